What follows belongs to an exercise in optimizing a design on an open flow for small area; a production flow would make more cautious choices. At most, simulation tests tie the RTL to the original design; equivalence was not proved. The runs stand in the order in which they began. Some may have run side by side, so a run need not build on the results above it, and the first need not be the original design. Some runs may be left out. An edit can pass the tests and still lose a function that they never use. The RTL of runs 4 to 8 was laid out without a check of its function. Power and IR drop assume default switching activity.

==> flow/design.v <==
`timescale 1ns / 10ps
module flex_counter
#(
	parameter NUM_CNT_BITS = 4
)
(
	input wire clk,
	input wire n_rst,
	input wire clear,
	input wire count_enable,
	input wire colsFlag,
	input wire [NUM_CNT_BITS-1:0] rollover_val,
	output reg [NUM_CNT_BITS-1:0] count_out,
	output reg rollover_flag
);
reg [NUM_CNT_BITS-1:0] count_out_storage;
reg rollover_flag_storage;
always_comb
begin
	count_out_storage = count_out;
	rollover_flag_storage = rollover_flag;
	if(clear == 1)
	begin
		count_out_storage = 0;
		rollover_flag_storage = 0;
	end
	else
	begin	
		if(count_enable == 1)
		begin
			count_out_storage = count_out + 1;
			rollover_flag_storage = 0;
			if((rollover_val < count_out_storage)) 
			begin
				count_out_storage = 1;
			end
			if(rollover_val == count_out_storage)
			begin
				rollover_flag_storage = 1;
			end
		end
	end
end
always_ff@(posedge clk, negedge n_rst)
begin
	if(n_rst == 0)
	begin
		count_out <= '0;  
		rollover_flag <= 1'b0;
	end
	else
	begin
		count_out <= count_out_storage;
		rollover_flag <= rollover_flag_storage;
	end
end
endmodule
`timescale 1ns / 10ps
module flex_counter2
#(
	parameter NUM_CNT_BITS = 4
)
(
	input wire clk,
	input wire n_rst,
	input wire clear,
	input wire count_enable,
	input wire [NUM_CNT_BITS-1:0] rollover_val,
	output reg [NUM_CNT_BITS-1:0] count_out,
	output reg rollover_flag
);
reg [NUM_CNT_BITS-1:0] count_out_storage;
reg rollover_flag_storage;
always_comb
begin
	count_out_storage = count_out;
	rollover_flag_storage = rollover_flag;
	if(clear == 1)
	begin
		count_out_storage = 0;
		rollover_flag_storage = 0;
	end
	else
	begin	
		if(count_enable == 1)
		begin
			count_out_storage = count_out + 1;
			rollover_flag_storage = 0;
			if(rollover_val < count_out_storage)
			begin
				count_out_storage = 0;
			end
			if(rollover_val == count_out_storage)
			begin
				rollover_flag_storage = 1;
			end
		end
	end
end
always_ff@(posedge clk, negedge n_rst)
begin
	if(n_rst == 0)
	begin
		count_out <= '0;  
		rollover_flag <= 1'b0;
	end
	else
	begin
		count_out <= count_out_storage;
		rollover_flag <= rollover_flag_storage;
	end
end
endmodule
module controller2
(
	input wire clk,
	input wire n_rst,
	input wire [31:0] startSignal,
	input wire [31:0] readDone,
	input wire [31:0] rwError,
	input wire [3:0] countVal,
	input wire [3:0] countOut,
 	input wire [31:0] signalToAssertWriteEnable,
	input wire [31:0] writeDone,
	output wire executeRead,
	output wire [31:0] readEnable,
	output wire [31:0] outputError,
	output wire grayReady,
	output wire grayReady2,
	output wire writeEnable,
	output wire [31:0] realOutputEnable
);
parameter [2:0] idle=3'b000, generateAddress=3'b001, waitForData=3'b010, storeGray=3'b011, error=3'b100, writing=3'b101;
reg [2:0] state, nxtState;
reg start,assertWrite,assertWriteTemp;
always_comb
begin
    nxtState=state;
	assertWrite=0;
	start=0;
    case(state)
	idle: begin
		if(startSignal[0]==1)
		begin
			nxtState=generateAddress;
		end
		else
		begin
			nxtState=idle;
		end
	end 
	generateAddress: begin
		nxtState=waitForData;
	end
	waitForData: begin
		if(readDone[0]==1 && rwError[0]==0)
		begin
			start=1;
			nxtState=storeGray;
		end
		else if (rwError[0]==1)
		begin
			nxtState=error;
		end
		else
		begin
			nxtState=waitForData;
		end
	end
	storeGray: begin
		if(countVal==9 && countOut==9)
		begin
			assertWrite=1'b1;
			nxtState=writing;
		end
		else if (countVal==3 && countOut==3)
		begin
			assertWrite=1'b1;
			nxtState=writing;
		end
 else
		begin
			nxtState=generateAddress;  
		end
	end
	writing: begin
		if(writeDone[0]==1)
		begin
			nxtState=generateAddress;
		end
		else
		begin
			nxtState=writing;
		end
	end
	error: begin
		nxtState=error;
	end
    endcase   
end
always @(posedge clk, negedge n_rst)
begin
    if(n_rst == 0)
    begin
        state<=idle;
	assertWriteTemp=0;
    end
    else
    begin
        state<=nxtState;
	assertWriteTemp=assertWrite;
    end
end
assign executeRead=(state==generateAddress);
assign readEnable=(state==waitForData);
assign outputError=(state==error);
assign grayReady= start ? 1 : 0;
assign grayReady2=(state==storeGray);
assign writeEnable= assertWriteTemp ? 1 : 0;
assign realOutputEnable= (state==writing);
endmodule 
module readController
(	
 	input logic clk,	
	input logic n_rst, 
	input logic [1:0] rowCount,
	input logic [9:0] colCount,
	input logic [8:0] offsetCount,
	input logic startSobel,
	input logic executeRead,  
	output logic [31:0] readAddress,	 
	output logic [3:0] numPixToLoad	 
);
logic [3:0] temp_numPixToLoad,temp2_numPixToLoad;
logic [31:0] temp_readAddress;
logic [3:0] set_numPixToLoad;
logic [31:0] set_readAddress;
always_comb
begin
	temp_readAddress = set_readAddress;
	temp_numPixToLoad = 4'b1001;
	if(colCount > 2'd2) 
	begin 
	  temp_numPixToLoad = 4'b0011; 
	end
	if(executeRead == 1'b1)
	begin
		temp_readAddress = ((rowCount + offsetCount)*640 + colCount) * 32;
	end 
end
always_ff@(posedge clk, negedge n_rst)
begin
	if(n_rst == 0)
	begin
		set_readAddress <= 32'b0;
		temp2_numPixToLoad <= 4'b1001;  	
	end
	else
	begin
		set_readAddress <= temp_readAddress;
		temp2_numPixToLoad <= temp_numPixToLoad;
	end
end
always_ff@(posedge clk, negedge n_rst)
begin
	if(n_rst == 0)
	begin
		set_numPixToLoad <= 4'b1001;  	
	end
	else
	begin
		set_numPixToLoad <= temp2_numPixToLoad;
	end
end
assign readAddress = set_readAddress;
assign numPixToLoad = set_numPixToLoad;
endmodule
module readCounters
(
	input logic clk,
	input logic n_rst,
	input logic executeRead, 
	output logic [1:0] rowCount,
	output logic [9:0] colCount,
	output logic [8:0] offsetCount,
	output logic cols_rollover_flag
);
logic rows_rollover_flag;
logic cols_rollover_flag_Temp,cols_rollover_flag_Temp2,cols_rollover_flag_Temp3;
logic offset_rollover_flag;
flex_counter2 #(2) ROWS(.clk(clk), .n_rst(n_rst), .count_enable(executeRead), .clear(rows_rollover_flag), .rollover_val(2'd3), .count_out(rowCount), .rollover_flag(rows_rollover_flag));  
flex_counter2 #(10) COLS(.clk(clk), .n_rst(n_rst), .count_enable(rows_rollover_flag), .clear(cols_rollover_flag_Temp), .rollover_val(10'd640), .count_out(colCount), .rollover_flag(cols_rollover_flag_Temp));  
flex_counter2 #(9) OFFSET(.clk(clk), .n_rst(n_rst), .count_enable(cols_rollover_flag_Temp), .clear(offset_rollover_flag), .rollover_val(9'd478), .count_out(offsetCount), .rollover_flag(offset_rollover_flag));  
always_ff@(posedge clk, negedge n_rst)
begin
	if(n_rst == 0)
	begin
		cols_rollover_flag_Temp2<=0;
	end
	else
	begin
		cols_rollover_flag_Temp2<=cols_rollover_flag_Temp;		
	end
end
always_ff@(posedge clk, negedge n_rst)
begin
	if(n_rst == 0)
	begin
		cols_rollover_flag_Temp3<=0;
	end
	else
	begin
		cols_rollover_flag_Temp3<=cols_rollover_flag_Temp2;		
	end
end
assign cols_rollover_flag=cols_rollover_flag_Temp3;
endmodule
module rgbToGray2
(
	input clk,
	input n_rst,
	input logic [31:0] inputData,
	output logic [7:0] grayPixel
);
logic [15:0] r;
logic [15:0] g;
logic [15:0] b;
logic [15:0] total;
reg [7:0] grayTemp;
always_comb
begin
	r = 54*inputData[23:16];
	g = 184*inputData[15:8];
	b = 18*inputData[7:0];
end
assign total = r + g + b;
always_ff@(posedge clk, negedge n_rst)
begin
	if(n_rst == 0)
	begin
		grayTemp<='0;
	end
	else
	begin
		grayTemp <= total[15:8]; 
	end
end
assign grayPixel=grayTemp;
endmodule 
module concat2(
input logic clk,
input logic n_rst,
input logic [7:0] pixel,
input logic [3:0] numPixToLoad,
input logic [3:0] count,
input logic grayReady,
input logic grayReady2,
output logic [71:0] matrix,
output logic [7:0] s1,s2,s3,s4,s5,s6,s7,s8,s9
);
reg [7:0] t1,t2,t3,t4,t5,t6,t7,t8,t9,m1,m2,m3,m4,m5,m6,m7,m8,m9;
always_comb
begin
	t1=m1;
	t2=m2;
	t3=m3;
	t4=m4;
	t5=m5;
	t6=m6;
	t7=m7;
	t8=m8;
	t9=m9;
	if(numPixToLoad==4'd9)
	begin
		t1=m1;
		t2=m2;
		t3=m3;
		t4=m4;
		t5=m5;
		t6=m6;
		t7=m7;
		t8=m8;
		t9=m9;
		if(count==4'd1) 
		begin
			t1=pixel;
		end
		else if(count==4'd2) 
		begin
			t4=pixel;		
		end
		else if(count==4'd3) 
		begin
			t7=pixel;
		end
		else if(count==4'd4) 
		begin
			t2=pixel;
		end
		else if(count==4'd5) 
		begin
			t5=pixel;
		end
		else if(count==4'd6) 
		begin
			t8=pixel;
		end
		else if(count==4'd7) 
		begin
			t3=pixel;
		end
		else if(count==4'd8) 
		begin
			t6=pixel;
		end
		else  
		begin
				t9=pixel;
		end
	end
	if(numPixToLoad==4'd3)
	begin
		t1=m1;
		t2=m2;
		t3=m3;
		t4=m4;
		t5=m5;
		t6=m6;
		t7=m7;
		t8=m8;
		t9=m9;
		if(count==4'd1 && grayReady2==1)
		begin
			t1=m2;
			t2=m3;
			t4=m5;
			t5=m6;
			t7=m8;
			t8=m9;
			t3=pixel;
		end
		if(count==4'd2 && grayReady2==1)
		begin
			t6=pixel;
		end
		if(count==4'd3 && grayReady2==1)
		begin
			t9=pixel;
		end
	end
end
always_ff@(posedge clk, negedge n_rst)
begin
	if(n_rst == 0)
	begin
		m1<='0;
		m2<='0;
		m3<='0;
		m4<='0;
		m5<='0;
		m6<='0;
		m7<='0;
		m8<='0;
		m9<='0;    
	end
	else
	begin
		m1<=t1;
		m2<=t2;
		m3<=t3;
		m4<=t4;
		m5<=t5;
		m6<=t6;
		m7<=t7;
		m8<=t8;
		m9<=t9;
	end
end
assign s1=m1;
assign s2=m2;
assign s3=m3;
assign s4=m4;
assign s5=m5;
assign s6=m6;
assign s7=m7;
assign s8=m8;
assign s9=m9;
assign matrix={m1,m2,m3,m4,m5,m6,m7,m8,m9};
endmodule 
module sobel( 
input wire clk,
input wire n_rst,
input wire [71:0] data,
output wire [7:0] out
);
reg [7:0] p1,p2,p3,p4,p5,p6,p7,p8,p9,outTemp;
assign p1=data[71:64];
assign p2=data[63:56];
assign p3=data[55:48];
assign p4=data[47:40];
assign p5=data[39:32];  
assign p6=data[31:24];
assign p7=data[23:16];
assign p8=data[15:8];
assign p9=data[7:0];
wire signed [10:0] gX,gY;   
wire signed [10:0] absGX,absGY;	
wire [10:0] sum;			
assign gX=((p3-p1)+((p6-p4)*2)+(p9-p7));   
assign gY=((p1-p7)+((p2-p8)*2)+(p3-p9));
assign absGX = (gX[10]? ~gX+1 : gX);	  
assign absGY = (gY[10]? ~gY+1 : gY);	
assign sum = (absGX+absGY);		 
assign outTemp = (sum[10]|sum[9]|sum[8])?8'd255 : sum[7:0];   
assign out=outTemp; 
endmodule
module captureOutput2(
	input wire clk,
	input wire n_rst,
	input wire holdIt,
	input wire [7:0] sobelValue,
	output wire [31:0] out,
	output wire useIt,
	output wire [31:0] read,
	output wire [31:0] write
);
reg [7:0] temp,temp2,temp3;
reg useItTemp,useItTemp2;
reg [31:0] readTemp,writeTemp;
reg rstTemp;
always_comb
begin
	if (holdIt==1)
	begin
		temp=sobelValue;
		useItTemp=1;
	end
	else
	begin
		temp='0;
		useItTemp=0;
	end
end
always_ff@(posedge clk, negedge n_rst)
begin
	if(n_rst == 0)
	begin
		temp2 <= '0;
		useItTemp2<=0;
	end
	else
	begin
		temp2 <= temp;
		useItTemp2<=useItTemp;
	end
end
always_ff@(posedge clk)
begin
	temp3<=out;
end
assign out= {24'd0, holdIt ? temp : temp3};
assign useIt=holdIt;
assign read=!useIt;
assign write=useIt;
endmodule 
module edgeDetection2(
	input logic clk,
    	input logic n_rst,
    	input logic startSignal,   
    	input logic [23:0] inputData,      
    	input logic rwError,        
    	input logic readDone,      
    	input logic writeDone,      
    	output logic [31:0] readAddress,      
    	output logic [7:0] outputData,      
    	output logic readEnable,   
    	output logic writeEnable,  
    	output logic outputError   
);
reg [1:0] rowCount;
reg [9:0] colCount;
reg [8:0] offsetCount;
reg [3:0] numPixToLoad;
reg executeRead;
reg grayReady,grayReady2;
reg [3:0] countOut;
reg startSobel;
reg [71:0] matrix;
reg [7:0] s1,s2,s3,s4,s5,s6,s7,s8,s9;
reg [7:0] grayPixel;
reg cols_rollover_flag;
reg assertWrite;
reg [7:0] sobelData;
reg [31:0] readTempSignal;
reg [31:0] writeEnableTempSignal;
logic [31:0] startSignal32, inputData32, rwError32, readDone32, writeDone32;
logic [31:0] outputData32, readEnable32, writeEnable32, outputError32;
assign startSignal32 = {31'd0, startSignal};
assign inputData32 = {8'd0, inputData};
assign rwError32 = {31'd0, rwError};
assign readDone32 = {31'd0, readDone};
assign writeDone32 = {31'd0, writeDone};
assign outputData = outputData32[7:0];
assign readEnable = readEnable32[0];
assign writeEnable = writeEnable32[0];
assign outputError = outputError32[0];
controller2 controller(
.clk(clk),
.n_rst(n_rst),
.startSignal(startSignal32),
.readDone(readDone32),
.rwError(rwError32),
.countVal(numPixToLoad),
.countOut(countOut),
.executeRead(executeRead),
.readEnable(readEnable32),
.outputError(outputError32),
.grayReady(grayReady),
.grayReady2(grayReady2),
.writeEnable(assertWrite),
.signalToAssertWriteEnable(writeEnableTempSignal),
.writeDone(writeDone32),
.realOutputEnable(writeEnable32)
);
readController readController(
.clk(clk),	
.n_rst(n_rst), 
.rowCount(rowCount),
.colCount(colCount),
.offsetCount(offsetCount),
.executeRead(executeRead),
.startSobel(startSobel),
.readAddress(readAddress),	
.numPixToLoad(numPixToLoad)	
);
readCounters readCounter(
.clk(clk),
.n_rst(n_rst),
.executeRead(executeRead), 
.rowCount(rowCount),
.colCount(colCount),
.offsetCount(offsetCount),
.cols_rollover_flag(cols_rollover_flag)
);
rgbToGray2 rgbToGray(
.clk(clk),
.n_rst(n_rst),
.inputData(inputData32),
.grayPixel(grayPixel)
);
flex_counter flexCounterStore(
.clk(clk),
.n_rst(n_rst),
.clear(cols_rollover_flag | rwError), 
.count_enable(grayReady),
.rollover_val(numPixToLoad),
.colsFlag(cols_rollover_flag),
.count_out(countOut),
.rollover_flag(startSobel)
);
concat2 concat(
.clk(clk),
.n_rst(n_rst),
.pixel(grayPixel),
.grayReady(grayReady),
.grayReady2(grayReady2),
.numPixToLoad(numPixToLoad),
.count(countOut),
.matrix(matrix),
.s1(s1),
.s2(s2),
.s3(s3),
.s4(s4),
.s5(s5),
.s6(s6),
.s7(s7),
.s8(s8),
.s9(s9)
);
sobel sobel(
.clk(clk),
.n_rst(n_rst),
.data(matrix),
.out(sobelData)
);
captureOutput2 captureOutput(
.clk(clk),
.n_rst(n_rst),
.holdIt(assertWrite),
.sobelValue(sobelData),
.out(outputData32),
.write(writeEnableTempSignal),
.read(readTempSignal)
);
endmodule 
==> flow/run.sh <==
#!/bin/bash
# synth_recipe.tcl (not shown) runs the flow's synth.tcl, then flattens the netlist and writes it again
# the make line also repeats each setting of config.mk as NAME=value (left out here)
make -C /OpenROAD-flow-scripts/flow DESIGN_CONFIG=/design/flow/config.mk WORK_HOME=/design/flow/orfs CLKGATE_MAP_FILE= SYNTH_SCRIPT=/design/flow/synth_recipe.tcl finish
==> flow/config.mk <==
export PLATFORM = sky130hd
export DESIGN_NAME = edgeDetection2
export DESIGN_NICKNAME = edgeDetection2
export VERILOG_FILES = /design/flow/design.v
export SDC_FILE = /design/flow/constraint.sdc
export NUM_CORES = 4
export LEC_CHECK = 0
export CAP_MARGIN = 20
export CORE_MARGIN = 2
export CORE_UTILIZATION = 40
export SLEW_MARGIN = 20
==> flow/constraint.sdc <==
create_clock -name core_clock -period 12.0 [get_ports {clk}]
set_input_delay 2.4000 -clock core_clock [delete_from_list [all_inputs] [get_ports {clk}]]
set_output_delay 2.4000 -clock core_clock [all_outputs]
set_load 0.01 [all_outputs]
==> run summary, run 1 <==
DIE HEIGHT=193 µm; post-synthesis cell area=0.0142 mm²; Antenna Nets Post-Route=0; Worst Setup Path Type=reg2out; core area=0.0353 mm²; GR Util All Layers=between 15 and 20%; post-cts sizing count=0; largest net degree at the start of global routing=86; async set-reset flop share out of synthesis=a little over nine tenths; Critical Path AT=7.71 ns; clock latency on the worst-skew pair=0.44 ns; die area=between 0.03 and 0.04 mm²; ys flop type=dfrtp_1; pins over their slew limit=0; Req. time, crit path=9.60 ns; initial antenna violation count=0; CTS Buffer Depth=2; number of global-route vias before repair=11000; Top cell by count, worst path=a21oi_1; DR vias/cell=5.11; cell count of the worst reg-to-reg path=29; TritonCTS buffer count=17; CP Capture Point=outputData[0]; Critical Path Start=concat.m7[1]; clock root buffer=clkbuf_16; reg-to-reg slack, setup=5.19 ns; Hold Slack=0.354 ns; Synth warnings=20; wire per inst=14.5 µm; HP Class=reg2reg; actual transition at the worst max-transition pin=1.00 ns; worst reg2reg startpoint=concat.m7[1]; Worst R2R End=captureOutput.temp3[0]; total gr overflow=0; RSZ-0062 raised after global routing=no; Layout area overhead=12.1%; synth unique cells=84; Clock transition at path regs=0.07 ns; layout cells sized above 1=4.76%; syn avg cell area=8.46 µm²; area of the multi-input gates=between 0.009 and 0.01 mm²; Largest stage delay, worst path=0.63 ns; Port Buffer Count=61; crit start category=flop; Worst path slowest cell=o311ai_2; Yosys top cell by area=dfrtp_1; Yosys top cell area share=24.1%; initial DRC count=about 530; Post-CTS Setup Inserts=0; nets=between 2000 and 2500; Clock Skews=0.0181 ns; Std-Cell Rows=69; CTS tree=built; fmax=98.9 MHz; Post-Syn Instances=1682; synthesis-stage register bit count=147; Finished Layout Cells=2206; Max-Cap Viols=0; worst-path fanout max=10; Hold Vio Cnt, Final=0; detailed-route via count=11300; initial core utilization=between 40% and 50%; # DRC=0; first-pass GRT wire length=54000 µm; Synth area leaders=dfrtp_1 (24%), ha_1 (17%), fa_1 (8.4%); Max-slew headroom=around a third; setup tns final=0 ns; CP Capture Type=output port; Post-synth EDFFs=0; Filler cells=3483; Die Wd=193 µm; DPL Wire Length=roughly 25000 µm; Final Critical Period=10.11 ns; CTS sink cnt=147; wirelength, routed=32000 µm; Final GP Congestion=0.841; Final period util=between 80% and 90%; placed cell count=2173; status=complete, no violations; Final setup viols=0; commonest non-fill, non-tap cell in the layout=inv_1; Reg area=between 0.003 and 0.004 mm²; H-tree depth=4; hold_buf cts=0; I/O pins=73; First-pass DRT Iterations=5; commonest cells after routing, fill and taps aside=inv_1 (249), ha_1 (190), a21oi_1 (182), dfrtp_1 (137), nor2_1 (132); sequential fraction of the synthesis area=between 20% and 30%; diode count=0
## cells in the mapped netlist, types with 3 or more instances
master and instances:
and3_1 14, a21oi_1 183, dfxtp_1 8, o21a_1 17, buf_1 3, inv_1 249
a211oi_1 10, xnor2_1 63, mux2_2 14, buf_4 11, fa_1 60, o21ai_0 95
a31oi_1 7, xor2_1 48, nand3b_1 4, nor3_1 27, dfrtp_1 137, o22ai_1 3
a22oi_1 4, nor4_1 5, nor2_1 133, o211ai_1 5, clkbuf_1 33, or2_2 9
o41ai_1 3, nand2b_1 34, and2_1 7, o21bai_1 10, nand4_1 9, a21o_1 27
nand2_1 95, or3_1 12, ha_1 191, nor2b_1 37, or2b_1 3, o31ai_1 8
nand3_1 41
## cells by family (layout without fill, tap and decap cells)
kind of cell             after synthesis  count (layout)  share of synthesized area [%]
AO/OA/AOI/OAI                        409             409                           17.1
XOR/XNOR                             113             113                           7.11
adder cells (fa/ha/maj)              251             251                           25.2
buffers and inverters                298             351                           8.17
flip-flops                           147             147                           25.6
multiplexers                          16              16                           1.25
other                                  1              11                         0.0264
AND/OR/NAND/NOR                      447             447                           15.5
## area by class of cell
class                      instances  area share, %
clock inverter                    15           1.32
tap                              461           3.62
clock buffer                      17           2.67
timing repair buffer              70           4.26
multi-input combinational       1247           59.4
sequential                       147           22.8
inverter                         249           5.86
## metrics by stage
stage	utilization, %	area (µm²)	setup WS, ns
floorplan	-	14300	3.46
detailed placement	43.3	15300	2.39
global placement	43.3	15300	2.53
CTS	45.1	15900	1.90
finish	45.2	15900	1.89
global route	45.2	15900	1.21
## critical path: cells and delay by family, from the launching register on
kind / cells / cell delay, ns
buf+inv: 4 / 0.82
fa+ha+maj: 4 / 1.25
xor+xnor: 2 / 0.56
mux: 1 / 0.43
flops: 1 / 0.42
compound gates: 15 / 3.11
simple gates: 4 / 0.69
## worst min path at each step
stage | end | cells after the start | from
4_1_cts | readController.set_numPixToLoad[1] | 0 | readController.temp2_numPixToLoad[1]
5_1_grt | readController.set_numPixToLoad[3] | 0 | readController.temp2_numPixToLoad[3]
6_report | readController.set_numPixToLoad[1] | 0 | readController.temp2_numPixToLoad[1]
2_1_floorplan | readController.set_numPixToLoad[1] | 0 | readController.temp2_numPixToLoad[1]
3_5_place_dp | readController.set_numPixToLoad[1] | 0 | readController.temp2_numPixToLoad[1]
3_3_place_gp | readController.set_numPixToLoad[1] | 0 | readController.temp2_numPixToLoad[1]
## registers in the layout (all words and copies together) (netlist names), 8 cells and up
signal                          cells
rgbToGray.grayTemp                  8
concat.m3                           8
concat.m1                           8
readCounter.COLS.count_out         10
readCounter.OFFSET.count_out        9
captureOutput.temp3                 8
concat.m9                           8
concat.m7                           8
concat.m6                           8
concat.m2                           8
readController.set_readAddress     21
concat.m4                           8
concat.m8                           8
concat.m5                           8
## layer usage
layer  up-vias  global-route usage (%)  part of all wire, %
met5         -                       0                    0
met2       161                    30.2                   46
met1      5321                    24.6                   50
li1       5765                       -                    -
met4         0                    3.88                  1.1
met3        32                    2.31                  2.8
Power of run 1 is not shown: the default activity estimate is doubtful for this run.
==> inputs of run 2 (changes only) <==
==> flow/design.v (replaced) <==
module fa_u(input a, input b, input c, output s, output co);
assign {co, s} = a + b + c;
endmodule
module ha_u(input a, input b, output s, output co);
assign {co, s} = a + b;
endmodule
module maj_u(input a, input b, input c, output co);
assign co = (a & b) | (a & c) | (b & c);
endmodule
module addr_calc(input [1:0] row, input [8:0] off, input [9:7] col, output [11:0] hi);
wire ad1, ad2; fa_u uad1 (.a(off[0]), .b(row[0]), .c(col[7]), .s(ad1), .co(ad2));
wire ad3, ad4; fa_u uad3 (.a(off[1]), .b(row[1]), .c(col[8]), .s(ad3), .co(ad4));
wire ad5, ad6; ha_u uad5 (.a(ad2), .b(ad3), .s(ad5), .co(ad6));
wire ad7, ad8; fa_u uad7 (.a(off[2]), .b(off[0]), .c(row[0]), .s(ad7), .co(ad8));
wire ad9, ad10; fa_u uad9 (.a(col[9]), .b(ad4), .c(ad7), .s(ad9), .co(ad10));
wire ad11, ad12; ha_u uad11 (.a(ad6), .b(ad9), .s(ad11), .co(ad12));
wire ad13, ad14; fa_u uad13 (.a(off[3]), .b(off[1]), .c(row[1]), .s(ad13), .co(ad14));
wire ad15, ad16; fa_u uad15 (.a(ad8), .b(ad13), .c(ad10), .s(ad15), .co(ad16));
wire ad17, ad18; ha_u uad17 (.a(ad12), .b(ad15), .s(ad17), .co(ad18));
wire ad19, ad20; fa_u uad19 (.a(off[4]), .b(off[2]), .c(ad14), .s(ad19), .co(ad20));
wire ad21, ad22; fa_u uad21 (.a(ad19), .b(ad16), .c(ad18), .s(ad21), .co(ad22));
wire ad23, ad24; fa_u uad23 (.a(off[5]), .b(off[3]), .c(ad20), .s(ad23), .co(ad24));
wire ad25, ad26; ha_u uad25 (.a(ad23), .b(ad22), .s(ad25), .co(ad26));
wire ad27, ad28; fa_u uad27 (.a(off[6]), .b(off[4]), .c(ad24), .s(ad27), .co(ad28));
wire ad29, ad30; ha_u uad29 (.a(ad27), .b(ad26), .s(ad29), .co(ad30));
wire ad31, ad32; fa_u uad31 (.a(off[7]), .b(off[5]), .c(ad28), .s(ad31), .co(ad32));
wire ad33, ad34; ha_u uad33 (.a(ad31), .b(ad30), .s(ad33), .co(ad34));
wire ad35, ad36; fa_u uad35 (.a(off[8]), .b(off[6]), .c(ad32), .s(ad35), .co(ad36));
wire ad37, ad38; ha_u uad37 (.a(ad35), .b(ad34), .s(ad37), .co(ad38));
wire ad39, ad40; fa_u uad39 (.a(off[7]), .b(ad36), .c(ad38), .s(ad39), .co(ad40));
wire ad41, ad42; ha_u uad41 (.a(off[8]), .b(ad40), .s(ad41), .co(ad42));
assign hi = {ad42, ad41, ad39, ad37, ad33, ad29, ad25, ad21, ad17, ad11, ad5, ad1};
endmodule
module grey_conv(input [23:0] inputData, output [7:0] g);
wire [7:0] R = inputData[23:16], G = inputData[15:8], B = inputData[7:0];
wire gc1, gc2; ha_u ugc1 (.a(R[0]), .b(B[0]), .s(gc1), .co(gc2));
wire gc3, gc4; fa_u ugc3 (.a(R[1]), .b(R[0]), .c(B[1]), .s(gc3), .co(gc4));
wire gc5, gc6; fa_u ugc5 (.a(G[0]), .b(gc2), .c(gc3), .s(gc5), .co(gc6));
wire gc7, gc8; fa_u ugc7 (.a(R[2]), .b(R[1]), .c(B[2]), .s(gc7), .co(gc8));
wire gc9, gc10; fa_u ugc9 (.a(G[1]), .b(gc4), .c(gc7), .s(gc9), .co(gc10));
wire gc11, gc12; ha_u ugc11 (.a(gc6), .b(gc9), .s(gc11), .co(gc12));
wire gc13, gc14; fa_u ugc13 (.a(R[3]), .b(R[2]), .c(B[3]), .s(gc13), .co(gc14));
wire gc15, gc16; fa_u ugc15 (.a(G[2]), .b(G[0]), .c(gc8), .s(gc15), .co(gc16));
wire gc17, gc18; fa_u ugc17 (.a(gc13), .b(gc10), .c(gc15), .s(gc17), .co(gc18));
wire gc19, gc20; ha_u ugc19 (.a(gc12), .b(gc17), .s(gc19), .co(gc20));
wire gc21, gc22; fa_u ugc21 (.a(R[4]), .b(R[3]), .c(B[4]), .s(gc21), .co(gc22));
wire gc23, gc24; fa_u ugc23 (.a(G[3]), .b(G[1]), .c(gc14), .s(gc23), .co(gc24));
wire gc25, gc26; fa_u ugc25 (.a(gc21), .b(gc16), .c(gc23), .s(gc25), .co(gc26));
wire gc27, gc28; fa_u ugc27 (.a(gc18), .b(gc25), .c(gc20), .s(gc27), .co(gc28));
wire gc29, gc30; fa_u ugc29 (.a(R[5]), .b(R[4]), .c(B[5]), .s(gc29), .co(gc30));
wire gc31, gc32; fa_u ugc31 (.a(G[4]), .b(G[2]), .c(gc22), .s(gc31), .co(gc32));
wire gc33, gc34; fa_u ugc33 (.a(gc29), .b(gc24), .c(gc31), .s(gc33), .co(gc34));
wire gc35, gc36; fa_u ugc35 (.a(gc26), .b(gc33), .c(gc28), .s(gc35), .co(gc36));
wire gc37, gc38; fa_u ugc37 (.a(R[6]), .b(R[5]), .c(B[6]), .s(gc37), .co(gc38));
wire gc39, gc40; fa_u ugc39 (.a(G[5]), .b(G[3]), .c(gc30), .s(gc39), .co(gc40));
wire gc41, gc42; fa_u ugc41 (.a(gc37), .b(gc32), .c(gc39), .s(gc41), .co(gc42));
wire gc43, gc44; fa_u ugc43 (.a(gc34), .b(gc41), .c(gc36), .s(gc43), .co(gc44));
wire gc45, gc46; fa_u ugc45 (.a(R[7]), .b(R[6]), .c(B[7]), .s(gc45), .co(gc46));
wire gc47, gc48; fa_u ugc47 (.a(G[6]), .b(G[4]), .c(gc38), .s(gc47), .co(gc48));
wire gc49, gc50; fa_u ugc49 (.a(gc45), .b(gc40), .c(gc47), .s(gc49), .co(gc50));
wire gc51, gc52; fa_u ugc51 (.a(gc42), .b(gc49), .c(gc44), .s(gc51), .co(gc52));
wire gc53, gc54; fa_u ugc53 (.a(R[7]), .b(G[7]), .c(G[5]), .s(gc53), .co(gc54));
wire gc55, gc56; fa_u ugc55 (.a(gc46), .b(gc53), .c(gc48), .s(gc55), .co(gc56));
wire gc57, gc58; fa_u ugc57 (.a(gc50), .b(gc55), .c(gc52), .s(gc57), .co(gc58));
wire gc59, gc60; fa_u ugc59 (.a(G[6]), .b(gc54), .c(gc56), .s(gc59), .co(gc60));
wire gc61, gc62; ha_u ugc61 (.a(gc59), .b(gc58), .s(gc61), .co(gc62));
wire gc63, gc64; fa_u ugc63 (.a(G[7]), .b(gc60), .c(gc62), .s(gc63), .co(gc64));
wire gc66 = G[0] & gc5;
wire gc68; maj_u ugc68 (.a(G[1]), .b(gc66), .c(gc11), .co(gc68));
wire gc69, gc70; fa_u ugc69 (.a(G[2]), .b(gc1), .c(gc19), .s(gc69), .co(gc70));
wire gc72 = gc68 & gc69;
wire gc73, gc74; fa_u ugc73 (.a(G[3]), .b(gc5), .c(gc70), .s(gc73), .co(gc74));
wire gc76; maj_u ugc76 (.a(gc27), .b(gc72), .c(gc73), .co(gc76));
wire gc77, gc78; fa_u ugc77 (.a(G[4]), .b(gc11), .c(gc74), .s(gc77), .co(gc78));
wire gc80; maj_u ugc80 (.a(gc35), .b(gc76), .c(gc77), .co(gc80));
wire gc81, gc82; fa_u ugc81 (.a(G[5]), .b(gc19), .c(gc78), .s(gc81), .co(gc82));
wire gc84; maj_u ugc84 (.a(gc43), .b(gc80), .c(gc81), .co(gc84));
wire gc85, gc86; fa_u ugc85 (.a(G[6]), .b(gc27), .c(gc82), .s(gc85), .co(gc86));
wire gc87, gc88; fa_u ugc87 (.a(gc51), .b(gc84), .c(gc85), .s(gc87), .co(gc88));
wire gc89, gc90; fa_u ugc89 (.a(G[7]), .b(gc35), .c(gc86), .s(gc89), .co(gc90));
wire gc91, gc92; fa_u ugc91 (.a(gc57), .b(gc88), .c(gc89), .s(gc91), .co(gc92));
wire gc93, gc94; fa_u ugc93 (.a(gc43), .b(gc61), .c(gc90), .s(gc93), .co(gc94));
wire gc95, gc96; ha_u ugc95 (.a(gc92), .b(gc93), .s(gc95), .co(gc96));
wire gc97, gc98; fa_u ugc97 (.a(gc51), .b(gc63), .c(gc94), .s(gc97), .co(gc98));
wire gc99, gc100; ha_u ugc99 (.a(gc96), .b(gc97), .s(gc99), .co(gc100));
wire gc101, gc102; fa_u ugc101 (.a(gc57), .b(gc64), .c(gc98), .s(gc101), .co(gc102));
wire gc103, gc104; ha_u ugc103 (.a(gc100), .b(gc101), .s(gc103), .co(gc104));
wire gc105, gc106; fa_u ugc105 (.a(gc61), .b(gc102), .c(gc104), .s(gc105), .co(gc106));
wire gc107, gc108; ha_u ugc107 (.a(gc63), .b(gc106), .s(gc107), .co(gc108));
wire gc109 = gc64 ^ gc108;
assign g = {gc109, gc107, gc105, gc103, gc99, gc95, gc91, gc87};
endmodule
module sobel_mag(input [7:0] m1,m2,m3,m4,m6,m7,m8,m9, output [7:0] outputData);
wire sa1 = ~(m3[0] ^ ~m7[0]);
wire sa2 = m3[0] | ~m7[0];
wire sa3, sa4; fa_u usa3 (.a(m3[1]), .b(~m7[1]), .c(sa2), .s(sa3), .co(sa4));
wire sa5, sa6; fa_u usa5 (.a(m3[2]), .b(~m7[2]), .c(sa4), .s(sa5), .co(sa6));
wire sa7, sa8; fa_u usa7 (.a(m3[3]), .b(~m7[3]), .c(sa6), .s(sa7), .co(sa8));
wire sa9, sa10; fa_u usa9 (.a(m3[4]), .b(~m7[4]), .c(sa8), .s(sa9), .co(sa10));
wire sa11, sa12; fa_u usa11 (.a(m3[5]), .b(~m7[5]), .c(sa10), .s(sa11), .co(sa12));
wire sa13, sa14; fa_u usa13 (.a(m3[6]), .b(~m7[6]), .c(sa12), .s(sa13), .co(sa14));
wire sa15, sa16; fa_u usa15 (.a(m3[7]), .b(~m7[7]), .c(sa14), .s(sa15), .co(sa16));
wire sa17 = ~sa16;
wire sa19 = ~(m9[0] ^ ~m1[0]);
wire sa20 = m9[0] | ~m1[0];
wire sa21, sa22; fa_u usa21 (.a(m9[1]), .b(~m1[1]), .c(sa20), .s(sa21), .co(sa22));
wire sa23, sa24; fa_u usa23 (.a(m9[2]), .b(~m1[2]), .c(sa22), .s(sa23), .co(sa24));
wire sa25, sa26; fa_u usa25 (.a(m9[3]), .b(~m1[3]), .c(sa24), .s(sa25), .co(sa26));
wire sa27, sa28; fa_u usa27 (.a(m9[4]), .b(~m1[4]), .c(sa26), .s(sa27), .co(sa28));
wire sa29, sa30; fa_u usa29 (.a(m9[5]), .b(~m1[5]), .c(sa28), .s(sa29), .co(sa30));
wire sa31, sa32; fa_u usa31 (.a(m9[6]), .b(~m1[6]), .c(sa30), .s(sa31), .co(sa32));
wire sa33, sa34; fa_u usa33 (.a(m9[7]), .b(~m1[7]), .c(sa32), .s(sa33), .co(sa34));
wire sa35 = ~sa34;
wire sa37 = ~(m6[0] ^ ~m4[0]);
wire sa38 = m6[0] | ~m4[0];
wire sa39, sa40; fa_u usa39 (.a(m6[1]), .b(~m4[1]), .c(sa38), .s(sa39), .co(sa40));
wire sa41, sa42; fa_u usa41 (.a(m6[2]), .b(~m4[2]), .c(sa40), .s(sa41), .co(sa42));
wire sa43, sa44; fa_u usa43 (.a(m6[3]), .b(~m4[3]), .c(sa42), .s(sa43), .co(sa44));
wire sa45, sa46; fa_u usa45 (.a(m6[4]), .b(~m4[4]), .c(sa44), .s(sa45), .co(sa46));
wire sa47, sa48; fa_u usa47 (.a(m6[5]), .b(~m4[5]), .c(sa46), .s(sa47), .co(sa48));
wire sa49, sa50; fa_u usa49 (.a(m6[6]), .b(~m4[6]), .c(sa48), .s(sa49), .co(sa50));
wire sa51, sa52; fa_u usa51 (.a(m6[7]), .b(~m4[7]), .c(sa50), .s(sa51), .co(sa52));
wire sa53 = ~sa52;
wire sa55 = ~(m2[0] ^ ~m8[0]);
wire sa56 = m2[0] | ~m8[0];
wire sa57, sa58; fa_u usa57 (.a(m2[1]), .b(~m8[1]), .c(sa56), .s(sa57), .co(sa58));
wire sa59, sa60; fa_u usa59 (.a(m2[2]), .b(~m8[2]), .c(sa58), .s(sa59), .co(sa60));
wire sa61, sa62; fa_u usa61 (.a(m2[3]), .b(~m8[3]), .c(sa60), .s(sa61), .co(sa62));
wire sa63, sa64; fa_u usa63 (.a(m2[4]), .b(~m8[4]), .c(sa62), .s(sa63), .co(sa64));
wire sa65, sa66; fa_u usa65 (.a(m2[5]), .b(~m8[5]), .c(sa64), .s(sa65), .co(sa66));
wire sa67, sa68; fa_u usa67 (.a(m2[6]), .b(~m8[6]), .c(sa66), .s(sa67), .co(sa68));
wire sa69, sa70; fa_u usa69 (.a(m2[7]), .b(~m8[7]), .c(sa68), .s(sa69), .co(sa70));
wire sa71 = ~sa70;
wire sa73, sa74; ha_u usa73 (.a(sa1), .b(sa19), .s(sa73), .co(sa74));
wire sa75, sa76; fa_u usa75 (.a(sa37), .b(sa74), .c(sa3), .s(sa75), .co(sa76));
wire sa77, sa78; ha_u usa77 (.a(sa21), .b(sa75), .s(sa77), .co(sa78));
wire sa79, sa80; fa_u usa79 (.a(sa39), .b(sa5), .c(sa23), .s(sa79), .co(sa80));
wire sa81, sa82; fa_u usa81 (.a(sa76), .b(sa78), .c(sa79), .s(sa81), .co(sa82));
wire sa83, sa84; fa_u usa83 (.a(sa41), .b(sa7), .c(sa25), .s(sa83), .co(sa84));
wire sa85, sa86; fa_u usa85 (.a(sa80), .b(sa82), .c(sa83), .s(sa85), .co(sa86));
wire sa87, sa88; fa_u usa87 (.a(sa43), .b(sa9), .c(sa27), .s(sa87), .co(sa88));
wire sa89, sa90; fa_u usa89 (.a(sa84), .b(sa86), .c(sa87), .s(sa89), .co(sa90));
wire sa91, sa92; fa_u usa91 (.a(sa45), .b(sa11), .c(sa29), .s(sa91), .co(sa92));
wire sa93, sa94; fa_u usa93 (.a(sa88), .b(sa90), .c(sa91), .s(sa93), .co(sa94));
wire sa95, sa96; fa_u usa95 (.a(sa47), .b(sa13), .c(sa31), .s(sa95), .co(sa96));
wire sa97, sa98; fa_u usa97 (.a(sa92), .b(sa94), .c(sa95), .s(sa97), .co(sa98));
wire sa99, sa100; fa_u usa99 (.a(sa49), .b(sa15), .c(sa33), .s(sa99), .co(sa100));
wire sa101, sa102; fa_u usa101 (.a(sa96), .b(sa98), .c(sa99), .s(sa101), .co(sa102));
wire sa103, sa104; fa_u usa103 (.a(sa51), .b(~sa17), .c(~sa35), .s(sa103), .co(sa104));
wire sa105, sa106; fa_u usa105 (.a(sa100), .b(sa103), .c(sa102), .s(sa105), .co(sa106));
wire sa107, sa108; fa_u usa107 (.a(~sa53), .b(sa104), .c(sa106), .s(sa107), .co(sa108));
wire sa109 = ~sa108;
wire sa111 = ~(sa1 ^ ~sa19);
wire sa112 = sa1 | ~sa19;
wire sa113, sa114; fa_u usa113 (.a(sa55), .b(sa3), .c(~sa21), .s(sa113), .co(sa114));
wire sa115, sa116; ha_u usa115 (.a(sa112), .b(sa113), .s(sa115), .co(sa116));
wire sa117, sa118; fa_u usa117 (.a(sa57), .b(sa5), .c(~sa23), .s(sa117), .co(sa118));
wire sa119, sa120; fa_u usa119 (.a(sa114), .b(sa116), .c(sa117), .s(sa119), .co(sa120));
wire sa121, sa122; fa_u usa121 (.a(sa59), .b(sa7), .c(~sa25), .s(sa121), .co(sa122));
wire sa123, sa124; fa_u usa123 (.a(sa118), .b(sa120), .c(sa121), .s(sa123), .co(sa124));
wire sa125, sa126; fa_u usa125 (.a(sa61), .b(sa9), .c(~sa27), .s(sa125), .co(sa126));
wire sa127, sa128; fa_u usa127 (.a(sa122), .b(sa124), .c(sa125), .s(sa127), .co(sa128));
wire sa129, sa130; fa_u usa129 (.a(sa63), .b(sa11), .c(~sa29), .s(sa129), .co(sa130));
wire sa131, sa132; fa_u usa131 (.a(sa126), .b(sa128), .c(sa129), .s(sa131), .co(sa132));
wire sa133, sa134; fa_u usa133 (.a(sa65), .b(sa13), .c(~sa31), .s(sa133), .co(sa134));
wire sa135, sa136; fa_u usa135 (.a(sa130), .b(sa132), .c(sa133), .s(sa135), .co(sa136));
wire sa137, sa138; fa_u usa137 (.a(sa67), .b(sa15), .c(~sa33), .s(sa137), .co(sa138));
wire sa139, sa140; fa_u usa139 (.a(sa134), .b(sa136), .c(sa137), .s(sa139), .co(sa140));
wire sa141, sa142; fa_u usa141 (.a(sa69), .b(~sa17), .c(sa35), .s(sa141), .co(sa142));
wire sa143, sa144; fa_u usa143 (.a(sa138), .b(sa141), .c(sa140), .s(sa143), .co(sa144));
wire sa145, sa146; fa_u usa145 (.a(~sa71), .b(sa142), .c(sa144), .s(sa145), .co(sa146));
wire sa147 = ~sa146;
wire sa149, sa150; fa_u usa149 (.a(ax0), .b(ay0), .c(sa109), .s(sa149), .co(sa150));
wire sa151, sa152; ha_u usa151 (.a(sa147), .b(sa149), .s(sa151), .co(sa152));
wire sa153, sa154; fa_u usa153 (.a(ax1), .b(ay1), .c(sa150), .s(sa153), .co(sa154));
wire sa155, sa156; ha_u usa155 (.a(sa152), .b(sa153), .s(sa155), .co(sa156));
wire sa157, sa158; fa_u usa157 (.a(ax2), .b(ay2), .c(sa154), .s(sa157), .co(sa158));
wire sa159, sa160; ha_u usa159 (.a(sa156), .b(sa157), .s(sa159), .co(sa160));
wire sa161, sa162; fa_u usa161 (.a(ax3), .b(ay3), .c(sa158), .s(sa161), .co(sa162));
wire sa163, sa164; ha_u usa163 (.a(sa160), .b(sa161), .s(sa163), .co(sa164));
wire sa165, sa166; fa_u usa165 (.a(ax4), .b(ay4), .c(sa162), .s(sa165), .co(sa166));
wire sa167, sa168; ha_u usa167 (.a(sa164), .b(sa165), .s(sa167), .co(sa168));
wire sa169, sa170; fa_u usa169 (.a(ax5), .b(ay5), .c(sa166), .s(sa169), .co(sa170));
wire sa171, sa172; ha_u usa171 (.a(sa168), .b(sa169), .s(sa171), .co(sa172));
wire sa173, sa174; fa_u usa173 (.a(ax6), .b(ay6), .c(sa170), .s(sa173), .co(sa174));
wire sa175, sa176; ha_u usa175 (.a(sa172), .b(sa173), .s(sa175), .co(sa176));
wire sa177, sa178; fa_u usa177 (.a(ax7), .b(ay7), .c(sa174), .s(sa177), .co(sa178));
wire sa179, sa180; ha_u usa179 (.a(sa176), .b(sa177), .s(sa179), .co(sa180));
wire sa181, sa182; fa_u usa181 (.a(ax8), .b(ay8), .c(sa178), .s(sa181), .co(sa182));
wire sa183, sa184; ha_u usa183 (.a(sa180), .b(sa181), .s(sa183), .co(sa184));
wire sa185, sa186; fa_u usa185 (.a(ax9), .b(ay9), .c(sa182), .s(sa185), .co(sa186));
wire sa187, sa188; ha_u usa187 (.a(sa184), .b(sa185), .s(sa187), .co(sa188));
wire sa189 = sa186 ^ sa188;
wire ax0 = sa73 ^ sa109;
wire ay0 = sa111 ^ sa147;
wire ax1 = sa77 ^ sa109;
wire ay1 = sa115 ^ sa147;
wire ax2 = sa81 ^ sa109;
wire ay2 = sa119 ^ sa147;
wire ax3 = sa85 ^ sa109;
wire ay3 = sa123 ^ sa147;
wire ax4 = sa89 ^ sa109;
wire ay4 = sa127 ^ sa147;
wire ax5 = sa93 ^ sa109;
wire ay5 = sa131 ^ sa147;
wire ax6 = sa97 ^ sa109;
wire ay6 = sa135 ^ sa147;
wire ax7 = sa101 ^ sa109;
wire ay7 = sa139 ^ sa147;
wire ax8 = sa105 ^ sa109;
wire ay8 = sa143 ^ sa147;
wire ax9 = sa107 ^ sa109;
wire ay9 = sa145 ^ sa147;
wire sat = sa189 | sa187 | sa183;
assign outputData = {sa179, sa175, sa171, sa167, sa163, sa159, sa155, sa151} | {8{sat}};
endmodule
module edgeDetection2(
    input  logic        clk,
    input  logic        n_rst,
    input  logic        startSignal,
    input  logic [23:0] inputData,
    input  logic        rwError,
    input  logic        readDone,
    input  logic        writeDone,
    output logic [31:0] readAddress,
    output logic [7:0]  outputData,
    output logic        readEnable,
    output logic        writeEnable,
    output logic        outputError
);
localparam [2:0] IDLE = 3'd0, GEN = 3'd1, WAITD = 3'd2, STORE = 3'd3,
                 ERR = 3'd4, WRITE = 3'd5;
reg [2:0] state;
wire exec  = (state == GEN);
wire store = (state == STORE);
wire grab  = (state == WAITD) & readDone & ~rwError;
reg  [3:0] cnt;      
reg        np3;      
wire       cntTop = np3 ? (cnt == 4'd3) : (cnt == 4'd9);
always_ff @(posedge clk, negedge n_rst)
    if (!n_rst) state <= IDLE;
    else case (state)
        IDLE:    if (startSignal) state <= GEN;
        GEN:     state <= WAITD;
        WAITD:   if (rwError) state <= ERR; else if (readDone) state <= STORE;
        STORE:   state <= cntTop ? WRITE : GEN;
        WRITE:   if (writeDone) state <= GEN;
        default: state <= state;
    endcase
assign readEnable  = (state == WAITD);
assign writeEnable = (state == WRITE);
assign outputError = (state == ERR);
reg [1:0] row;       
reg [9:0] col;       
reg [8:0] off;       
wire rowWrap = row[1] & row[0];
wire colWrap = col[9] & col[7];
wire offWrap = &{off[8:6], off[4:1]};
reg  colWrapD1, colWrapD2;
reg  np3Pre;
wire [9:0] colInc; wire [10:0] colC;
wire [8:0] offInc; wire [9:0] offC;
assign colC[0] = 1'b1;
assign offC[0] = 1'b1;
genvar gi;
generate
    for (gi = 0; gi < 10; gi = gi + 1) begin : colIncBit
        ha_u u (.a(col[gi]), .b(colC[gi]), .s(colInc[gi]), .co(colC[gi+1]));
    end
    for (gi = 0; gi < 9; gi = gi + 1) begin : offIncBit
        ha_u u (.a(off[gi]), .b(offC[gi]), .s(offInc[gi]), .co(offC[gi+1]));
    end
endgenerate
always_ff @(posedge clk, negedge n_rst)
    if (!n_rst) begin
        row <= '0; col <= '0; off <= '0;
        colWrapD1 <= 1'b0; colWrapD2 <= 1'b0;
        np3Pre <= 1'b0; np3 <= 1'b0;
    end else begin
        if (rowWrap) row <= '0; else if (exec) row <= {row[1] ^ row[0], ~row[0]};
        if (colWrap) col <= '0; else if (rowWrap) col <= colInc;
        if (offWrap) off <= '0; else if (colWrap) off <= offInc;
        colWrapD1 <= colWrap;
        colWrapD2 <= colWrapD1;
        np3Pre <= (|col[9:2]) | (col[1] & col[0]);
        np3 <= np3Pre;
    end
wire [11:0] addrHi;
addr_calc addrCalc (.row(row), .off(off), .col(col[9:7]), .hi(addrHi));
reg [18:0] addr;
always_ff @(posedge clk)
    if (exec) addr <= {addrHi, col[6:0]};
assign readAddress = {8'd0, addr, 5'd0};
always_ff @(posedge clk, negedge n_rst)
    if (!n_rst) cnt <= '0;
    else if (colWrapD2) cnt <= '0;
    else if (grab) begin
        if (np3 ? (cnt >= 4'd3) : (cnt >= 4'd9)) cnt <= 4'd1;
        else cnt <= cnt + 4'd1;
    end
wire [7:0] grey;
grey_conv greyConv (.inputData(inputData), .g(grey));
reg [7:0] pixel;
always_ff @(posedge clk) pixel <= grey;
reg [7:0] m1, m2, m3, m4, m5, m6, m7, m8, m9;
always_ff @(posedge clk) begin
    if (!np3) begin
        case (cnt)
            4'd1: m1 <= pixel;
            4'd2: m4 <= pixel;
            4'd3: m7 <= pixel;
            4'd4: m2 <= pixel;
            4'd5: m5 <= pixel;
            4'd6: m8 <= pixel;
            4'd7: m3 <= pixel;
            4'd8: m6 <= pixel;
            default: m9 <= pixel;
        endcase
    end else if (store) begin
        if (cnt == 4'd1) begin
            m1 <= m2; m2 <= m3; m3 <= pixel;
            m4 <= m5; m5 <= m6;
            m7 <= m8; m8 <= m9;
        end
        if (cnt == 4'd2) m6 <= pixel;
        if (cnt == 4'd3) m9 <= pixel;
    end
end
sobel_mag sobelMag (.m1(m1), .m2(m2), .m3(m3), .m4(m4), .m6(m6), .m7(m7),
                    .m8(m8), .m9(m9), .outputData(outputData));
endmodule
--- a/flow/config.mk
+++ b/flow/config.mk
@@ -11 +11,2 @@
 export SLEW_MARGIN = 20
+export SYNTH_HIERARCHICAL = 1
==> run 2 against run 1 <==
The layout now fails its checks (setup timing). Synthesized cell count down 59%. Routed wire length down 51%. Register-to-register slack better by 2.7 ns. Area after synthesis down 37%. Critical endpoint is now outputData[1]. Non-clock buffer count up 7.
==> run summary, run 2 <==
die area=approximately 0.023 mm²; nets=959; Largest stage delay, worst path=0.55 ns; diode count=0; Worst R2R End=addr[17]; DR vias/cell=about 4.8; Final period util=105%; Layout area overhead=17.8%; Post-Syn Instances=approximately 690; GR Util All Layers=between 10% and 20%; pins over their slew limit=0; # DRC=0; DIE HEIGHT=153 µm; number of global-route vias before repair=5488; Port Buffer Count=59; Synth area leaders=edfxtp_1 (31%), fa_1 (28%), dfrtp_1 (9.0%); ys flop type=edfxtp_1; DPL Wire Length=12700 µm; initial DRC count=roughly 230; syn avg cell area=12.9 µm²; Max-Cap Viols=0; synthesis-stage register bit count=roughly 130; Final GP Congestion=between 0.7 and 0.8; initial antenna violation count=0; hold path endpoint=np3; RSZ-0062 raised after global routing=yes; Std-Cell Rows=54; commonest cells after routing, fill and taps aside=nand2_1 (125), edfxtp_1 (91), fa_1 (85), ha_1 (58), inv_1 (55); hold_buf cts=0; Worst path slowest cell=fa_2; first-pass GRT wire length=27100 µm; post-synthesis cell area=0.00889 mm²; biggest regs=addr x19, col x10, off x9; CP Capture Type=output port; Synth warnings=7; Die Wd=153 µm; CTS Buffer Depth=2; total gr overflow=0; First-pass DRT Iterations=4; most frequent cells after synthesis=nand2_1 (125), fa_1 (123), edfxtp_1 (91); Antenna Nets Post-Route=0; CTS sink cnt=between 100 and 150; Worst Setup Path Type=reg2out; Top cell by count, worst path=fa_2; I/O pins=73; max FFs per register=19; Reg with most FFs=addr; Yosys top cell by area=edfxtp_1; Critical Path AT=10.15 ns; commonest non-fill, non-tap cell in the layout=nand2_1; layout cells sized above 1=16.1%; core area=0.0218 mm²; Req. time, crit path=around 9.6 ns; reg-to-reg slack, setup=7.89 ns; most frequent cell after synthesis=nand2_1; largest net degree at the start of global routing=68; CTS tree=built; placed cell count=1007; crit start category=flop; Finished Layout Cells=1040; cell count of the worst reg-to-reg path=9; clock root buffer=clkbuf_16; Final setup viols=8; H-tree depth=4; initial core utilization=about 41%; detailed-route via count=4948; violated checks=setup timing; Hold Vio Cnt, Final=0; Post-synth EDFFs=between 90 and 100; actual transition at the worst max-transition pin=roughly 1.0 ns; synth unique cells=46; async set-reset flop share out of synthesis=around 24%; Final Worst Setup Slack=-0.546 ns; HP Start=np3Pre; Clock transition at path regs=0.06 ns; wirelength, routed=15800 µm; HP Class=reg2reg; status=failed layout checks; Yosys top cell area share=30.7%; Critical Path Start=m9[0]; worst reg2reg startpoint=off[3]; Clock Skews=0.0125 ns; Max-slew headroom=30.2%; sequential fraction of the synthesis area=41.5%; hold depth=0; clock latency on the worst-skew pair=~0.42 ns; fmax=79.7 MHz; wire per inst=15.2 µm; worst-path fanout max=8; Final Critical Period=between 10 and 15 ns; TritonCTS buffer count=17
run 2: cell count changes after synthesis, moves of 35 or more:
| cell | before | now |
|---|---|---|
| a21oi_1 | 183 | 19 |
| dfrtp_1 | 137 | 32 |
| edfxtp_1 | 0 | 91 |
| fa_1 | 60 | 123 |
| ha_1 | 191 | 59 |
| inv_1 | 249 | 56 |
| nand3_1 | 41 | 6 |
| nor2_1 | 133 | 17 |
| o21ai_0 | 95 | 3 |
| xnor2_1 | 63 | 20 |
| xor2_1 | 48 | 3 |
run 2: how the worst max path moves through the flow:
stage | endpoint | cells after the start | slack (ns)
after CTS | outputData[1] | 30 | -0.60
after global routing | outputData[2] | 29 | -0.87
after floorplan | outputData[0] | 29 | 0.03
final | outputData[1] | 30 | -0.55
after global placement | outputData[7] | 30 | -0.63
after detailed placement | outputData[5] | 29 | -0.75
run 2: worst max-delay path, delay by kind of cell (launching register included):
family                   cells  cell delay, ns
AND/OR/NAND/NOR              1            0.43
XOR/XNOR                     2            0.36
buffers and inverters        4            0.35
flip-flops                   1            0.38
adder cells (fa/ha/maj)     23            8.21
run 2: cell families after synthesis:
group | count (synthesis) | share of synthesized area, %
other cells | 2 | 0.0844
mux | 11 | 1.25
flops | 131 | 41.5
fa+ha+maj | 186 | 36.5
compound gates | 32 | 2.07
xor+xnor | 23 | 2.27
buf+inv | 106 | 5.99
simple gates | 197 | 10.3
run 2: Yosys stat by module, one instance, submodules excluded:
module | cells inside | times used
ha_u | 1 | 48
maj_u | 1 | 4
sobel_mag | 87 | 1
edgeDetection2 | 403 | 1
grey_conv | 11 | 1
addr_calc | 12 | 1
fa_u | 1 | 123
run 2: layout make-up:
cell class / count / area (µm²)
clock buffer: 19 / 464
clock inverter: 13 / 121
fill: 1891 / 11300
inverter: 56 / 210
multi-input combinational: 464 / 4900
sequential: 131 / 3690
tap: 280 / 350
timing repair buffer: 77 / 736
run 2: timing repair:
item,in CTS,in global routing
pin swaps,33,0
setup endpoints to repair,8,8
buffers inserted,0,1
gates resized for setup,47,0
run 2: per-layer routing:
metal  share of wire (%)  GRT usage (%)  wire [µm]
met5                   0              0          0
met3                 3.3           2.55        523
met2                  50           23.9       7830
met1                  46           19.6       7290
met4                0.95           3.92        150
run 2: per-stage QoR:
stage	setup slack (ns)	TNS (ns)	util, %	hold WS (ns)	instance area (µm²)
2_1_floorplan	0.0287	0	-	0.331	9080
3_3_place_gp	-0.634	-5.05	45.1	0.336	9840
3_5_place_dp	-0.753	-5.98	45.1	0.344	9840
4_1_cts	-0.597	-4.77	47.9	0.358	10500
5_1_grt	-0.872	-6.93	48.0	0.370	10500
6_report	-0.546	-4.35	48.0	0.356	10500
Power of run 2 is left out: the tool's default activity adds up to more than one toggle a clock period on the data nets, which glitch-free logic cannot reach.
==> inputs of run 3 (changes only) <==
--- a/flow/design.v
+++ b/flow/design.v
@@ -328,4 +328,8 @@
 end
+wire [7:0] mag;
 sobel_mag sobelMag (.m1(m1), .m2(m2), .m3(m3), .m4(m4), .m6(m6), .m7(m7),
-                    .m8(m8), .m9(m9), .outputData(outputData));
+                    .m8(m8), .m9(pixel), .outputData(mag));
+reg [7:0] outR;
+always_ff @(posedge clk) outR <= mag;
+assign outputData = outR;
 endmodule
==> run 3 against run 2 <==
The run now finishes clean. Final cell count did not move. Via count rose by 0.61%. Non-clock buffer count fell by 13. First-iteration DRC count rose by 2.1%. Register-to-register slack got worse by 6.9 ns. Clock skew fell by 0.0031 ns. Global-route usage rose by 0.59 points. Sequential cell count rose by 8. Critical path depth fell by 3. Routed wire length rose by 5.1%.
==> run summary, run 3 <==
placed cell count=1008; Reg with most FFs=addr; die area=between 0.02 and 0.025 mm²; RSZ-0062 raised after global routing=no; crit start category=flop; core area=about 0.022 mm²; cell count of the worst reg-to-reg path=27; post-cts sizing count=0; clock latency on the worst-skew pair=0.43 ns; Final Critical Period=10.97 ns; detailed-route via count=4978; total gr overflow=0; Finished Layout Cells=1040; wirelength, routed=16600 µm; actual transition at the worst max-transition pin=a little under 1 ns; setup tns final=0 ns; ys flop type=edfxtp_1; Post-Syn Instances=around 700; commonest cells after routing, fill and taps aside=nand2_1 (125), fa_1 (123), edfxtp_1 (91), ha_1 (59), clkdlybuf4s50_1 (59); Clock transition at path regs=approximately 0.070 ns; initial core utilization=40.3%; number of global-route vias before repair=5525; layout cells sized above 1=6.23%; initial DRC count=238; Req. time, crit path=12.30 ns; CP Capture Type=flop; Final setup viols=0; reg-to-reg slack, setup=1.03 ns; post-synthesis cell area=0.00905 mm²; Post-CTS Setup Inserts=0; worst-path fanout max=11; wire per inst=16.0 µm; DPL Wire Length=12900 µm; Yosys top cell by area=edfxtp_1; HP Start=np3Pre; Antenna Nets Post-Route=0; Yosys top cell area share=a little under a third; Worst Setup Path Type=reg2reg; Final period util=91.4%; CTS Buffer Depth=2; Hold Slack=approximately 0.36 ns; Clock Skews=around 0.0094 ns; Critical Path AT=11.26 ns; H-tree depth=4; initial antenna violation count=0; nets=954; worst reg2reg startpoint=m3[0]; Synth area leaders=edfxtp_1 (30%), fa_1 (27%), dfrtp_1 (8.8%); synthesis-stage register bit count=139; TritonCTS buffer count=17; diode count=0; Std-Cell Rows=55; First-pass DRT Iterations=4; CTS tree=built; largest net degree at the start of global routing=68; hold_buf cts=0; Final GP Congestion=0.873; most frequent cells after synthesis=nand2_1 (125), fa_1 (123), edfxtp_1 (91); clock root buffer=clkbuf_16; CTS sink cnt=139; max FFs per register=19; Placement Setup Slack=0.992 ns; async set-reset flop share out of synthesis=23.0%; sequential fraction of the synthesis area=42.6%; pins over their slew limit=0; Post-synth EDFFs=91; Max-Cap Viols=0; Layout area overhead=15.1%; biggest regs=addr x19, col x10, off x9; status=complete, no violations; commonest non-fill, non-tap cell in the layout=nand2_1; Max-slew headroom=34.5%; hold depth=0; Die Wd=154 µm; I/O pins=73; synth unique cells=45; HP Class=reg2reg; hold path endpoint=np3; syn avg cell area=13.0 µm²; Filler cells=1950; Synth warnings=7; most frequent cell after synthesis=nand2_1; Hold Vio Cnt, Final=0; Worst R2R End=outR[3]; fmax=91.2 MHz; Port Buffer Count=59; GR Util All Layers=15.0%; Final Worst Setup Slack=around 1.0 ns; DIE HEIGHT=154 µm; DR vias/cell=4.79; # DRC=0; first-pass GRT wire length=27800 µm
run 3: cells by family (layout without fill, tap and decap cells):
group	after synthesis	after routing	share of synthesized area, %
AOI/OAI and AO/OA	32	32	2.03
xor gates and xnor gates	23	23	2.23
adders and majority gates	186	186	35.9
buffers and inverters	106	152	5.90
DFF	139	139	42.6
muxes	11	11	1.23
other	2	15	0.0830
and+or+nand+nor	197	197	10.1
run 3: worst max-delay path by stage:
| stage | start | to | slack, ns | cells after the start |
|---|---|---|---|---|
| 2_1_floorplan | m3[0] | outR[0] | 1.60 | 28 |
| 3_3_place_gp | m3[0] | outR[3] | 1.24 | 27 |
| 3_5_place_dp | m3[0] | outR[3] | 0.99 | 27 |
| 4_1_cts | m3[0] | outR[3] | 0.98 | 27 |
| 5_1_grt | m3[0] | outR[2] | 0.63 | 27 |
| 6_report | m3[0] | outR[3] | 1.03 | 27 |
run 3: metrics by stage:
| stage | util, % | area [µm²] |
|---|---|---|
| 2_1_floorplan | - | 9100 |
| 3_3_place_gp | 43.5 | 9770 |
| 3_5_place_dp | 43.5 | 9770 |
| 4_1_cts | 46.4 | 10400 |
| 5_1_grt | 46.4 | 10400 |
| 6_report | 46.4 | 10400 |
run 3: layer usage:
metal	wire length (µm)	track usage [%]	vias to the layer above	share of wire [%]
met5	0	0	-	0
met4	224	4.28	0	1.3
met3	546	3.56	14	3.3
met2	8150	24.4	94	49
met1	7670	20.2	2538	46
li1	-	-	2332	-
run 3: cell type report:
type	count	area, µm²	area share, %
clock buffer	18	450	4.33
clock inverter	14	190	1.83
inverter	56	210	2.02
multi-input combinational	464	4720	45.4
sequential	139	3850	37.0
tap	285	357	3.42
timing repair buffer	64	628	6.03
run 3: worst max-delay path, stage by stage (launching register included):
cell,delay [ns]
edfxtp_1,0.38
inv_1,0.07
ha_1,0.13
inv_1,0.04
fa_1,0.38
fa_1,0.57
fa_1,0.46
fa_1,0.40
fa_1,0.43
fa_1,0.43
fa_1,0.43
fa_1,0.43
fa_1,0.43
fa_1,0.40
fa_1,0.65
xor2_1,0.27
fa_1,0.43
fa_1,0.40
fa_1,0.39
fa_1,0.40
fa_1,0.40
fa_1,0.40
fa_1,0.41
fa_1,0.40
fa_1,0.41
fa_1,0.44
ha_1,0.36
or4_1,0.49
run 3: Yosys stat by module (local to each module, per instance):
| module | cells inside | times used | flops+latches |
|---|---|---|---|
| edgeDetection2 | 411 | 1 | 139 |
| fa_u | 1 | 123 | 0 |
| ha_u | 1 | 48 | 0 |
| grey_conv | 11 | 1 | 0 |
| addr_calc | 12 | 1 | 0 |
| maj_u | 1 | 4 | 0 |
| sobel_mag | 87 | 1 | 0 |
Power of run 3 is left out for the same reason.
==> inputs of run 4 (changes only) <==
--- a/flow/design.v
+++ b/flow/design.v
@@ -287,8 +287,20 @@
     end
+wire rowZ  = ~(row[1] | row[0]);
+wire colZ  = ~(|col);
+wire offZ  = ~(|off);
+wire back  = rowZ & colZ;             
+wire [6:0] colLoDec; wire [7:0] colBw;
+assign colBw[0] = rowZ;
+generate
+    for (gi = 0; gi < 7; gi = gi + 1) begin : colDecBit
+        assign colLoDec[gi] = col[gi] ^ colBw[gi];
+        assign colBw[gi+1]  = ~col[gi] & colBw[gi];
+    end
+endgenerate
+wire [2:0] colHi = back ? 3'd4 : (col[9:7] - {2'd0, colBw[7]});
+wire [1:0] k = rowZ ? (back ? 2'd1 : 2'd2) : (row - 2'd1);
+wire [8:0] offR = off | ({9{back & offZ}} & 9'd478);
 wire [11:0] addrHi;
-addr_calc addrCalc (.row(row), .off(off), .col(col[9:7]), .hi(addrHi));
-reg [18:0] addr;
-always_ff @(posedge clk)
-    if (exec) addr <= {addrHi, col[6:0]};
-assign readAddress = {8'd0, addr, 5'd0};
+addr_calc addrCalc (.row(k), .off(offR), .col(colHi), .hi(addrHi));
+assign readAddress = {8'd0, addrHi, colLoDec, 5'd0};
 always_ff @(posedge clk, negedge n_rst)
--- a/flow/config.mk
+++ b/flow/config.mk
@@ -10,2 +10,5 @@
 export CORE_UTILIZATION = 40
+export CTS_BUF_LIST = sky130_fd_sc_hd__clkbuf_8
+export CTS_CLUSTER_DIAMETER = 80
+export CTS_CLUSTER_SIZE = 30
 export SLEW_MARGIN = 20
==> run 4 against run 3 <==
Clock skew grew 0.0087 ns. Sequential cell count is 19 lower. Synthesized cell count increased by 3.9%. Still clean on timing, DRC and antenna. Largest cell class unchanged. Critical path type unchanged.
==> run summary, run 4 <==
DIE HEIGHT=152 µm; most frequent cells after synthesis=nand2_1 (127), fa_1 (123), inv_1 (74); die area=approximately 0.023 mm²; detailed-route via count=roughly 5000; DPL Wire Length=12000 µm; HP Start=colWrapD1; commonest cells after routing, fill and taps aside=nand2_1 (127), fa_1 (123), inv_1 (76), edfxtp_1 (72), ha_1 (69); ys flop type=edfxtp_1; Max-slew headroom=30.6%; Finished Core Util=45.6%; commonest non-fill, non-tap cell in the layout=nand2_1; DR vias/cell=4.68; reg-to-reg slack, setup=1.10 ns; async set-reset flop share out of synthesis=26.7%; # DRC=0; Req. time, crit path=between 10 and 15 ns; Worst R2R End=outR[6]; initial antenna violation count=0; Final setup viols=0; Std-Cell Rows=54; biggest regs=col x10, off x9; HP Class=reg2reg; initial core utilization=40.5%; most frequent cell after synthesis=nand2_1; fmax=91.7 MHz; cell count of the worst reg-to-reg path=27; sequential fraction of the synthesis area=37.5%; number of global-route vias before repair=just over 5000; Final Critical Period=about 11 ns; Yosys top cell area share=28.1%; I/O pins=73; met3 Use GR=3.51%; Post-synth EDFFs=72; post-synthesis cell area=0.00875 mm²; pins over their slew limit=0; Post-CTS Setup Inserts=0; core area=0.0216 mm²; worst-path fanout max=11; actual transition at the worst max-transition pin=1.04 ns; largest net degree at the start of global routing=67; Worst Setup Path Type=reg2reg; Post-Syn Instances=~720; wirelength, routed=15400 µm; post-cts sizing count=0; nets=992; Layout area overhead=12.7%; Port Buffer Count=59; Final GP Congestion=0.759; synthesis-stage register bit count=120; GR Util All Layers=14.1%; Clock Skews=0.0181 ns; status=complete, no violations; Synth warnings=7; CP Capture Type=flop; clock root buffer=clkbuf_8; H-tree depth=4; Max-Cap Viols=0; routing usage on met1=roughly a fifth; worst reg2reg startpoint=m3[0]; First-pass DRT Iterations=4; RSZ-0062 raised after global routing=no; Synth area leaders=fa_1 (28%), edfxtp_1 (25%), ha_1 (9.9%); CTS tree=built; Yosys top cell by area=fa_1; CTS sink cnt=120; Die Wd=152 µm; Hold Slack=0.354 ns; hold_buf cts=0; diode count=0; CP Capture Point=outR[6]; Finished Layout Cells=1063; Most Crowded Layer GR=met2; placed cell count=1031; Reg with most FFs=col; wire per inst=14.4 µm; max FFs per register=10; first-pass GRT wire length=26000 µm; crit start category=flop; Final period util=90.8%; CTS Buffer Depth=2; synth unique cells=42; Hold Vio Cnt, Final=0; layout cells sized above 1=approximately 6.6%; Clock transition at path regs=0.08 ns; TritonCTS buffer count=17; setup tns final=0 ns; met2 usage in global routing=21.1%; Antenna Nets Post-Route=0; clock latency on the worst-skew pair=approximately 0.44 ns; Critical Path Start=m3[0]; total gr overflow=0; Critical Path AT=11.20 ns; syn avg cell area=12.1 µm²; initial DRC count=about 350
[run 4: cell type report]
| cell class | instances | area [µm²] |
|---|---|---|
| Sequential cell | 120 | 3280 |
| Clock buffer | 19 | 262 |
| Clock inverter | 13 | 126 |
| Multi-Input combinational cell | 493 | 4930 |
| Fill cell | 1994 | 11800 |
| Timing Repair Buffer | 64 | 628 |
| Tap cell | 280 | 350 |
| Inverter | 74 | 278 |
[run 4: worst max-delay path, stage by stage, from the launching register on]
cell	delay [ns]
edfxtp_1	0.39
inv_1	0.07
ha_1	0.14
inv_1	0.05
fa_1	0.37
fa_1	0.56
fa_1	0.45
fa_1	0.40
fa_1	0.43
fa_1	0.43
fa_1	0.43
fa_1	0.44
fa_1	0.43
fa_1	0.39
fa_1	0.64
xor2_1	0.27
fa_1	0.43
fa_1	0.39
fa_1	0.39
fa_1	0.39
fa_1	0.39
fa_1	0.39
fa_1	0.41
fa_1	0.41
fa_1	0.40
fa_1	0.45
ha_1	0.36
or4_1	0.50
[run 4: kinds of logic after synthesis]
group	synth area share, %
AO/OA/AOI/OAI	2.43
XOR/XNOR	2.40
adder cells (fa/ha/maj)	38.5
buffers and inverters	6.82
flip-flops	37.5
multiplexers	1.14
other	0.0858
AND/OR/NAND/NOR	11.1
[run 4: stage by stage]
| step | setup slack (ns) | cell area, µm² |
|---|---|---|
| detailed placement | 1.10 | 9470 |
| CTS | 1.06 | 9850 |
| finish | 1.10 | 9860 |
| global placement | 1.22 | 9450 |
| global route | 0.637 | 9860 |
| floorplan | 1.60 | 8800 |
[run 4: worst min path at each step]
stage | end | slack [ns] | cells after the start
2_1_floorplan | colWrapD2 | 0.33 | 0
3_3_place_gp | colWrapD2 | 0.34 | 0
3_5_place_dp | colWrapD2 | 0.34 | 0
4_1_cts | colWrapD2 | 0.36 | 0
5_1_grt | colWrapD2 | 0.37 | 0
6_report | colWrapD2 | 0.35 | 0
[run 4: per-layer routing]
layer	part of all wire (%)	up-vias
met1	49	2500
met5	0	-
li1	-	2388
met2	47	87
met3	3.6	2
met4	0.26	0
[run 4: Yosys stat by module (local to each module, per instance)]
module	copies in the design	cells inside	flops+latches
maj_u	4	1	0
sobel_mag	1	87	0
addr_calc	1	12	0
fa_u	123	1	0
edgeDetection2	1	438	120
ha_u	48	1	0
grey_conv	1	11	0
Power of run 4 is left out for the same reason.
==> inputs of run 5 (changes only) <==
--- a/flow/config.mk
+++ b/flow/config.mk
@@ -10,5 +10,2 @@
 export CORE_UTILIZATION = 40
-export CTS_BUF_LIST = sky130_fd_sc_hd__clkbuf_8
-export CTS_CLUSTER_DIAMETER = 80
-export CTS_CLUSTER_SIZE = 30
 export SLEW_MARGIN = 20
==> run 5 against run 4 <==
Still clean. Sequential share of layout area down 0.60 points. Sequential cell count is the same. Area after synthesis is the same. Core utilization rose by 0.84 points. Fmax fell by 0.11%. First-iteration DRC count up 2.6%. Clock-buffer cell count up 4. Critical path type unchanged.
==> run summary, run 5 <==
Reg area=0.00328 mm²; Post-synth EDFFs=72; diode count=0; actual transition at the worst max-transition pin=approximately 1.0 ns; die area=0.0231 mm²; H-tree depth=4; Placement Setup Slack=~1.1 ns; DIE HEIGHT=152 µm; wirelength, routed=15500 µm; syn avg cell area=12.1 µm²; GR Util All Layers=14.2%; hold_buf cts=0; Max-slew headroom=31.8%; # DRC=0; placed cell count=1031; Final Critical Period=around 11 ns; Layout area overhead=14.8%; synth unique cells=42; Antenna Nets Post-Route=0; Synth area leaders=fa_1 (28%), edfxtp_1 (25%), ha_1 (9.9%); HP Class=reg2reg; Reg with most FFs=col; Std-Cell Rows=54; commonest non-fill, non-tap cell in the layout=nand2_1; largest net degree at the start of global routing=67; core area=0.0216 mm²; CTS sink cnt=120; CP Capture Type=flop; status=complete, no violations; setup tns final=0 ns; worst-path fanout max=11; biggest regs=col x10, off x9; Yosys top cell by area=fa_1; Die Wd=152 µm; initial antenna violation count=0; area of the multi-input gates=about 0.0049 mm²; CTS Buffer Depth=2; most frequent cells after synthesis=nand2_1 (127), fa_1 (123), inv_1 (74); synthesis-stage register bit count=120; total gr overflow=0; CTS tree=built; Clock Skews=around 0.011 ns; Final Worst Setup Slack=between 1 and 1.5 ns; post-cts sizing count=0; TritonCTS buffer count=17; max FFs per register=10; post-synthesis cell area=0.00875 mm²; cell count of the worst reg-to-reg path=27; ys flop type=edfxtp_1; Yosys top cell area share=28.1%; Req. time, crit path=12.28 ns; Critical Path AT=11.19 ns; hold depth=0; fmax=91.6 MHz; clock root buffer=clkbuf_16; Max-Cap Viols=0; Clock transition at path regs=0.06 ns; initial core utilization=between 40% and 50%; first-pass GRT wire length=26200 µm; RSZ-0062 raised after global routing=no; initial DRC count=354; most frequent cell after synthesis=nand2_1; clock latency on the worst-skew pair=0.42 ns; wire per inst=14.6 µm; reg-to-reg slack, setup=1.09 ns; crit start category=flop; pins over their slew limit=0; commonest cells after routing, fill and taps aside=nand2_1 (127), fa_1 (123), inv_1 (74), edfxtp_1 (72), ha_1 (69); Synth warnings=7; Final setup viols=0; I/O pins=73; DR vias/cell=roughly 4.6; sequential fraction of the synthesis area=37.5%; Filler cells=1965; Post-CTS Setup Inserts=0; Hold Vio Cnt, Final=0; First-pass DRT Iterations=4; layout cells sized above 1=around 6.6%; Finished Layout Cells=1063; DPL Wire Length=12000 µm; Port Buffer Count=59; Final GP Congestion=0.759; Worst Setup Path Type=reg2reg; async set-reset flop share out of synthesis=a little over a quarter; Final period util=~91%; detailed-route via count=4938; number of global-route vias before repair=5124; nets=~990; Post-Syn Instances=just over 700
==> run 5: cell counts after synthesis <==
No cell type changed its count.
==> run 5: worst paths after layout <==
| kind | from | endpoint |
|---|---|---|
| max | m3[0] | outR[6] |
| min | colWrapD1 | colWrapD2 |
| max reg2reg | m3[0] | outR[6] |
| min reg2reg | colWrapD1 | colWrapD2 |
| max in group asynchronous | n_rst | np3 |
| min in group asynchronous | n_rst | state[0] |
==> run 5: through the flow <==
stage	utilization [%]	hold slack, ns	area (µm²)
floorplan	-	0.331	8800
global placement	43.7	0.335	9450
detailed placement	43.8	0.338	9470
CTS	46.4	0.351	10000
global route	46.5	0.363	10000
finish	46.5	0.348	10000
==> run 5: cell families (layout without fill, tap and decap cells) <==
| family | after synthesis | after routing | synth area share [%] |
|---|---|---|---|
| AND/OR/NAND/NOR | 211 | 211 | 11.1 |
| adder cells (fa/ha/maj) | 196 | 196 | 38.5 |
| buffers and inverters | 123 | 170 | 6.82 |
| flip-flops | 120 | 120 | 37.5 |
| AO/OA/AOI/OAI | 37 | 37 | 2.43 |
| XOR/XNOR | 24 | 24 | 2.40 |
| multiplexers | 10 | 10 | 1.14 |
| other | 2 | 15 | 0.0858 |
==> run 5: final cells by class <==
cell class                 instances  area share [%]
timing repair buffer              64            6.25
clock inverter                     9           0.586
clock buffer                      23            5.08
sequential                       120            32.7
multi-input combinational        493            49.1
inverter                          74            2.77
tap                              280            3.49
==> run 5: per-module statistics from Yosys (local to each module, per instance) <==
| module | area [µm²] | flip-flops and latches | cells inside |
|---|---|---|---|
| addr_calc | 90.1 | 0 | 12 |
| edgeDetection2 | 4960 | 120 | 438 |
| fa_u | 20.0 | 0 | 1 |
| grey_conv | 81.3 | 0 | 11 |
| ha_u | 12.5 | 0 | 1 |
| maj_u | 11.3 | 0 | 1 |
| sobel_mag | 508 | 0 | 87 |
==> run 5: critical path: stages, from the launching register on <==
cell and delay [ns]:
edfxtp_1 0.38, inv_1 0.07, ha_1 0.14, inv_1 0.05, fa_1 0.37, fa_1 0.56
fa_1 0.45, fa_1 0.40, fa_1 0.43, fa_1 0.43, fa_1 0.43, fa_1 0.44
fa_1 0.44, fa_1 0.39, fa_1 0.64, xor2_1 0.27, fa_1 0.43, fa_1 0.39
fa_1 0.39, fa_1 0.39, fa_1 0.40, fa_1 0.39, fa_1 0.41, fa_1 0.40
fa_1 0.39, fa_1 0.45, ha_1 0.35, or4_1 0.50
==> run 5: layer usage <==
metal	part of all wire, %	vias to the layer above	GRT usage [%]
li1	-	2389	-
met1	48	2453	21.1
met2	47	88	21.5
met3	4.7	8	3.42
met4	0.72	0	3.07
met5	0	-	0
Power of run 5 is left out for the same reason.
==> inputs of run 6 (changes only) <==
--- a/flow/design.v
+++ b/flow/design.v
@@ -301,3 +301,6 @@
 wire [1:0] k = rowZ ? (back ? 2'd1 : 2'd2) : (row - 2'd1);
-wire [8:0] offR = off | ({9{back & offZ}} & 9'd478);
+reg offWrapRd;
+always_ff @(posedge clk)
+    if (exec) offWrapRd <= offWrap;
+wire [8:0] offR = off | ({9{(back & offZ) | offWrapRd}} & 9'd478);
 wire [11:0] addrHi;
==> flow/flow/run.sh (new file) <==
#!/bin/bash
set -e
export BUFFER_PORTS_ARGS="-buffer_cell sky130_fd_sc_hd__buf_1"
export CTS_ARGS="-sink_clustering_enable -repair_clock_nets -dont_use_dummy_load -buf_list sky130_fd_sc_hd__clkbuf_8"
bash standard.sh > standard.log 2>&1
==> flow/standard.sh (new file) <==
#!/bin/bash
# synth_recipe.tcl (not shown) runs the flow's synth.tcl, then flattens the netlist and writes it again
# the make line also repeats each setting of config.mk as NAME=value (left out here)
make -C /OpenROAD-flow-scripts/flow DESIGN_CONFIG=/design/flow/config.mk WORK_HOME=/design/flow/orfs CLKGATE_MAP_FILE= SYNTH_SCRIPT=/design/flow/synth_recipe.tcl "${@:-finish}"
removed: flow/run.sh
==> run 6 against run 5 <==
Still clean on timing, DRC and antenna. Sequential cell count up 1. Non-clock buffer count down 3. Via count up 0.73%. Sequential share of layout area up 2.7 points. Die area up 0.63%. Register-to-register slack about the same. Clock-buffer cell count down 6. First-iteration DRC count down 7.1%. Critical path type unchanged. Critical endpoint is now outR[1]. Largest cell class unchanged. Highest routed layer unchanged.
==> run summary, run 6 <==
status=complete, no violations; first-pass GRT wire length=25400 µm; GR Util All Layers=13.6%; ys flop type=edfxtp_1; diode count=0; H-tree depth=4; async set-reset flop share out of synthesis=26.4%; DR vias/cell=4.75; placed cell count=approximately 1000; DPL Wire Length=around 12000 µm; initial core utilization=roughly 41%; commonest cells after routing, fill and taps aside=nand2_1 (125), fa_1 (123), inv_1 (76), edfxtp_1 (73), ha_1 (69); setup tns final=0 ns; Worst R2R End=outR[1]; Final Worst Setup Slack=1.09 ns; Reg with most FFs=col; Final Critical Period=~11 ns; Final period util=roughly nine tenths; Critical Path AT=about 11 ns; initial DRC count=329; syn avg cell area=between 10 and 15 µm²; Clock Skews=0.0325 ns; Layout area overhead=6.31%; I/O pins=73; Placement Setup Slack=approximately 1.0 ns; Worst Setup Path Type=reg2reg; Port Buffer Count=59; CTS tree=built; detailed-route via count=just under 5000; clock latency on the worst-skew pair=0.43 ns; crit start category=flop; Post-synth EDFFs=73; Antenna Nets Post-Route=0; Max-slew headroom=28.6%; CP Capture Point=outR[1]; CP Capture Type=flop; actual transition at the worst max-transition pin=1.07 ns; Reg area=0.00331 mm²; most frequent cells after synthesis=nand2_1 (125), fa_1 (123), inv_1 (76); biggest regs=col x10, off x9; area of the multi-input gates=0.00494 mm²; RSZ-0062 raised after global routing=no; Final GP Congestion=0.748; post-cts sizing count=0; TritonCTS buffer count=17; Post-Layout Inst Area=0.00936 mm²; Critical Path Start=m3[0]; wirelength, routed=14800 µm; Die Wd=152 µm; reg-to-reg slack, setup=1.09 ns; HP Class=reg2reg; Req. time, crit path=12.28 ns; synthesis-stage register bit count=roughly 120; CTS Buffer Depth=2; Clock transition at path regs=approximately 0.08 ns; CTS sink cnt=121; Final setup viols=0; fmax=91.7 MHz; Hold Vio Cnt, Final=0; layout cells sized above 1=between 4 and 5%; commonest non-fill, non-tap cell in the layout=nand2_1; synth unique cells=46; Synth area leaders=fa_1 (28%), edfxtp_1 (25%), ha_1 (9.8%); First-pass DRT Iterations=5; most frequent cell after synthesis=nand2_1; sequential fraction of the synthesis area=37.6%; cell count of the worst reg-to-reg path=27; worst reg2reg startpoint=m3[0]; Synth warnings=7; hold_buf cts=0; Filler cells=approximately 2000; Std-Cell Rows=54; worst-path fanout max=11; wire per inst=14.2 µm; nets=991; initial antenna violation count=0; Post-Syn Instances=just over 700; DIE HEIGHT=152 µm; # DRC=0; Finished Layout Cells=1047; die area=~0.023 mm²; Max-Cap Viols=0; total gr overflow=0; Yosys top cell by area=fa_1; core area=0.0217 mm²; number of global-route vias before repair=5169; pins over their slew limit=0; Post-CTS Setup Inserts=0; Post-DP Area=0.00911 mm²; post-synthesis cell area=0.00880 mm²; clock root buffer=clkbuf_8; largest net degree at the start of global routing=68; Yosys top cell area share=28.0%; max FFs per register=10
-- run 6: cell count changes after synthesis, moves of 3 or more --
cell      before  now
nand3b_1       5    2
nor2_1        21   28
nor2b_1        5    0
nor3_1         1    4
nor4_1         4    1
-- run 6: metal layers --
metal	part of all wire (%)	track usage, %	wire length, µm
met5	0	0	0
met4	1.1	3.47	161
met3	3.9	2.96	572
met2	45	20.6	6740
met1	50	19.9	7360
-- run 6: how the worst min path moves through the flow --
| stage | startpoint | end | slack [ns] | cells past startpoint |
|---|---|---|---|---|
| after floorplan | colWrapD1 | colWrapD2 | 0.33 | 0 |
| after global placement | colWrapD1 | colWrapD2 | 0.34 | 0 |
| after detailed placement | np3Pre | np3 | 0.33 | 0 |
| after CTS | colWrapD1 | colWrapD2 | 0.35 | 0 |
| after global routing | colWrapD1 | colWrapD2 | 0.35 | 0 |
| final | colWrapD1 | colWrapD2 | 0.35 | 0 |
-- run 6: per-stage QoR --
stage	util [%]	hold slack [ns]
final	43.2	0.351
after global routing	43.2	0.354
after CTS	43.1	0.353
after detailed placement	42.0	0.335
after global placement	42.0	0.337
after floorplan	-	0.331
-- run 6: cell families after synthesis --
group,after synthesis,share of synthesized area [%]
AO/OA/AOI/OAI,37,2.59
XOR/XNOR,24,2.39
adder cells (fa/ha/maj),196,38.3
buffers and inverters,127,6.88
flip-flops,121,37.6
multiplexers,10,1.14
other,2,0.0853
AND/OR/NAND/NOR,210,11.0
-- run 6: Yosys stat by module, one instance, submodules excluded, excerpt --
module          flip-flops and latches  cell area (µm²)  cells inside  times used
ha_u                                 0             12.5             1          48
fa_u                                 0             20.0             1         123
sobel_mag                            0              508            87           1
grey_conv                            0             81.3            11           1
edgeDetection2                     121             5020           442           1
addr_calc                            0             90.1            12           1
-- run 6: worst max-delay path, stage by stage, from the launching register on --
cell and delay [ns]:
edfxtp_1 0.39, inv_1 0.07, ha_1 0.13, inv_1 0.05, fa_1 0.37, fa_1 0.57
fa_1 0.45, fa_1 0.40, fa_1 0.43, fa_1 0.43, fa_1 0.43, fa_1 0.44
fa_1 0.43, fa_1 0.40, fa_1 0.63, xor2_1 0.27, fa_1 0.44, fa_1 0.39
fa_1 0.39, fa_1 0.39, fa_1 0.39, fa_1 0.38, fa_1 0.41, fa_1 0.39
fa_1 0.40, fa_1 0.45, ha_1 0.35, or4_1 0.49
-- run 6: cell type report --
cell class | count | area share (%)
clock buffer | 17 | 2.50
timing repair buffer | 61 | 2.54
inverter | 76 | 3.05
tap | 280 | 3.74
multi-input combinational | 492 | 52.8
sequential | 121 | 35.4
Power of run 6 is not shown: the default activity estimate is doubtful for this run.
==> inputs of run 7 (changes only) <==
--- a/flow/design.v
+++ b/flow/design.v
@@ -92,125 +92,125 @@
 endmodule
-module sobel_mag(input [7:0] m1,m2,m3,m4,m6,m7,m8,m9, output [7:0] outputData);
-wire sa1 = ~(m3[0] ^ ~m7[0]);
-wire sa2 = m3[0] | ~m7[0];
-wire sa3, sa4; fa_u usa3 (.a(m3[1]), .b(~m7[1]), .c(sa2), .s(sa3), .co(sa4));
-wire sa5, sa6; fa_u usa5 (.a(m3[2]), .b(~m7[2]), .c(sa4), .s(sa5), .co(sa6));
-wire sa7, sa8; fa_u usa7 (.a(m3[3]), .b(~m7[3]), .c(sa6), .s(sa7), .co(sa8));
-wire sa9, sa10; fa_u usa9 (.a(m3[4]), .b(~m7[4]), .c(sa8), .s(sa9), .co(sa10));
-wire sa11, sa12; fa_u usa11 (.a(m3[5]), .b(~m7[5]), .c(sa10), .s(sa11), .co(sa12));
-wire sa13, sa14; fa_u usa13 (.a(m3[6]), .b(~m7[6]), .c(sa12), .s(sa13), .co(sa14));
-wire sa15, sa16; fa_u usa15 (.a(m3[7]), .b(~m7[7]), .c(sa14), .s(sa15), .co(sa16));
-wire sa17 = ~sa16;
-wire sa19 = ~(m9[0] ^ ~m1[0]);
-wire sa20 = m9[0] | ~m1[0];
-wire sa21, sa22; fa_u usa21 (.a(m9[1]), .b(~m1[1]), .c(sa20), .s(sa21), .co(sa22));
-wire sa23, sa24; fa_u usa23 (.a(m9[2]), .b(~m1[2]), .c(sa22), .s(sa23), .co(sa24));
-wire sa25, sa26; fa_u usa25 (.a(m9[3]), .b(~m1[3]), .c(sa24), .s(sa25), .co(sa26));
-wire sa27, sa28; fa_u usa27 (.a(m9[4]), .b(~m1[4]), .c(sa26), .s(sa27), .co(sa28));
-wire sa29, sa30; fa_u usa29 (.a(m9[5]), .b(~m1[5]), .c(sa28), .s(sa29), .co(sa30));
-wire sa31, sa32; fa_u usa31 (.a(m9[6]), .b(~m1[6]), .c(sa30), .s(sa31), .co(sa32));
-wire sa33, sa34; fa_u usa33 (.a(m9[7]), .b(~m1[7]), .c(sa32), .s(sa33), .co(sa34));
-wire sa35 = ~sa34;
-wire sa37 = ~(m6[0] ^ ~m4[0]);
-wire sa38 = m6[0] | ~m4[0];
-wire sa39, sa40; fa_u usa39 (.a(m6[1]), .b(~m4[1]), .c(sa38), .s(sa39), .co(sa40));
-wire sa41, sa42; fa_u usa41 (.a(m6[2]), .b(~m4[2]), .c(sa40), .s(sa41), .co(sa42));
-wire sa43, sa44; fa_u usa43 (.a(m6[3]), .b(~m4[3]), .c(sa42), .s(sa43), .co(sa44));
-wire sa45, sa46; fa_u usa45 (.a(m6[4]), .b(~m4[4]), .c(sa44), .s(sa45), .co(sa46));
-wire sa47, sa48; fa_u usa47 (.a(m6[5]), .b(~m4[5]), .c(sa46), .s(sa47), .co(sa48));
-wire sa49, sa50; fa_u usa49 (.a(m6[6]), .b(~m4[6]), .c(sa48), .s(sa49), .co(sa50));
-wire sa51, sa52; fa_u usa51 (.a(m6[7]), .b(~m4[7]), .c(sa50), .s(sa51), .co(sa52));
-wire sa53 = ~sa52;
-wire sa55 = ~(m2[0] ^ ~m8[0]);
-wire sa56 = m2[0] | ~m8[0];
-wire sa57, sa58; fa_u usa57 (.a(m2[1]), .b(~m8[1]), .c(sa56), .s(sa57), .co(sa58));
-wire sa59, sa60; fa_u usa59 (.a(m2[2]), .b(~m8[2]), .c(sa58), .s(sa59), .co(sa60));
-wire sa61, sa62; fa_u usa61 (.a(m2[3]), .b(~m8[3]), .c(sa60), .s(sa61), .co(sa62));
-wire sa63, sa64; fa_u usa63 (.a(m2[4]), .b(~m8[4]), .c(sa62), .s(sa63), .co(sa64));
-wire sa65, sa66; fa_u usa65 (.a(m2[5]), .b(~m8[5]), .c(sa64), .s(sa65), .co(sa66));
-wire sa67, sa68; fa_u usa67 (.a(m2[6]), .b(~m8[6]), .c(sa66), .s(sa67), .co(sa68));
-wire sa69, sa70; fa_u usa69 (.a(m2[7]), .b(~m8[7]), .c(sa68), .s(sa69), .co(sa70));
-wire sa71 = ~sa70;
-wire sa73, sa74; ha_u usa73 (.a(sa1), .b(sa19), .s(sa73), .co(sa74));
-wire sa75, sa76; fa_u usa75 (.a(sa37), .b(sa74), .c(sa3), .s(sa75), .co(sa76));
-wire sa77, sa78; ha_u usa77 (.a(sa21), .b(sa75), .s(sa77), .co(sa78));
-wire sa79, sa80; fa_u usa79 (.a(sa39), .b(sa5), .c(sa23), .s(sa79), .co(sa80));
-wire sa81, sa82; fa_u usa81 (.a(sa76), .b(sa78), .c(sa79), .s(sa81), .co(sa82));
-wire sa83, sa84; fa_u usa83 (.a(sa41), .b(sa7), .c(sa25), .s(sa83), .co(sa84));
-wire sa85, sa86; fa_u usa85 (.a(sa80), .b(sa82), .c(sa83), .s(sa85), .co(sa86));
-wire sa87, sa88; fa_u usa87 (.a(sa43), .b(sa9), .c(sa27), .s(sa87), .co(sa88));
-wire sa89, sa90; fa_u usa89 (.a(sa84), .b(sa86), .c(sa87), .s(sa89), .co(sa90));
-wire sa91, sa92; fa_u usa91 (.a(sa45), .b(sa11), .c(sa29), .s(sa91), .co(sa92));
-wire sa93, sa94; fa_u usa93 (.a(sa88), .b(sa90), .c(sa91), .s(sa93), .co(sa94));
-wire sa95, sa96; fa_u usa95 (.a(sa47), .b(sa13), .c(sa31), .s(sa95), .co(sa96));
-wire sa97, sa98; fa_u usa97 (.a(sa92), .b(sa94), .c(sa95), .s(sa97), .co(sa98));
-wire sa99, sa100; fa_u usa99 (.a(sa49), .b(sa15), .c(sa33), .s(sa99), .co(sa100));
-wire sa101, sa102; fa_u usa101 (.a(sa96), .b(sa98), .c(sa99), .s(sa101), .co(sa102));
-wire sa103, sa104; fa_u usa103 (.a(sa51), .b(~sa17), .c(~sa35), .s(sa103), .co(sa104));
-wire sa105, sa106; fa_u usa105 (.a(sa100), .b(sa103), .c(sa102), .s(sa105), .co(sa106));
-wire sa107, sa108; fa_u usa107 (.a(~sa53), .b(sa104), .c(sa106), .s(sa107), .co(sa108));
-wire sa109 = ~sa108;
-wire sa111 = ~(sa1 ^ ~sa19);
-wire sa112 = sa1 | ~sa19;
-wire sa113, sa114; fa_u usa113 (.a(sa55), .b(sa3), .c(~sa21), .s(sa113), .co(sa114));
-wire sa115, sa116; ha_u usa115 (.a(sa112), .b(sa113), .s(sa115), .co(sa116));
-wire sa117, sa118; fa_u usa117 (.a(sa57), .b(sa5), .c(~sa23), .s(sa117), .co(sa118));
-wire sa119, sa120; fa_u usa119 (.a(sa114), .b(sa116), .c(sa117), .s(sa119), .co(sa120));
-wire sa121, sa122; fa_u usa121 (.a(sa59), .b(sa7), .c(~sa25), .s(sa121), .co(sa122));
-wire sa123, sa124; fa_u usa123 (.a(sa118), .b(sa120), .c(sa121), .s(sa123), .co(sa124));
-wire sa125, sa126; fa_u usa125 (.a(sa61), .b(sa9), .c(~sa27), .s(sa125), .co(sa126));
-wire sa127, sa128; fa_u usa127 (.a(sa122), .b(sa124), .c(sa125), .s(sa127), .co(sa128));
-wire sa129, sa130; fa_u usa129 (.a(sa63), .b(sa11), .c(~sa29), .s(sa129), .co(sa130));
-wire sa131, sa132; fa_u usa131 (.a(sa126), .b(sa128), .c(sa129), .s(sa131), .co(sa132));
-wire sa133, sa134; fa_u usa133 (.a(sa65), .b(sa13), .c(~sa31), .s(sa133), .co(sa134));
-wire sa135, sa136; fa_u usa135 (.a(sa130), .b(sa132), .c(sa133), .s(sa135), .co(sa136));
-wire sa137, sa138; fa_u usa137 (.a(sa67), .b(sa15), .c(~sa33), .s(sa137), .co(sa138));
-wire sa139, sa140; fa_u usa139 (.a(sa134), .b(sa136), .c(sa137), .s(sa139), .co(sa140));
-wire sa141, sa142; fa_u usa141 (.a(sa69), .b(~sa17), .c(sa35), .s(sa141), .co(sa142));
-wire sa143, sa144; fa_u usa143 (.a(sa138), .b(sa141), .c(sa140), .s(sa143), .co(sa144));
-wire sa145, sa146; fa_u usa145 (.a(~sa71), .b(sa142), .c(sa144), .s(sa145), .co(sa146));
-wire sa147 = ~sa146;
-wire sa149, sa150; fa_u usa149 (.a(ax0), .b(ay0), .c(sa109), .s(sa149), .co(sa150));
-wire sa151, sa152; ha_u usa151 (.a(sa147), .b(sa149), .s(sa151), .co(sa152));
-wire sa153, sa154; fa_u usa153 (.a(ax1), .b(ay1), .c(sa150), .s(sa153), .co(sa154));
-wire sa155, sa156; ha_u usa155 (.a(sa152), .b(sa153), .s(sa155), .co(sa156));
-wire sa157, sa158; fa_u usa157 (.a(ax2), .b(ay2), .c(sa154), .s(sa157), .co(sa158));
-wire sa159, sa160; ha_u usa159 (.a(sa156), .b(sa157), .s(sa159), .co(sa160));
-wire sa161, sa162; fa_u usa161 (.a(ax3), .b(ay3), .c(sa158), .s(sa161), .co(sa162));
-wire sa163, sa164; ha_u usa163 (.a(sa160), .b(sa161), .s(sa163), .co(sa164));
-wire sa165, sa166; fa_u usa165 (.a(ax4), .b(ay4), .c(sa162), .s(sa165), .co(sa166));
-wire sa167, sa168; ha_u usa167 (.a(sa164), .b(sa165), .s(sa167), .co(sa168));
-wire sa169, sa170; fa_u usa169 (.a(ax5), .b(ay5), .c(sa166), .s(sa169), .co(sa170));
-wire sa171, sa172; ha_u usa171 (.a(sa168), .b(sa169), .s(sa171), .co(sa172));
-wire sa173, sa174; fa_u usa173 (.a(ax6), .b(ay6), .c(sa170), .s(sa173), .co(sa174));
-wire sa175, sa176; ha_u usa175 (.a(sa172), .b(sa173), .s(sa175), .co(sa176));
-wire sa177, sa178; fa_u usa177 (.a(ax7), .b(ay7), .c(sa174), .s(sa177), .co(sa178));
-wire sa179, sa180; ha_u usa179 (.a(sa176), .b(sa177), .s(sa179), .co(sa180));
-wire sa181, sa182; fa_u usa181 (.a(ax8), .b(ay8), .c(sa178), .s(sa181), .co(sa182));
-wire sa183, sa184; ha_u usa183 (.a(sa180), .b(sa181), .s(sa183), .co(sa184));
-wire sa185, sa186; fa_u usa185 (.a(ax9), .b(ay9), .c(sa182), .s(sa185), .co(sa186));
-wire sa187, sa188; ha_u usa187 (.a(sa184), .b(sa185), .s(sa187), .co(sa188));
-wire sa189 = sa186 ^ sa188;
-wire ax0 = sa73 ^ sa109;
-wire ay0 = sa111 ^ sa147;
-wire ax1 = sa77 ^ sa109;
-wire ay1 = sa115 ^ sa147;
-wire ax2 = sa81 ^ sa109;
-wire ay2 = sa119 ^ sa147;
-wire ax3 = sa85 ^ sa109;
-wire ay3 = sa123 ^ sa147;
-wire ax4 = sa89 ^ sa109;
-wire ay4 = sa127 ^ sa147;
-wire ax5 = sa93 ^ sa109;
-wire ay5 = sa131 ^ sa147;
-wire ax6 = sa97 ^ sa109;
-wire ay6 = sa135 ^ sa147;
-wire ax7 = sa101 ^ sa109;
-wire ay7 = sa139 ^ sa147;
-wire ax8 = sa105 ^ sa109;
-wire ay8 = sa143 ^ sa147;
-wire ax9 = sa107 ^ sa109;
-wire ay9 = sa145 ^ sa147;
-wire sat = sa189 | sa187 | sa183;
-assign outputData = {sa179, sa175, sa171, sa167, sa163, sa159, sa155, sa151} | {8{sat}};
+module sobel_mag(input [7:0] m1,m2,m3,n4,m6,n7,n8,n9, output [7:0] outputData);
+wire sc1 = ~(m3[0] ^ n7[0]);
+wire sc2 = m3[0] | n7[0];
+wire sc3, sc4; fa_u usc3 (.a(m3[1]), .b(n7[1]), .c(sc2), .s(sc3), .co(sc4));
+wire sc5, sc6; fa_u usc5 (.a(m3[2]), .b(n7[2]), .c(sc4), .s(sc5), .co(sc6));
+wire sc7, sc8; fa_u usc7 (.a(m3[3]), .b(n7[3]), .c(sc6), .s(sc7), .co(sc8));
+wire sc9, sc10; fa_u usc9 (.a(m3[4]), .b(n7[4]), .c(sc8), .s(sc9), .co(sc10));
+wire sc11, sc12; fa_u usc11 (.a(m3[5]), .b(n7[5]), .c(sc10), .s(sc11), .co(sc12));
+wire sc13, sc14; fa_u usc13 (.a(m3[6]), .b(n7[6]), .c(sc12), .s(sc13), .co(sc14));
+wire sc15, sc16; fa_u usc15 (.a(m3[7]), .b(n7[7]), .c(sc14), .s(sc15), .co(sc16));
+wire sc17 = ~sc16;
+wire sc19 = ~(m1[0] ^ n9[0]);
+wire sc20 = m1[0] | n9[0];
+wire sc21, sc22; fa_u usc21 (.a(m1[1]), .b(n9[1]), .c(sc20), .s(sc21), .co(sc22));
+wire sc23, sc24; fa_u usc23 (.a(m1[2]), .b(n9[2]), .c(sc22), .s(sc23), .co(sc24));
+wire sc25, sc26; fa_u usc25 (.a(m1[3]), .b(n9[3]), .c(sc24), .s(sc25), .co(sc26));
+wire sc27, sc28; fa_u usc27 (.a(m1[4]), .b(n9[4]), .c(sc26), .s(sc27), .co(sc28));
+wire sc29, sc30; fa_u usc29 (.a(m1[5]), .b(n9[5]), .c(sc28), .s(sc29), .co(sc30));
+wire sc31, sc32; fa_u usc31 (.a(m1[6]), .b(n9[6]), .c(sc30), .s(sc31), .co(sc32));
+wire sc33, sc34; fa_u usc33 (.a(m1[7]), .b(n9[7]), .c(sc32), .s(sc33), .co(sc34));
+wire sc35 = ~sc34;
+wire sc37 = ~(m6[0] ^ n4[0]);
+wire sc38 = m6[0] | n4[0];
+wire sc39, sc40; fa_u usc39 (.a(m6[1]), .b(n4[1]), .c(sc38), .s(sc39), .co(sc40));
+wire sc41, sc42; fa_u usc41 (.a(m6[2]), .b(n4[2]), .c(sc40), .s(sc41), .co(sc42));
+wire sc43, sc44; fa_u usc43 (.a(m6[3]), .b(n4[3]), .c(sc42), .s(sc43), .co(sc44));
+wire sc45, sc46; fa_u usc45 (.a(m6[4]), .b(n4[4]), .c(sc44), .s(sc45), .co(sc46));
+wire sc47, sc48; fa_u usc47 (.a(m6[5]), .b(n4[5]), .c(sc46), .s(sc47), .co(sc48));
+wire sc49, sc50; fa_u usc49 (.a(m6[6]), .b(n4[6]), .c(sc48), .s(sc49), .co(sc50));
+wire sc51, sc52; fa_u usc51 (.a(m6[7]), .b(n4[7]), .c(sc50), .s(sc51), .co(sc52));
+wire sc53 = ~sc52;
+wire sc55 = ~(m2[0] ^ n8[0]);
+wire sc56 = m2[0] | n8[0];
+wire sc57, sc58; fa_u usc57 (.a(m2[1]), .b(n8[1]), .c(sc56), .s(sc57), .co(sc58));
+wire sc59, sc60; fa_u usc59 (.a(m2[2]), .b(n8[2]), .c(sc58), .s(sc59), .co(sc60));
+wire sc61, sc62; fa_u usc61 (.a(m2[3]), .b(n8[3]), .c(sc60), .s(sc61), .co(sc62));
+wire sc63, sc64; fa_u usc63 (.a(m2[4]), .b(n8[4]), .c(sc62), .s(sc63), .co(sc64));
+wire sc65, sc66; fa_u usc65 (.a(m2[5]), .b(n8[5]), .c(sc64), .s(sc65), .co(sc66));
+wire sc67, sc68; fa_u usc67 (.a(m2[6]), .b(n8[6]), .c(sc66), .s(sc67), .co(sc68));
+wire sc69, sc70; fa_u usc69 (.a(m2[7]), .b(n8[7]), .c(sc68), .s(sc69), .co(sc70));
+wire sc71 = ~sc70;
+wire sc73 = ~(sc1 ^ ~sc19);
+wire sc74 = sc1 | ~sc19;
+wire sc75, sc76; fa_u usc75 (.a(sc37), .b(sc3), .c(~sc21), .s(sc75), .co(sc76));
+wire sc77, sc78; ha_u usc77 (.a(sc74), .b(sc75), .s(sc77), .co(sc78));
+wire sc79, sc80; fa_u usc79 (.a(sc39), .b(sc5), .c(~sc23), .s(sc79), .co(sc80));
+wire sc81, sc82; fa_u usc81 (.a(sc76), .b(sc78), .c(sc79), .s(sc81), .co(sc82));
+wire sc83, sc84; fa_u usc83 (.a(sc41), .b(sc7), .c(~sc25), .s(sc83), .co(sc84));
+wire sc85, sc86; fa_u usc85 (.a(sc80), .b(sc82), .c(sc83), .s(sc85), .co(sc86));
+wire sc87, sc88; fa_u usc87 (.a(sc43), .b(sc9), .c(~sc27), .s(sc87), .co(sc88));
+wire sc89, sc90; fa_u usc89 (.a(sc84), .b(sc86), .c(sc87), .s(sc89), .co(sc90));
+wire sc91, sc92; fa_u usc91 (.a(sc45), .b(sc11), .c(~sc29), .s(sc91), .co(sc92));
+wire sc93, sc94; fa_u usc93 (.a(sc88), .b(sc90), .c(sc91), .s(sc93), .co(sc94));
+wire sc95, sc96; fa_u usc95 (.a(sc47), .b(sc13), .c(~sc31), .s(sc95), .co(sc96));
+wire sc97, sc98; fa_u usc97 (.a(sc92), .b(sc94), .c(sc95), .s(sc97), .co(sc98));
+wire sc99, sc100; fa_u usc99 (.a(sc49), .b(sc15), .c(~sc33), .s(sc99), .co(sc100));
+wire sc101, sc102; fa_u usc101 (.a(sc96), .b(sc98), .c(sc99), .s(sc101), .co(sc102));
+wire sc103, sc104; fa_u usc103 (.a(sc51), .b(~sc17), .c(sc35), .s(sc103), .co(sc104));
+wire sc105, sc106; fa_u usc105 (.a(sc100), .b(sc103), .c(sc102), .s(sc105), .co(sc106));
+wire sc107, sc108; fa_u usc107 (.a(~sc53), .b(sc104), .c(sc106), .s(sc107), .co(sc108));
+wire sc109 = ~sc108;
+wire sc111, sc112; ha_u usc111 (.a(sc1), .b(sc19), .s(sc111), .co(sc112));
+wire sc113, sc114; fa_u usc113 (.a(sc55), .b(sc112), .c(sc3), .s(sc113), .co(sc114));
+wire sc115, sc116; ha_u usc115 (.a(sc21), .b(sc113), .s(sc115), .co(sc116));
+wire sc117, sc118; fa_u usc117 (.a(sc57), .b(sc5), .c(sc23), .s(sc117), .co(sc118));
+wire sc119, sc120; fa_u usc119 (.a(sc114), .b(sc116), .c(sc117), .s(sc119), .co(sc120));
+wire sc121, sc122; fa_u usc121 (.a(sc59), .b(sc7), .c(sc25), .s(sc121), .co(sc122));
+wire sc123, sc124; fa_u usc123 (.a(sc118), .b(sc120), .c(sc121), .s(sc123), .co(sc124));
+wire sc125, sc126; fa_u usc125 (.a(sc61), .b(sc9), .c(sc27), .s(sc125), .co(sc126));
+wire sc127, sc128; fa_u usc127 (.a(sc122), .b(sc124), .c(sc125), .s(sc127), .co(sc128));
+wire sc129, sc130; fa_u usc129 (.a(sc63), .b(sc11), .c(sc29), .s(sc129), .co(sc130));
+wire sc131, sc132; fa_u usc131 (.a(sc126), .b(sc128), .c(sc129), .s(sc131), .co(sc132));
+wire sc133, sc134; fa_u usc133 (.a(sc65), .b(sc13), .c(sc31), .s(sc133), .co(sc134));
+wire sc135, sc136; fa_u usc135 (.a(sc130), .b(sc132), .c(sc133), .s(sc135), .co(sc136));
+wire sc137, sc138; fa_u usc137 (.a(sc67), .b(sc15), .c(sc33), .s(sc137), .co(sc138));
+wire sc139, sc140; fa_u usc139 (.a(sc134), .b(sc136), .c(sc137), .s(sc139), .co(sc140));
+wire sc141, sc142; fa_u usc141 (.a(sc69), .b(~sc17), .c(~sc35), .s(sc141), .co(sc142));
+wire sc143, sc144; fa_u usc143 (.a(sc138), .b(sc141), .c(sc140), .s(sc143), .co(sc144));
+wire sc145, sc146; fa_u usc145 (.a(~sc71), .b(sc142), .c(sc144), .s(sc145), .co(sc146));
+wire sc147 = ~sc146;
+wire sc149, sc150; fa_u usc149 (.a(ax0), .b(ay0), .c(sc109), .s(sc149), .co(sc150));
+wire sc151, sc152; ha_u usc151 (.a(sc147), .b(sc149), .s(sc151), .co(sc152));
+wire sc153, sc154; fa_u usc153 (.a(ax1), .b(ay1), .c(sc150), .s(sc153), .co(sc154));
+wire sc155, sc156; ha_u usc155 (.a(sc152), .b(sc153), .s(sc155), .co(sc156));
+wire sc157, sc158; fa_u usc157 (.a(ax2), .b(ay2), .c(sc154), .s(sc157), .co(sc158));
+wire sc159, sc160; ha_u usc159 (.a(sc156), .b(sc157), .s(sc159), .co(sc160));
+wire sc161, sc162; fa_u usc161 (.a(ax3), .b(ay3), .c(sc158), .s(sc161), .co(sc162));
+wire sc163, sc164; ha_u usc163 (.a(sc160), .b(sc161), .s(sc163), .co(sc164));
+wire sc165, sc166; fa_u usc165 (.a(ax4), .b(ay4), .c(sc162), .s(sc165), .co(sc166));
+wire sc167, sc168; ha_u usc167 (.a(sc164), .b(sc165), .s(sc167), .co(sc168));
+wire sc169, sc170; fa_u usc169 (.a(ax5), .b(ay5), .c(sc166), .s(sc169), .co(sc170));
+wire sc171, sc172; ha_u usc171 (.a(sc168), .b(sc169), .s(sc171), .co(sc172));
+wire sc173, sc174; fa_u usc173 (.a(ax6), .b(ay6), .c(sc170), .s(sc173), .co(sc174));
+wire sc175, sc176; ha_u usc175 (.a(sc172), .b(sc173), .s(sc175), .co(sc176));
+wire sc177, sc178; fa_u usc177 (.a(ax7), .b(ay7), .c(sc174), .s(sc177), .co(sc178));
+wire sc179, sc180; ha_u usc179 (.a(sc176), .b(sc177), .s(sc179), .co(sc180));
+wire sc181, sc182; fa_u usc181 (.a(ax8), .b(ay8), .c(sc178), .s(sc181), .co(sc182));
+wire sc183, sc184; ha_u usc183 (.a(sc180), .b(sc181), .s(sc183), .co(sc184));
+wire sc185, sc186; fa_u usc185 (.a(ax9), .b(ay9), .c(sc182), .s(sc185), .co(sc186));
+wire sc187, sc188; ha_u usc187 (.a(sc184), .b(sc185), .s(sc187), .co(sc188));
+wire sc189 = sc186 ^ sc188;
+wire ax0 = sc73 ^ sc109;
+wire ay0 = sc111 ^ sc147;
+wire ax1 = sc77 ^ sc109;
+wire ay1 = sc115 ^ sc147;
+wire ax2 = sc81 ^ sc109;
+wire ay2 = sc119 ^ sc147;
+wire ax3 = sc85 ^ sc109;
+wire ay3 = sc123 ^ sc147;
+wire ax4 = sc89 ^ sc109;
+wire ay4 = sc127 ^ sc147;
+wire ax5 = sc93 ^ sc109;
+wire ay5 = sc131 ^ sc147;
+wire ax6 = sc97 ^ sc109;
+wire ay6 = sc135 ^ sc147;
+wire ax7 = sc101 ^ sc109;
+wire ay7 = sc139 ^ sc147;
+wire ax8 = sc105 ^ sc109;
+wire ay8 = sc143 ^ sc147;
+wire ax9 = sc107 ^ sc109;
+wire ay9 = sc145 ^ sc147;
+wire sat = sc189 | sc187 | sc183;
+assign outputData = {sc179, sc175, sc171, sc167, sc163, sc159, sc155, sc151} | {8{sat}};
 endmodule
@@ -319,3 +319,4 @@
 always_ff @(posedge clk) pixel <= grey;
-reg [7:0] m1, m2, m3, m4, m5, m6, m7, m8, m9;
+reg [7:0] m1, m2, m3, n4, m5, m6, n7, n8, n9;
+wire [7:0] npixel = ~pixel;
 always_ff @(posedge clk) begin
@@ -324,10 +325,10 @@
             4'd1: m1 <= pixel;
-            4'd2: m4 <= pixel;
-            4'd3: m7 <= pixel;
+            4'd2: n4 <= npixel;
+            4'd3: n7 <= npixel;
             4'd4: m2 <= pixel;
             4'd5: m5 <= pixel;
-            4'd6: m8 <= pixel;
+            4'd6: n8 <= npixel;
             4'd7: m3 <= pixel;
             4'd8: m6 <= pixel;
-            default: m9 <= pixel;
+            default: n9 <= npixel;
         endcase
@@ -336,7 +337,7 @@
             m1 <= m2; m2 <= m3; m3 <= pixel;
-            m4 <= m5; m5 <= m6;
-            m7 <= m8; m8 <= m9;
+            n4 <= ~m5; m5 <= m6;
+            n7 <= n8; n8 <= n9;
         end
         if (cnt == 4'd2) m6 <= pixel;
-        if (cnt == 4'd3) m9 <= pixel;
+        if (cnt == 4'd3) n9 <= npixel;
     end
@@ -344,4 +345,4 @@
 wire [7:0] mag;
-sobel_mag sobelMag (.m1(m1), .m2(m2), .m3(m3), .m4(m4), .m6(m6), .m7(m7),
-                    .m8(m8), .m9(pixel), .outputData(mag));
+sobel_mag sobelMag (.m1(m1), .m2(m2), .m3(m3), .n4(n4), .m6(m6), .n7(n7),
+                    .n8(n8), .n9(npixel), .outputData(mag));
 reg [7:0] outR;
==> flow/flow/run.sh (replaced) <==
#!/bin/bash
set -e
export BUFFER_PORTS_ARGS="-buffer_cell sky130_fd_sc_hd__buf_1"
export CTS_ARGS="-sink_clustering_enable -repair_clock_nets -dont_use_dummy_load -buf_list sky130_fd_sc_hd__clkbuf_8 -sink_clustering_size 30 -sink_clustering_max_diameter 100"
bash standard.sh > standard.log 2>&1
==> run 7 against run 6 <==
Area after synthesis decreased by 0.36%. Sequential share of layout area increased by 0.095 points. Highest routed layer unchanged. Hold slack got worse by 0.00054 ns.
==> run summary, run 7 <==
largest net degree at the start of global routing=84; HP Start=colWrapD1; nets=969; CP Capture Type=flop; sequential fraction of the synthesis area=37.8%; commonest cells after routing, fill and taps aside=fa_1 (123), nand2_1 (93), edfxtp_1 (73), ha_1 (69), inv_1 (60); Reg with most FFs=col; Clock transition at path regs=0.06 ns; Final Critical Period=between 10 and 15 ns; Yosys top cell by area=fa_1; DPL Wire Length=12300 µm; worst-path fanout max=11; worst reg2reg startpoint=pixel[0]; Max-slew headroom=a little under a third; post-synthesis xor/xnor area fraction=around 2.4%; Max-Cap Viols=0; first-pass GRT wire length=26100 µm; clock latency on the worst-skew pair=0.44 ns; initial antenna violation count=0; CTS Buffer Depth=2; most frequent cell after synthesis=fa_1; synthesis-stage register bit count=121; I/O pins=73; layout cells sized above 1=5.10%; # DRC=0; Critical Path AT=around 11 ns; Post-Syn Instances=between 700 and 800; Worst Setup Path Type=reg2reg; CTS tree=built; Layout area overhead=6.40%; Largest stage delay, worst path=0.63 ns; CTS sink cnt=121; diode count=0; Final GP Congestion=0.808; actual transition at the worst max-transition pin=1.03 ns; post-synthesis simple-gate area fraction=roughly a tenth; HP Class=reg2reg; biggest regs=col x10, off x9; number of global-route vias before repair=between 5000 and 6000; reg-to-reg slack, setup=0.97 ns; Synth Area in Compound Gates=4.19%; die area=0.0231 mm²; hold path endpoint=colWrapD2; commonest non-fill, non-tap cell in the layout=fa_1; Req. time, crit path=12.28 ns; synth unique cells=46; Die Wd=152 µm; mux contribution to synthesized area=1.14%; crit start category=flop; status=complete, no violations; DR vias/cell=4.80; Hold Vio Cnt, Final=0; Post-CTS Setup Inserts=0; Final Worst Setup Slack=0.973 ns; Worst path slowest cell=fa_1; max FFs per register=10; syn avg cell area=roughly 12 µm²; hold depth=0; GR Util All Layers=about 14%; RSZ-0062 raised after global routing=no; core area=between 0.02 and 0.025 mm²; initial DRC count=328; Reg area=between 0.003 and 0.004 mm²; post-synthesis cell area=0.00877 mm²; total gr overflow=0; Post-Layout Inst Area=0.00934 mm²; hold_buf cts=0; Final setup viols=0; pins over their slew limit=0; most frequent cells after synthesis=fa_1 (123), nand2_1 (93), edfxtp_1 (73); Final period util=91.9%; TritonCTS buffer count=17; clock root buffer=clkbuf_8; Placement Setup Slack=0.966 ns; Std-Cell Rows=54; Hold Slack=roughly 0.35 ns; First-pass DRT Iterations=4; Post-synth EDFFs=73; detailed-route via count=4918; Antenna Nets Post-Route=0; setup tns final=0 ns; async set-reset flop share out of synthesis=roughly a quarter; Yosys top cell area share=approximately 28%; wirelength, routed=approximately 15000 µm; Port Buffer Count=59; Post-DP Area=0.00909 mm²; main combinational cell family by area after synthesis=adder cells; Filler cells=slightly above 2000; post-cts sizing count=0; ys flop type=edfxtp_1; fmax=90.7 MHz; post-synthesis adder-cell area fraction=between 30 and 40%; Clock Skews=0.0224 ns; H-tree depth=4; Synth warnings=7; wire per inst=~15 µm; DIE HEIGHT=around 150 µm; Worst R2R End=outR[4]; Top cell by count, worst path=fa_1; Synth area leaders=fa_1 (28%), edfxtp_1 (25%), ha_1 (9.8%); area of the multi-input gates=around 0.005 mm²; cell count of the worst reg-to-reg path=29; initial core utilization=40.5%
## run 7: cells by family (layout without fill, tap and decap cells)
kind of cell / count (synthesis) / count (layout)
buf+inv: 113 / 140
xor+xnor: 24 / 24
compound gates: 61 / 61
mux: 10 / 10
flops: 121 / 121
fa+ha+maj: 196 / 196
simple gates: 178 / 178
other cells: 2 / 15
## run 7: critical path, delay by kind of cell (launching register included)
family	cells	cell delay, ns
adders and majority gates	23	9.49
and+or+nand+nor	1	0.50
DFF	1	0.41
xor gates and xnor gates	1	0.27
buffers and inverters	4	0.25
## run 7: metrics by stage
stage	instances	utilization (%)
finish	1025	43.0
global placement	1005	41.8
detailed placement	1007	41.9
CTS	1024	43.0
global route	1025	43.0
floorplan	718	-
## run 7: area by class of cell
class,count,area share (%)
Clock buffer,17,2.51
Tap cell,280,3.75
Multi-Input combinational cell,484,53.1
Sequential cell,121,35.5
Inverter,60,2.41
Timing Repair Buffer,63,2.71
## run 7: how the worst max path moves through the flow
stage	cells past startpoint	slack [ns]	endpoint	startpoint
after floorplan	28	1.63	outR[0]	m3[0]
after global placement	29	1.15	outR[0]	pixel[0]
after detailed placement	29	0.97	outR[4]	pixel[0]
after CTS	29	0.95	outR[4]	pixel[0]
after global routing	29	0.54	outR[1]	pixel[0]
final	29	0.97	outR[4]	pixel[0]
## run 7: layer usage
layer  global-route usage (%)  wire, µm  vias up
li1                         -         -     2355
met2                     21.3      6980       83
met1                     20.8      7620     2469
met4                     3.92       127        0
met3                     3.51       677       11
met5                        0         0        -
## run 7: modules after synthesis, one instance, submodules excluded
module / cell area (µm²) / times used
fa_u: 20.0 / 123
edgeDetection2: 5080 / 1
maj_u: 11.3 / 4
ha_u: 12.5 / 48
grey_conv: 81.3 / 1
addr_calc: 90.1 / 1
sobel_mag: 418 / 1
Power of run 7 is not shown: the default activity estimate is doubtful for this run.
==> inputs of run 8 (changes only) <==
==> flow/flow/run.sh (replaced) <==
#!/bin/bash
set -e
export BUFFER_PORTS_ARGS="-buffer_cell sky130_fd_sc_hd__buf_1"
export CTS_ARGS="-sink_clustering_enable -repair_clock_nets -dont_use_dummy_load -buf_list sky130_fd_sc_hd__clkbuf_4 -sink_clustering_size 12 -sink_clustering_max_diameter 60"
bash standard.sh > standard.log 2>&1
==> run 8 against run 7 <==
Sequential cell count is the same. Global-route usage shrank 0.11 points. Register-to-register slack hardly changed. Final cell count barely moved. Area after synthesis unchanged. Still clean. Design area decreased by 1.1%.
==> run summary, run 8 <==
status=complete, no violations; synth unique cells=46; # DRC=0; worst path bufs/invs=4; main combinational cell family by area after synthesis=adder cells; worst-path fanout max=11; most frequent cells after synthesis=fa_1 (123), nand2_1 (93), edfxtp_1 (73); synthesis-stage register bit count=121; post-synthesis xor/xnor area fraction=2.40%; sequential fraction of the synthesis area=37.8%; wire per inst=15.0 µm; RSZ-0062 raised after global routing=no; syn avg cell area=around 12 µm²; post-cts sizing count=0; CP Capture Type=flop; Post-CTS Setup Inserts=0; CTS sink cnt=121; actual transition at the worst max-transition pin=between 1 and 1.5 ns; Top cell by count, worst path=fa_1; setup tns final=0 ns; placed cell count=1007; post-synthesis cell area=roughly 0.009 mm²; Critical Path AT=11.39 ns; Yosys top cell area share=28.1%; Req. time, crit path=12.36 ns; Worst path slowest cell=fa_1; crit start category=flop; largest net degree at the start of global routing=84; Synth warnings=7; Synth area leaders=fa_1 (28%), edfxtp_1 (25%), ha_1 (9.8%); initial antenna violation count=1; Std-Cell Rows=54; number of global-route vias before repair=between 5000 and 6000; Synth Area in Compound Gates=approximately 4.2%; core area=between 0.02 and 0.025 mm²; Largest stage delay, worst path=0.63 ns; async set-reset flop share out of synthesis=between 20% and 30%; post-synthesis adder-cell area fraction=38.4%; mux contribution to synthesized area=1.14%; Filler cells=around 2000; total gr overflow=0; Finished Layout Cells=1026; Post-Syn Instances=705; max FFs per register=10; die area=0.0231 mm²; Crit path max-delay family=adder cells; detailed-route via count=approximately 5000; clock root buffer=clkbuf_4; Worst Setup Path Type=reg2reg; first-pass GRT wire length=26000 µm; Post-synth EDFFs=73; Max-Cap Viols=0; Final GP Congestion=0.808; Hold Vio Cnt, Final=0; nets=969; Max-slew headroom=30.7%; Final setup viols=0; Layout area overhead=5.22%; commonest cells after routing, fill and taps aside=fa_1 (123), nand2_1 (93), edfxtp_1 (73), ha_1 (69), inv_1 (60); GR Util All Layers=14.1%; DR vias/cell=4.83; Port Buffer Count=between 50 and 60; biggest regs=col x10, off x9; Clock Skews=0.0339 ns; post-synthesis simple-gate area fraction=roughly a tenth; Yosys top cell by area=fa_1; DPL Wire Length=12300 µm; clock latency on the worst-skew pair=~0.52 ns; ys flop type=edfxtp_1; fmax=~90 MHz; CTS Buffer Depth=2; initial DRC count=318; most frequent cell after synthesis=fa_1; H-tree depth=4; Die Wd=152 µm; layout cells sized above 1=5.10%; hold_buf cts=0; pins over their slew limit=0; Final Critical Period=11.02 ns; First-pass DRT Iterations=4; Clock transition at path regs=0.08 ns; Reg with most FFs=col; TritonCTS buffer count=17; Final period util=between 90% and 100%; commonest non-fill, non-tap cell in the layout=fa_1; Antenna Nets Post-Route=0; wirelength, routed=15400 µm; I/O pins=73; HP Class=reg2reg; initial core utilization=40.5%; CTS tree=built; DIE HEIGHT=152 µm
## run 8: cell counts after synthesis
Identical to the previous run, type by type.
## run 8: Yosys stat by module (local to each module, per instance)
module,cells inside,copies in the design
sobel_mag,63,1
ha_u,1,48
edgeDetection2,444,1
grey_conv,11,1
fa_u,1,123
addr_calc,12,1
maj_u,1,4
## run 8: final timing paths
check	end	cells past startpoint	slack, ns	from
max in group asynchronous	np3	1	9.45	n_rst
max	outR[4]	29	0.98	pixel[0]
min	colWrapD2	0	0.36	colWrapD1
min reg2reg	colWrapD2	0	0.36	colWrapD1
max reg2reg	outR[4]	29	0.98	pixel[0]
min in group asynchronous	col[2]	1	1.95	n_rst
## run 8: layout make-up
cell class	count	area, µm²	share of cell area, %
Multi-Input combinational cell	484	4960	53.7
Clock buffer	17	128	1.38
Timing Repair Buffer	63	253	2.74
Inverter	60	225	2.44
Tap cell	280	350	3.80
Sequential cell	121	3310	35.9
Antenna cell	1	2.50	0.0271
## run 8: per-layer routing
| layer | vias to the layer above | GRT usage, % | wire length [µm] |
|---|---|---|---|
| li1 | 2356 | - | - |
| met1 | 2491 | 20.6 | 7570 |
| met2 | 99 | 21.4 | 6970 |
| met3 | 12 | 3.42 | 679 |
| met4 | 0 | 3.65 | 133 |
| met5 | - | 0 | 0 |
## run 8: logic make-up after synthesis
logic type,Yosys count
fa+ha+maj,196
simple gates,178
flops,121
buf+inv,113
compound gates,61
xor+xnor,24
mux,10
other cells,2
## run 8: per-stage QoR
stage               hold slack (ns)  instance area [µm²]  util (%)  setup slack (ns)
floorplan                     0.331                 8820         -              1.63
global placement              0.334                 9070      41.8              1.15
detailed placement            0.337                 9090      41.9             0.966
CTS                           0.355                 9220      42.5             0.947
global route                  0.375                 9230      42.6             0.536
finish                        0.359                 9230      42.6             0.978
Power of run 8 is not shown: the default activity estimate is doubtful for this run.
==> inputs of run 9 (changes only) <==
--- a/flow/design.v
+++ b/flow/design.v
@@ -102,115 +102,109 @@
 wire sc15, sc16; fa_u usc15 (.a(m3[7]), .b(n7[7]), .c(sc14), .s(sc15), .co(sc16));
-wire sc17 = ~sc16;
-wire sc19 = ~(m1[0] ^ n9[0]);
-wire sc20 = m1[0] | n9[0];
-wire sc21, sc22; fa_u usc21 (.a(m1[1]), .b(n9[1]), .c(sc20), .s(sc21), .co(sc22));
-wire sc23, sc24; fa_u usc23 (.a(m1[2]), .b(n9[2]), .c(sc22), .s(sc23), .co(sc24));
-wire sc25, sc26; fa_u usc25 (.a(m1[3]), .b(n9[3]), .c(sc24), .s(sc25), .co(sc26));
-wire sc27, sc28; fa_u usc27 (.a(m1[4]), .b(n9[4]), .c(sc26), .s(sc27), .co(sc28));
-wire sc29, sc30; fa_u usc29 (.a(m1[5]), .b(n9[5]), .c(sc28), .s(sc29), .co(sc30));
-wire sc31, sc32; fa_u usc31 (.a(m1[6]), .b(n9[6]), .c(sc30), .s(sc31), .co(sc32));
-wire sc33, sc34; fa_u usc33 (.a(m1[7]), .b(n9[7]), .c(sc32), .s(sc33), .co(sc34));
-wire sc35 = ~sc34;
-wire sc37 = ~(m6[0] ^ n4[0]);
-wire sc38 = m6[0] | n4[0];
-wire sc39, sc40; fa_u usc39 (.a(m6[1]), .b(n4[1]), .c(sc38), .s(sc39), .co(sc40));
-wire sc41, sc42; fa_u usc41 (.a(m6[2]), .b(n4[2]), .c(sc40), .s(sc41), .co(sc42));
-wire sc43, sc44; fa_u usc43 (.a(m6[3]), .b(n4[3]), .c(sc42), .s(sc43), .co(sc44));
-wire sc45, sc46; fa_u usc45 (.a(m6[4]), .b(n4[4]), .c(sc44), .s(sc45), .co(sc46));
-wire sc47, sc48; fa_u usc47 (.a(m6[5]), .b(n4[5]), .c(sc46), .s(sc47), .co(sc48));
-wire sc49, sc50; fa_u usc49 (.a(m6[6]), .b(n4[6]), .c(sc48), .s(sc49), .co(sc50));
-wire sc51, sc52; fa_u usc51 (.a(m6[7]), .b(n4[7]), .c(sc50), .s(sc51), .co(sc52));
-wire sc53 = ~sc52;
-wire sc55 = ~(m2[0] ^ n8[0]);
-wire sc56 = m2[0] | n8[0];
-wire sc57, sc58; fa_u usc57 (.a(m2[1]), .b(n8[1]), .c(sc56), .s(sc57), .co(sc58));
-wire sc59, sc60; fa_u usc59 (.a(m2[2]), .b(n8[2]), .c(sc58), .s(sc59), .co(sc60));
-wire sc61, sc62; fa_u usc61 (.a(m2[3]), .b(n8[3]), .c(sc60), .s(sc61), .co(sc62));
-wire sc63, sc64; fa_u usc63 (.a(m2[4]), .b(n8[4]), .c(sc62), .s(sc63), .co(sc64));
-wire sc65, sc66; fa_u usc65 (.a(m2[5]), .b(n8[5]), .c(sc64), .s(sc65), .co(sc66));
-wire sc67, sc68; fa_u usc67 (.a(m2[6]), .b(n8[6]), .c(sc66), .s(sc67), .co(sc68));
-wire sc69, sc70; fa_u usc69 (.a(m2[7]), .b(n8[7]), .c(sc68), .s(sc69), .co(sc70));
-wire sc71 = ~sc70;
-wire sc73 = ~(sc1 ^ ~sc19);
-wire sc74 = sc1 | ~sc19;
-wire sc75, sc76; fa_u usc75 (.a(sc37), .b(sc3), .c(~sc21), .s(sc75), .co(sc76));
-wire sc77, sc78; ha_u usc77 (.a(sc74), .b(sc75), .s(sc77), .co(sc78));
-wire sc79, sc80; fa_u usc79 (.a(sc39), .b(sc5), .c(~sc23), .s(sc79), .co(sc80));
+wire sc17 = ~(m1[0] ^ n9[0]);
+wire sc18 = m1[0] | n9[0];
+wire sc19, sc20; fa_u usc19 (.a(m1[1]), .b(n9[1]), .c(sc18), .s(sc19), .co(sc20));
+wire sc21, sc22; fa_u usc21 (.a(m1[2]), .b(n9[2]), .c(sc20), .s(sc21), .co(sc22));
+wire sc23, sc24; fa_u usc23 (.a(m1[3]), .b(n9[3]), .c(sc22), .s(sc23), .co(sc24));
+wire sc25, sc26; fa_u usc25 (.a(m1[4]), .b(n9[4]), .c(sc24), .s(sc25), .co(sc26));
+wire sc27, sc28; fa_u usc27 (.a(m1[5]), .b(n9[5]), .c(sc26), .s(sc27), .co(sc28));
+wire sc29, sc30; fa_u usc29 (.a(m1[6]), .b(n9[6]), .c(sc28), .s(sc29), .co(sc30));
+wire sc31, sc32; fa_u usc31 (.a(m1[7]), .b(n9[7]), .c(sc30), .s(sc31), .co(sc32));
+wire sc33 = ~(m6[0] ^ n4[0]);
+wire sc34 = m6[0] | n4[0];
+wire sc35, sc36; fa_u usc35 (.a(m6[1]), .b(n4[1]), .c(sc34), .s(sc35), .co(sc36));
+wire sc37, sc38; fa_u usc37 (.a(m6[2]), .b(n4[2]), .c(sc36), .s(sc37), .co(sc38));
+wire sc39, sc40; fa_u usc39 (.a(m6[3]), .b(n4[3]), .c(sc38), .s(sc39), .co(sc40));
+wire sc41, sc42; fa_u usc41 (.a(m6[4]), .b(n4[4]), .c(sc40), .s(sc41), .co(sc42));
+wire sc43, sc44; fa_u usc43 (.a(m6[5]), .b(n4[5]), .c(sc42), .s(sc43), .co(sc44));
+wire sc45, sc46; fa_u usc45 (.a(m6[6]), .b(n4[6]), .c(sc44), .s(sc45), .co(sc46));
+wire sc47, sc48; fa_u usc47 (.a(m6[7]), .b(n4[7]), .c(sc46), .s(sc47), .co(sc48));
+wire sc49 = ~(m2[0] ^ n8[0]);
+wire sc50 = m2[0] | n8[0];
+wire sc51, sc52; fa_u usc51 (.a(m2[1]), .b(n8[1]), .c(sc50), .s(sc51), .co(sc52));
+wire sc53, sc54; fa_u usc53 (.a(m2[2]), .b(n8[2]), .c(sc52), .s(sc53), .co(sc54));
+wire sc55, sc56; fa_u usc55 (.a(m2[3]), .b(n8[3]), .c(sc54), .s(sc55), .co(sc56));
+wire sc57, sc58; fa_u usc57 (.a(m2[4]), .b(n8[4]), .c(sc56), .s(sc57), .co(sc58));
+wire sc59, sc60; fa_u usc59 (.a(m2[5]), .b(n8[5]), .c(sc58), .s(sc59), .co(sc60));
+wire sc61, sc62; fa_u usc61 (.a(m2[6]), .b(n8[6]), .c(sc60), .s(sc61), .co(sc62));
+wire sc63, sc64; fa_u usc63 (.a(m2[7]), .b(n8[7]), .c(sc62), .s(sc63), .co(sc64));
+wire sc65 = ~(sc1 ^ ~sc17);
+wire sc66 = sc1 | ~sc17;
+wire sc67, sc68; fa_u usc67 (.a(sc33), .b(sc3), .c(~sc19), .s(sc67), .co(sc68));
+wire sc69, sc70; ha_u usc69 (.a(sc66), .b(sc67), .s(sc69), .co(sc70));
+wire sc71, sc72; fa_u usc71 (.a(sc35), .b(sc5), .c(~sc21), .s(sc71), .co(sc72));
+wire sc73, sc74; fa_u usc73 (.a(sc68), .b(sc70), .c(sc71), .s(sc73), .co(sc74));
+wire sc75, sc76; fa_u usc75 (.a(sc37), .b(sc7), .c(~sc23), .s(sc75), .co(sc76));
+wire sc77, sc78; fa_u usc77 (.a(sc72), .b(sc74), .c(sc75), .s(sc77), .co(sc78));
+wire sc79, sc80; fa_u usc79 (.a(sc39), .b(sc9), .c(~sc25), .s(sc79), .co(sc80));
 wire sc81, sc82; fa_u usc81 (.a(sc76), .b(sc78), .c(sc79), .s(sc81), .co(sc82));
-wire sc83, sc84; fa_u usc83 (.a(sc41), .b(sc7), .c(~sc25), .s(sc83), .co(sc84));
+wire sc83, sc84; fa_u usc83 (.a(sc41), .b(sc11), .c(~sc27), .s(sc83), .co(sc84));
 wire sc85, sc86; fa_u usc85 (.a(sc80), .b(sc82), .c(sc83), .s(sc85), .co(sc86));
-wire sc87, sc88; fa_u usc87 (.a(sc43), .b(sc9), .c(~sc27), .s(sc87), .co(sc88));
+wire sc87, sc88; fa_u usc87 (.a(sc43), .b(sc13), .c(~sc29), .s(sc87), .co(sc88));
 wire sc89, sc90; fa_u usc89 (.a(sc84), .b(sc86), .c(sc87), .s(sc89), .co(sc90));
-wire sc91, sc92; fa_u usc91 (.a(sc45), .b(sc11), .c(~sc29), .s(sc91), .co(sc92));
+wire sc91, sc92; fa_u usc91 (.a(sc45), .b(sc15), .c(~sc31), .s(sc91), .co(sc92));
 wire sc93, sc94; fa_u usc93 (.a(sc88), .b(sc90), .c(sc91), .s(sc93), .co(sc94));
-wire sc95, sc96; fa_u usc95 (.a(sc47), .b(sc13), .c(~sc31), .s(sc95), .co(sc96));
-wire sc97, sc98; fa_u usc97 (.a(sc92), .b(sc94), .c(sc95), .s(sc97), .co(sc98));
-wire sc99, sc100; fa_u usc99 (.a(sc49), .b(sc15), .c(~sc33), .s(sc99), .co(sc100));
-wire sc101, sc102; fa_u usc101 (.a(sc96), .b(sc98), .c(sc99), .s(sc101), .co(sc102));
-wire sc103, sc104; fa_u usc103 (.a(sc51), .b(~sc17), .c(sc35), .s(sc103), .co(sc104));
-wire sc105, sc106; fa_u usc105 (.a(sc100), .b(sc103), .c(sc102), .s(sc105), .co(sc106));
-wire sc107, sc108; fa_u usc107 (.a(~sc53), .b(sc104), .c(sc106), .s(sc107), .co(sc108));
-wire sc109 = ~sc108;
-wire sc111, sc112; ha_u usc111 (.a(sc1), .b(sc19), .s(sc111), .co(sc112));
-wire sc113, sc114; fa_u usc113 (.a(sc55), .b(sc112), .c(sc3), .s(sc113), .co(sc114));
-wire sc115, sc116; ha_u usc115 (.a(sc21), .b(sc113), .s(sc115), .co(sc116));
-wire sc117, sc118; fa_u usc117 (.a(sc57), .b(sc5), .c(sc23), .s(sc117), .co(sc118));
-wire sc119, sc120; fa_u usc119 (.a(sc114), .b(sc116), .c(sc117), .s(sc119), .co(sc120));
-wire sc121, sc122; fa_u usc121 (.a(sc59), .b(sc7), .c(sc25), .s(sc121), .co(sc122));
-wire sc123, sc124; fa_u usc123 (.a(sc118), .b(sc120), .c(sc121), .s(sc123), .co(sc124));
-wire sc125, sc126; fa_u usc125 (.a(sc61), .b(sc9), .c(sc27), .s(sc125), .co(sc126));
-wire sc127, sc128; fa_u usc127 (.a(sc122), .b(sc124), .c(sc125), .s(sc127), .co(sc128));
-wire sc129, sc130; fa_u usc129 (.a(sc63), .b(sc11), .c(sc29), .s(sc129), .co(sc130));
-wire sc131, sc132; fa_u usc131 (.a(sc126), .b(sc128), .c(sc129), .s(sc131), .co(sc132));
-wire sc133, sc134; fa_u usc133 (.a(sc65), .b(sc13), .c(sc31), .s(sc133), .co(sc134));
-wire sc135, sc136; fa_u usc135 (.a(sc130), .b(sc132), .c(sc133), .s(sc135), .co(sc136));
-wire sc137, sc138; fa_u usc137 (.a(sc67), .b(sc15), .c(sc33), .s(sc137), .co(sc138));
-wire sc139, sc140; fa_u usc139 (.a(sc134), .b(sc136), .c(sc137), .s(sc139), .co(sc140));
-wire sc141, sc142; fa_u usc141 (.a(sc69), .b(~sc17), .c(~sc35), .s(sc141), .co(sc142));
-wire sc143, sc144; fa_u usc143 (.a(sc138), .b(sc141), .c(sc140), .s(sc143), .co(sc144));
-wire sc145, sc146; fa_u usc145 (.a(~sc71), .b(sc142), .c(sc144), .s(sc145), .co(sc146));
-wire sc147 = ~sc146;
-wire sc149, sc150; fa_u usc149 (.a(ax0), .b(ay0), .c(sc109), .s(sc149), .co(sc150));
-wire sc151, sc152; ha_u usc151 (.a(sc147), .b(sc149), .s(sc151), .co(sc152));
-wire sc153, sc154; fa_u usc153 (.a(ax1), .b(ay1), .c(sc150), .s(sc153), .co(sc154));
+wire sc95, sc96; fa_u usc95 (.a(sc47), .b(sc16), .c(~sc32), .s(sc95), .co(sc96));
+wire sc97, sc98; fa_u usc97 (.a(sc92), .b(sc95), .c(sc94), .s(sc97), .co(sc98));
+wire sc99, sc100; fa_u usc99 (.a(sc48), .b(sc96), .c(sc98), .s(sc99), .co(sc100));
+wire sc101, sc102; ha_u usc101 (.a(sc1), .b(sc17), .s(sc101), .co(sc102));
+wire sc103, sc104; fa_u usc103 (.a(sc49), .b(sc102), .c(sc3), .s(sc103), .co(sc104));
+wire sc105, sc106; ha_u usc105 (.a(sc19), .b(sc103), .s(sc105), .co(sc106));
+wire sc107, sc108; fa_u usc107 (.a(sc51), .b(sc5), .c(sc21), .s(sc107), .co(sc108));
+wire sc109, sc110; fa_u usc109 (.a(sc104), .b(sc106), .c(sc107), .s(sc109), .co(sc110));
+wire sc111, sc112; fa_u usc111 (.a(sc53), .b(sc7), .c(sc23), .s(sc111), .co(sc112));
+wire sc113, sc114; fa_u usc113 (.a(sc108), .b(sc110), .c(sc111), .s(sc113), .co(sc114));
+wire sc115, sc116; fa_u usc115 (.a(sc55), .b(sc9), .c(sc25), .s(sc115), .co(sc116));
+wire sc117, sc118; fa_u usc117 (.a(sc112), .b(sc114), .c(sc115), .s(sc117), .co(sc118));
+wire sc119, sc120; fa_u usc119 (.a(sc57), .b(sc11), .c(sc27), .s(sc119), .co(sc120));
+wire sc121, sc122; fa_u usc121 (.a(sc116), .b(sc118), .c(sc119), .s(sc121), .co(sc122));
+wire sc123, sc124; fa_u usc123 (.a(sc59), .b(sc13), .c(sc29), .s(sc123), .co(sc124));
+wire sc125, sc126; fa_u usc125 (.a(sc120), .b(sc122), .c(sc123), .s(sc125), .co(sc126));
+wire sc127, sc128; fa_u usc127 (.a(sc61), .b(sc15), .c(sc31), .s(sc127), .co(sc128));
+wire sc129, sc130; fa_u usc129 (.a(sc124), .b(sc126), .c(sc127), .s(sc129), .co(sc130));
+wire sc131, sc132; fa_u usc131 (.a(sc63), .b(sc16), .c(sc32), .s(sc131), .co(sc132));
+wire sc133, sc134; fa_u usc133 (.a(sc128), .b(sc131), .c(sc130), .s(sc133), .co(sc134));
+wire sc135, sc136; fa_u usc135 (.a(sc64), .b(sc132), .c(sc134), .s(sc135), .co(sc136));
+wire sc137, sc138; fa_u usc137 (.a(ax0), .b(ay0), .c(~sc100), .s(sc137), .co(sc138));
+wire sc139, sc140; ha_u usc139 (.a(~sc136), .b(sc137), .s(sc139), .co(sc140));
+wire sc141, sc142; fa_u usc141 (.a(ax1), .b(ay1), .c(sc138), .s(sc141), .co(sc142));
+wire sc143, sc144; ha_u usc143 (.a(sc140), .b(sc141), .s(sc143), .co(sc144));
+wire sc145, sc146; fa_u usc145 (.a(ax2), .b(ay2), .c(sc142), .s(sc145), .co(sc146));
+wire sc147, sc148; ha_u usc147 (.a(sc144), .b(sc145), .s(sc147), .co(sc148));
+wire sc149, sc150; fa_u usc149 (.a(ax3), .b(ay3), .c(sc146), .s(sc149), .co(sc150));
+wire sc151, sc152; ha_u usc151 (.a(sc148), .b(sc149), .s(sc151), .co(sc152));
+wire sc153, sc154; fa_u usc153 (.a(ax4), .b(ay4), .c(sc150), .s(sc153), .co(sc154));
 wire sc155, sc156; ha_u usc155 (.a(sc152), .b(sc153), .s(sc155), .co(sc156));
-wire sc157, sc158; fa_u usc157 (.a(ax2), .b(ay2), .c(sc154), .s(sc157), .co(sc158));
+wire sc157, sc158; fa_u usc157 (.a(ax5), .b(ay5), .c(sc154), .s(sc157), .co(sc158));
 wire sc159, sc160; ha_u usc159 (.a(sc156), .b(sc157), .s(sc159), .co(sc160));
-wire sc161, sc162; fa_u usc161 (.a(ax3), .b(ay3), .c(sc158), .s(sc161), .co(sc162));
+wire sc161, sc162; fa_u usc161 (.a(ax6), .b(ay6), .c(sc158), .s(sc161), .co(sc162));
 wire sc163, sc164; ha_u usc163 (.a(sc160), .b(sc161), .s(sc163), .co(sc164));
-wire sc165, sc166; fa_u usc165 (.a(ax4), .b(ay4), .c(sc162), .s(sc165), .co(sc166));
+wire sc165, sc166; fa_u usc165 (.a(ax7), .b(ay7), .c(sc162), .s(sc165), .co(sc166));
 wire sc167, sc168; ha_u usc167 (.a(sc164), .b(sc165), .s(sc167), .co(sc168));
-wire sc169, sc170; fa_u usc169 (.a(ax5), .b(ay5), .c(sc166), .s(sc169), .co(sc170));
+wire sc169, sc170; fa_u usc169 (.a(ax8), .b(ay8), .c(sc166), .s(sc169), .co(sc170));
 wire sc171, sc172; ha_u usc171 (.a(sc168), .b(sc169), .s(sc171), .co(sc172));
-wire sc173, sc174; fa_u usc173 (.a(ax6), .b(ay6), .c(sc170), .s(sc173), .co(sc174));
+wire sc173, sc174; fa_u usc173 (.a(ax9), .b(ay9), .c(sc170), .s(sc173), .co(sc174));
 wire sc175, sc176; ha_u usc175 (.a(sc172), .b(sc173), .s(sc175), .co(sc176));
-wire sc177, sc178; fa_u usc177 (.a(ax7), .b(ay7), .c(sc174), .s(sc177), .co(sc178));
-wire sc179, sc180; ha_u usc179 (.a(sc176), .b(sc177), .s(sc179), .co(sc180));
-wire sc181, sc182; fa_u usc181 (.a(ax8), .b(ay8), .c(sc178), .s(sc181), .co(sc182));
-wire sc183, sc184; ha_u usc183 (.a(sc180), .b(sc181), .s(sc183), .co(sc184));
-wire sc185, sc186; fa_u usc185 (.a(ax9), .b(ay9), .c(sc182), .s(sc185), .co(sc186));
-wire sc187, sc188; ha_u usc187 (.a(sc184), .b(sc185), .s(sc187), .co(sc188));
-wire sc189 = sc186 ^ sc188;
-wire ax0 = sc73 ^ sc109;
-wire ay0 = sc111 ^ sc147;
-wire ax1 = sc77 ^ sc109;
-wire ay1 = sc115 ^ sc147;
-wire ax2 = sc81 ^ sc109;
-wire ay2 = sc119 ^ sc147;
-wire ax3 = sc85 ^ sc109;
-wire ay3 = sc123 ^ sc147;
-wire ax4 = sc89 ^ sc109;
-wire ay4 = sc127 ^ sc147;
-wire ax5 = sc93 ^ sc109;
-wire ay5 = sc131 ^ sc147;
-wire ax6 = sc97 ^ sc109;
-wire ay6 = sc135 ^ sc147;
-wire ax7 = sc101 ^ sc109;
-wire ay7 = sc139 ^ sc147;
-wire ax8 = sc105 ^ sc109;
-wire ay8 = sc143 ^ sc147;
-wire ax9 = sc107 ^ sc109;
-wire ay9 = sc145 ^ sc147;
-wire sat = sc189 | sc187 | sc183;
-assign outputData = {sc179, sc175, sc171, sc167, sc163, sc159, sc155, sc151} | {8{sat}};
+wire sc177 = sc174 ^ sc176;
+wire ax0 = sc65 ^ ~sc100;
+wire ay0 = sc101 ^ ~sc136;
+wire ax1 = sc69 ^ ~sc100;
+wire ay1 = sc105 ^ ~sc136;
+wire ax2 = sc73 ^ ~sc100;
+wire ay2 = sc109 ^ ~sc136;
+wire ax3 = sc77 ^ ~sc100;
+wire ay3 = sc113 ^ ~sc136;
+wire ax4 = sc81 ^ ~sc100;
+wire ay4 = sc117 ^ ~sc136;
+wire ax5 = sc85 ^ ~sc100;
+wire ay5 = sc121 ^ ~sc136;
+wire ax6 = sc89 ^ ~sc100;
+wire ay6 = sc125 ^ ~sc136;
+wire ax7 = sc93 ^ ~sc100;
+wire ay7 = sc129 ^ ~sc136;
+wire ax8 = sc97 ^ ~sc100;
+wire ay8 = sc133 ^ ~sc136;
+wire ax9 = sc99 ^ ~sc100;
+wire ay9 = sc135 ^ ~sc136;
+wire sat = sc177 | sc175 | sc171;
+assign outputData = {sc167, sc163, sc159, sc155, sc151, sc147, sc143, sc139} | {8{sat}};
 endmodule
--- a/flow/config.mk
+++ b/flow/config.mk
@@ -10,2 +10,5 @@
 export CORE_UTILIZATION = 40
+export CTS_BUF_LIST = sky130_fd_sc_hd__clkbuf_8
+export CTS_CLUSTER_DIAMETER = 80
+export CTS_CLUSTER_SIZE = 30
 export SLEW_MARGIN = 20
==> run 9 against run 8 <==
Still clean. Non-clock buffer count down 1. Sequential share of layout area is essentially flat. Die area did not move. Area after synthesis unchanged. Via count down 1.2%. Final cell count hardly changed. Core utilization barely moved. Hold slack better by 0.00051 ns. First-iteration DRC count fell by 12%. Clock skew up 0.0094 ns. Clock-buffer cell count unchanged. Sequential cell count stayed put. Largest cell class unchanged. Highest routed layer unchanged.
==> run summary, run 9 <==
status=complete, no violations; Clock Skews=between 0.04 and 0.05 ns; Met1 Routed Length=7710 µm; initial core utilization=40.5%; Die Wd=between 150 and 200 µm; Final period util=91.4%; clock latency on the worst-skew pair=0.51 ns; synthesis-stage register bit count=121; core area=0.0217 mm²; post-synthesis cell area=0.00877 mm²; max FFs per register=10; total gr overflow=0; Final setup viols=0; Post-synth EDFFs=between 70 and 80; fmax=91.1 MHz; detailed-route via count=4900; sequential fraction of the synthesis area=37.8%; CTS sink cnt=about 120; async set-reset flop share out of synthesis=26.4%; worst path bufs/invs=4; die area=around 0.023 mm²; Max-Cap Viols=0; GR Util All Layers=a little over an eighth; Clock transition at path regs=roughly 0.090 ns; Final Critical Period=10.97 ns; # DRC=0; number of global-route vias before repair=4978; ys flop type=edfxtp_1; Worst Setup Path Type=reg2reg; post-cts sizing count=0; reg-to-reg slack, setup=1.03 ns; TritonCTS buffer count=17; pins over their slew limit=0; first-pass GRT wire length=25400 µm; nets=968; top routing layer in use=met4; DPL Wire Length=12000 µm; worst reg2reg startpoint=pixel[0]; Post-Syn Instances=705; Critical Path AT=approximately 11 ns; wirelength, routed=14900 µm; actual transition at the worst max-transition pin=1.08 ns; wire per inst=around 15 µm; Port Buffer Count=59; Critical Path Start=pixel[0]; met2 wire len=6610 µm; CTS Buffer Depth=2; commonest cells after routing, fill and taps aside=fa_1 (123), nand2_1 (93), edfxtp_1 (73), ha_1 (69), inv_1 (60); DIE HEIGHT=152 µm; Hold Vio Cnt, Final=0; Crit path max-delay family=adder cells; I/O pins=73; met3 WL=between 500 and 600 µm; Req. time, crit path=12.35 ns; RSZ-0062 raised after global routing=no; clock root buffer=clkbuf_4; Synth warnings=7; syn avg cell area=approximately 12 µm²; Reg with most FFs=col; CTS tree=built; commonest non-fill, non-tap cell in the layout=fa_1; Worst path slowest cell=fa_1; worst-path fanout max=11; Std-Cell Rows=54; most frequent cells after synthesis=fa_1 (123), nand2_1 (93), edfxtp_1 (73); Largest stage delay, worst path=0.62 ns; CP Capture Type=flop; Synth area leaders=fa_1 (28%), edfxtp_1 (25%), ha_1 (9.8%); Antenna Nets Post-Route=0; Post-CTS Setup Inserts=0; synth unique cells=46; Final GP Congestion=0.804; H-tree depth=4; initial antenna violation count=1; most frequent cell after synthesis=fa_1; Layout area overhead=5.13%; hold_buf cts=0; Max-slew headroom=27.7%; Yosys top cell by area=fa_1; HP Start=np3Pre; initial DRC count=about 280; crit start category=flop; largest net degree at the start of global routing=84; First-pass DRT Iterations=5; HP Class=reg2reg; Top cell by count, worst path=fa_1; Yosys top cell area share=28.1%; setup tns final=0 ns; DR vias/cell=4.78; biggest regs=col x10, off x9; layout cells sized above 1=4.97%
## run 9: cell count changes in the layout (fill, tap and decap cells not counted), sizes merged
cell  previous run  this run
buf             62        61
## run 9: Yosys stat by module (local to each module, per instance)
module          cells  area, µm²  copies in the design
addr_calc          12       90.1                     1
fa_u                1       20.0                   123
grey_conv          11       81.3                     1
maj_u               1       11.3                     4
ha_u                1       12.5                    48
sobel_mag          63        418                     1
edgeDetection2    444       5080                     1
## run 9: cells by family (layout without fill, tap and decap cells)
| logic type | Yosys count | count (layout) | share of synthesized area (%) |
|---|---|---|---|
| XOR/XNOR | 24 | 24 | 2.40 |
| AO/OA/AOI/OAI | 61 | 61 | 4.19 |
| adder cells (fa/ha/maj) | 196 | 196 | 38.4 |
| other | 2 | 16 | 0.0856 |
| buffers and inverters | 113 | 139 | 6.32 |
| multiplexers | 10 | 10 | 1.14 |
| flip-flops | 121 | 121 | 37.8 |
| AND/OR/NAND/NOR | 178 | 178 | 9.68 |
## run 9: worst paths after layout
path / endpoint / cells past startpoint
worst max-delay path: outR[1] / 29
worst min-delay path: np3 / 0
worst max register to register: outR[1] / 29
worst min register to register: np3 / 0
max in group asynchronous: np3 / 1
min in group asynchronous: col[3] / 1
## run 9: stage by stage
step / area, µm² / util (%) / hold slack (ns) / instances / setup slack (ns)
after floorplan: 8820 / - / 0.331 / 718 / 1.63
after global placement: 9070 / 41.8 / 0.335 / 1005 / 1.15
after detailed placement: 9090 / 41.9 / 0.341 / 1007 / 1.04
after CTS: 9220 / 42.5 / 0.363 / 1024 / 1.02
after global routing: 9220 / 42.5 / 0.376 / 1025 / 0.573
final: 9220 / 42.5 / 0.359 / 1025 / 1.03
## run 9: area by class of cell
class                           instances  area (µm²)
Clock buffer                           17         128
Antenna cell                            1        2.50
Timing Repair Buffer                   62         245
Sequential cell                       121        3310
Tap cell                              280         350
Multi-Input combinational cell        484        4960
Fill cell                            2021       12500
Inverter                               60         225
## run 9: worst register-to-register path: cells and delay by family, from the launching register on
kind / cells / cell delay, ns
xor+xnor: 1 / 0.27
fa+ha+maj: 23 / 9.44
buf+inv: 4 / 0.24
flops: 1 / 0.41
simple gates: 1 / 0.48
## run 9: routing by layer
| metal | vias up | track usage [%] |
|---|---|---|
| li1 | 2357 | - |
| met3 | 7 | 3.05 |
| met1 | 2456 | 20.8 |
| met2 | 80 | 20.1 |
| met4 | 0 | 3.29 |
| met5 | - | 0 |
Power of run 9 is not shown: the default activity estimate is doubtful for this run.
==> inputs of run 10 (changes only) <==
--- a/flow/design.v
+++ b/flow/design.v
@@ -9,2 +9,5 @@
 endmodule
+module sel3_u(input a, input b, input c, input sa, input sb, input sc, output y);
+assign y = (sa & a) | (sb & b) | (sc & c);
+endmodule
 module addr_calc(input [1:0] row, input [8:0] off, input [9:7] col, output [11:0] hi);
@@ -228,2 +231,3 @@
 wire exec  = (state == GEN);
+wire sWait = (state == WAITD);
 wire store = (state == STORE);
@@ -252,4 +256,4 @@
 wire offWrap = &{off[8:6], off[4:1]};
-reg  colWrapD1, colWrapD2;
 reg  np3Pre;
+wire colWrapD2 = np3 & ~np3Pre;
 wire [9:0] colInc; wire [10:0] colC;
@@ -270,3 +274,2 @@
         row <= '0; col <= '0; off <= '0;
-        colWrapD1 <= 1'b0; colWrapD2 <= 1'b0;
         np3Pre <= 1'b0; np3 <= 1'b0;
@@ -275,5 +278,4 @@
         if (colWrap) col <= '0; else if (rowWrap) col <= colInc;
-        if (offWrap) off <= '0; else if (colWrap) off <= offInc;
-        colWrapD1 <= colWrap;
-        colWrapD2 <= colWrapD1;
+        if (offWrap) begin if (!(exec | sWait)) off <= '0; end
+        else if (colWrap) off <= offInc;
         np3Pre <= (|col[9:2]) | (col[1] & col[0]);
@@ -295,6 +297,3 @@
 wire [1:0] k = rowZ ? (back ? 2'd1 : 2'd2) : (row - 2'd1);
-reg offWrapRd;
-always_ff @(posedge clk)
-    if (exec) offWrapRd <= offWrap;
-wire [8:0] offR = off | ({9{(back & offZ) | offWrapRd}} & 9'd478);
+wire [8:0] offR = off | ({9{back & offZ}} & 9'd478);
 wire [11:0] addrHi;
@@ -315,24 +314,28 @@
 wire [7:0] npixel = ~pixel;
-always_ff @(posedge clk) begin
-    if (!np3) begin
-        case (cnt)
-            4'd1: m1 <= pixel;
-            4'd2: n4 <= npixel;
-            4'd3: n7 <= npixel;
-            4'd4: m2 <= pixel;
-            4'd5: m5 <= pixel;
-            4'd6: n8 <= npixel;
-            4'd7: m3 <= pixel;
-            4'd8: m6 <= pixel;
-            default: n9 <= npixel;
-        endcase
-    end else if (store) begin
-        if (cnt == 4'd1) begin
-            m1 <= m2; m2 <= m3; m3 <= pixel;
-            n4 <= ~m5; m5 <= m6;
-            n7 <= n8; n8 <= n9;
-        end
-        if (cnt == 4'd2) m6 <= pixel;
-        if (cnt == 4'd3) n9 <= npixel;
+wire shift3 = np3 & store & (cnt == 4'd1);
+wire [9:0] ld;       
+assign ld[0] = 1'b0;
+generate
+    for (gi = 1; gi < 10; gi = gi + 1) begin : ldDec
+        assign ld[gi] = ~np3 & (gi == 9 ? (cnt == 4'd9 || cnt == 4'd0) : (cnt == gi));
+    end
+endgenerate
+wire [7:0] m1d, m2d, n4d, m5d, n7d, n8d;
+wire h1 = ~(ld[1] | shift3), h2 = ~(ld[4] | shift3), h4 = ~(ld[2] | shift3),
+     h5 = ~(ld[5] | shift3), h7 = ~(ld[3] | shift3), h8 = ~(ld[6] | shift3);
+generate
+    for (gi = 0; gi < 8; gi = gi + 1) begin : winSel
+        sel3_u s1 (.a(m1[gi]), .b(m2[gi]),  .c(pixel[gi]),  .sa(h1), .sb(shift3), .sc(ld[1]), .y(m1d[gi]));
+        sel3_u s2 (.a(m2[gi]), .b(m3[gi]),  .c(pixel[gi]),  .sa(h2), .sb(shift3), .sc(ld[4]), .y(m2d[gi]));
+        sel3_u s4 (.a(n4[gi]), .b(~m5[gi]), .c(npixel[gi]), .sa(h4), .sb(shift3), .sc(ld[2]), .y(n4d[gi]));
+        sel3_u s5 (.a(m5[gi]), .b(m6[gi]),  .c(pixel[gi]),  .sa(h5), .sb(shift3), .sc(ld[5]), .y(m5d[gi]));
+        sel3_u s7 (.a(n7[gi]), .b(n8[gi]),  .c(npixel[gi]), .sa(h7), .sb(shift3), .sc(ld[3]), .y(n7d[gi]));
+        sel3_u s8 (.a(n8[gi]), .b(n9[gi]),  .c(npixel[gi]), .sa(h8), .sb(shift3), .sc(ld[6]), .y(n8d[gi]));
     end
+endgenerate
+always_ff @(posedge clk) begin
+    m1 <= m1d; m2 <= m2d; n4 <= n4d; m5 <= m5d; n7 <= n7d; n8 <= n8d;
+    if (ld[7] | (np3 & store & (cnt == 4'd1))) m3 <= pixel;
+    if (ld[8] | (np3 & store & (cnt == 4'd2))) m6 <= pixel;
+    if (ld[9] | (np3 & store & (cnt == 4'd3))) n9 <= npixel;
 end
==> flow/flow/run.sh (replaced) <==
#!/bin/bash
set -e
export BUFFER_PORTS_ARGS="-buffer_cell sky130_fd_sc_hd__buf_1"
export CTS_ARGS="-sink_clustering_enable -repair_clock_nets -dont_use_dummy_load -buf_list {sky130_fd_sc_hd__clkbuf_4 sky130_fd_sc_hd__clkbuf_8}"
bash standard.sh > standard.log 2>&1
--- a/flow/config.mk
+++ b/flow/config.mk
@@ -10,5 +10,2 @@
 export CORE_UTILIZATION = 40
-export CTS_BUF_LIST = sky130_fd_sc_hd__clkbuf_8
-export CTS_CLUSTER_DIAMETER = 80
-export CTS_CLUSTER_SIZE = 30
 export SLEW_MARGIN = 20
==> run 10 against run 9 <==
Critical endpoint is now outR[3]. Sequential cell count fell by 3. Clock skew fell by 0.022 ns. Still clean. Clock-buffer cell count did not move. Hold slack improved by 0.072 ns. Via count rose by 1.5%. Sequential share of layout area fell by 5.3 points. Final cell count fell by 2.3%. Fmax rose by 0.11%. Design area fell by 2.6%. Critical path depth fell by 1.
==> run summary, run 10 <==
Yosys top cell by area=fa_1; ys flop type=dfxtp_1; syn avg cell area=~12 µm²; Post-Syn Instances=679; async set-reset flop share out of synthesis=25.4%; Die Wd=149 µm; Post-CTS Setup Inserts=0; post-synthesis cell area=0.00841 mm²; max FFs per register=10; I/O pins=73; CTS tree=built; layout cells sized above 1=5.23%; Clock Skews=0.0209 ns; actual transition at the worst max-transition pin=around 0.96 ns; CP Capture Type=flop; H-tree depth=4; initial core utilization=40.4%; Req. time, crit path=12.30 ns; DIE HEIGHT=149 µm; Clock transition at path regs=0.07 ns; CTS sink cnt=118; TritonCTS buffer count=17; post-cts sizing count=0; reg-to-reg slack, setup=1.04 ns; area of the multi-input gates=between 0.004 and 0.005 mm²; Worst Setup Path Type=reg2reg; Final period util=91.3%; hold_buf cts=0; pins over their slew limit=0; core area=0.0208 mm²; Max-slew headroom=a little over a third; crit start category=flop; Synth area leaders=fa_1 (29%), dfxtp_1 (15%), ha_1 (10%); biggest regs=col x10, off x9; first-pass GRT wire length=25900 µm; Critical Path AT=roughly 11 ns; GR Util All Layers=14.9%; detailed-route via count=between 4000 and 5000; Final Critical Period=10.96 ns; largest net degree at the start of global routing=56; fmax=~91 MHz; clock root buffer=clkbuf_8; First-pass DRT Iterations=6; wire per inst=15.0 µm; # DRC=0; Top cell by count, worst path=fa_1; commonest cells after routing, fill and taps aside=fa_1 (123), inv_1 (112), ha_1 (69), dfxtp_1 (64), buf_1 (58); sequential fraction of the synthesis area=32.7%; worst-path fanout max=11; diode count=0; Largest stage delay, worst path=0.63 ns; most frequent cells after synthesis=fa_1 (123), inv_1 (112), ha_1 (69); clock latency on the worst-skew pair=0.44 ns; Synth warnings=7; commonest non-fill, non-tap cell in the layout=fa_1; RSZ-0062 raised after global routing=no; Reg with most FFs=col; number of global-route vias before repair=5231; most frequent cell after synthesis=fa_1; wirelength, routed=15000 µm; Final setup viols=0; Hold Vio Cnt, Final=0; Worst path slowest cell=fa_1; CTS Buffer Depth=2; Max-Cap Viols=0; Port Buffer Count=59; initial antenna violation count=0; Final GP Congestion=between 0.7 and 0.8; initial DRC count=between 400 and 500; nets=950; setup tns final=0 ns; Std-Cell Rows=between 50 and 60; Post-synth EDFFs=24; HP Class=reg2reg; DPL Wire Length=roughly 12000 µm; Filler cells=between 1500 and 2000; synthesis-stage register bit count=approximately 120; DR vias/cell=4.97; status=complete, no violations; Yosys top cell area share=between 20% and 30%; Antenna Nets Post-Route=0; Layout area overhead=6.75%; synth unique cells=48; Reg area=0.00275 mm²; total gr overflow=0; die area=0.0222 mm²
==> run 10: cell count changes in the layout (fill, tap and decap cells not counted), moves of 16 or more <==
cell,before,now
a222oi_1,0,48
clkbuf_4,17,0
clkbuf_8,0,17
dfxtp_1,16,64
edfxtp_1,73,24
inv_1,60,112
nand2_1,93,6
o21ai_0,21,5
==> run 10: kinds of logic (layout without fill, tap and decap cells) <==
kind of cell             count (synthesis)  count (layout)  share of synthesized area (%)
XOR/XNOR                                25              25                           2.60
adder cells (fa/ha/maj)                196             196                           40.1
buffers and inverters                  157             191                           8.69
AO/OA/AOI/OAI                           81              81                           8.58
AND/OR/NAND/NOR                         89              89                           5.93
flip-flops                             118             118                           32.7
other                                    2              15                         0.0893
multiplexers                            11              11                           1.31
==> run 10: cell type report <==
class | instances | share of cell area, %
inverter | 112 | 4.68
clock buffer | 17 | 2.61
timing repair buffer | 62 | 2.73
tap | 275 | 3.83
sequential | 118 | 30.7
multi-input combinational | 417 | 55.5
==> run 10: layer usage <==
metal / track usage [%] / part of all wire, %
met1: 20.8 / 49
met2: 23.1 / 46
met3: 3.24 / 3.8
met4: 4.71 / 1.4
met5: 0 / 0
==> run 10: final timing paths <==
kind                       cells past startpoint  endpoint  startpoint
min                                            2     n8[0]       n9[0]
max reg2reg                                   28   outR[3]    pixel[0]
max in group asynchronous                      1    off[0]       n_rst
min in group asynchronous                      1    col[4]       n_rst
min reg2reg                                    2     n8[0]       n9[0]
max                                           28   outR[3]    pixel[0]
==> run 10: critical path: cells and delay by family, from the launching register on <==
family                     cells  cell delay (ns)
adders and majority gates     23             9.43
and+or+nand+nor                1             0.49
DFF                            1             0.42
buffers and inverters          3             0.26
xor gates and xnor gates       1             0.25
==> run 10: metrics by stage <==
stage | instances | util [%] | hold WS [ns] | area [µm²] | worst slack (ns)
after floorplan | 692 | - | 0.385 | 8460 | 1.61
after global placement | 984 | 42.0 | 0.429 | 8750 | 1.13
after detailed placement | 984 | 42.0 | 0.416 | 8750 | 0.987
after CTS | 1001 | 43.1 | 0.425 | 8980 | 0.986
after global routing | 1001 | 43.1 | 0.442 | 8980 | 0.609
final | 1001 | 43.1 | 0.432 | 8980 | 1.04
==> run 10: modules after synthesis (local to each module, per instance), a selection <==
module,area [µm²],flip-flops and latches,times used,cells inside
edgeDetection2,4050,118,1,322
grey_conv,81.3,0,1,11
sel3_u,13.8,0,48,2
ha_u,12.5,0,48,1
maj_u,11.3,0,4,1
sobel_mag,418,0,1,63
Power of run 10 is not shown: default switching activity piles up to over one toggle a cycle in this logic, so the estimate is an artifact.
==> inputs of run 11 (changes only) <==
==> flow/flow/run.sh (replaced) <==
#!/bin/bash
set -e
export BUFFER_PORTS_ARGS="-buffer_cell sky130_fd_sc_hd__buf_1"
export CTS_ARGS="-sink_clustering_enable -repair_clock_nets -dont_use_dummy_load -buf_list sky130_fd_sc_hd__clkbuf_4 -sink_clustering_size 12 -sink_clustering_max_diameter 60"
bash standard.sh > standard.log 2>&1
==> run 11 against run 10 <==
Non-clock buffer count did not move. Register-to-register slack is essentially flat. First-iteration DRC count up 6.6%. Sequential share of layout area rose by 0.36 points. Sequential cell count did not move. Largest cell class unchanged. Highest routed layer unchanged.
==> run summary, run 11 <==
initial core utilization=40.4%; HP Class=reg2reg; area of the multi-input gates=0.00498 mm²; hold path endpoint=n8[0]; Post-CTS Setup Inserts=0; commonest cells after routing, fill and taps aside=fa_1 (123), inv_1 (112), ha_1 (69), dfxtp_1 (64), buf_1 (58); wire per inst=14.9 µm; worst-path fanout max=11; Crit path max-delay family=adder cells; syn avg cell area=around 12 µm²; H-tree depth=4; hold depth=2; DR vias/cell=4.99; Hold Vio Cnt, Final=0; Reg with most FFs=col; Layout area overhead=5.52%; Clock Skews=0.0402 ns; ys flop type=dfxtp_1; Synth warnings=7; hold_buf cts=0; largest net degree at the start of global routing=56; Req. time, crit path=12.39 ns; async set-reset flop share out of synthesis=about a quarter; post-cts sizing count=0; CTS tree=built; Critical Path AT=11.35 ns; status=complete, no violations; cell count of the worst reg-to-reg path=28; Final Critical Period=about 11 ns; Yosys top cell by area=fa_1; GR Util All Layers=14.7%; biggest regs=col x10, off x9; most frequent cell after synthesis=fa_1; Worst path slowest cell=fa_1; CTS sink cnt=118; # DRC=0; synthesis-stage register bit count=118; First-pass DRT Iterations=6; max FFs per register=10; RSZ-0062 raised after global routing=no; Yosys top cell area share=between 20 and 30%; worst reg2reg startpoint=pixel[0]; Final GP Congestion=0.776; I/O pins=73; TritonCTS buffer count=17; first-pass GRT wire length=around 26000 µm; DPL Wire Length=12100 µm; Max-slew headroom=33.8%; DIE HEIGHT=~150 µm; Clock transition at path regs=0.10 ns; Worst R2R End=outR[3]; Antenna Nets Post-Route=0; sequential fraction of the synthesis area=32.7%; Synth area leaders=fa_1 (29%), dfxtp_1 (15%), ha_1 (10%); layout cells sized above 1=between 5 and 6%; Post-synth EDFFs=24; crit start category=flop; synth unique cells=48; total gr overflow=0; actual transition at the worst max-transition pin=a little under 1 ns; initial DRC count=437; most frequent cells after synthesis=fa_1 (123), inv_1 (112), ha_1 (69); Max-Cap Viols=0; Post-Syn Instances=679; HP Start=n9[0]; detailed-route via count=roughly 5000; pins over their slew limit=0; fmax=91.3 MHz; clock root buffer=clkbuf_4; Die Wd=149 µm; Filler cells=1967; CTS Buffer Depth=2; Largest stage delay, worst path=0.63 ns; Std-Cell Rows=53; Worst Setup Path Type=reg2reg; Reg area=0.00275 mm²; commonest non-fill, non-tap cell in the layout=fa_1; Final Worst Setup Slack=1.04 ns; Final period util=about 90%; worst path bufs/invs=3; post-synthesis cell area=0.00841 mm²; core area=0.0208 mm²; Critical Path Start=pixel[0]; CP Capture Type=flop; initial antenna violation count=1; nets=950; Port Buffer Count=between 50 and 60; setup tns final=0 ns; clock latency on the worst-skew pair=between 0.5 and 0.6 ns; Top cell by count, worst path=fa_1; wirelength, routed=~15000 µm; Final setup viols=0; number of global-route vias before repair=5222; Placement Setup Slack=0.987 ns; reg-to-reg slack, setup=1.04 ns; die area=between 0.02 and 0.025 mm²
## run 11: cell counts after synthesis
No cell type changed its count.
## run 11: metal layers
| metal | up-vias | global-route usage (%) | share of wire (%) |
|---|---|---|---|
| met5 | - | 0 | 0 |
| met4 | 0 | 4.43 | 1.3 |
| met3 | 13 | 2.87 | 4.1 |
| met2 | 111 | 22.8 | 45 |
| met1 | 2494 | 20.8 | 49 |
| li1 | 2378 | - | - |
## run 11: tightest hold or removal path: stages, from the launching register on
cell,delay (ns)
edfxtp_1,0.32
a222oi_1,0.06
inv_1,0.05
## run 11: cell families after synthesis
family	synth area share [%]
DFF	32.7
buffers and inverters	8.69
xor gates and xnor gates	2.60
muxes	1.31
AOI/OAI and AO/OA	8.58
and+or+nand+nor	5.93
other	0.0893
adders and majority gates	40.1
## run 11: how the worst max path moves through the flow
stage | cells past startpoint | slack [ns] | endpoint
floorplan | 29 | 1.61 | outR[0]
global placement | 28 | 1.13 | outR[7]
detailed placement | 28 | 0.99 | outR[6]
CTS | 28 | 0.98 | outR[6]
global route | 30 | 0.61 | outR[6]
finish | 28 | 1.04 | outR[3]
## run 11: final cells by class
type	count	area share, %
multi-input cells	417	56.1
flip-flops and latches	118	31.0
inverters	112	4.74
well taps	275	3.88
repair buffers	62	2.76
clock buffers	17	1.44
diodes	1	0.0282
## run 11: modules after synthesis, one instance, submodules excluded
module	area (µm²)	times used	cells inside	flops+latches
addr_calc	90.1	1	12	0
grey_conv	81.3	1	11	0
ha_u	12.5	48	1	0
maj_u	11.3	4	1	0
sel3_u	13.8	48	2	0
edgeDetection2	4050	1	322	118
sobel_mag	418	1	63	0
fa_u	20.0	123	1	0
## run 11: through the flow
stage	utilization [%]	hold WS (ns)	instances	instance area, µm²
2_1_floorplan	-	0.385	692	8460
3_3_place_gp	42.0	0.429	984	8750
3_5_place_dp	42.0	0.416	984	8750
4_1_cts	42.6	0.425	1001	8870
5_1_grt	42.6	0.452	1002	8880
6_report	42.6	0.425	1002	8880
Power of run 11 is left out for the same reason.
==> inputs of run 12 (changes only) <==
--- a/flow/design.v
+++ b/flow/design.v
@@ -12,2 +12,5 @@
 endmodule
+module sel3n_u(input a, input b, input c, input sa, input sb, input sc, output y);
+assign y = ~((sa & a) | (sb & b) | (sc & c));
+endmodule
 module addr_calc(input [1:0] row, input [8:0] off, input [9:7] col, output [11:0] hi);
@@ -329,3 +332,3 @@
         sel3_u s2 (.a(m2[gi]), .b(m3[gi]),  .c(pixel[gi]),  .sa(h2), .sb(shift3), .sc(ld[4]), .y(m2d[gi]));
-        sel3_u s4 (.a(n4[gi]), .b(~m5[gi]), .c(npixel[gi]), .sa(h4), .sb(shift3), .sc(ld[2]), .y(n4d[gi]));
+        sel3n_u s4 (.a(~n4[gi]), .b(m5[gi]), .c(pixel[gi]), .sa(h4), .sb(shift3), .sc(ld[2]), .y(n4d[gi]));
         sel3_u s5 (.a(m5[gi]), .b(m6[gi]),  .c(pixel[gi]),  .sa(h5), .sb(shift3), .sc(ld[5]), .y(m5d[gi]));
==> flow/flow/run.sh (replaced) <==
#!/bin/bash
set -e
export BUFFER_PORTS_ARGS="-buffer_cell sky130_fd_sc_hd__buf_1"
export CTS_ARGS="-sink_clustering_enable -repair_clock_nets -dont_use_dummy_load -buf_list sky130_fd_sc_hd__clkbuf_8 -sink_clustering_size 30 -sink_clustering_max_diameter 150"
bash standard.sh > standard.log 2>&1
==> run 12 against run 11 <==
Core utilization up 1.1 points. Design area up 0.73%. Clock skew down 0.022 ns. Largest cell class unchanged. Register-to-register slack worse by 0.16 ns. Critical path depth up 1. Fmax down 1.4%. Still clean on timing, DRC and antenna. Routed wire length up 3.5%. Critical endpoint is now outR[6]. Global-route usage up 0.55 points. First-iteration DRC count up 6.9%.
==> run summary, run 12 <==
Top cell by count, worst path=fa_1; CTS sink cnt=118; Critical Path AT=around 11 ns; core area=roughly 0.020 mm²; Placement Setup Slack=0.861 ns; async set-reset flop share out of synthesis=25.4%; Reg with most FFs=col; actual transition at the worst max-transition pin=0.924 ns; Clock transition at path regs=0.07 ns; Yosys top cell area share=29.4%; HP Class=reg2reg; Final Critical Period=11.12 ns; Yosys top cell by area=fa_1; Final Worst Setup Slack=0.882 ns; diode count=0; pins over their slew limit=0; clock latency on the worst-skew pair=0.43 ns; TritonCTS buffer count=17; post-synthesis simple-gate area fraction=5.96%; clock root buffer=clkbuf_8; Synth Area in Compound Gates=roughly 8.6%; most frequent cell after synthesis=fa_1; DR vias/cell=5.16; Largest stage delay, worst path=0.63 ns; Post-Syn Instances=671; crit start category=flop; die area=0.0221 mm²; wirelength, routed=around 15000 µm; Filler cells=~1900; initial antenna violation count=0; status=complete, no violations; commonest non-fill, non-tap cell in the layout=fa_1; total gr overflow=0; largest net degree at the start of global routing=56; Post-CTS Setup Inserts=0; fmax=89.9 MHz; Final setup viols=0; post-cts sizing count=0; Die Wd=about 150 µm; Synth area leaders=fa_1 (29%), dfxtp_1 (15%), ha_1 (10%); Req. time, crit path=12.30 ns; CTS tree=built; biggest regs=col x10, off x9; I/O pins=73; # DRC=0; Post-synth EDFFs=24; post-synthesis xor/xnor area fraction=under 10%; initial core utilization=41.0%; DPL Wire Length=12600 µm; Final GP Congestion=roughly 0.86; synthesis-stage register bit count=~120; DIE HEIGHT=149 µm; First-pass DRT Iterations=8; Worst Setup Path Type=reg2reg; Antenna Nets Post-Route=0; post-synthesis adder-cell area fraction=40.2%; post-synthesis cell area=0.00838 mm²; most frequent cells after synthesis=fa_1 (123), inv_1 (104), ha_1 (69); layout cells sized above 1=5.01%; initial DRC count=467; ys flop type=dfxtp_1; wire per inst=15.7 µm; H-tree depth=4; mux contribution to synthesized area=1.31%; synth unique cells=48; number of global-route vias before repair=5486; syn avg cell area=~12 µm²; main combinational cell family by area after synthesis=adder cells; commonest cells after routing, fill and taps aside=fa_1 (123), inv_1 (104), ha_1 (69), dfxtp_1 (64), buf_1 (59); Std-Cell Rows=52; CP Capture Type=flop; Max-Cap Viols=0; Port Buffer Count=59; Hold Vio Cnt, Final=0; Clock Skews=roughly 0.018 ns; max FFs per register=10; hold_buf cts=0; first-pass GRT wire length=26400 µm; nets=942; Final period util=92.6%; worst-path fanout max=11; Synth warnings=7; Layout area overhead=6.67%; sequential fraction of the synthesis area=32.8%; setup tns final=0 ns; CTS Buffer Depth=2; detailed-route via count=5098; RSZ-0062 raised after global routing=no; Worst path slowest cell=fa_1; GR Util All Layers=around 15%; Max-slew headroom=38.0%
-- run 12: cell type report --
type	instances	area (µm²)	area share (%)
multi-input combinational	417	4980	55.7
sequential	118	2750	30.8
inverter	104	390	4.37
tap	270	338	3.78
timing repair buffer	62	244	2.73
clock buffer	17	234	2.62
-- run 12: per-stage QoR --
stage	hold WS, ns	cells	utilization [%]	instance area, µm²
3_5_place_dp	0.408	971	42.6	8710
5_1_grt	0.446	988	43.8	8940
6_report	0.413	988	43.8	8940
4_1_cts	0.429	988	43.8	8940
2_1_floorplan	0.385	684	-	8430
3_3_place_gp	0.408	971	42.6	8710
-- run 12: layer usage --
metal	vias to the layer above	track usage [%]	part of all wire (%)
met5	-	0	0
met4	0	6.62	1.8
met3	19	3.18	4.3
met2	140	25.0	49
met1	2585	19.5	45
li1	2354	-	-
-- run 12: path summary, 6_finish.rpt --
| check | from | end | slack (ns) | depth (start not counted) |
|---|---|---|---|---|
| worst min-delay path | np3Pre | np3 | 0.41 | 0 |
| worst max-delay path | pixel[0] | outR[6] | 0.88 | 29 |
| min in group asynchronous | n_rst | col[5] | 1.98 | 2 |
| max in group asynchronous | n_rst | cnt[2] | 9.72 | 2 |
| worst min register to register | np3Pre | np3 | 0.41 | 0 |
| worst max register to register | pixel[0] | outR[6] | 0.88 | 29 |
-- run 12: kinds of logic after synthesis --
| kind of cell | Yosys count |
|---|---|
| fa+ha+maj | 196 |
| buf+inv | 149 |
| flops | 118 |
| simple gates | 89 |
| compound gates | 81 |
| xor+xnor | 25 |
| mux | 11 |
| other cells | 2 |
-- run 12: critical path: cells and delay by family, from the launching register on --
| kind | cells | cell delay [ns] |
|---|---|---|
| adder cells (fa/ha/maj) | 23 | 9.47 |
| AND/OR/NAND/NOR | 1 | 0.50 |
| flip-flops | 1 | 0.45 |
| buffers and inverters | 4 | 0.31 |
| XOR/XNOR | 1 | 0.27 |
-- run 12: modules after synthesis (local to each module, per instance), a selection --
module | area [µm²] | copies in the design
addr_calc | 90.1 | 1
edgeDetection2 | 4050 | 1
ha_u | 12.5 | 48
sel3_u | 13.8 | 40
sel3n_u | 10.0 | 8
sobel_mag | 418 | 1
Power of run 12 is left out for the same reason.
==> inputs of run 13 (changes only) <==
==> flow/flow/run.sh (replaced) <==
#!/bin/bash
set -e
export BUFFER_PORTS_ARGS="-buffer_cell sky130_fd_sc_hd__buf_1"
export CTS_ARGS="-sink_clustering_enable -repair_clock_nets -dont_use_dummy_load -buf_list sky130_fd_sc_hd__clkbuf_4 -sink_clustering_size 20 -sink_clustering_max_diameter 120"
bash standard.sh > standard.log 2>&1
==> run 13 against run 12 <==
Die area unchanged. Register-to-register slack about the same. Area after synthesis unchanged. Still clean on timing, DRC and antenna. Core utilization decreased by 0.51 points. Routed wire length decreased by 0.41%. Sequential cell count unchanged. Critical endpoint unchanged. Clock skew increased by 0.019 ns. Design area decreased by 1.2%. Final cell count increased by 0.10%. Global-route usage decreased by 0.17 points.
==> run summary, run 13 <==
CP Capture Type=flop; GR Util All Layers=between 10% and 20%; CTS sink cnt=between 100 and 150; DPL Wire Length=12600 µm; Post-Syn Instances=671; CTS Buffer Depth=2; initial core utilization=between 40% and 50%; main combinational cell family by area after synthesis=adder cells; actual transition at the worst max-transition pin=0.924 ns; Largest stage delay, worst path=0.63 ns; Hold Vio Cnt, Final=0; async set-reset flop share out of synthesis=25.4%; hold depth=0; Top cell by count, worst path=fa_1; Worst Setup Path Type=reg2reg; post-synthesis xor/xnor area fraction=2.61%; Std-Cell Rows=52; TritonCTS buffer count=17; Critical Path Start=pixel[0]; biggest regs=col x10, off x9; commonest cells after routing, fill and taps aside=fa_1 (123), inv_1 (104), ha_1 (69), dfxtp_1 (64), buf_1 (59); largest net degree at the start of global routing=56; post-synthesis cell area=0.00838 mm²; Clock Skews=between 0.03 and 0.04 ns; Final GP Congestion=0.865; Post-synth EDFFs=24; die area=0.0221 mm²; Post-CTS Setup Inserts=0; met3 Use GR=3.46%; synthesis-stage register bit count=118; worst reg2reg startpoint=pixel[0]; ys flop type=dfxtp_1; Synth warnings=7; Port Buffer Count=59; Yosys top cell area share=between 20 and 30%; sequential fraction of the synthesis area=between 30% and 40%; Max-slew headroom=38.0%; detailed-route via count=between 5000 and 6000; Critical Path AT=11.52 ns; First-pass DRT Iterations=9; Final period util=92.7%; post-cts sizing count=0; wire per inst=roughly 16 µm; pins over their slew limit=0; nets=942; initial DRC count=442; Final setup viols=0; Synth Area in Compound Gates=8.61%; number of global-route vias before repair=between 5000 and 6000; mux contribution to synthesized area=approximately 1.3%; max FFs per register=10; Clock transition at path regs=0.10 ns; layout cells sized above 1=5.01%; Layout area overhead=5.43%; clock latency on the worst-skew pair=between 0.5 and 0.6 ns; total gr overflow=0; cell count of the worst reg-to-reg path=29; commonest non-fill, non-tap cell in the layout=fa_1; hold_buf cts=0; post-synthesis simple-gate area fraction=under 10%; Req. time, crit path=12.40 ns; DIE HEIGHT=between 100 and 150 µm; Worst path slowest cell=fa_1; H-tree depth=4; Reg with most FFs=col; CP Capture Point=outR[6]; I/O pins=73; clock root buffer=clkbuf_4; initial antenna violation count=1; Die Wd=149 µm; Yosys top cell by area=fa_1; met2 usage in global routing=24.9%; most frequent cell after synthesis=fa_1; synth unique cells=48; wirelength, routed=15400 µm; routing usage on met1=between 10% and 20%; crit start category=flop; Most Crowded Layer GR=met2; RSZ-0062 raised after global routing=no; Synth area leaders=fa_1 (29%), dfxtp_1 (15%), ha_1 (10%); status=complete, no violations; # DRC=0; Antenna Nets Post-Route=0; syn avg cell area=12.5 µm²; setup tns final=0 ns; CTS tree=built; HP Class=reg2reg; Filler cells=1952; Final Critical Period=11.12 ns; core area=0.0204 mm²; fmax=89.9 MHz; Max-Cap Viols=0; DR vias/cell=5.14; post-synthesis adder-cell area fraction=between 40% and 50%; Worst R2R End=outR[6]; worst-path fanout max=11; reg-to-reg slack, setup=0.88 ns; first-pass GRT wire length=26300 µm; most frequent cells after synthesis=fa_1 (123), inv_1 (104), ha_1 (69)
[run 13: cell counts after synthesis]
Identical to the previous run, type by type.
[run 13: area by class of cell]
type | count | area (µm²) | area share (%)
sequential | 118 | 2750 | 31.1
timing repair buffer | 62 | 244 | 2.76
inverter | 104 | 390 | 4.42
clock buffer | 17 | 128 | 1.44
multi-input combinational | 417 | 4980 | 56.4
tap | 270 | 338 | 3.82
antenna | 1 | 2.50 | 0.0283
[run 13: per-module statistics from Yosys (local to each module, per instance)]
module	area [µm²]	cells inside	copies in the design	flops+latches
edgeDetection2	4050	322	1	118
sobel_mag	418	63	1	0
addr_calc	90.1	12	1	0
grey_conv	81.3	11	1	0
fa_u	20.0	1	123	0
sel3_u	13.8	2	40	0
ha_u	12.5	1	48	0
maj_u	11.3	1	4	0
sel3n_u	10.0	1	8	0
[run 13: worst min path at each step]
| stage | slack [ns] | endpoint | from |
|---|---|---|---|
| floorplan | 0.39 | np3 | np3Pre |
| global placement | 0.41 | np3 | np3Pre |
| detailed placement | 0.41 | np3 | np3Pre |
| CTS | 0.43 | n4[2] | m5[2] |
| global route | 0.45 | n4[2] | m5[2] |
| finish | 0.42 | np3 | np3Pre |
[run 13: metrics by stage]
stage          setup slack, ns  utilization, %  instances  hold slack, ns  cell area [µm²]
6_report                 0.880            43.3        989           0.419             8840
5_1_grt                  0.412            43.3        989           0.446             8840
4_1_cts                  0.854            43.2        988           0.430             8830
3_5_place_dp             0.861            42.6        971           0.408             8710
3_3_place_gp              1.05            42.6        971           0.408             8710
2_1_floorplan             1.60               -        684           0.385             8430
[run 13: kinds of logic after synthesis]
| kind of cell | count (synthesis) |
|---|---|
| buf+inv | 149 |
| flops | 118 |
| compound gates | 81 |
| other cells | 2 |
| simple gates | 89 |
| mux | 11 |
| fa+ha+maj | 196 |
| xor+xnor | 25 |
[run 13: metal layers]
metal | up-vias | share of wire (%)
met1 | 2574 | 45
met4 | 0 | 1.6
li1 | 2357 | -
met5 | - | 0
met3 | 19 | 4.2
met2 | 129 | 49
[run 13: worst max-delay path: cells and delay by family (launching register included)]
kind          cells  cell delay, ns
simple gates      1            0.50
fa+ha+maj        23            9.47
xor+xnor          1            0.27
buf+inv           4            0.32
flops             1            0.46
Power of run 13 is left out for the same reason.
==> inputs of run 14 (changes only) <==
--- a/flow/design.v
+++ b/flow/design.v
@@ -12,2 +12,11 @@
 endmodule
+module big_u(input a, input b, input c, output y);
+assign y = ~((a ~^ b) & (b ~^ c));
+endmodule
+module or4_u(input a, input b, input c, input d, output y);
+assign y = a | b | c | d;
+endmodule
+module or2_u(input a, input b, output y);
+assign y = a | b;
+endmodule
 module sel3n_u(input a, input b, input c, input sa, input sb, input sc, output y);
@@ -188,7 +197,3 @@
 wire sc167, sc168; ha_u usc167 (.a(sc164), .b(sc165), .s(sc167), .co(sc168));
-wire sc169, sc170; fa_u usc169 (.a(ax8), .b(ay8), .c(sc166), .s(sc169), .co(sc170));
-wire sc171, sc172; ha_u usc171 (.a(sc168), .b(sc169), .s(sc171), .co(sc172));
-wire sc173, sc174; fa_u usc173 (.a(ax9), .b(ay9), .c(sc170), .s(sc173), .co(sc174));
-wire sc175, sc176; ha_u usc175 (.a(sc172), .b(sc173), .s(sc175), .co(sc176));
-wire sc177 = sc174 ^ sc176;
+wire sc169, sc170; ha_u usc169 (.a(sc166), .b(sc168), .s(sc169), .co(sc170));
 wire ax0 = sc65 ^ ~sc100;
@@ -209,8 +214,11 @@
 wire ay7 = sc129 ^ ~sc136;
-wire ax8 = sc97 ^ ~sc100;
-wire ay8 = sc133 ^ ~sc136;
-wire ax9 = sc99 ^ ~sc100;
-wire ay9 = sc135 ^ ~sc136;
-wire sat = sc177 | sc175 | sc171;
-assign outputData = {sc167, sc163, sc159, sc155, sc151, sc147, sc143, sc139} | {8{sat}};
+wire bigx, bigy;
+big_u ubigx (.a(~sc100), .b(sc99), .c(sc97), .y(bigx));
+big_u ubigy (.a(~sc136), .b(sc135), .c(sc133), .y(bigy));
+wire sat; or4_u usat (.a(bigx), .b(bigy), .c(sc170), .d(sc169), .y(sat));
+wire [7:0] sum = {sc167, sc163, sc159, sc155, sc151, sc147, sc143, sc139};
+genvar i;
+generate for (i = 0; i < 8; i = i + 1) begin : satBit
+    or2_u u (.a(sum[i]), .b(sat), .y(outputData[i]));
+end endgenerate
 endmodule
==> run 14 against run 13 <==
Clock-buffer cell count stayed put. Fmax is 3.1% higher. Sequential share of layout area is 0.18 points higher.
==> run summary, run 14 <==
status=complete, no violations; Final GP Congestion=approximately 0.88; Crit path max-delay family=adder cells; I/O pins=73; initial DRC count=457; syn avg cell area=approximately 12 µm²; Critical Path AT=around 11 ns; die area=0.0220 mm²; Post-Syn Instances=670; synthesis-stage register bit count=between 100 and 150; CP Capture Type=flop; commonest cells after routing, fill and taps aside=fa_1 (121), inv_1 (104), ha_1 (68), dfxtp_1 (64), buf_1 (59); cell count of the worst reg-to-reg path=29; post-synthesis simple-gate area fraction=under 10%; Top cell by count, worst path=fa_1; post-synthesis xor/xnor area fraction=2.19%; Met1 Routed Length=7010 µm; GR Util All Layers=14.9%; first-pass GRT wire length=around 26000 µm; Yosys top cell area share=29.0%; pins over their slew limit=0; TritonCTS buffer count=17; initial core utilization=approximately 41%; worst-path fanout max=9; hold depth=2; Clock Skews=around 0.042 ns; worst path bufs/invs=4; Placement Setup Slack=between 1 and 1.5 ns; Finished Core Util=about 43%; wirelength, routed=15500 µm; layout cells sized above 1=5.44%; Synth Area in Compound Gates=8.65%; # DRC=0; Final period util=89.9%; most frequent cell after synthesis=fa_1; core area=0.0204 mm²; setup tns final=0 ns; HP Class=reg2reg; Req. time, crit path=12.39 ns; Worst path slowest cell=fa_1; Post-DP Area=0.00866 mm²; total gr overflow=0; HP Start=n9[1]; Post-CTS Setup Inserts=0; Critical Path Start=pixel[0]; Std-Cell Rows=52; top routing layer in use=met4; Antenna Nets Post-Route=0; biggest regs=col x10, off x9; DR vias/cell=5.14; Final Worst Setup Slack=approximately 1.2 ns; async set-reset flop share out of synthesis=25.4%; wire per inst=15.7 µm; synth unique cells=51; clock root buffer=clkbuf_4; crit start category=flop; CTS tree=built; fmax=between 90 and 100 MHz; Worst R2R End=outR[7]; Largest stage delay, worst path=0.61 ns; largest net degree at the start of global routing=56; Final Critical Period=roughly 11 ns; Yosys top cell by area=fa_1; Post-synth EDFFs=24; nets=around 940; H-tree depth=4; hold_buf cts=0; worst reg2reg startpoint=pixel[0]; most frequent cells after synthesis=fa_1 (121), inv_1 (104), ha_1 (68); Hold Vio Cnt, Final=0; Max-slew headroom=36.6%; DIE HEIGHT=148 µm; ys flop type=dfxtp_1; Post-Layout Inst Area=0.00879 mm²; post-synthesis cell area=0.00834 mm²; commonest non-fill, non-tap cell in the layout=fa_1; initial antenna violation count=1; reg-to-reg slack, setup=1.22 ns; Layout area overhead=5.31%; post-cts sizing count=0; CTS Buffer Depth=2; post-synthesis adder-cell area fraction=a little under 40%; met3 WL=673 µm; clock latency on the worst-skew pair=approximately 0.52 ns; actual transition at the worst max-transition pin=0.945 ns; Worst Setup Path Type=reg2reg; hold path endpoint=n8[1]; DPL Wire Length=12700 µm; CTS sink cnt=118; max FFs per register=10; met2 wire len=approximately 7600 µm; main combinational cell family by area after synthesis=adder cells; Reg with most FFs=col; number of global-route vias before repair=5378; detailed-route via count=just over 5000; sequential fraction of the synthesis area=approximately a third; Clock transition at path regs=0.11 ns; Die Wd=148 µm; Max-Cap Viols=0; Synth area leaders=fa_1 (29%), dfxtp_1 (15%), ha_1 (10%); RSZ-0062 raised after global routing=no; Port Buffer Count=59; Final setup viols=0; First-pass DRT Iterations=7; mux contribution to synthesized area=1.32%; Filler cells=1879; Synth warnings=7
[run 14: kinds of logic (layout without fill, tap and decap cells)]
group | Yosys count | after routing
buf+inv | 149 | 183
fa+ha+maj | 193 | 193
flops | 118 | 118
mux | 11 | 11
simple gates | 96 | 96
xor+xnor | 20 | 20
other cells | 2 | 16
compound gates | 81 | 81
[run 14: worst max-delay path by stage]
stage / slack [ns] / depth (start not counted) / endpoint
2_1_floorplan: 1.91 / 30 / outR[0]
3_3_place_gp: 1.43 / 29 / outR[0]
3_5_place_dp: 1.25 / 29 / outR[2]
4_1_cts: 1.20 / 29 / outR[5]
5_1_grt: 0.68 / 29 / outR[7]
6_report: 1.22 / 29 / outR[7]
[run 14: layer usage]
layer,up-vias,global-route usage [%]
met5,-,0
met3,15,3.47
li1,2345,-
met4,0,4.48
met2,154,24.8
met1,2560,19.6
[run 14: cell type report]
class                   instances  area [µm²]  share of cell area [%]
flip-flops and latches        118        2750                    31.3
inverters                     104         390                    4.44
diodes                          1        2.50                  0.0285
well taps                     270         338                    3.85
clock buffers                  17         128                    1.45
repair buffers                 62         244                    2.78
multi-input cells             416        4930                    56.1
[run 14: per-stage QoR]
step / hold slack (ns) / std cells
floorplan: 0.385 / 683
global placement: 0.410 / 970
detailed placement: 0.428 / 970
CTS: 0.419 / 987
global route: 0.473 / 988
finish: 0.430 / 988
[run 14: per-module statistics from Yosys, one instance, submodules excluded, excerpt]
module          times used  cells  flops+latches
addr_calc                1     12              0
big_u                    2      3              0
edgeDetection2           1    322            118
fa_u                   121      1              0
grey_conv                1     11              0
ha_u                    47      1              0
maj_u                    4      1              0
or2_u                    8      1              0
or4_u                    1      1              0
sel3n_u                  8      1              0
sobel_mag                1     50              0
[run 14: worst min-delay path: stages, from the launching register on]
cell and delay, ns:
edfxtp_1 0.32, a222oi_1 0.06, inv_1 0.05
Power of run 14 is left out for the same reason.
==> inputs of run 15 (changes only) <==
--- a/flow/design.v
+++ b/flow/design.v
@@ -271,4 +271,4 @@
 wire [8:0] offInc; wire [9:0] offC;
-assign colC[0] = 1'b1;
-assign offC[0] = 1'b1;
+assign colC[0] = rowWrap;
+assign offC[0] = colWrap;
 genvar gi;
@@ -288,5 +288,4 @@
         if (rowWrap) row <= '0; else if (exec) row <= {row[1] ^ row[0], ~row[0]};
-        if (colWrap) col <= '0; else if (rowWrap) col <= colInc;
-        if (offWrap) begin if (!(exec | sWait)) off <= '0; end
-        else if (colWrap) off <= offInc;
+        col <= colInc & {10{~colWrap}};
+        off <= offInc & {9{~(offWrap & ~(exec | sWait))}};
         np3Pre <= (|col[9:2]) | (col[1] & col[0]);
==> run 15 against run 14 <==
Non-clock buffer count fell by 1. Hold slack got worse by 0.053 ns. First-iteration DRC count increased by 17%. Synthesized cell count shrank 2.8%. Fmax grew 1.0%. Highest routed layer unchanged. Area after synthesis is 1.2% lower. Clock skew down 0.0080 ns. Sequential cell count did not move. Sequential share of layout area grew 0.38 points. Clock-buffer cell count unchanged.
==> run summary, run 15 <==
Post-DP Area=0.00855 mm²; DIE HEIGHT=approximately 150 µm; cell depth of the worst setup path=29; Hold Vio Cnt, Final=0; Max-slew headroom=28.7%; Synth area leaders=fa_1 (29%), dfxtp_1 (16%), ha_1 (10%); Largest stage delay, worst path=~0.6 ns; worst-path fanout max=9; nets=921; CP Capture Type=flop; total gr overflow=0; Top cell by count, worst path=fa_1; synthesis-stage register bit count=between 100 and 150; syn avg cell area=12.7 µm²; Critical Path AT=11.09 ns; Clock Skews=0.0340 ns; TritonCTS buffer count=17; met2 usage in global routing=approximately 24%; wirelength, routed=15300 µm; ys flop type=dfxtp_1; post-cts sizing count=0; synth unique cells=55; wire per inst=15.7 µm; largest net degree at the start of global routing=between 50 and 60; Worst path slowest cell=fa_1; Final GP Congestion=0.836; number of global-route vias before repair=5354; layout cells sized above 1=6.14%; async set-reset flop share out of synthesis=25.4%; DPL Wire Length=12600 µm; clock root buffer=clkbuf_4; RSZ-0062 raised after global routing=no; biggest regs=col x10, off x9; worst path bufs/invs=4; pins over their slew limit=0; Yosys top cell by area=fa_1; Req. time, crit path=12.42 ns; Clock transition at path regs=0.09 ns; hold_buf cts=0; most frequent cell after synthesis=fa_1; Worst Setup Path Type=reg2reg; Die Wd=148 µm; Antenna Nets Post-Route=0; reg-to-reg slack, setup=around 1.3 ns; Final period util=88.9%; initial antenna violation count=1; placed cell count=953; initial DRC count=535; first-pass GRT wire length=25800 µm; CTS Buffer Depth=2; initial core utilization=between 40% and 50%; actual transition at the worst max-transition pin=between 1 and 1.5 ns; status=complete, no violations; fmax=93.7 MHz; GR Util All Layers=15.0%; Most Crowded Layer GR=met2; Max-Cap Viols=0; DR vias/cell=5.06; die area=0.0218 mm²; # DRC=0; sequential fraction of the synthesis area=33.4%; Layout area overhead=5.35%; commonest cells after routing, fill and taps aside=fa_1 (121), inv_1 (106), ha_1 (68), dfxtp_1 (64), buf_1 (59); met3 Use GR=3.55%; core area=0.0202 mm²; Crit path max-delay family=adder cells; clock latency on the worst-skew pair=0.52 ns; Post-Layout Inst Area=0.00868 mm²; HP Class=reg2reg; Finished Layout Cells=971; Port Buffer Count=around 60; CTS tree=built; Final Critical Period=10.67 ns; cell count of the worst reg-to-reg path=29; most frequent cells after synthesis=fa_1 (121), inv_1 (106), ha_1 (68); detailed-route via count=4915; post-synthesis cell area=0.00824 mm²; Finished Core Util=between 40% and 50%; Final setup viols=0; H-tree depth=4; hold depth=0; Reg with most FFs=col; Yosys top cell area share=between 20 and 30%; CTS sink cnt=between 100 and 150; I/O pins=73; setup tns final=0 ns; commonest non-fill, non-tap cell in the layout=fa_1; Synth warnings=7; routing usage on met1=19.8%; Post-synth EDFFs=24; max FFs per register=10; First-pass DRT Iterations=7; crit start category=flop; Post-CTS Setup Inserts=0; Post-Syn Instances=651; Std-Cell Rows=52
-- run 15: cell count changes after synthesis, sizes merged, moves of 3 or more --
cell,change
nor2,-14
mux2i,-11
and2,+10
nor2b,+9
a22o,-7
a21oi,-5
o21ai,+5
buf,-3
-- run 15: per-module statistics from Yosys, one instance, submodules excluded --
module          copies in the design  flops+latches  cells  area [µm²]
edgeDetection2                     1            118    303        3950
sobel_mag                          1              0     50         334
addr_calc                          1              0     12        90.1
grey_conv                          1              0     11        81.3
big_u                              2              0      3        20.0
fa_u                             121              0      1        20.0
sel3_u                            40              0      2        13.8
ha_u                              47              0      1        12.5
maj_u                              4              0      1        11.3
sel3n_u                            8              0      1        10.0
or4_u                              1              0      1        7.51
or2_u                              8              0      1        6.26
-- run 15: cells by family after synthesis --
| logic type | count (synthesis) | synth area share (%) |
|---|---|---|
| buf+inv | 147 | 8.58 |
| xor+xnor | 20 | 2.22 |
| simple gates | 96 | 7.20 |
| mux | 1 | 0.137 |
| flops | 118 | 33.4 |
| fa+ha+maj | 193 | 40.3 |
| compound gates | 75 | 8.14 |
| other cells | 1 | 0.0455 |
-- run 15: path summary, 6_finish.rpt --
| kind | to | start |
|---|---|---|
| worst min-delay path | np3 | np3Pre |
| min in group asynchronous | col[3] | n_rst |
| worst max register to register | outR[0] | pixel[0] |
| max in group asynchronous | off[1] | n_rst |
| worst min register to register | np3 | np3Pre |
| worst max-delay path | outR[0] | pixel[0] |
-- run 15: final cells by class --
| cell class | count | area (µm²) |
|---|---|---|
| Inverter | 106 | 398 |
| Clock buffer | 17 | 128 |
| Antenna cell | 1 | 2.50 |
| Fill cell | 1875 | 11600 |
| Sequential cell | 118 | 2750 |
| Timing Repair Buffer | 61 | 236 |
| Multi-Input combinational cell | 398 | 4820 |
| Tap cell | 270 | 338 |
-- run 15: per-stage QoR --
| step | hold slack, ns | worst slack (ns) |
|---|---|---|
| 6_report | 0.377 | 1.33 |
| 5_1_grt | 0.406 | 0.845 |
| 4_1_cts | 0.380 | 1.28 |
| 3_5_place_dp | 0.361 | 1.23 |
| 3_3_place_gp | 0.364 | 1.44 |
| 2_1_floorplan | 0.349 | 1.91 |
-- run 15: layer usage --
layer  vias up  routed length (µm)
li1       2276                   -
met1      2479                6870
met2       146                7570
met3        14                 680
met4         0                 170
met5         -                   0
Power of run 15 is left out for the same reason.
==> inputs of run 16 (changes only) <==
--- a/flow/design.v
+++ b/flow/design.v
@@ -295,3 +295,2 @@
 wire colZ  = ~(|col);
-wire offZ  = ~(|off);
 wire back  = rowZ & colZ;             
@@ -307,5 +306,4 @@
 wire [1:0] k = rowZ ? (back ? 2'd1 : 2'd2) : (row - 2'd1);
-wire [8:0] offR = off | ({9{back & offZ}} & 9'd478);
 wire [11:0] addrHi;
-addr_calc addrCalc (.row(k), .off(offR), .col(colHi), .hi(addrHi));
+addr_calc addrCalc (.row(k), .off(off), .col(colHi), .hi(addrHi));
 assign readAddress = {8'd0, addrHi, colLoDec, 5'd0};
==> run 16 against run 15 <==
Routed wire length down 0.55%. Sequential cell count unchanged. Largest cell class unchanged. Clock-buffer cell count stayed put. Core utilization about the same. Non-clock buffer count did not move. Worst setup slack got worse by 0.10 ns. Critical path depth did not move. Hold slack improved by 0.049 ns. Sequential share of layout area grew 0.13 points. Via count fell by 0.49%. Global-route usage rose by 0.053 points. Critical endpoint unchanged.
==> run summary, run 16 <==
async set-reset flop share out of synthesis=about a quarter; sequential fraction of the synthesis area=around a third; DR vias/cell=5.06; RSZ-0062 raised after global routing=no; Clock power frac=between 10% and 20%; Post-CTS Setup Inserts=0; hold depth=0; Top cell by count, worst path=fa_1; HP Class=reg2reg; syn avg cell area=12.7 µm²; TritonCTS buffer count=17; most frequent cell after synthesis=fa_1; max FFs per register=10; hold path endpoint=np3; synthesis-stage register bit count=around 120; first-pass GRT wire length=around 26000 µm; initial core utilization=between 40% and 50%; Synth area leaders=fa_1 (30%), dfxtp_1 (16%), ha_1 (10%); Sw Share=40.5%; detailed-route via count=4891; Largest stage delay, worst path=0.61 ns; Final Worst Setup Slack=1.23 ns; status=complete, no violations; fmax=92.8 MHz; Antenna Nets Post-Route=0; Worst path slowest cell=fa_1; Worst Setup Path Type=reg2reg; Worst R2R End=outR[0]; Cell Pwr Density=between 200 and 250 mW/mm²; Flop pwr share=~28%; DPL Wire Length=12500 µm; First-pass DRT Iterations=6; Final period util=~90%; hold_buf cts=0; die area=0.0217 mm²; GR Util All Layers=15.1%; internal power=1.06 mW; core area=0.0202 mm²; commonest non-fill, non-tap cell in the layout=fa_1; crit start category=flop; setup tns final=0 ns; layout cells sized above 1=4.89%; initial antenna violation count=1; Post-synth EDFFs=24; Logic pwr share=62.0%; CP Capture Type=flop; H-tree depth=4; VDD IR max=0.155 mV; commonest cells after routing, fill and taps aside=fa_1 (121), inv_1 (108), ha_1 (68), dfxtp_1 (64), buf_1 (59); Yosys top cell area share=29.5%; Hold Vio Cnt, Final=0; wirelength, routed=15200 µm; Critical Path AT=between 10 and 15 ns; CTS sink cnt=approximately 120; initial DRC count=399; Layout area overhead=5.32%; total gr overflow=0; reg-to-reg slack, setup=approximately 1.2 ns; largest net degree at the start of global routing=54; ys flop type=dfxtp_1; Final Critical Period=10.77 ns; Final setup viols=0; worst-path fanout max=9; # DRC=0; P_leak=4.06 nW; pins over their slew limit=0; biggest regs=col x10, off x9; synth unique cells=47; clock latency on the worst-skew pair=0.50 ns; cell count of the worst reg-to-reg path=29; nets=about 900; number of global-route vias before repair=5249; Yosys top cell by area=fa_1; Die Wd=147 µm; worst reg2reg startpoint=pixel[0]; actual transition at the worst max-transition pin=1.01 ns; Reg with most FFs=col; Synth warnings=7; Std-Cell Rows=52; Port Buffer Count=59; clock root buffer=clkbuf_4; post-synthesis cell area=0.00821 mm²; Req. time, crit path=about 12 ns; CTS Buffer Depth=2; Max-slew headroom=32.1%; Final GP Congestion=0.875; Max-Cap Viols=0; Clock transition at path regs=about 0.10 ns; Post-Syn Instances=648; I/O pins=73; switching power total=0.725 mW; most frequent cells after synthesis=fa_1 (121), inv_1 (108), ha_1 (68); post-cts sizing count=0; wire per inst=15.7 µm; Placement Setup Slack=approximately 1.3 ns; DIE HEIGHT=~150 µm; HP Start=np3Pre; Total Power=1.79 mW; CTS tree=built; Clock Skews=0.0297 ns
[run 16: layout make-up]
| cell class | count | area [µm²] |
|---|---|---|
| flip-flops and latches | 118 | 2750 |
| clock buffers | 17 | 128 |
| inverters | 108 | 405 |
| repair buffers | 61 | 236 |
| fillers | 1937 | 11500 |
| well taps | 270 | 338 |
| multi-input cells | 392 | 4780 |
| diodes | 1 | 2.50 |
[run 16: critical path, delay by kind of cell, from the launching register on]
family	cells	cell delay, ns
flops	1	0.46
fa+ha+maj	22	8.78
xor+xnor	1	0.26
buf+inv	4	0.32
simple gates	2	0.82
[run 16: worst max path at each step]
stage	from	end	slack, ns	depth (start not counted)
4_1_cts	pixel[0]	outR[0]	1.24	29
2_1_floorplan	pixel[0]	outR[0]	1.91	30
3_3_place_gp	pixel[0]	outR[0]	1.44	29
5_1_grt	pixel[0]	outR[0]	0.73	29
3_5_place_dp	pixel[0]	outR[4]	1.26	29
6_report	pixel[0]	outR[0]	1.23	29
[run 16: logic make-up (layout without fill, tap and decap cells)]
kind of cell               Yosys count  count (layout)  synth area share (%)
buffers and inverters              150             186                  8.81
DFF                                118             118                  33.5
and+or+nand+nor                     91              91                  6.80
xor gates and xnor gates            20              20                  2.23
other                                1              14                0.0457
adders and majority gates          193             193                  40.4
muxes                                1               1                 0.122
AOI/OAI and AO/OA                   74              74                  8.03
[run 16: through the flow]
| stage | instances | hold slack, ns | cell area [µm²] | util (%) |
|---|---|---|---|---|
| 2_1_floorplan | 660 | 0.369 | 8250 | - |
| 3_3_place_gp | 949 | 0.386 | 8510 | 42.2 |
| 3_5_place_dp | 949 | 0.394 | 8510 | 42.2 |
| 4_1_cts | 966 | 0.435 | 8640 | 42.8 |
| 5_1_grt | 967 | 0.454 | 8640 | 42.9 |
| 6_report | 967 | 0.426 | 8640 | 42.9 |
[run 16: power by group through the flow]
stage | Sequential (mW) | Clock, mW | Combinational, mW
2_1_floorplan | 0.491 | 0 | 1.00
3_3_place_gp | 0.499 | 0 | 1.11
3_5_place_dp | 0.503 | 0 | 1.15
4_1_cts | 0.494 | 0.196 | 1.16
5_1_grt | 0.500 | 0.213 | 1.33
6_report | 0.494 | 0.185 | 1.11
[run 16: Yosys stat by module, one instance, submodules excluded, excerpt]
module / cells / copies in the design / flops+latches
or4_u: 1 / 1 / 0
edgeDetection2: 300 / 1 / 118
ha_u: 1 / 47 / 0
big_u: 3 / 2 / 0
fa_u: 1 / 121 / 0
sel3_u: 2 / 40 / 0
sobel_mag: 50 / 1 / 0
grey_conv: 11 / 1 / 0
addr_calc: 12 / 1 / 0
or2_u: 1 / 8 / 0
maj_u: 1 / 4 / 0
[run 16: metal layers]
layer	vias to the layer above	share of wire [%]	GRT usage (%)
met2	150	50	25.3
met3	7	4.8	3.45
met1	2486	44	19.8
met4	0	0.59	3.99
li1	2248	-	-
met5	-	0	0
==> inputs of run 17 (changes only) <==
--- a/flow/design.v
+++ b/flow/design.v
@@ -247,3 +247,14 @@
 reg        np3;      
-wire       cntTop = np3 ? (cnt == 4'd3) : (cnt == 4'd9);
+wire [9:0] cntIs;
+assign cntIs[0] = ~cnt[3] & ~cnt[2] & ~cnt[1] & ~cnt[0];
+assign cntIs[1] = ~cnt[3] & ~cnt[2] & ~cnt[1] &  cnt[0];
+assign cntIs[2] = ~cnt[2] &  cnt[1] & ~cnt[0];
+assign cntIs[3] = ~cnt[2] &  cnt[1] &  cnt[0];
+assign cntIs[4] =  cnt[2] & ~cnt[1] & ~cnt[0];
+assign cntIs[5] =  cnt[2] & ~cnt[1] &  cnt[0];
+assign cntIs[6] =  cnt[2] &  cnt[1] & ~cnt[0];
+assign cntIs[7] =  cnt[2] &  cnt[1] &  cnt[0];
+assign cntIs[8] =  cnt[3] & ~cnt[0];
+assign cntIs[9] =  cnt[3] &  cnt[0];
+wire       cntTop = np3 ? cntIs[3] : cntIs[9];
 always_ff @(posedge clk, negedge n_rst)
@@ -288,4 +299,4 @@
         if (rowWrap) row <= '0; else if (exec) row <= {row[1] ^ row[0], ~row[0]};
-        col <= colInc & {10{~colWrap}};
-        off <= offInc & {9{~(offWrap & ~(exec | sWait))}};
+        col <= colInc & ~({10{colWrap}} & 10'd640);
+        off <= offInc & ~({9{offWrap & ~(exec | sWait)}} & 9'd478);
         np3Pre <= (|col[9:2]) | (col[1] & col[0]);
@@ -313,3 +324,3 @@
     else if (grab) begin
-        if (np3 ? (cnt >= 4'd3) : (cnt >= 4'd9)) cnt <= 4'd1;
+        if (np3 ? (cnt[3] | cnt[2] | (cnt[1] & cnt[0])) : cntIs[9]) cnt <= 4'd1;
         else cnt <= cnt + 4'd1;
@@ -322,3 +333,3 @@
 wire [7:0] npixel = ~pixel;
-wire shift3 = np3 & store & (cnt == 4'd1);
+wire shift3 = np3 & store & cntIs[1];
 wire [9:0] ld;       
@@ -327,3 +338,3 @@
     for (gi = 1; gi < 10; gi = gi + 1) begin : ldDec
-        assign ld[gi] = ~np3 & (gi == 9 ? (cnt == 4'd9 || cnt == 4'd0) : (cnt == gi));
+        assign ld[gi] = ~np3 & (gi == 9 ? (cntIs[9] | cntIs[0]) : cntIs[gi]);
     end
@@ -345,5 +356,5 @@
     m1 <= m1d; m2 <= m2d; n4 <= n4d; m5 <= m5d; n7 <= n7d; n8 <= n8d;
-    if (ld[7] | (np3 & store & (cnt == 4'd1))) m3 <= pixel;
-    if (ld[8] | (np3 & store & (cnt == 4'd2))) m6 <= pixel;
-    if (ld[9] | (np3 & store & (cnt == 4'd3))) n9 <= npixel;
+    if (ld[7] | shift3) m3 <= pixel;
+    if (ld[8] | (np3 & store & cntIs[2])) m6 <= pixel;
+    if (ld[9] | (np3 & store & cntIs[3])) n9 <= npixel;
 end
--- a/flow/flow/run.sh
+++ b/flow/flow/run.sh
@@ -1,2 +1,8 @@
 #!/bin/bash
+# The standard layout (standard.sh) with two changes:
+#  - the port buffers are the smallest buffer cell (sky130_fd_sc_hd__buf_1);
+#  - clock tree synthesis inserts no dummy loads and builds the tree from
+#    sky130_fd_sc_hd__clkbuf_4.
+# All of standard.sh's output goes to standard.log; each ORFS step keeps its
+# own log under orfs/logs/.
 set -e
==> run 17 against run 16 <==
Final cell count down 0.62%. Fmax up 0.83%. Register-to-register slack better by 0.09 ns. Global-route usage down 0.56 points. Die area down 0.99%. Highest routed layer unchanged.
==> run summary, run 17 <==
Critical Path Start=pixel[0]; Std-Cell Rows=52; GR Util All Layers=~14%; detailed-route via count=4804; synth unique cells=54; Post-CTS Setup Inserts=0; Yosys top cell area share=29.8%; initial antenna violation count=1; sequential fraction of the synthesis area=between 30% and 40%; post-synthesis cell area=between 0.008 and 0.009 mm²; Final GP Congestion=0.892; Top cell by count, worst path=fa_1; DR vias/cell=5.00; Hold Slack=0.428 ns; post-cts sizing count=0; async set-reset flop share out of synthesis=roughly a quarter; first-pass GRT wire length=24900 µm; largest net degree at the start of global routing=52; commonest non-fill, non-tap cell in the layout=fa_1; Critical Path AT=11.10 ns; clock latency on the worst-skew pair=~0.54 ns; Post-Layout Inst Area=between 0.008 and 0.009 mm²; syn avg cell area=roughly 13 µm²; CTS sink cnt=118; RSZ-0062 raised after global routing=no; Worst Setup Path Type=reg2reg; Clock Skews=0.0431 ns; Max-Cap Viols=0; CTS Buffer Depth=2; CP Capture Type=flop; DPL Wire Length=12100 µm; clock root buffer=clkbuf_4; nets=907; Largest stage delay, worst path=0.60 ns; HP Start=m5[1]; Post-Syn Instances=639; most frequent cells after synthesis=fa_1 (121), inv_1 (103), dfxtp_1 (64), ha_1 (64), a222oi_1 (48); Post-DP Area=0.00848 mm²; worst reg2reg startpoint=pixel[0]; max FFs per register=10; TritonCTS buffer count=17; DIE HEIGHT=147 µm; pins over their slew limit=0; number of global-route vias before repair=around 5300; synthesis-stage register bit count=118; ys flop type=dfxtp_1; # DRC=0; Antenna Nets Post-Route=0; actual transition at the worst max-transition pin=slightly above 0.9 ns; crit start category=flop; Layout area overhead=5.98%; wire per inst=15.2 µm; CTS tree=built; Synth area leaders=fa_1 (30%), dfxtp_1 (16%), ha_1 (9.9%); Port Buffer Count=59; First-pass DRT Iterations=6; initial core utilization=40.4%; most frequent cell after synthesis=fa_1; Die Wd=147 µm; Worst path slowest cell=fa_1; hold_buf cts=0; Req. time, crit path=12.41 ns; HP Class=reg2reg; biggest regs=col x10, off x9; Yosys top cell by area=fa_1; wirelength, routed=roughly 15000 µm; worst-path fanout max=9; commonest cells after routing, fill and taps aside=fa_1 (121), inv_1 (103), ha_1 (64), dfxtp_1 (64), buf_1 (59); Hold Vio Cnt, Final=0; Reg with most FFs=col; fmax=93.6 MHz; die area=0.0215 mm²; Filler cells=1863; Max-slew headroom=37.5%; Final Critical Period=10.69 ns; Clock transition at path regs=0.09 ns; total gr overflow=0; H-tree depth=4; Post-synth EDFFs=24; initial DRC count=338; Final setup viols=0; status=complete, no violations; I/O pins=73; core area=0.0201 mm²; Synth warnings=7; layout cells sized above 1=4.93%; setup tns final=0 ns; Final period util=89.0%
-- run 17: changes by cell type in the layout (fill, tap and decap cells not counted), sizes merged, moves of 4 or more --
cell   before  now
and2       17    4
ha         68   64
inv       108  103
nor2b      11   17
nor3b       0    4
-- run 17: per-module statistics from Yosys (local to each module, per instance) --
module          flip-flops and latches  cells  times used  area [µm²]
sel3n_u                              0      1           8        10.0
fa_u                                 0      1         121        20.0
edgeDetection2                     118    291           1        3830
addr_calc                            0     12           1        90.1
or4_u                                0      1           1        7.51
sobel_mag                            0     50           1         334
ha_u                                 0      1          47        12.5
big_u                                0      3           2        20.0
maj_u                                0      1           4        11.3
sel3_u                               0      2          40        13.8
or2_u                                0      1           8        6.26
grey_conv                            0     11           1        81.3
-- run 17: final timing paths --
kind,slack [ns],to,cells after the start
max,1.31,outR[6],29
min,0.43,n4[1],1
max reg2reg,1.31,outR[6],29
min reg2reg,0.43,n4[1],1
max in group asynchronous,9.81,off[8],2
min in group asynchronous,1.83,col[7],2
-- run 17: cell type report --
type,count,area [µm²],share of cell area (%)
multi-input combinational,387,4740,55.1
sequential,118,2750,32.0
inverter,104,390,4.53
tap,270,338,3.92
timing repair buffer,64,259,3.01
clock buffer,17,128,1.48
antenna,1,2.50,0.0291
-- run 17: kinds of logic (layout without fill, tap and decap cells) --
logic type	after synthesis	in the layout	synth area share, %
AOI/OAI and AO/OA	74	74	8.16
xor gates and xnor gates	20	20	2.25
adders and majority gates	189	189	40.2
buffers and inverters	146	185	8.52
DFF	118	118	33.9
other	1	14	0.0462
and+or+nand+nor	91	91	6.92
-- run 17: layer usage --
layer  GRT usage, %  routed length [µm]  vias to the layer above
met1           18.3                6520                     2445
met4           4.37                 101                        0
met3           3.00                 551                       10
li1               -                   -                     2247
met5              0                   0                        -
met2           25.2                7480                      102
-- run 17: stage by stage --
step	setup slack (ns)	utilization [%]	cells
floorplan	1.91	-	651
global placement	1.43	42.2	943
detailed placement	1.28	42.2	943
CTS	1.28	42.8	960
global route	0.818	42.8	961
finish	1.31	42.8	961
-- run 17: worst max-delay path, delay by kind of cell, from the launching register on --
family | cells | cell delay (ns)
xor gates and xnor gates | 1 | 0.26
and+or+nand+nor | 2 | 0.84
buffers and inverters | 4 | 0.33
adders and majority gates | 22 | 8.70
DFF | 1 | 0.46
Power of run 17 is left out: the tool's default activity adds up to more than one toggle a clock period on the data nets, which glitch-free logic cannot reach.
==> inputs of run 18 (changes only) <==
--- a/flow/flow/run.sh
+++ b/flow/flow/run.sh
@@ -9,3 +9,3 @@
 export BUFFER_PORTS_ARGS="-buffer_cell sky130_fd_sc_hd__buf_1"
-export CTS_ARGS="-sink_clustering_enable -repair_clock_nets -dont_use_dummy_load -buf_list sky130_fd_sc_hd__clkbuf_4 -sink_clustering_size 20 -sink_clustering_max_diameter 120"
+export CTS_ARGS="-sink_clustering_enable -repair_clock_nets -dont_use_dummy_load -buf_list sky130_fd_sc_hd__clkbuf_4 -sink_clustering_size 12 -sink_clustering_max_diameter 60"
 bash standard.sh > standard.log 2>&1
==> run 18 against run 17 <==
Die area stayed put. Fmax stayed put. First-iteration DRC count stayed put. Non-clock buffer count stayed put. Design area stayed put. Clock-buffer cell count stayed put. Via count stayed put. Sequential share of layout area stayed put. Critical path type unchanged. Global-route usage stayed put. Worst setup slack stayed put. Area after synthesis stayed put. Still clean on timing, DRC and antenna. Highest routed layer unchanged.
==> run summary, run 18 <==
Worst Setup Path Type=reg2reg; Clock Skews=roughly 0.043 ns; Top cell by count, worst path=fa_1; Hold Slack=between 0.4 and 0.5 ns; DIE HEIGHT=around 150 µm; placed cell count=943; top routing layer in use=met4; First-pass DRT Iterations=6; crit start category=flop; Max-slew headroom=37.5%; H-tree depth=4; async set-reset flop share out of synthesis=25.4%; Port Buffer Count=59; number of global-route vias before repair=5252; wire per inst=15.2 µm; hold_buf cts=0; syn avg cell area=12.7 µm²; met3 WL=551 µm; Antenna Nets Post-Route=0; commonest cells after routing, fill and taps aside=fa_1 (121), inv_1 (103), ha_1 (64), dfxtp_1 (64), buf_1 (59); setup tns final=0 ns; worst-path fanout max=9; worst reg2reg startpoint=pixel[0]; Yosys top cell area share=between 20% and 30%; Hold Vio Cnt, Final=0; max FFs per register=10; Final Worst Setup Slack=between 1 and 1.5 ns; ys flop type=dfxtp_1; fmax=93.6 MHz; initial core utilization=between 40% and 50%; status=complete, no violations; detailed-route via count=4804; Req. time, crit path=roughly 12 ns; CTS Buffer Depth=2; synth unique cells=54; most frequent cells after synthesis=fa_1 (121), inv_1 (103), dfxtp_1 (64), ha_1 (64), a222oi_1 (48); die area=between 0.02 and 0.025 mm²; Largest stage delay, worst path=0.60 ns; DR vias/cell=5.00; TritonCTS buffer count=17; post-synthesis cell area=0.00812 mm²; GR Util All Layers=about 14%; hold path endpoint=n4[1]; CTS sink cnt=118; area of the multi-input gates=around 0.0047 mm²; Std-Cell Rows=between 50 and 60; Post-Syn Instances=639; pins over their slew limit=0; reg-to-reg slack, setup=between 1 and 1.5 ns; total gr overflow=0; Synth warnings=7; wirelength, routed=14600 µm; Final period util=about nine tenths; clock latency on the worst-skew pair=about 0.54 ns; Reg area=0.00275 mm²; HP Start=m5[1]; first-pass GRT wire length=around 25000 µm; Yosys top cell by area=fa_1; commonest non-fill, non-tap cell in the layout=fa_1; Layout area overhead=5.98%; most frequent cell after synthesis=fa_1; Synth area leaders=fa_1 (30%), dfxtp_1 (16%), ha_1 (9.9%); layout cells sized above 1=under 10%; Final GP Congestion=~0.89; Max-Cap Viols=0; clock root buffer=clkbuf_4; post-cts sizing count=0; DPL Wire Length=about 12000 µm; sequential fraction of the synthesis area=33.9%; initial DRC count=338; CTS tree=built; Met1 Routed Length=6520 µm; Final setup viols=0; core area=a little over 0.02 mm²; CP Capture Type=flop; largest net degree at the start of global routing=52; Finished Layout Cells=between 900 and 1000; HP Class=reg2reg; I/O pins=73; nets=907; RSZ-0062 raised after global routing=no; # DRC=0; met2 wire len=around 7500 µm; Die Wd=between 100 and 150 µm; Post-synth EDFFs=24; Post-CTS Setup Inserts=0; actual transition at the worst max-transition pin=0.931 ns; synthesis-stage register bit count=118; Clock transition at path regs=0.09 ns; Worst R2R End=outR[6]; Critical Path AT=11.10 ns; Worst path slowest cell=fa_1; initial antenna violation count=1; Filler cells=about 1900; Placement Setup Slack=1.28 ns; Reg with most FFs=col; Final Critical Period=10.69 ns; hold depth=1; biggest regs=col x10, off x9; cell count of the worst reg-to-reg path=29
## run 18: area by class of cell
class                      count  area share (%)
multi-input combinational    387            55.1
sequential                   118            32.0
inverter                     104            4.53
tap                          270            3.92
timing repair buffer          64            3.01
clock buffer                  17            1.48
antenna                        1          0.0291
## run 18: worst max-delay path by stage
| stage | from | to |
|---|---|---|
| final | pixel[0] | outR[6] |
| after global routing | pixel[0] | outR[7] |
| after CTS | pixel[0] | outR[6] |
| after detailed placement | pixel[0] | outR[6] |
| after global placement | pixel[0] | outR[7] |
| after floorplan | pixel[0] | outR[0] |
## run 18: worst max-delay path: cells and delay by family (launching register included)
family                   cells  cell delay (ns)
XOR/XNOR                     1             0.26
adder cells (fa/ha/maj)     22             8.70
flip-flops                   1             0.46
buffers and inverters        4             0.33
AND/OR/NAND/NOR              2             0.84
## run 18: per-stage QoR
step / cell area (µm²) / utilization [%]
floorplan: 8170 / -
global placement: 8480 / 42.2
detailed placement: 8480 / 42.2
CTS: 8610 / 42.8
global route: 8610 / 42.8
finish: 8610 / 42.8
## run 18: kinds of logic (layout without fill, tap and decap cells)
kind of cell               Yosys count  after routing  share of synthesized area, %
AOI/OAI and AO/OA                   74             74                          8.16
xor gates and xnor gates            20             20                          2.25
adders and majority gates          189            189                          40.2
buffers and inverters              146            185                          8.52
DFF                                118            118                          33.9
other                                1             14                        0.0462
and+or+nand+nor                     91             91                          6.92
## run 18: layer usage
layer  GRT usage (%)  up-vias
met1            18.3     2445
met5               0        -
met4            4.37        0
met3            3.00       10
met2            25.2      102
li1                -     2247
## run 18: per-module statistics from Yosys (local to each module, per instance), excerpt
| module | cell area, µm² | flops+latches | times used |
|---|---|---|---|
| fa_u | 20.0 | 0 | 121 |
| sobel_mag | 334 | 0 | 1 |
| addr_calc | 90.1 | 0 | 1 |
| sel3n_u | 10.0 | 0 | 8 |
| or2_u | 6.26 | 0 | 8 |
| or4_u | 7.51 | 0 | 1 |
| sel3_u | 13.8 | 0 | 40 |
| grey_conv | 81.3 | 0 | 1 |
| edgeDetection2 | 3830 | 118 | 1 |
| maj_u | 11.3 | 0 | 4 |
Power of run 18 is left out for the same reason.
==> inputs of run 19 (changes only) <==
--- a/flow/flow/run.sh
+++ b/flow/flow/run.sh
@@ -9,3 +9,3 @@
 export BUFFER_PORTS_ARGS="-buffer_cell sky130_fd_sc_hd__buf_1"
-export CTS_ARGS="-sink_clustering_enable -repair_clock_nets -dont_use_dummy_load -buf_list sky130_fd_sc_hd__clkbuf_4 -sink_clustering_size 12 -sink_clustering_max_diameter 60"
+export CTS_ARGS="-sink_clustering_enable -repair_clock_nets -dont_use_dummy_load -buf_list sky130_fd_sc_hd__clkbuf_4 -sink_clustering_size 10 -sink_clustering_max_diameter 40"
 bash standard.sh > standard.log 2>&1
==> run 19 against run 18 <==
Fmax unchanged. Non-clock buffer count unchanged. First-iteration DRC count unchanged. Core utilization unchanged. Final cell count unchanged. Clock skew unchanged. Design area unchanged. Routed wire length unchanged. Critical endpoint unchanged. Worst setup slack unchanged.
==> run summary, run 19 <==
Clock Skews=0.0431 ns; Filler cells=1863; # DRC=0; Post-CTS Setup Inserts=0; total gr overflow=0; Final setup viols=0; TritonCTS buffer count=17; CTS tree=built; detailed-route via count=4804; post-synthesis cell area=around 0.0081 mm²; Layout area overhead=5.98%; status=complete, no violations; First-pass DRT Iterations=6; Max-Cap Viols=0; syn avg cell area=roughly 13 µm²; Top cell by count, worst path=fa_1; initial core utilization=40.4%; Hold Vio Cnt, Final=0; Final Critical Period=10.69 ns; Port Buffer Count=59; max FFs per register=10; cell count of the worst reg-to-reg path=29; Post-synth EDFFs=24; Final period util=89.0%; Std-Cell Rows=52; Clock transition at path regs=approximately 0.090 ns; clock latency on the worst-skew pair=0.54 ns; post-cts sizing count=0; commonest non-fill, non-tap cell in the layout=fa_1; HP Class=reg2reg; Reg with most FFs=col; Final GP Congestion=0.892; DPL Wire Length=approximately 12000 µm; DR vias/cell=5.00; ys flop type=dfxtp_1; Worst path slowest cell=fa_1; synth unique cells=between 50 and 60; Synth area leaders=fa_1 (30%), dfxtp_1 (16%), ha_1 (9.9%); setup tns final=0 ns; worst-path fanout max=9; worst reg2reg startpoint=pixel[0]; async set-reset flop share out of synthesis=25.4%; commonest cells after routing, fill and taps aside=fa_1 (121), inv_1 (103), ha_1 (64), dfxtp_1 (64), buf_1 (59); crit start category=flop; biggest regs=col x10, off x9; Worst R2R End=outR[6]; wirelength, routed=14600 µm; Yosys top cell by area=fa_1; Max-slew headroom=37.5%; layout cells sized above 1=under 10%; reg-to-reg slack, setup=1.31 ns; wire per inst=15.2 µm; Die Wd=between 100 and 150 µm; hold path endpoint=n4[1]; I/O pins=73; Critical Path AT=around 11 ns; nets=907; CP Capture Type=flop; H-tree depth=4; sequential fraction of the synthesis area=between 30% and 40%; CTS sink cnt=118; largest net degree at the start of global routing=between 50 and 60; initial DRC count=between 300 and 400; Yosys top cell area share=29.8%; Antenna Nets Post-Route=0; HP Start=m5[1]; number of global-route vias before repair=approximately 5300; GR Util All Layers=between 10% and 20%; first-pass GRT wire length=24900 µm; DIE HEIGHT=about 150 µm; Synth warnings=7; CTS Buffer Depth=2; RSZ-0062 raised after global routing=no; Post-Syn Instances=639; most frequent cells after synthesis=fa_1 (121), inv_1 (103), dfxtp_1 (64), ha_1 (64), a222oi_1 (48); Worst Setup Path Type=reg2reg; clock root buffer=clkbuf_4; initial antenna violation count=1; fmax=slightly above 90 MHz; Critical Path Start=pixel[0]; most frequent cell after synthesis=fa_1; core area=0.0201 mm²; Req. time, crit path=12.41 ns; pins over their slew limit=0; Largest stage delay, worst path=0.60 ns; hold_buf cts=0; hold depth=1; die area=roughly 0.021 mm²; actual transition at the worst max-transition pin=0.931 ns; synthesis-stage register bit count=118
-- run 19: cell families (layout without fill, tap and decap cells) --
| family | Yosys count | in the layout | share of synthesized area, % |
|---|---|---|---|
| fa+ha+maj | 189 | 189 | 40.2 |
| buf+inv | 146 | 185 | 8.52 |
| flops | 118 | 118 | 33.9 |
| simple gates | 91 | 91 | 6.92 |
| compound gates | 74 | 74 | 8.16 |
| xor+xnor | 20 | 20 | 2.25 |
| other cells | 1 | 14 | 0.0462 |
-- run 19: routing by layer --
metal / part of all wire, % / vias to the layer above / track usage [%]
met1: 44 / 2445 / 18.3
met4: 0.69 / 0 / 4.37
met5: 0 / - / 0
li1: - / 2247 / -
met3: 3.8 / 10 / 3.00
met2: 51 / 102 / 25.2
-- run 19: worst max path at each step --
stage / to / slack, ns / cells after the start
2_1_floorplan: outR[0] / 1.91 / 30
3_3_place_gp: outR[7] / 1.43 / 29
3_5_place_dp: outR[6] / 1.28 / 29
4_1_cts: outR[6] / 1.28 / 29
5_1_grt: outR[7] / 0.82 / 29
6_report: outR[6] / 1.31 / 29
-- run 19: Yosys stat by module (local to each module, per instance) --
| module | flip-flops and latches | cells inside |
|---|---|---|
| sobel_mag | 0 | 50 |
| big_u | 0 | 3 |
| grey_conv | 0 | 11 |
| maj_u | 0 | 1 |
| sel3_u | 0 | 2 |
| edgeDetection2 | 118 | 291 |
| fa_u | 0 | 1 |
| sel3n_u | 0 | 1 |
| or2_u | 0 | 1 |
| ha_u | 0 | 1 |
| addr_calc | 0 | 12 |
| or4_u | 0 | 1 |
-- run 19: worst max-delay path: cells and delay by family, from the launching register on --
family        cells  cell delay, ns
buf+inv           4            0.33
simple gates      2            0.84
xor+xnor          1            0.26
flops             1            0.46
fa+ha+maj        22            8.70
-- run 19: cell type report --
class	instances	area [µm²]	share of cell area, %
Multi-Input combinational cell	387	4740	55.1
Sequential cell	118	2750	32.0
Inverter	104	390	4.53
Tap cell	270	338	3.92
Timing Repair Buffer	64	259	3.01
Clock buffer	17	128	1.48
Antenna cell	1	2.50	0.0291
-- run 19: per-stage QoR --
step	std cells	instance area, µm²	hold slack (ns)	util (%)	setup slack [ns]
floorplan	651	8170	0.366	-	1.91
CTS	960	8610	0.429	42.8	1.28
detailed placement	943	8480	0.395	42.2	1.28
global placement	943	8480	0.393	42.2	1.43
global route	961	8610	0.462	42.8	0.818
finish	961	8610	0.428	42.8	1.31
Power of run 19 is left out for the same reason.
==> inputs of run 20 (changes only) <==
--- a/flow/flow/run.sh
+++ b/flow/flow/run.sh
@@ -9,3 +9,3 @@
 export BUFFER_PORTS_ARGS="-buffer_cell sky130_fd_sc_hd__buf_1"
-export CTS_ARGS="-sink_clustering_enable -repair_clock_nets -dont_use_dummy_load -buf_list sky130_fd_sc_hd__clkbuf_4 -sink_clustering_size 10 -sink_clustering_max_diameter 40"
+export CTS_ARGS="-sink_clustering_enable -repair_clock_nets -dont_use_dummy_load -buf_list sky130_fd_sc_hd__clkbuf_4 -sink_clustering_size 20 -sink_clustering_max_diameter 120"
 bash standard.sh > standard.log 2>&1
--- a/flow/config.mk
+++ b/flow/config.mk
@@ -9,3 +9,3 @@
 export CORE_MARGIN = 2
-export CORE_UTILIZATION = 40
+export CORE_UTILIZATION = 60
 export SLEW_MARGIN = 20
==> run 20 against run 19 <==
Still clean on timing, DRC and antenna. First-iteration DRC count increased by 49%. Area after synthesis unchanged. Critical path depth unchanged. Global-route usage increased by 9.2 points. Final cell count decreased by 10%. Sequential share of layout area increased by 0.49 points. Register-to-register slack improved by 0.04 ns. Critical endpoint unchanged.
==> run summary, run 20 <==
# DRC=0; reg-to-reg slack, setup=1.35 ns; detailed-route via count=4855; sequential fraction of the synthesis area=around 34%; Critical Path AT=11.05 ns; met2 wire len=8380 µm; TritonCTS buffer count=17; fmax=roughly 94 MHz; Critical Path Start=pixel[0]; setup tns final=0 ns; Reg with most FFs=col; biggest regs=col x10, off x9; Largest stage delay, worst path=0.60 ns; pins over their slew limit=0; synthesis-stage register bit count=118; diode count=0; post-cts sizing count=0; post-synthesis adder-cell area fraction=40.2%; Die Wd=120 µm; number of global-route vias before repair=roughly 5300; Std-Cell Rows=42; Clock transition at path regs=0.09 ns; CTS tree=built; Reg area=0.00275 mm²; GR Util All Layers=23.7%; Worst Setup Path Type=reg2reg; actual transition at the worst max-transition pin=1.02 ns; Port Buffer Count=59; DPL Wire Length=12500 µm; crit start category=flop; commonest non-fill, non-tap cell in the layout=fa_1; Synth warnings=7; CTS sink cnt=about 120; Hold Vio Cnt, Final=0; clock root buffer=clkbuf_4; most frequent cells after synthesis=fa_1 (121), inv_1 (103), dfxtp_1 (64), ha_1 (64), a222oi_1 (48); Antenna Nets Post-Route=0; initial DRC count=503; First-pass DRT Iterations=8; mux contribution to synthesized area=0%; Filler cells=around 1100; largest net degree at the start of global routing=52; worst-path fanout max=9; wirelength, routed=approximately 16000 µm; Yosys top cell area share=29.8%; Clock Skews=between 0.04 and 0.05 ns; Final Critical Period=10.65 ns; max FFs per register=10; core area=0.0132 mm²; Final period util=88.7%; Worst path slowest cell=fa_1; RSZ-0062 raised after global routing=no; status=complete, no violations; layout cells sized above 1=4.79%; CP Capture Type=flop; main combinational cell family by area after synthesis=adder cells; synth unique cells=54; H-tree depth=4; HP Class=reg2reg; post-synthesis cell area=0.00812 mm²; Post-synth EDFFs=24; Met1 Routed Length=6130 µm; Synth area leaders=fa_1 (30%), dfxtp_1 (16%), ha_1 (9.9%); ys flop type=dfxtp_1; Hold Slack=0.422 ns; I/O pins=73; wire per inst=approximately 18 µm; DR vias/cell=5.61; clock latency on the worst-skew pair=0.53 ns; area of the multi-input gates=~0.0047 mm²; nets=906; total gr overflow=0; die area=0.0145 mm²; CTS Buffer Depth=2; Synth Area in Compound Gates=under 10%; DIE HEIGHT=120 µm; Req. time, crit path=12.40 ns; Max-Cap Viols=0; Final setup viols=0; Yosys top cell by area=fa_1; met3 WL=699 µm; hold_buf cts=0; most frequent cell after synthesis=fa_1; Layout area overhead=4.39%; Top cell by count, worst path=fa_1; commonest cells after routing, fill and taps aside=fa_1 (121), inv_1 (103), ha_1 (64), dfxtp_1 (64), buf_1 (59); Max-slew headroom=approximately 31%; Final GP Congestion=0.839; initial antenna violation count=0; Post-CTS Setup Inserts=0; Post-Syn Instances=639; HP Start=np3Pre; first-pass GRT wire length=26000 µm; syn avg cell area=12.7 µm²; async set-reset flop share out of synthesis=25.4%; worst reg2reg startpoint=pixel[0]; top routing layer in use=met4; post-synthesis simple-gate area fraction=under 10%; initial core utilization=61.3%; post-synthesis xor/xnor area fraction=2.25%
run 20: area by class of cell:
class / count / share of cell area (%)
timing repair buffer: 63 / 2.97
multi-input combinational: 387 / 55.9
clock buffer: 17 / 1.50
tap: 176 / 2.60
sequential: 118 / 32.5
inverter: 104 / 4.60
run 20: through the flow:
step	worst slack, ns	cell area, µm²	instances	utilization [%]
2_1_floorplan	1.91	8170	651	-
3_3_place_gp	1.48	8350	848	63.0
3_5_place_dp	1.28	8350	848	63.1
4_1_cts	1.30	8480	865	64.0
5_1_grt	0.853	8480	865	64.0
6_report	1.35	8480	865	64.0
run 20: metal layers:
layer / track usage (%) / up-vias
met5: 0 / -
met4: 8.50 / 0
met3: 4.62 / 23
met2: 43.0 / 133
met1: 28.1 / 2446
li1: - / 2253
run 20: critical path: cells and delay by family, from the launching register on:
kind	cells	cell delay (ns)
fa+ha+maj	22	8.71
flops	1	0.44
xor+xnor	1	0.26
buf+inv	4	0.30
simple gates	2	0.85
run 20: path summary, 6_finish.rpt:
path	depth (start not counted)	to
worst max-delay path	29	outR[6]
max in group asynchronous	2	col[1]
worst max register to register	29	outR[6]
min in group asynchronous	2	cnt[0]
worst min-delay path	0	np3
worst min register to register	0	np3
run 20: cells by family (layout without fill, tap and decap cells):
group	Yosys count	after routing
adder cells (fa/ha/maj)	189	189
AO/OA/AOI/OAI	74	74
XOR/XNOR	20	20
flip-flops	118	118
other	1	13
buffers and inverters	146	184
AND/OR/NAND/NOR	91	91
run 20: per-module statistics from Yosys, one instance, submodules excluded, a selection:
module          copies in the design  area [µm²]  cells inside  flip-flops and latches
edgeDetection2                     1        3830           291                     118
sobel_mag                          1         334            50                       0
addr_calc                          1        90.1            12                       0
grey_conv                          1        81.3            11                       0
fa_u                             121        20.0             1                       0
big_u                              2        20.0             3                       0
ha_u                              47        12.5             1                       0
maj_u                              4        11.3             1                       0
sel3n_u                            8        10.0             1                       0
or4_u                              1        7.51             1                       0
or2_u                              8        6.26             1                       0
Power of run 20 is left out for the same reason.
==> inputs of run 21 (changes only) <==
--- a/flow/flow/run.sh
+++ b/flow/flow/run.sh
@@ -9,3 +9,3 @@
 export BUFFER_PORTS_ARGS="-buffer_cell sky130_fd_sc_hd__buf_1"
-export CTS_ARGS="-sink_clustering_enable -repair_clock_nets -dont_use_dummy_load -buf_list sky130_fd_sc_hd__clkbuf_4 -sink_clustering_size 20 -sink_clustering_max_diameter 120"
+export CTS_ARGS="-sink_clustering_enable -repair_clock_nets -dont_use_dummy_load -buf_list sky130_fd_sc_hd__clkbuf_4 -sink_clustering_size 20 -sink_clustering_max_diameter 120 -sink_buffer_max_cap_derate 0.5"
 bash standard.sh > standard.log 2>&1
--- a/flow/config.mk
+++ b/flow/config.mk
@@ -9,3 +9,3 @@
 export CORE_MARGIN = 2
-export CORE_UTILIZATION = 60
+export CORE_UTILIZATION = 40
 export SLEW_MARGIN = 20
==> run 21 against run 20 <==
Critical path type unchanged. Routed wire length down 5.5%. Sequential share of layout area down 0.49 points. Register-to-register slack worse by 0.04 ns. Still clean. Die area up 48%.
==> run summary, run 21 <==
status=complete, no violations; synthesis-stage register bit count=between 100 and 150; fmax=93.6 MHz; clock latency on the worst-skew pair=0.54 ns; setup tns final=0 ns; Reg with most FFs=col; Yosys top cell by area=fa_1; CTS Buffer Depth=2; Critical Path Start=pixel[0]; Worst Setup Path Type=reg2reg; syn avg cell area=12.7 µm²; die area=roughly 0.021 mm²; crit start category=flop; First-pass DRT Iterations=6; commonest non-fill, non-tap cell in the layout=fa_1; Hold Vio Cnt, Final=0; CTS tree=built; worst reg2reg startpoint=pixel[0]; sequential fraction of the synthesis area=between 30% and 40%; Hold Slack=0.428 ns; TritonCTS buffer count=17; clock root buffer=clkbuf_4; initial antenna violation count=1; Worst path slowest cell=fa_1; ys flop type=dfxtp_1; synth unique cells=54; DPL Wire Length=12100 µm; Yosys top cell area share=29.8%; layout cells sized above 1=4.93%; Layout area overhead=5.98%; Largest stage delay, worst path=0.60 ns; initial core utilization=slightly above 40%; commonest cells after routing, fill and taps aside=fa_1 (121), inv_1 (103), ha_1 (64), dfxtp_1 (64), buf_1 (59); most frequent cell after synthesis=fa_1; Max-Cap Viols=0; DIE HEIGHT=147 µm; Synth area leaders=fa_1 (30%), dfxtp_1 (16%), ha_1 (9.9%); post-synthesis cell area=0.00812 mm²; worst-path fanout max=9; RSZ-0062 raised after global routing=no; detailed-route via count=around 4800; initial DRC count=338; Synth warnings=7; nets=approximately 910; Antenna Nets Post-Route=0; wire per inst=15.2 µm; hold_buf cts=0; actual transition at the worst max-transition pin=between 0.9 and 1 ns; Port Buffer Count=59; number of global-route vias before repair=between 5000 and 6000; Post-Syn Instances=639; Critical Path AT=11.10 ns; Finished Layout Cells=961; DR vias/cell=5.00; total gr overflow=0; Post-synth EDFFs=24; HP Class=reg2reg; HP Start=m5[1]; Std-Cell Rows=52; H-tree depth=4; Req. time, crit path=12.41 ns; largest net degree at the start of global routing=52; Final GP Congestion=between 0.8 and 0.9; Max-slew headroom=37.5%; GR Util All Layers=14.5%; Post-CTS Setup Inserts=0; placed cell count=943; first-pass GRT wire length=24900 µm; CTS sink cnt=118; Die Wd=~150 µm; pins over their slew limit=0; wirelength, routed=14600 µm; biggest regs=col x10, off x9; Final Critical Period=around 11 ns; max FFs per register=10; post-cts sizing count=0; CP Capture Type=flop; # DRC=0; core area=around 0.020 mm²; Clock Skews=0.0431 ns; Clock transition at path regs=around 0.09 ns; I/O pins=73; Final period util=89.0%; Top cell by count, worst path=fa_1; Final setup viols=0; async set-reset flop share out of synthesis=roughly a quarter; most frequent cells after synthesis=fa_1 (121), inv_1 (103), dfxtp_1 (64), ha_1 (64), a222oi_1 (48)
==> run 21: cell counts after synthesis <==
Identical to the previous run, type by type.
==> run 21: kinds of logic (layout without fill, tap and decap cells) <==
family                     Yosys count  in the layout  share of synthesized area [%]
AOI/OAI and AO/OA                   74             74                           8.16
and+or+nand+nor                     91             91                           6.92
DFF                                118            118                           33.9
buffers and inverters              146            185                           8.52
adders and majority gates          189            189                           40.2
other                                1             14                         0.0462
xor gates and xnor gates            20             20                           2.25
==> run 21: stage by stage <==
step           setup WS (ns)  utilization, %  cell area [µm²]
3_5_place_dp            1.28            42.2             8480
2_1_floorplan           1.91               -             8170
4_1_cts                 1.28            42.8             8610
5_1_grt                0.818            42.8             8610
6_report                1.31            42.8             8610
3_3_place_gp            1.43            42.2             8480
==> run 21: layout make-up <==
class,count,area [µm²]
clock buffer,17,128
fill,1863,11500
inverter,104,390
antenna,1,2.50
tap,270,338
timing repair buffer,64,259
multi-input combinational,387,4740
sequential,118,2750
==> run 21: per-module statistics from Yosys (local to each module, per instance) <==
module	copies in the design	cells inside
edgeDetection2	1	291
sobel_mag	1	50
addr_calc	1	12
grey_conv	1	11
big_u	2	3
fa_u	121	1
sel3_u	40	2
ha_u	47	1
maj_u	4	1
sel3n_u	8	1
or4_u	1	1
or2_u	8	1
==> run 21: critical path: cells and delay by family (launching register included) <==
kind | cells | cell delay, ns
xor gates and xnor gates | 1 | 0.26
and+or+nand+nor | 2 | 0.84
adders and majority gates | 22 | 8.70
buffers and inverters | 4 | 0.33
DFF | 1 | 0.46
==> run 21: final timing paths <==
kind                       endpoint  slack [ns]  cells past startpoint
max                         outR[6]        1.31                     29
max in group asynchronous    off[8]        9.81                      2
min in group asynchronous    col[7]        1.83                      2
min                           n4[1]        0.43                      1
min reg2reg                   n4[1]        0.43                      1
max reg2reg                 outR[6]        1.31                     29
==> run 21: metal layers <==
metal | part of all wire [%] | up-vias | track usage [%]
li1 | - | 2247 | -
met1 | 44 | 2445 | 18.3
met2 | 51 | 102 | 25.2
met3 | 3.8 | 10 | 3.00
met4 | 0.69 | 0 | 4.37
met5 | 0 | - | 0
Power of run 21 is left out for the same reason.
==> inputs of run 22 (changes only) <==
--- a/flow/flow/run.sh
+++ b/flow/flow/run.sh
@@ -9,3 +9,3 @@
 export BUFFER_PORTS_ARGS="-buffer_cell sky130_fd_sc_hd__buf_1"
-export CTS_ARGS="-sink_clustering_enable -repair_clock_nets -dont_use_dummy_load -buf_list sky130_fd_sc_hd__clkbuf_4 -sink_clustering_size 20 -sink_clustering_max_diameter 120 -sink_buffer_max_cap_derate 0.5"
+export CTS_ARGS="-sink_clustering_enable -repair_clock_nets -dont_use_dummy_load -buf_list sky130_fd_sc_hd__clkbuf_4 -sink_clustering_size 20 -sink_clustering_max_diameter 120"
 bash standard.sh > standard.log 2>&1
--- a/flow/config.mk
+++ b/flow/config.mk
@@ -9,3 +9,3 @@
 export CORE_MARGIN = 2
-export CORE_UTILIZATION = 40
+export CORE_UTILIZATION = 80
 export SLEW_MARGIN = 20
==> run 22 against run 21 <==
Still clean. Non-clock buffer count shrank 1. Final cell count is 14% lower. Core utilization increased by 43 points. Critical path type unchanged.
==> run summary, run 22 <==
post-synthesis cell area=0.00812 mm²; Layout area overhead=3.79%; Final Critical Period=about 11 ns; wirelength, routed=17600 µm; Max-slew headroom=about 27%; Worst R2R End=outR[0]; Final GP Congestion=approximately 0.93; Post-Syn Instances=between 600 and 700; Final setup viols=0; Synth warnings=7; worst-path fanout max=9; Final period util=90.3%; initial antenna violation count=0; HP Start=np3Pre; Yosys top cell area share=29.8%; most frequent cell after synthesis=fa_1; hold depth=0; Worst Setup Path Type=reg2reg; synthesis-stage register bit count=118; layout cells sized above 1=4.93%; setup tns final=0 ns; hold path endpoint=np3; # DRC=0; status=complete, no violations; diode count=0; clock root buffer=clkbuf_4; post-synthesis xor/xnor area fraction=2.25%; syn avg cell area=12.7 µm²; hold_buf cts=0; commonest non-fill, non-tap cell in the layout=fa_1; first-pass GRT wire length=between 20000 and 30000 µm; RSZ-0062 raised after global routing=no; Antenna Nets Post-Route=0; CP Capture Type=flop; post-synthesis adder-cell area fraction=40.2%; die area=0.0110 mm²; Largest stage delay, worst path=a little over 0.6 ns; sequential fraction of the synthesis area=33.9%; DIE HEIGHT=105 µm; Max-Cap Viols=0; Req. time, crit path=12.40 ns; Port Buffer Count=59; DR vias/cell=6.33; worst reg2reg startpoint=pixel[0]; Clock Skews=0.0362 ns; nets=906; main combinational cell family by area after synthesis=adder cells; Reg with most FFs=col; total gr overflow=0; TritonCTS buffer count=17; First-pass DRT Iterations=7; biggest regs=col x10, off x9; actual transition at the worst max-transition pin=1.10 ns; Top cell by count, worst path=fa_1; fmax=92.3 MHz; post-cts sizing count=0; commonest cells after routing, fill and taps aside=fa_1 (121), inv_1 (103), ha_1 (64), dfxtp_1 (64), buf_1 (59); wire per inst=around 21 µm; Die Wd=between 100 and 150 µm; initial DRC count=a little under 600; DPL Wire Length=13700 µm; HP Class=reg2reg; pins over their slew limit=0; CTS sink cnt=118; core area=0.00982 mm²; initial core utilization=approximately 83%; Clock transition at path regs=0.09 ns; Post-synth EDFFs=24; Post-CTS Setup Inserts=0; reg-to-reg slack, setup=approximately 1.2 ns; largest net degree at the start of global routing=52; CTS tree=built; number of global-route vias before repair=approximately 5800; Critical Path AT=11.23 ns; Hold Vio Cnt, Final=0; clock latency on the worst-skew pair=0.53 ns; GR Util All Layers=between 30% and 40%; crit start category=flop; synth unique cells=54; Synth Area in Compound Gates=8.16%; Std-Cell Rows=36; cell count of the worst reg-to-reg path=29; max FFs per register=10; Worst path slowest cell=fa_1; Yosys top cell by area=fa_1; mux contribution to synthesized area=0%; Filler cells=484; most frequent cells after synthesis=fa_1 (121), inv_1 (103), dfxtp_1 (64), ha_1 (64), a222oi_1 (48); post-synthesis simple-gate area fraction=about 6.9%; detailed-route via count=5206; CTS Buffer Depth=2; I/O pins=73; H-tree depth=4; Synth area leaders=fa_1 (30%), dfxtp_1 (16%), ha_1 (9.9%); async set-reset flop share out of synthesis=25.4%; ys flop type=dfxtp_1
-- run 22: cell counts after synthesis --
No cell type changed its count.
-- run 22: per-stage QoR --
step	instance area, µm²	hold slack (ns)	setup WS, ns	util, %	cells
6_report	8430	0.422	1.16	85.9	822
5_1_grt	8430	0.441	0.815	85.9	822
4_1_cts	8430	0.427	1.24	85.8	822
3_5_place_dp	8300	0.407	1.29	84.5	805
3_3_place_gp	8290	0.406	1.58	84.5	805
2_1_floorplan	8170	0.366	1.91	-	651
-- run 22: critical path, delay by kind of cell (launching register included) --
| kind | cells | cell delay [ns] |
|---|---|---|
| buffers and inverters | 4 | 0.34 |
| DFF | 1 | 0.45 |
| and+or+nand+nor | 2 | 0.83 |
| xor gates and xnor gates | 1 | 0.27 |
| adders and majority gates | 22 | 8.84 |
-- run 22: cell families after synthesis --
logic type                 Yosys count
AOI/OAI and AO/OA                   74
xor gates and xnor gates            20
adders and majority gates          189
buffers and inverters              146
DFF                                118
other                                1
and+or+nand+nor                     91
-- run 22: routing by layer --
metal	routed length, µm	part of all wire, %	vias to the layer above	track usage [%]
li1	-	-	2254	-
met1	6060	34	2615	39.2
met2	9360	53	264	60.9
met3	1120	6.3	73	7.61
met4	1030	5.9	0	20.9
met5	0	0	-	0
-- run 22: final cells by class --
class | count | area, µm² | share of cell area (%)
multi-input cells | 387 | 4740 | 56.3
flip-flops and latches | 118 | 2750 | 32.6
inverters | 104 | 390 | 4.63
repair buffers | 63 | 251 | 2.98
well taps | 133 | 166 | 1.97
clock buffers | 17 | 128 | 1.51
-- run 22: worst max path at each step --
stage	cells past startpoint	slack, ns	startpoint	to
after floorplan	30	1.91	pixel[0]	outR[0]
after global placement	29	1.58	pixel[0]	outR[4]
after detailed placement	29	1.29	pixel[0]	outR[0]
after CTS	29	1.24	pixel[0]	outR[0]
after global routing	29	0.81	pixel[0]	outR[6]
final	29	1.16	pixel[0]	outR[0]
-- run 22: per-module statistics from Yosys (local to each module, per instance), a selection --
| module | flip-flops and latches | cells inside |
|---|---|---|
| sel3n_u | 0 | 1 |
| grey_conv | 0 | 11 |
| sel3_u | 0 | 2 |
| or2_u | 0 | 1 |
| maj_u | 0 | 1 |
| sobel_mag | 0 | 50 |
| ha_u | 0 | 1 |
| addr_calc | 0 | 12 |
| edgeDetection2 | 118 | 291 |
| fa_u | 0 | 1 |
Power of run 22 is left out for the same reason.
==> inputs of run 23 (changes only) <==
--- a/flow/config.mk
+++ b/flow/config.mk
@@ -9,3 +9,3 @@
 export CORE_MARGIN = 2
-export CORE_UTILIZATION = 80
+export CORE_UTILIZATION = 70
 export SLEW_MARGIN = 20
==> run 23 against run 22 <==
Hold slack worse by 0.0015 ns. Final cell count increased by 1.3%. Clock-buffer cell count unchanged. Worst setup slack improved by 0.063 ns. Non-clock buffer count up 1. Core utilization down 12 points. Global-route usage down 8.5 points. Critical path depth is the same. First-iteration DRC count increased by 2.7%. Register-to-register slack better by 0.06 ns. Sequential cell count stayed put. Via count fell by 5.8%.
==> run summary, run 23 <==
status=complete, no violations; crit start category=flop; synthesis-stage register bit count=118; Post-DP Area=0.00831 mm²; Yosys top cell by area=fa_1; setup tns final=0 ns; placed cell count=816; Post-synth EDFFs=24; number of global-route vias before repair=between 5000 and 6000; initial antenna violation count=0; initial DRC count=just over 600; First-pass DRT Iterations=6; Clock transition at path regs=0.11 ns; DIE HEIGHT=112 µm; wire per inst=18.1 µm; clock root buffer=clkbuf_4; core area=around 0.011 mm²; Antenna Nets Post-Route=0; Top cell by count, worst path=fa_1; Worst path slowest cell=fa_1; I/O pins=73; initial core utilization=71.5%; Port Buffer Count=59; CP Capture Type=flop; Max-Cap Viols=0; Final GP Congestion=0.839; Final period util=89.8%; Synth warnings=7; HP Class=reg2reg; syn avg cell area=12.7 µm²; Post-Syn Instances=639; Final Critical Period=10.77 ns; Hold Vio Cnt, Final=0; H-tree depth=4; ys flop type=dfxtp_1; biggest regs=col x10, off x9; Die Wd=112 µm; async set-reset flop share out of synthesis=25.4%; Std-Cell Rows=39; # DRC=0; DR vias/cell=5.89; Req. time, crit path=12.40 ns; Yosys top cell area share=29.8%; Post-Layout Inst Area=0.00844 mm²; Largest stage delay, worst path=a little over 0.6 ns; CTS tree=built; layout cells sized above 1=around 4.8%; Reg with most FFs=col; diode count=0; fmax=92.8 MHz; pins over their slew limit=0; CTS sink cnt=118; TritonCTS buffer count=17; CTS Buffer Depth=2; Layout area overhead=3.88%; commonest cells after routing, fill and taps aside=fa_1 (121), inv_1 (103), ha_1 (64), dfxtp_1 (64), buf_1 (59); RSZ-0062 raised after global routing=no; DPL Wire Length=~12000 µm; Max-slew headroom=32.3%; Final setup viols=0; detailed-route via count=4906; max FFs per register=10; worst-path fanout max=9; Finished Core Util=between 70% and 80%; clock latency on the worst-skew pair=0.52 ns; total gr overflow=0; post-cts sizing count=0; Post-CTS Setup Inserts=0; post-synthesis cell area=around 0.0081 mm²; most frequent cell after synthesis=fa_1; Finished Layout Cells=833; most frequent cells after synthesis=fa_1 (121), inv_1 (103), dfxtp_1 (64), ha_1 (64), a222oi_1 (48); hold_buf cts=0; Synth area leaders=fa_1 (30%), dfxtp_1 (16%), ha_1 (9.9%); commonest non-fill, non-tap cell in the layout=fa_1; Critical Path AT=roughly 11 ns; wirelength, routed=roughly 15000 µm; largest net degree at the start of global routing=52; Clock Skews=0.0358 ns; synth unique cells=54; nets=907; Worst Setup Path Type=reg2reg; sequential fraction of the synthesis area=between 30 and 40%; first-pass GRT wire length=between 20000 and 30000 µm; actual transition at the worst max-transition pin=a little over 1 ns; GR Util All Layers=26.3%; die area=0.0125 mm²
-- run 23: cell types whose count changed in the layout (fill, tap and decap cells not counted) --
cell	before	now
o21ai_1	3	2
buf_2	0	1
o21ai_0	4	5
nor3_1	4	6
nor3_2	2	0
-- run 23: through the flow --
stage / hold slack, ns / worst slack [ns]
floorplan: 0.366 / 1.91
global placement: 0.421 / 1.52
detailed placement: 0.424 / 1.23
CTS: 0.432 / 1.20
global route: 0.443 / 0.797
finish: 0.421 / 1.23
-- run 23: path summary, 6_finish.rpt --
kind / startpoint / endpoint / slack (ns) / cells after the start
setup / recovery: pixel[0] / outR[7] / 1.23 / 29
hold / removal: np3Pre / np3 / 0.42 / 0
setup reg to reg: pixel[0] / outR[7] / 1.23 / 29
hold reg to reg: np3Pre / np3 / 0.42 / 0
max in group asynchronous: n_rst / row[0] / 9.81 / 2
min in group asynchronous: n_rst / cnt[2] / 1.88 / 2
-- run 23: final cells by class --
type | instances | area [µm²]
fillers | 805 | 2930
repair buffers | 64 | 256
inverters | 104 | 390
flip-flops and latches | 118 | 2750
multi-input cells | 387 | 4730
well taps | 143 | 179
clock buffers | 17 | 128
-- run 23: layer usage --
layer | part of all wire [%] | track usage, %
met1 | 38 | 31.4
met5 | 0 | 0
met2 | 54 | 47.2
met3 | 5.6 | 5.72
met4 | 1.9 | 9.55
-- run 23: per-module statistics from Yosys (local to each module, per instance) --
module,cells,times used
sel3_u,2,40
fa_u,1,121
grey_conv,11,1
ha_u,1,47
maj_u,1,4
big_u,3,2
or4_u,1,1
or2_u,1,8
edgeDetection2,291,1
sobel_mag,50,1
addr_calc,12,1
sel3n_u,1,8
-- run 23: worst max-delay path: cells and delay by family, from the launching register on --
kind                     cells  cell delay [ns]
adder cells (fa/ha/maj)     22             8.76
XOR/XNOR                     1             0.26
buffers and inverters        4             0.32
flip-flops                   1             0.46
AND/OR/NAND/NOR              2             0.84
-- run 23: cell families after synthesis --
group	count (synthesis)	share of synthesized area, %
buf+inv	146	8.52
simple gates	91	6.92
xor+xnor	20	2.25
other cells	1	0.0462
flops	118	33.9
fa+ha+maj	189	40.2
compound gates	74	8.16
Power of run 23 is left out for the same reason.
==> inputs of run 24 (changes only) <==
--- a/flow/flow/run.sh
+++ b/flow/flow/run.sh
@@ -9,3 +9,3 @@
 export BUFFER_PORTS_ARGS="-buffer_cell sky130_fd_sc_hd__buf_1"
-export CTS_ARGS="-sink_clustering_enable -repair_clock_nets -dont_use_dummy_load -buf_list sky130_fd_sc_hd__clkbuf_4 -sink_clustering_size 20 -sink_clustering_max_diameter 120"
+export CTS_ARGS="-sink_clustering_enable -repair_clock_nets -dont_use_dummy_load -buf_list {sky130_fd_sc_hd__clkbuf_2 sky130_fd_sc_hd__clkbuf_4}"
 bash standard.sh > standard.log 2>&1
==> run 24 against run 23 <==
Final cell count unchanged. Routed wire length unchanged. Synthesized cell count unchanged. Via count unchanged. Clock skew unchanged. Clock-buffer cell count unchanged. Sequential share of layout area unchanged. Design area unchanged. Core utilization unchanged. Global-route usage unchanged. Register-to-register slack about the same. Critical path type unchanged. Highest routed layer unchanged.
==> run summary, run 24 <==
worst-path fanout max=9; DPL Wire Length=around 12000 µm; met3 Use GR=5.72%; Reg with most FFs=col; HP Start=np3Pre; syn avg cell area=around 13 µm²; Post-DP Area=0.00831 mm²; Std-Cell Rows=39; synth unique cells=54; post-synthesis xor/xnor area fraction=approximately 2.2%; detailed-route via count=~5000; Finished Core Util=74.2%; async set-reset flop share out of synthesis=between 20 and 30%; H-tree depth=4; commonest non-fill, non-tap cell in the layout=fa_1; Post-Syn Instances=639; First-pass DRT Iterations=6; Max-slew headroom=32.3%; Worst Setup Path Type=reg2reg; synthesis-stage register bit count=about 120; most frequent cells after synthesis=fa_1 (121), inv_1 (103), dfxtp_1 (64), ha_1 (64), a222oi_1 (48); initial DRC count=606; HP Class=reg2reg; Clock transition at path regs=0.11 ns; Worst R2R End=outR[7]; RSZ-0062 raised after global routing=no; nets=907; post-synthesis cell area=0.00812 mm²; Max-Cap Viols=0; Top cell by count, worst path=fa_1; Final GP Congestion=about 0.84; Port Buffer Count=59; setup tns final=0 ns; commonest cells after routing, fill and taps aside=fa_1 (121), inv_1 (103), ha_1 (64), dfxtp_1 (64), buf_1 (59); worst path bufs/invs=4; Clock Skews=0.0358 ns; # DRC=0; Layout area overhead=3.88%; reg-to-reg slack, setup=around 1.2 ns; status=complete, no violations; Final setup viols=0; total gr overflow=0; main combinational cell family by area after synthesis=adder cells; I/O pins=73; DIE HEIGHT=112 µm; routing usage on met1=31.4%; initial antenna violation count=0; wirelength, routed=approximately 15000 µm; most frequent cell after synthesis=fa_1; wire per inst=18.1 µm; Post-CTS Setup Inserts=0; Antenna Nets Post-Route=0; CTS Buffer Depth=2; Most Crowded Layer GR=met2; pins over their slew limit=0; Yosys top cell area share=29.8%; DR vias/cell=slightly below 6; biggest regs=col x10, off x9; hold path endpoint=np3; post-synthesis simple-gate area fraction=about 6.9%; ys flop type=dfxtp_1; core area=0.0114 mm²; Post-Layout Inst Area=0.00844 mm²; diode count=0; Final Critical Period=10.77 ns; Hold Vio Cnt, Final=0; Synth Area in Compound Gates=8.16%; hold_buf cts=0; clock root buffer=clkbuf_4; Worst path slowest cell=fa_1; die area=0.0125 mm²; layout cells sized above 1=between 4 and 5%; Critical Path AT=roughly 11 ns; largest net degree at the start of global routing=52; initial core utilization=71.5%; Req. time, crit path=12.40 ns; actual transition at the worst max-transition pin=1.01 ns; Die Wd=112 µm; CP Capture Type=flop; Crit path max-delay family=adder cells; max FFs per register=10; post-cts sizing count=0; Post-synth EDFFs=24; post-synthesis adder-cell area fraction=40.2%; clock latency on the worst-skew pair=0.52 ns; GR Util All Layers=26.3%; Synth area leaders=fa_1 (30%), dfxtp_1 (16%), ha_1 (9.9%); Synth warnings=7; cell count of the worst reg-to-reg path=29; met2 usage in global routing=47.2%; CTS sink cnt=around 120; first-pass GRT wire length=25300 µm; Final period util=89.8%; crit start category=flop; TritonCTS buffer count=17; Yosys top cell by area=fa_1; fmax=92.8 MHz; sequential fraction of the synthesis area=33.9%; Filler cells=805; Largest stage delay, worst path=roughly 0.6 ns; hold depth=0; number of global-route vias before repair=5335; CTS tree=built; mux contribution to synthesized area=0%; worst reg2reg startpoint=pixel[0]
-- run 24: worst max path at each step --
stage,start,to,slack [ns],cells past startpoint
finish,pixel[0],outR[7],1.23,29
global route,pixel[0],outR[0],0.80,29
global placement,pixel[0],outR[2],1.52,29
floorplan,pixel[0],outR[0],1.91,30
CTS,pixel[0],outR[7],1.20,29
detailed placement,pixel[0],outR[7],1.23,29
-- run 24: final cells by class --
type	count	area (µm²)	share of cell area, %
Inverter	104	390	4.63
Timing Repair Buffer	64	256	3.04
Sequential cell	118	2750	32.6
Multi-Input combinational cell	387	4730	56.1
Tap cell	143	179	2.12
Clock buffer	17	128	1.51
-- run 24: cell families (layout without fill, tap and decap cells) --
logic type,count (synthesis),in the layout
other cells,1,13
flops,118,118
compound gates,74,74
fa+ha+maj,189,189
buf+inv,146,185
xor+xnor,20,20
simple gates,91,91
-- run 24: through the flow --
stage	setup slack [ns]	instances	hold slack (ns)
finish	1.23	833	0.421
CTS	1.20	833	0.432
detailed placement	1.23	816	0.424
global route	0.797	833	0.443
global placement	1.52	815	0.421
floorplan	1.91	651	0.366
-- run 24: Yosys stat by module, one instance, submodules excluded, excerpt --
module	flops+latches	area, µm²	copies in the design	cells
or2_u	0	6.26	8	1
fa_u	0	20.0	121	1
sobel_mag	0	334	1	50
maj_u	0	11.3	4	1
edgeDetection2	118	3830	1	291
sel3_u	0	13.8	40	2
grey_conv	0	81.3	1	11
big_u	0	20.0	2	3
sel3n_u	0	10.0	8	1
or4_u	0	7.51	1	1
-- run 24: worst register-to-register path: cells and delay by family, from the launching register on --
| family | cells | cell delay (ns) |
|---|---|---|
| buffers and inverters | 4 | 0.32 |
| XOR/XNOR | 1 | 0.27 |
| adder cells (fa/ha/maj) | 22 | 8.76 |
| flip-flops | 1 | 0.46 |
| AND/OR/NAND/NOR | 2 | 0.84 |
-- run 24: routing by layer --
| layer | vias up | wire (µm) | part of all wire (%) |
|---|---|---|---|
| li1 | 2245 | - | - |
| met1 | 2455 | 5730 | 38 |
| met2 | 183 | 8180 | 54 |
| met3 | 23 | 838 | 5.6 |
| met4 | 0 | 291 | 1.9 |
| met5 | - | 0 | 0 |
Power of run 24 is left out for the same reason.

==> port drivers added, routing unchanged <==
No port has a modelled driver above. Below, the same layouts with a new extraction and two added sets of constraints.
Step 1 (the two cells are an assumption about what drives the block):
set clk [get_ports {clk}]
set_driving_cell -lib_cell sky130_fd_sc_hd__clkbuf_16 $clk
set_driving_cell -lib_cell sky130_fd_sc_hd__buf_2 [delete_from_list [all_inputs] $clk]
Step 2 adds t to the input delays and takes it off the output delays; t is the mean of the earliest and latest rising clock arrival at the registers after step 1. Input paths then give back, and output paths get back, about the clock's delay inside the block.
Slacks: ideal / step 1 / step 2; pairs: ideal / step 1.
| run | t, ns | slack for setup (ns) | worst data-port slew with drivers (ns) | pins driven straight from the clock port |
|---|---|---|---|---|
| run 1 | 0.485 | 1.887 / 1.833 / 2.318 | 0.04 | 1 |
| run 2 | 0.453 | -0.546 / -0.590 / -0.137 | 0.03 | 1 |
| run 3 | 0.466 | 1.035 / 1.035 / 1.035 | 0.04 | 1 |
| run 4 | 0.467 | 1.098 / 1.098 / 1.098 | 0.03 | 1 |
| run 5 | 0.459 | 1.086 / 1.086 / 1.086 | 0.03 | 1 |
| run 6 | 0.452 | 1.090 / 1.090 / 1.090 | 0.03 | 1 |
| run 7 | 0.463 | 0.973 / 0.973 / 0.973 | 0.03 | 1 |
| run 8 | 0.547 | 0.978 / 0.978 / 0.978 | 0.03 | 1 |
| run 9 | 0.535 | 1.027 / 1.027 / 1.027 | 0.03 | 1 |
| run 10 | 0.470 | 1.039 / 1.039 / 1.039 | 0.03 | 1 |
| run 11 | 0.546 | 1.041 / 1.041 / 1.041 | 0.03 | 1 |
| run 12 | 0.460 | 0.882 / 0.882 / 0.882 | 0.03 | 1 |
| run 13 | 0.539 | 0.880 / 0.880 / 0.880 | 0.03 | 1 |
| run 14 | 0.541 | 1.218 / 1.218 / 1.218 | 0.03 | 1 |
| run 15 | 0.542 | 1.329 / 1.329 / 1.329 | 0.04 | 1 |
| run 16 | 0.524 | 1.226 / 1.226 / 1.226 | 0.04 | 1 |
| run 17 | 0.554 | 1.315 / 1.315 / 1.315 | 0.05 | 1 |
| run 18 | 0.554 | 1.315 / 1.315 / 1.315 | 0.05 | 1 |
| run 19 | 0.554 | 1.315 / 1.315 / 1.315 | 0.05 | 1 |
| run 20 | 0.539 | 1.352 / 1.352 / 1.352 | 0.03 | 1 |
| run 21 | 0.554 | 1.315 / 1.315 / 1.315 | 0.05 | 1 |
| run 22 | 0.543 | 1.162 / 1.162 / 1.162 | 0.04 | 1 |
| run 23 | 0.536 | 1.225 / 1.225 / 1.225 | 0.04 | 1 |
| run 24 | 0.536 | 1.225 / 1.225 / 1.225 | 0.04 | 1 |
